Source: an optimization exercise on an open RTL-to-GDS flow (aim: small area). Production flows keep margins and buffers that such runs may drop. Where RTL was checked, it was by simulation tests only, not by an equivalence proof against the original. Order is by start time. A run may have started before the one above it ended, and the first run may already hold edits. The series may have gaps, and a smaller design here may also do less where the tests do not look. Only the layout flow was run in runs 2 and 5; the RTL was not checked for function there. In runs 8 to 15 the design's own scripts or RTL, not TritonCTS, make the clock network. The clock input has no modelled driver; a real chip could not lean on it and would need a root buffer or a full tree.

==> flow/design.v <==
module reaction_game(
    input  wire clk,
    input  wire start_btn,
    input  wire resp_btn,
    input  wire reset_btn,
    output reg  [7:0] leds,
    output reg  [6:0] seg,
    output reg        dp,
    output reg  [7:0] an,
    output wire       piezo,
    output reg lcd_rs,
    output reg lcd_rw,
    output reg lcd_e,
    output reg [7:0] lcd_data,
    output wire fc_r,
    output wire fc_g,
    output wire fc_b
);
parameter CLOCK_FREQ=8000;
parameter MS_TICKS=CLOCK_FREQ/1000;
reg [31:0] clk_cnt;
reg ms_tick;
always@(posedge clk)begin
    if(reset_btn)begin clk_cnt<=0;ms_tick<=0;end
    else if(clk_cnt>=MS_TICKS-1)begin clk_cnt<=0;ms_tick<=1;end
    else begin clk_cnt<=clk_cnt+1;ms_tick<=0;end
end
parameter S_IDLE=0,S_WAIT=1,S_SIGNAL=2,S_CAPTURE=3,S_RESULT=4,S_FALSE=5;
reg [2:0] state,next_state,prev_state;
reg [15:0] lfsr;
always@(posedge clk)begin
    if(reset_btn) lfsr<=16'hACE1;
    else if(state==S_IDLE) lfsr<=16'hACE1;
    else lfsr<={lfsr[14:0],lfsr[15]^lfsr[13]^lfsr[12]^lfsr[10]};
end
parameter MIN_WAIT=500,MAX_WAIT=2000;
wire [31:0] wait_rng=MAX_WAIT-MIN_WAIT+1;
reg [31:0] wait_ms,wait_tgt,ms_counter,false_ms;
reg [3:0] wait_step;
reg was_signal;
reg intro_play;reg [31:0] intro_ms;
reg play_good,play_bad;
reg [15:0] melody_ms;reg [3:0] melody_step;
always@(*)begin
    next_state=state;
    case(state)
        S_IDLE:   if(start_btn) next_state=S_WAIT;
        S_WAIT:   if(resp_btn) next_state=S_FALSE; else if(wait_ms>=wait_tgt) next_state=S_SIGNAL;
        S_SIGNAL: if(resp_btn) next_state=S_CAPTURE;
        S_CAPTURE:next_state=S_RESULT;
        S_RESULT: if(start_btn) next_state=S_IDLE;
        S_FALSE:  if(false_ms>=2000) next_state=S_IDLE;
    endcase
end
always@(posedge clk)begin
    if(reset_btn)begin state<=S_IDLE;prev_state<=S_IDLE;end
    else begin prev_state<=state;state<=next_state;end
    was_signal<=(state==S_SIGNAL);
    if(reset_btn)begin
        ms_counter<=0;wait_ms<=0;false_ms<=0;wait_step<=0;wait_tgt<=0;was_signal<=0;
        intro_play<=0;intro_ms<=0;play_good<=0;play_bad<=0;
    end else
    case(state)
    S_IDLE:begin
        ms_counter<=0;wait_ms<=0;false_ms<=0;wait_step<=0;
        wait_tgt<=MIN_WAIT+(lfsr%wait_rng);
        intro_play<=0;intro_ms<=0;play_good<=0;play_bad<=0;
    end
    S_WAIT:begin
        if(!intro_play)begin intro_play<=1;intro_ms<=0;end
        if(ms_tick)begin intro_ms<=intro_ms+1;wait_ms<=wait_ms+1;if(wait_ms%10==0)wait_step<=wait_step+1;end
        play_good<=0;play_bad<=0;
    end
    S_SIGNAL:begin
        intro_play<=0;
        if(!was_signal)ms_counter<=0;
        else if(ms_tick)ms_counter<=ms_counter+1;
    end
    S_CAPTURE:intro_play<=0;
    S_RESULT:begin
        intro_play<=0;
        if(prev_state!=S_RESULT)begin
            if(ms_counter<1000)begin play_good<=1;play_bad<=0;end
            else begin play_good<=0;play_bad<=1;end
        end else begin
            if(melody_step>=7)begin play_good<=0;play_bad<=0;end
        end
    end
    S_FALSE:begin
        intro_play<=0;if(ms_tick)false_ms<=false_ms+1;ms_counter<=0;play_good<=0;play_bad<=0;
    end
    endcase
end
always@(*)begin
    case(state)
        S_IDLE:leds=8'b00000001;
        S_WAIT:leds=(8'b1<<wait_step[1:0]);
        S_SIGNAL, S_CAPTURE:leds=8'hFF;
        S_RESULT:leds=(ms_counter<=1000)?8'h0F:8'hF0;
        S_FALSE:leds=(false_ms%200<100)?8'hFF:8'h00;
        default:leds=8'b1;
    endcase
end
localparam T1=25000,T2=16666,T3=12500,FT=25000;
localparam Y0=9500,Y1=7100,Y2=6400,Y3=4800,Y4=6400,Y5=7100,Y6=9500;
localparam W0=13000,W1=15000,W2=19000,W3=22500,W4=26000,W5=30000,W6=34000;
reg [15:0] p_cnt;reg p_out;reg [31:0] tone;
always@(posedge clk)begin
    if(reset_btn)begin melody_ms<=0;melody_step<=0;end
    else if(play_good||play_bad)begin
        if(ms_tick)begin
            if(melody_step<12)begin
                if(melody_ms>=180)begin melody_ms<=0;melody_step<=melody_step+1;end
                else melody_ms<=melody_ms+1;
            end
        end
    end else begin melody_ms<=0;melody_step<=0;end
end
always@(posedge clk)begin
    tone=32'hFFFFFFFF;
    if(reset_btn)begin p_cnt<=0;p_out<=0;end
    else if(state==S_FALSE)begin
        if(p_cnt>=FT)begin p_cnt<=0;p_out<=~p_out;end else p_cnt<=p_cnt+1;
    end
    else if(intro_play)begin
        if(intro_ms<120)tone=T1;else if(intro_ms<240)tone=T2;else if(intro_ms<360)tone=T3;
        else tone=32'hFFFFFFFF;
        if(tone==32'hFFFFFFFF)begin p_cnt<=0;p_out<=0;end
        else if(p_cnt>=tone)begin p_cnt<=0;p_out<=~p_out;end else p_cnt<=p_cnt+1;
    end
    else if(play_good)begin
        case(melody_step)
            0:tone=Y0;1:tone=Y1;2:tone=Y2;3:tone=Y3;4:tone=Y4;5:tone=Y5;6:tone=Y6;
            default:tone=32'hFFFFFFFF;
        endcase
        if(tone==32'hFFFFFFFF)begin p_cnt<=0;p_out<=0;end
        else if(p_cnt>=tone)begin p_cnt<=0;p_out<=~p_out;end else p_cnt<=p_cnt+1;
    end
    else if(play_bad)begin
        case(melody_step)
            0:tone=W0;1:tone=W1;2:tone=W2;3:tone=W3;4:tone=W4;5:tone=W5;6:tone=W6;
            default:tone=32'hFFFFFFFF;
        endcase
        if(tone==32'hFFFFFFFF)begin p_cnt<=0;p_out<=0;end
        else if(p_cnt>=tone)begin p_cnt<=0;p_out<=~p_out;end else p_cnt<=p_cnt+1;
    end
    else begin p_cnt<=0;p_out<=0;end
end
assign piezo=p_out;
assign fc_r=1'b0;
assign fc_g=1'b0;
assign fc_b=1'b0;
reg [15:0] scan_div;reg[2:0] digit_sel;reg[3:0] digit;
always@(posedge clk)begin
    if(reset_btn)begin scan_div<=0;digit_sel<=0;end
    else begin scan_div<=scan_div+1;digit_sel<=scan_div[15:13];end
end
wire [13:0] sec=ms_counter/1000;
wire [13:0] ms10=(ms_counter%1000)/10;
wire [3:0] s_t=(sec/10)%10,s_o=sec%10,mt=(ms10/10)%10,mo=ms10%10;
always@(*)begin
    an=8'hFF;
    case(digit_sel)
        0:begin an[0]=0;digit=s_t;end
        1:begin an[1]=0;digit=s_o;end
        2:begin an[2]=0;digit=mt;end
        3:begin an[3]=0;digit=mo;end
        default:digit=4'hF;
    endcase
end
function [6:0] map(input[3:0]v);case(v)
0:map=7'b0111111;
1:map=7'b0000110;
2:map=7'b1011011;
3:map=7'b1001111;
4:map=7'b1100110;
5:map=7'b1101101;
6:map=7'b1111101;
7:map=7'b0000111;
8:map=7'b1111111;
9:map=7'b1101111;
default:map=7'b0000000;
endcase endfunction
always@(*)begin seg=map(digit);
dp=(digit_sel==1);end
function [47:0] msg1(input [2:0] s, input fast);
    case (s)
        S_IDLE:     msg1 = {"START "};
        S_WAIT:     msg1 = {"WAIT  "};
        S_SIGNAL:   msg1 = {"GO!!  "};
        S_RESULT:   msg1 = (fast ? {"GOOD!!"} : {"AGAIN "});
        S_FALSE:    msg1 = {"FALSE "};
        default:    msg1 = {"------"};
    endcase
endfunction
function [7:0] pick6(input [47:0] m, input integer i);
    case (i)
        1: pick6 = m[47:40];
        2: pick6 = m[39:32];
        3: pick6 = m[31:24];
        4: pick6 = m[23:16];
        5: pick6 = m[15:8];
        6: pick6 = m[7:0];
        default: pick6 = 8'h20;
    endcase
endfunction
reg [47:0] line1;
always @(*) begin
    line1 = msg1(state, (ms_counter < 1000));
end
reg [7:0] lcd_idx;
reg [1:0] lcd_phase;
reg [7:0] lcd_wait;
reg [2:0] lcd_prev_state;
always @(posedge clk) begin
    lcd_rw <= 0;
    if (reset_btn) begin
        lcd_prev_state <= 7;
        lcd_idx <= 0;
        lcd_phase <= 0;
        lcd_wait <= 0;
        lcd_rs <= 0;
        lcd_data <= 0;
        lcd_e <= 0;
    end else
    if (state != lcd_prev_state) begin
        lcd_prev_state <= state;
        lcd_idx <= 0;
        lcd_phase <= 0;
        lcd_wait <= 0;
    end else begin
        case (lcd_phase)
        0: begin
            if (lcd_idx == 0) begin
                lcd_rs   <= 0;
                lcd_data <= 8'h80;  
            end
            else begin
                lcd_rs   <= 1;      
                lcd_data <= pick6(line1, lcd_idx);
            end
            lcd_e <= 0;
            lcd_phase <= 1;
        end
        1: begin
            lcd_e <= 1;
            lcd_phase <= 2;
        end
        2: begin
            lcd_e <= 0;
            lcd_wait <= 0;
            lcd_phase <= 3;
        end
        3: begin
            if (ms_tick) begin
                lcd_wait <= lcd_wait + 1;
                if (lcd_wait >= 2) begin
                    lcd_wait <= 0;
                    lcd_idx <= lcd_idx + 1;
                    if (lcd_idx >= 6)
                        lcd_idx <= 6;  
                    else
                        lcd_phase <= 0;
                end
            end
        end
        endcase
    end
end
endmodule
==> flow/run.sh <==
#!/bin/bash
# synth_recipe.tcl (not shown) runs the flow's synth.tcl, then flattens the netlist and writes it again
# the make line also repeats each setting of config.mk as NAME=value (left out here)
make -C /OpenROAD-flow-scripts/flow DESIGN_CONFIG=/design/flow/config.mk WORK_HOME=/design/flow/orfs CLKGATE_MAP_FILE= SYNTH_SCRIPT=/design/flow/synth_recipe.tcl finish
==> flow/config.mk <==
export PLATFORM = sky130hd
export DESIGN_NAME = reaction_game
export DESIGN_NICKNAME = reaction_game
export VERILOG_FILES = /design/flow/design.v
export SDC_FILE = /design/flow/constraint.sdc
export NUM_CORES = 4
export LEC_CHECK = 0
export CAP_MARGIN = 20
export CORE_MARGIN = 2
export CORE_UTILIZATION = 40
export SLEW_MARGIN = 20
==> flow/constraint.sdc <==
create_clock -name core_clock -period 45.0 [get_ports {clk}]
set_input_delay 9.0000 -clock core_clock [delete_from_list [all_inputs] [get_ports {clk}]]
set_output_delay 9.0000 -clock core_clock [all_outputs]
set_load 0.01 [all_outputs]
==> flow_results.org, run 1 <==
** Placed design
- Detailed placement finished with a half-perimeter wire length of 80.6 mm.
- GP Congestion :: ~0.95
- PortBufs :: 34

** Critical path
- In this run the worst path has a maximum fanout of 26.
- The critical path is of the reg -> out type.
- R2r setup slk :: approximately 26 ns
- Worst EP required :: 36.00 ns
- Crit-path max cell delay :: 0.88 ns
- In this run the worst setup path begins at ms_counter[27].
- Largest delay share family, worst path :: compound AO/OA/AOI/OAI gates
- Worst R2R Start :: wait_ms[31]
- STA puts the critical path data arrival time at about 31 ns.
- Cell with the most instances on the worst path :: sky130_fd_sc_hd__o21ai_1
- STA classifies the critical path endpoint as an output port.
- Together, buffers and inverters on the worst path number 2.
- Highest-delay cell along the critical path :: sky130_fd_sc_hd__xnor2_1
- STA classifies the critical path startpoint as a register.

** Routing
- After detailed routing, the total wire length is between 100 and 150 mm.
- Routed wirelength normalized by instance count :: 15.9 µm
- Vias :: approximately 40000
- Pre-antenna DRT Iters :: 6
- Vias/cell :: approximately 6
- Iteration-0 DRC count of the detailed router :: 3388
- The count of nets left with antenna violations once routing finished came out at 0.
- Detailed-route DRC error count :: 0

** Clock tree
- H-tree depth :: 2
- Post-CTS repair changed the size of 0 cells.
- Clk pin slew, worst setup/hold paths :: ~0.060 ns
- Maximum buffer depth of the clock tree :: 3
- Sink count of the clock tree :: roughly 310
- For this design, the CTS-stage hold fixing added 0 buffers.
- Post-CTS setup-driven buffer insertion count :: 0
- TritonCTS built the clock tree.
- The tree is rooted in a sky130_fd_sc_hd__clkbuf_16.
- Clk latency of the worst-skew pair :: a little under 0.6 ns
- In this run, CTS created clock tree buffers numbering 40.

** Logic synthesis
- For this run, asynchronously set or reset flops after synthesis account for 0%.
- After synthesis, the largest family of logic cells by area is compound AO/OA/AOI/OAI gates.
- Avg Cell Area, Syn :: between 7 and 8 µm²
- Summing the areas of all fa, ha and maj instances in the mapped netlist gives between 4 and 5% of the synthesized area.
- After synthesis the netlist holds a flip-flop and latch count of between 300 and 400.
- Post-synthesis cell area :: roughly 40000 µm²
- Fraction of the mapped netlist area in compound gates :: 32.0%
- Summing the areas of all and, or, nand and nor instances in the mapped netlist gives around 30% of the synthesized area.
- Multiplexer cells account for around 3.8% of the synthesized area.
- Sequential area share after synthesis :: about 16%
- EDFF count, synth :: 0
- In this run, distinct cell masters in the synthesized netlist total approximately 160.
- The most used flip-flop cell after synthesis is sky130_fd_sc_hd__dfxtp_1.
- Synthesized instance count :: 5634
- Yosys warnings :: 1
- The synthesized netlist devotes under 10% of its cell area to XOR and XNOR gates.

** Min path
- The startpoint identified for the worst hold timing path is wait_tgt[18].
- Hold WC Path Type :: reg -> reg

** Flow run
- Across the run, the number of max-cap violations was 0.

** Final layout
- The area growth from synthesis to layout is 6.08%.
- Filler cell count in the final layout :: just over 10000
- Final-stage net count :: between 5000 and 6000
- The number of antenna diodes in the final layout is 0.
- Fraction of final layout cells with drive strength greater than 1 :: between 6 and 7%
- The library cells used most frequently in the layout, excluding fill and tap cells, are sky130_fd_sc_hd__nor2_1 (678), sky130_fd_sc_hd__nand2_1 (526), sky130_fd_sc_hd__a21oi_1 (416).
- The library cell used most frequently in the layout, excluding fill and tap cells, is sky130_fd_sc_hd__nor2_1.

** Die
- Once the floorplan was initialized, standard cells occupied between 40 and 50% of the core.
- Die Wd :: 318 µm
- The floorplan step defined a core boundary enclosing around 98000 µm².
- Std-Cell Rows :: between 100 and 150
- Height of the chip :: roughly 320 µm
- 43 I/O pins were placed.
- Full die area :: approximately 100000 µm²

** Timing
- Setup TNS Final :: 0 ns
- Setup violations remaining at the end of the flow were counted as 0.
- Max frequency :: 24.9 MHz
- Share of the cycle needed by the critical path after routing :: between 80% and 90%
- Max-slew headroom at the worst pin :: 29.3%
- For the pin with the worst max-slew slack, the measured transition is about 1.0 ns.
- Across all hold checks on the routed design, the worst slack comes to 0.451 ns.
- Setup repair after global routing left no endpoint under its margin.
- Clock skew after layout :: between 0.02 and 0.025 ns
- Number of hold violations in the final report :: 0
- Final period demand of the worst path :: slightly above 40 ns
- Final Max Tran Viols :: 0

** Global route
- Total grt overflow :: 0
- Maximum number of pins on one net before global-route repair :: around 80
- The number of antenna violations at the first check in global routing is 0.
- First-pass GRT wire length :: 183 mm
- The via count of the first global-routing pass came to roughly 37000.
- Total track usage :: approximately 20%

** Run status
- Result of the run :: complete, no violations
-- path summary, 6_finish.rpt --
path | end | depth (start not counted)
hold / removal | wait_tgt[18] | 1
setup / recovery | seg[0] | 84
setup reg to reg | wait_step[0] | 75
hold reg to reg | wait_tgt[18] | 1
-- cells in the mapped netlist, types with 91 or more instances --
cell,count,area share (%)
sky130_fd_sc_hd__nand2_1,526,5.0
sky130_fd_sc_hd__mux2i_1,91,2.3
sky130_fd_sc_hd__a21oi_1,416,5.3
sky130_fd_sc_hd__xnor2_1,222,4.9
sky130_fd_sc_hd__nand3_1,218,2.8
sky130_fd_sc_hd__clkbuf_1,183,1.7
sky130_fd_sc_hd__nor2_1,679,6.5
sky130_fd_sc_hd__inv_1,162,1.5
sky130_fd_sc_hd__nor3_1,185,2.3
sky130_fd_sc_hd__nand2b_1,93,1.5
sky130_fd_sc_hd__xor2_1,148,3.3
sky130_fd_sc_hd__o21ai_0,333,4.2
sky130_fd_sc_hd__ha_1,130,4.1
sky130_fd_sc_hd__dfxtp_1,308,16
-- registers in the layout (all words and copies together) (netlist names), 3 cells and up --
register,flops
melody_step,4
prev_state,3
p_cnt,16
lcd_prev_state,3
clk_cnt,32
wait_tgt,32
lcd_idx,8
wait_ms,32
intro_ms,32
state,3
ms_counter,32
melody_ms,16
lcd_wait,8
scan_div,16
false_ms,32
lfsr,16
lcd_data,8
digit_sel,3
-- routing by layer --
layer | GRT usage [%] | vias up | wire length, µm
li1 | - | 20600 | -
met1 | 28.9 | 19000 | 53300
met2 | 33.1 | 921 | 48400
met3 | 1.80 | 119 | 4360
met4 | 4.91 | 0 | 1940
met5 | 0 | - | 0
-- stage by stage --
step | instance area [µm²] | util, % | setup WS [ns] | cells
after floorplan | 39600 | - | 12.47 | 5668
after global placement | 40400 | 41.2 | 6.70 | 6722
after detailed placement | 40400 | 41.2 | 5.95 | 6722
after CTS | 41900 | 42.7 | 5.19 | 6796
after global routing | 41900 | 42.7 | 2.38 | 6797
final | 41900 | 42.7 | 4.76 | 6797
-- cell type report --
cell class	count	area, µm²	area share (%)
Clock buffer	44	1050	2.50
Clock inverter	30	408	0.973
Inverter	179	672	1.60
Multi-Input combinational cell	4881	31400	75.0
Sequential cell	308	6170	14.7
Tap cell	1287	1610	3.84
Timing Repair Buffer	68	591	1.41
-- kinds of logic after synthesis --
group | Yosys count
buf+inv | 479
fa+ha+maj | 157
simple gates | 2381
xor+xnor | 380
flops | 308
compound gates | 1788
mux | 139
other cells | 2
-- worst reg2reg max path, delay by kind of cell (launching register included) --
kind,cells,cell delay [ns]
AOI/OAI and AO/OA,41,10.53
and+or+nand+nor,17,2.50
muxes,6,2.06
xor gates and xnor gates,4,1.48
adders and majority gates,3,1.00
buffers and inverters,4,0.56
DFF,1,0.42
Power of run 1 is not shown: the default activity estimate is doubtful for this run.
==> inputs of run 2 (changes only) <==
==> flow/design.v (replaced) <==
module reaction_game(
    input  wire clk,
    input  wire start_btn,
    input  wire resp_btn,
    input  wire reset_btn,
    output reg  [7:0] leds,
    output reg  [6:0] seg,
    output reg        dp,
    output reg  [7:0] an,
    output wire       piezo,
    output wire lcd_rs,
    output wire lcd_rw,
    output reg  lcd_e,
    output reg [7:0] lcd_data,
    output wire fc_r,
    output wire fc_g,
    output wire fc_b
);
reg [15:0] scan;
reg        first;       
always @(posedge clk) begin
    if (reset_btn) scan <= 16'hFFFF;
    else           scan <= scan + 1'b1;
    first <= reset_btn;
end
wire ms_tick = &scan[2:0];
localparam S_IDLE=3'd0, S_WAIT=3'd1, S_SIGNAL=3'd2, S_CAPTURE=3'd3, S_RESULT=3'd4, S_FALSE=3'd5;
reg [2:0] state, next_state;
reg       chg;          
wire st_idle   = (state == S_IDLE);
wire st_wait   = (state == S_WAIT);
wire st_signal = (state == S_SIGNAL);
wire st_result = (state == S_RESULT);
wire st_false  = (state == S_FALSE);
reg [3:0] d0, d1, d2, d3, d4;
reg       hi;
wire m500  = (d3 != 0) | (d2 >= 5);                        
wire fast  = ~hi & (d4 == 0) & (d3 == 0);                  
wire le1k  = fast | (~hi & (d4 == 0) & (d3 == 1) & (d2 == 0) & (d1 == 0) & (d0 == 0));
reg [15:0] lfsr;
always @(posedge clk) begin
    if (reset_btn | st_idle) lfsr <= 16'hACE1;
    else lfsr <= {lfsr[14:0], lfsr[15]^lfsr[13]^lfsr[12]^lfsr[10]};
end
reg  [15:0] x;
wire [16:0] x_sub = {1'b0, x} - 17'd1501;
wire        x_ge  = ~x_sub[16];
wire        wait_done = m500 & (x[10:0] == 0);
always @(posedge clk) begin
    if (st_idle)              x <= lfsr;
    else if (x_ge)            x <= x_sub[15:0];
    else if (ms_tick & m500)  x <= x - 1'b1;
end
always @(*) begin
    next_state = state;
    case (state)
        S_IDLE:    if (start_btn) next_state = S_WAIT;
        S_WAIT:    if (resp_btn) next_state = S_FALSE; else if (wait_done) next_state = S_SIGNAL;
        S_SIGNAL:  if (resp_btn) next_state = S_CAPTURE;
        S_CAPTURE: next_state = S_RESULT;
        S_RESULT:  if (start_btn) next_state = S_IDLE;
        S_FALSE:   if (d3[1]) next_state = S_IDLE;
        default:   next_state = state;
    endcase
end
always @(posedge clk) begin
    if (reset_btn) begin state <= S_IDLE; chg <= 1'b1; end
    else begin state <= next_state; chg <= (next_state != state); end
end
wire cnt_clr = st_idle | (st_wait & (resp_btn | wait_done)) | (st_false & d3[1]);
wire cnt_inc = ms_tick & (st_wait | st_false | (st_signal & ~chg));
wire c0 = cnt_inc & (d0 == 9);
wire c1 = c0 & (d1 == 9);
wire c2 = c1 & (d2 == 9);
wire c3 = c2 & (d3 == 9);
wire c4 = c3 & (d4 == 9);
always @(posedge clk) begin
    if (reset_btn | cnt_clr) begin
        d0 <= 0; d1 <= 0; d2 <= 0; d3 <= 0; d4 <= 0; hi <= 0;
    end else begin
        if (cnt_inc) d0 <= c0 ? 4'd0 : d0 + 1'b1;
        if (c0) d1 <= c1 ? 4'd0 : d1 + 1'b1;
        if (c1) d2 <= c2 ? 4'd0 : d2 + 1'b1;
        if (c2) d3 <= c3 ? 4'd0 : d3 + 1'b1;
        if (c3) d4 <= c4 ? 4'd0 : d4 + 1'b1;
        if (c4) hi <= 1'b1;
    end
end
reg       play;
reg [7:0] mel_ms;
reg [2:0] mel_step;
always @(posedge clk) begin
    if (reset_btn) play <= 1'b0;
    else play <= st_result & (chg | (play & ~&mel_step));
end
always @(posedge clk) begin
    if (reset_btn | ~play) begin mel_ms <= 0; mel_step <= 0; end
    else if (ms_tick) begin
        if (mel_ms >= 180) begin mel_ms <= 0; mel_step <= mel_step + 1'b1; end
        else mel_ms <= mel_ms + 1'b1;
    end
end
localparam T1=25000,T2=16666,T3=12500,FT=25000;
localparam Y0=9500,Y1=7100,Y2=6400,Y3=4800,Y4=6400,Y5=7100,Y6=9500;
localparam W0=13000,W1=15000,W2=19000,W3=22500,W4=26000,W5=30000,W6=34000;
wire lt120 = (d3 == 0) & ((d2 == 0) | ((d2 == 1) & (d1 < 2)));
wire lt240 = (d3 == 0) & ((d2 < 2) | ((d2 == 2) & (d1 < 4)));
wire lt360 = (d3 == 0) & ((d2 < 3) | ((d2 == 3) & (d1 < 6)));
reg [15:0] tone;
reg        sound;
always @(*) begin
    tone = 16'd0; sound = 1'b0;
    if (st_false) begin tone = FT; sound = 1'b1; end
    else if (st_wait & ~chg) begin
        sound = lt360;
        tone = lt120 ? T1 : lt240 ? T2 : T3;
    end else if (play) begin
        sound = ~&mel_step;
        if (fast)
            case (mel_step)
                0: tone=Y0; 1: tone=Y1; 2: tone=Y2; 3: tone=Y3; 4: tone=Y4; 5: tone=Y5; default: tone=Y6;
            endcase
        else
            case (mel_step)
                0: tone=W0; 1: tone=W1; 2: tone=W2; 3: tone=W3; 4: tone=W4; 5: tone=W5; default: tone=W6;
            endcase
    end
end
reg [15:0] p_cnt; reg p_out;
always @(posedge clk) begin
    if (reset_btn | ~sound) begin p_cnt <= 0; p_out <= 0; end
    else if (p_cnt >= tone) begin p_cnt <= 0; p_out <= ~p_out; end
    else p_cnt <= p_cnt + 1'b1;
end
assign piezo = p_out;
assign fc_r = 1'b0;
assign fc_g = 1'b0;
assign fc_b = 1'b0;
wire [1:0] wstep = d1[1:0] + {d2[0], 1'b0} + (d0 != 0);
always @(*) begin
    case (state)
        S_IDLE:              leds = 8'b00000001;
        S_WAIT:              leds = 8'b1 << wstep;
        S_SIGNAL, S_CAPTURE: leds = 8'hFF;
        S_RESULT:            leds = le1k ? 8'h0F : 8'hF0;
        S_FALSE:             leds = d2[0] ? 8'h00 : 8'hFF;
        default:             leds = 8'b1;
    endcase
end
wire [2:0] digit_sel = first ? 3'd0 : scan[15:13];
wire       blank = st_wait | st_false;
reg  [3:0] digit;
always @(*) begin
    an = 8'hFF;
    case (digit_sel)
        0: begin an[0] = 0; digit = d4; end
        1: begin an[1] = 0; digit = d3; end
        2: begin an[2] = 0; digit = d2; end
        3: begin an[3] = 0; digit = d1; end
        default: digit = 4'hF;
    endcase
    if (blank & ~digit_sel[2]) digit = 4'd0;
end
function [6:0] map(input [3:0] v);
    case (v)
        0: map = 7'b0111111;
        1: map = 7'b0000110;
        2: map = 7'b1011011;
        3: map = 7'b1001111;
        4: map = 7'b1100110;
        5: map = 7'b1101101;
        6: map = 7'b1111101;
        7: map = 7'b0000111;
        8: map = 7'b1111111;
        9: map = 7'b1101111;
        default: map = 7'b0000000;
    endcase
endfunction
always @(*) begin
    seg = map(digit);
    dp = (digit_sel == 1);
end
function [7:0] lcd_char(input [2:0] s, input f, input [2:0] i);
    reg [47:0] m;
    begin
        case (s)
            S_IDLE:   m = "START ";
            S_WAIT:   m = "WAIT  ";
            S_SIGNAL: m = "GO!!  ";
            S_RESULT: m = f ? "GOOD!!" : "AGAIN ";
            S_FALSE:  m = "FALSE ";
            default:  m = "------";
        endcase
        case (i)
            1: lcd_char = m[47:40];
            2: lcd_char = m[39:32];
            3: lcd_char = m[31:24];
            4: lcd_char = m[23:16];
            5: lcd_char = m[15:8];
            6: lcd_char = m[7:0];
            default: lcd_char = 8'h80;
        endcase
    end
endfunction
reg [2:0] lcd_idx;
reg [2:0] lcd_st;       
always @(posedge clk) begin
    if (reset_btn | chg) begin
        lcd_idx <= 0;
        lcd_st <= 0;
    end else begin
        case (lcd_st)
            3'd0, 3'd1, 3'd2: lcd_st <= lcd_st + 1'b1;
            3'd3, 3'd4: if (ms_tick) lcd_st <= lcd_st + 1'b1;
            default: if (ms_tick) begin
                if (lcd_idx == 6) lcd_st <= 3'd3;
                else begin lcd_st <= 0; lcd_idx <= lcd_idx + 1'b1; end
            end
        endcase
    end
end
always @(posedge clk) begin
    if (reset_btn) begin lcd_e <= 0; lcd_data <= 0; end
    else if (~chg) begin
        lcd_e <= (lcd_st == 1);
        if (lcd_st == 0) lcd_data <= lcd_char(state, fast, lcd_idx);
    end
end
assign lcd_rs = lcd_data[6] | lcd_data[5];
assign lcd_rw = 1'b0;
endmodule
==> run 2 against run 1 <==
Non-clock buffer count fell by 28. Count of clock-buffer cells in the layout fell by 24. Flip-flop and latch count fell by 190.
==> flow_results.org, run 2 <==
** Placed design
- GP Congestion :: approximately 0.86
- PortBufs :: 34
- Detailed placement HPWL :: around 14 mm

** Routing
- For this run, the detailed router's first-pass iteration total came to 5.
- For this block, the initial DRC count from the detailed router was 420.
- Vias/cell :: 5.53
- Routed wirelength normalized by instance count :: around 15 µm
- The detail route stage leaves a number of antenna-violating nets equal to 0.
- In the routed design, unresolved DRC markers number 0.
- The final route contains 7152 vias.
- For this block, the routed nets add up to approximately 20 mm of wire.

** Critical path
- Highest net fanout along the worst path :: 38
- Arrival time of the worst setup path :: between 3 and 4 ns
- Kind of end point of the critical path :: output port
- Launching element type of the critical path :: register
- Crit path kind :: reg -> out
- At the worst endpoint, the required time is ~36 ns.

** Logic synthesis
- EDFF count, synth :: 16
- Counting flops and latches in the post-synthesis netlist gives 118.
- sky130_fd_sc_hd__nor2_1 is the most common cell in the netlist.
- After synthesis, the most frequently instantiated cells are sky130_fd_sc_hd__nor2_1 (103), sky130_fd_sc_hd__dfxtp_1 (102), sky130_fd_sc_hd__nand2_1 (78), sky130_fd_sc_hd__a21oi_1 (65), sky130_fd_sc_hd__ha_1 (65).
- Of all cell types, the one taking the most synthesized area is sky130_fd_sc_hd__dfxtp_1.
- For this run, the leading register cell type out of synthesis is sky130_fd_sc_hd__dfxtp_1.
- Area share of the leading cell type in the synthesized netlist :: 25.1%
- Area share of xor/xnor cells in the synthesized design :: ~3.9%
- After synthesis, the largest family of logic cells by area is simple AND/OR/NAND/NOR gates.
- In the synthesized netlist, the number of instances is between 1000 and 1500.
- After Yosys synthesis, full adders, half adders and majority gates account for under 10% of the synthesized area.
- A synthesized cell averages about 8.0 µm².
- In the post-synthesis netlist, the biggest area contributors are sky130_fd_sc_hd__dfxtp_1 (25%), sky130_fd_sc_hd__ha_1 (10%), sky130_fd_sc_hd__edfxtp_1 (5.9%).
- Sequential elements use between 30% and 40% of the synthesized area.
- Fraction of the mapped netlist area in compound gates :: 21.4%
- Post-synthesis share of cell area spent on and, or, nand and nor gates :: between 20% and 30%
- Counting flops with an async set or reset pin after synthesis yields a share of 0%.
- In the synthesized netlist, mux cells make up around 2.1% of the area.
- Yosys warnings :: 1
- Post-synthesis cell area :: 8140 µm²
- The synthesized netlist contains between 70 and 80 unique library cells.

** Timing
- Share of the cycle needed by the critical path after routing :: between 20% and 30%
- Setup repair after global routing left no endpoint under its margin.
- Setup violations remaining at the end of the flow were counted as 0.
- Setup total negative slack on the finished layout was measured at 0 ns.
- The routed design could run at a clock period as short as 12.67 ns.
- Final Max Tran Viols :: 0
- Derived from the worst setup path, the maximum achievable clock frequency is ~79 MHz.
- Slew at the pin with the worst max-slew slack :: about 1.0 ns
- Clock skew after layout :: between 0.006 and 0.007 ns
- The total count of hold-check failures in the final report was 0.
- Max-slew headroom at the worst pin :: a little under a third

** Final layout
- The post-route netlist has 6.35% of its cells at a drive strength greater than 1.
- Final-stage net count :: 1079
- The library cells used most frequently in the layout, excluding fill and tap cells, are sky130_fd_sc_hd__nor2_1 (103), sky130_fd_sc_hd__dfxtp_1 (102), sky130_fd_sc_hd__nand2_1 (78).
- Number of diodes :: 0
- Filler cell count in the final layout :: 1974
- Relative to the synthesized area, the layout overhead comes to 13.0%.
- The library cell used most frequently in the layout, excluding fill and tap cells, is sky130_fd_sc_hd__nor2_1.

** Die
- Once the floorplan was initialized, standard cells occupied between 40% and 50% of the core.
- The die covers around 22000 µm².
- Std-Cell Rows :: between 50 and 60
- Count of pins on the block boundary :: 43
- The floorplan step set the die width to 147 µm.
- Core region area :: 20100 µm²
- Height of the chip :: approximately 150 µm

** Global route
- Total track usage :: about a fifth
- Total grt overflow :: 0
- Maximum number of pins on one net before global-route repair :: 42
- Vias in the first global route :: around 6600
- The first global-routing pass estimated ~33 mm of wire.
- The number of antenna violations at the first check in global routing is 0.

** Clock tree
- CTS root buf :: sky130_fd_sc_hd__clkbuf_16
- Counting the buffers created by CTS gives 17.
- H-tree depth :: 4
- Counting along the longest clock path gives a buffer depth of 2.
- Clock-pin slew was measured on the worst setup and hold paths at 0.05 ns.
- Cts hold-fix bufs :: 0
- Post-CTS setup-driven buffer insertion count :: 0
- Sink count of the clock tree :: about 120
- The later pin in the worst-skew pair is clocked with a latency of between 0.4 and 0.5 ns.
- CTS tree :: done
- Count of instances resized after the clock tree is built :: 0

** Run status
- The flow ran to the end and the layout has no timing, DRC or antenna violations.

** Flow run
- Max-cap violations in this run came to 0.

** Min path
- The min-delay analysis places its worst path in the category reg -> reg.
[run 2: cell count changes in the layout (fill, tap and decap cells not counted), sizes merged, moves of 206 or more]
cell / delta
a21oi: -361
dfxtp: -206
nand2: -450
nor2: -586
o21ai: -334
xnor2: -206
[run 2: logic make-up (layout without fill, tap and decap cells)]
group	after synthesis	after routing
compound gates	260	260
flops	118	118
buf+inv	111	116
fa+ha+maj	65	65
simple gates	403	403
other cells	2	8
xor+xnor	36	36
mux	17	17
[run 2: per-stage QoR]
stage / std cells / hold WS, ns / util (%) / setup WS [ns] / area [µm²]
5_1_grt: 1293 / 0.440 / 45.7 / 32.00 / 9200
6_report: 1293 / 0.412 / 45.7 / 32.33 / 9200
3_5_place_dp: 1261 / 0.404 / 42.7 / 32.80 / 8590
2_1_floorplan: 1018 / 0.383 / - / 33.44 / 8160
4_1_cts: 1293 / 0.418 / 45.7 / 32.33 / 9200
3_3_place_gp: 1261 / 0.397 / 42.7 / 32.87 / 8590
[run 2: final timing paths]
path,from,endpoint,slack (ns),depth (start not counted)
worst max register to register,d4[0],p_cnt[15],40.93,13
worst max-delay path,state[0],seg[3],32.33,10
worst min-delay path,scan[0],scan[0],0.41,1
worst min register to register,scan[0],scan[0],0.41,1
[run 2: area by class of cell]
type                    instances  area (µm²)  share of cell area [%]
flip-flops and latches        118        2520                    27.4
repair buffers                 40         385                    4.19
well taps                     270         338                    3.67
clock buffers                  20         457                    4.97
inverters                      44         165                    1.80
multi-input cells             789        5180                    56.3
clock inverters                12         151                    1.65
[run 2: worst max-delay path, cell delays in order, from the launching register on]
cell and delay (ns):
sky130_fd_sc_hd__dfxtp_1 0.30, sky130_fd_sc_hd__buf_4 0.31, sky130_fd_sc_hd__nor2b_1 0.40, sky130_fd_sc_hd__nor3_1 0.14
sky130_fd_sc_hd__a221oi_1 0.73, sky130_fd_sc_hd__inv_1 0.15, sky130_fd_sc_hd__ha_1 0.34, sky130_fd_sc_hd__nor2_1 0.11
sky130_fd_sc_hd__a22o_1 0.13, sky130_fd_sc_hd__a21o_1 0.10, sky130_fd_sc_hd__clkdlybuf4s50_1 0.52
[run 2: routing by layer]
| metal | track usage (%) | vias up | wire (µm) |
|---|---|---|---|
| li1 | - | 3642 | - |
| met1 | 26.0 | 3361 | 9940 |
| met2 | 29.6 | 128 | 8910 |
| met3 | 3.62 | 21 | 674 |
| met4 | 5.58 | 0 | 286 |
| met5 | 0 | - | 0 |
Power of run 2 is not shown: the default activity estimate is doubtful for this run.
==> inputs of run 3 (changes only) <==
--- a/flow/design.v
+++ b/flow/design.v
@@ -19,3 +19,2 @@
 reg [15:0] scan;
-reg        first;       
 always @(posedge clk) begin
@@ -23,3 +22,2 @@
     else           scan <= scan + 1'b1;
-    first <= reset_btn;
 end
@@ -39,15 +37,12 @@
 wire le1k  = fast | (~hi & (d4 == 0) & (d3 == 1) & (d2 == 0) & (d1 == 0) & (d0 == 0));
+localparam [15:0] INJ = 16'h544F;    
 reg [15:0] lfsr;
-always @(posedge clk) begin
-    if (reset_btn | st_idle) lfsr <= 16'hACE1;
-    else lfsr <= {lfsr[14:0], lfsr[15]^lfsr[13]^lfsr[12]^lfsr[10]};
-end
-reg  [15:0] x;
-wire [16:0] x_sub = {1'b0, x} - 17'd1501;
-wire        x_ge  = ~x_sub[16];
-wire        wait_done = m500 & (x[10:0] == 0);
-always @(posedge clk) begin
-    if (st_idle)              x <= lfsr;
-    else if (x_ge)            x <= x_sub[15:0];
-    else if (ms_tick & m500)  x <= x - 1'b1;
+reg [4:0]  inj;                      
+wire       inj_on = ~inj[4];
+wire       lfsr_init = reset_btn | (st_idle & ~start_btn);
+always @(posedge clk) begin
+    if (lfsr_init) lfsr <= 16'hACE1;
+    else lfsr <= {lfsr[14:0], st_idle ? 1'b1 : inj_on ? INJ[inj[3:0]] : (lfsr[15]^lfsr[13]^lfsr[12]^lfsr[10])};
+    if (st_idle) inj <= 5'd1;
+    else if (inj_on) inj <= inj + 1'b1;
 end
@@ -88,49 +83,26 @@
 end
-reg       play;
-reg [7:0] mel_ms;
-reg [2:0] mel_step;
+reg        play;
+reg        p_out;
+assign piezo = p_out;
+localparam [13:0] MEL_K0  = 14'd10135;
+localparam [13:0] MEL_END = 14'h3FFF;
+reg  [13:0] m_cnt;
+wire [11:0] r2    = {m_cnt[10:0] & {11{~st_idle}}, lfsr[15]};
+wire [12:0] r2sub = {1'b0, r2} - 13'd1501;
+wire        wait_done = m500 & (m_cnt[10:0] == 0);
+wire        mel_end = (m_cnt == MEL_END);
+always @(posedge clk) begin
+    if (st_idle | inj_on)                       m_cnt <= {3'b0, r2sub[12] ? r2[10:0] : r2sub[10:0]};
+    else if (st_result & chg)                   m_cnt <= MEL_K0;
+    else if (play & ms_tick & (m_cnt[13:3] == 0)) m_cnt <= MEL_END;
+    else if (play | (ms_tick & m500))           m_cnt <= m_cnt - 1'b1;
+end
 always @(posedge clk) begin
     if (reset_btn) play <= 1'b0;
-    else play <= st_result & (chg | (play & ~&mel_step));
-end
-always @(posedge clk) begin
-    if (reset_btn | ~play) begin mel_ms <= 0; mel_step <= 0; end
-    else if (ms_tick) begin
-        if (mel_ms >= 180) begin mel_ms <= 0; mel_step <= mel_step + 1'b1; end
-        else mel_ms <= mel_ms + 1'b1;
-    end
-end
-localparam T1=25000,T2=16666,T3=12500,FT=25000;
-localparam Y0=9500,Y1=7100,Y2=6400,Y3=4800,Y4=6400,Y5=7100,Y6=9500;
-localparam W0=13000,W1=15000,W2=19000,W3=22500,W4=26000,W5=30000,W6=34000;
-wire lt120 = (d3 == 0) & ((d2 == 0) | ((d2 == 1) & (d1 < 2)));
-wire lt240 = (d3 == 0) & ((d2 < 2) | ((d2 == 2) & (d1 < 4)));
-wire lt360 = (d3 == 0) & ((d2 < 3) | ((d2 == 3) & (d1 < 6)));
-reg [15:0] tone;
-reg        sound;
-always @(*) begin
-    tone = 16'd0; sound = 1'b0;
-    if (st_false) begin tone = FT; sound = 1'b1; end
-    else if (st_wait & ~chg) begin
-        sound = lt360;
-        tone = lt120 ? T1 : lt240 ? T2 : T3;
-    end else if (play) begin
-        sound = ~&mel_step;
-        if (fast)
-            case (mel_step)
-                0: tone=Y0; 1: tone=Y1; 2: tone=Y2; 3: tone=Y3; 4: tone=Y4; 5: tone=Y5; default: tone=Y6;
-            endcase
-        else
-            case (mel_step)
-                0: tone=W0; 1: tone=W1; 2: tone=W2; 3: tone=W3; 4: tone=W4; 5: tone=W5; default: tone=W6;
-            endcase
-    end
-end
-reg [15:0] p_cnt; reg p_out;
-always @(posedge clk) begin
-    if (reset_btn | ~sound) begin p_cnt <= 0; p_out <= 0; end
-    else if (p_cnt >= tone) begin p_cnt <= 0; p_out <= ~p_out; end
-    else p_cnt <= p_cnt + 1'b1;
-end
-assign piezo = p_out;
+    else play <= st_result & (chg | (play & ~mel_end));
+end
+always @(posedge clk) begin
+    if (reset_btn) p_out <= 0;
+    else p_out <= play & ~mel_end & fast & (p_out | (m_cnt == MEL_K0 - 14'd4800));
+end
 assign fc_r = 1'b0;
@@ -149,3 +121,3 @@
 end
-wire [2:0] digit_sel = first ? 3'd0 : scan[15:13];
+wire [2:0] digit_sel = (lcd_data[7:5] == 0) ? 3'd0 : scan[15:13];
 wire       blank = st_wait | st_false;
--- a/flow/config.mk
+++ b/flow/config.mk
@@ -7,2 +7,3 @@
 export LEC_CHECK = 0
+export ABC_AREA = 1
 export CAP_MARGIN = 20
==> run 3 against run 2 <==
Maximum frequency rose by 6.3%. Flip-flop and latch count fell by 25. Final cell count fell by 13%. Register-to-register slack improved by 1.2 ns. Core utilization fell by 0.30 points. Synthesized area fell by 25%. Worst hold slack got worse by 0.0045 ns. Global-route usage fell by 0.72 points. Routed wire length fell by 29%.
==> flow_results.org, run 3 <==
** Routing
- Routed wirelength normalized by instance count :: between 10 and 15 µm
- Total detailed-routing wirelength :: between 10 and 15 mm
- Before antenna repair, the detailed router went through 5 iterations.
- After detailed routing, the number of vias per cell comes to approximately 5.
- The detail route stage leaves a number of antenna-violating nets equal to 0.
- The final route contains 5534 vias.
- Detailed-route DRC error count :: 0
- The first routing iteration left roughly 400 violations.

** Final layout
- Leaving out fill and tap cells, the most frequent cell in the layout is sky130_fd_sc_hd__nand2_1.
- Layout Cells excl Fill :: around 1100
- The library cells used most frequently in the layout, excluding fill and tap cells, are sky130_fd_sc_hd__nand2_1 (219), sky130_fd_sc_hd__inv_1 (129), sky130_fd_sc_hd__nor2_1 (97).
- The post-route netlist has between 5 and 6% of its cells at a drive strength greater than 1.
- After the last flow step, the layout net total stands at around 980.
- In the final layout, the registers with the most flip-flops are lfsr x16, scan x16, m_cnt x14.
- Number of diodes :: 0
- Filler cell count in the final layout :: about 1600
- The area growth from synthesis to layout is 11.9%.

** Critical path
- The largest individual stage delay along the critical path comes from the cell sky130_fd_sc_hd__clkdlybuf4s50_1.
- Number of buffer and inverter stages on the critical path :: 2
- STA puts the critical path data arrival time at about 3 ns.
- The worst register-to-register path has a setup slack of about 42 ns.
- In this run the critical register-to-register path is captured at m_cnt[7].
- Launching element type of the critical path :: register
- Largest delay share family, worst path :: simple AND/OR/NAND/NOR gates
- For this run, the slowest stage of the critical path takes 0.53 ns.
- Worst R2R Path Depth :: 7
- Highest net fanout along the worst path :: 7
- STA classifies the critical path endpoint as an output port.
- Among the stages of the critical path, the cell type that occurs most often is sky130_fd_sc_hd__nand2_1.
- By startpoint and endpoint, the worst setup path is classified as reg -> out.
- Worst R2R Start :: state[1]
- STA puts the critical path data required time at around 36 ns.
- Critical Path, Cell by Cell :: nor2_1, nand2_2, o21ai_0, nand3_1, nand2_1, nor2_1, nand2_1, nand2_1, ha_1, inv_1, nand3_1, nand2_1, nand2_1, nand2_1, clkdlybuf4s50_1

** Logic synthesis
- After synthesis, the cell types taking the most area are sky130_fd_sc_hd__dfxtp_1 (27%), sky130_fd_sc_hd__nand2_1 (13%), sky130_fd_sc_hd__ha_1 (8.4%).
- Most used standard cell by instance count after synthesis :: sky130_fd_sc_hd__nand2_1
- Distinct cell type count after synthesis :: 45
- For this run, the number of Yosys warnings is 1.
- Avg Cell Area, Syn :: 6.78 µm²
- Share of async-settable or async-resettable flops after synthesis :: 0%
- Synthesized instance count :: about 900
- Synthesized flop and latch total :: 93
- EDFF count, synth :: 11
- The most used flip-flop cell after synthesis is sky130_fd_sc_hd__dfxtp_1.
- The commonest cells after synthesis are sky130_fd_sc_hd__nand2_1 (219), sky130_fd_sc_hd__inv_1 (129), sky130_fd_sc_hd__nor2_1 (97), sky130_fd_sc_hd__dfxtp_1 (82), sky130_fd_sc_hd__nand3_1 (76).
- The top cell type by area accounts for around 27% of the synthesized area.
- The synthesized netlist occupies a cell area of between 6000 and 7000 µm².
- Post-synth top area cell :: sky130_fd_sc_hd__dfxtp_1
- Sequential area share after synthesis :: around a third

** Clock tree
- The clock tree synthesis step divided the H-tree into 3 levels.
- TritonCTS built the clock tree.
- Sink count of the clock tree :: 93
- Clock latency on the worst-skew pair, taken at its later pin, is around 0.36 ns.
- Clock-pin slew was measured on the worst setup and hold paths at ~0.07 ns.
- Cts hold-fix bufs :: 0
- Post-CTS setup-driven buffer insertion count :: 0
- Counting the buffers created by CTS gives 9.
- The tree is rooted in a sky130_fd_sc_hd__clkbuf_16.
- Count of instances resized after the clock tree is built :: 0
- The clock passes through at most 2 buffers.

** Placed design
- Total instance count after detailed placement :: around 1100
- GP Congestion :: between 0.8 and 0.9
- PortBufs :: 34
- Detailed placement HPWL :: approximately 11 mm

** Die
- In this run the horizontal extent of the chip is 128 µm.
- Row generation in the floorplan step produced between 40 and 50 rows.
- During I/O placement, the number of pins put on the boundary was 43.
- Effective utilization at floorplan :: 40.6%
- Height of the chip :: between 100 and 150 µm
- The die covers 16300 µm².
- The region available for standard cell placement spans approximately 15000 µm².

** Timing
- Setup violations remaining at the end of the flow were counted as 0.
- Number of hold violations in the final report :: 0
- Slew at the pin with the worst max-slew slack :: approximately 0.8 ns
- Setup total negative slack on the finished layout was measured at 0 ns.
- Across the routed clock network, the largest skew measured is 0.00847 ns.
- Max frequency :: between 80 and 90 MHz
- Final period demand of the worst path :: ~12 ns
- Setup repair after global routing left no endpoint under its margin.
- Final Max Tran Viols :: 0
- Share of the cycle needed by the critical path after routing :: between 20% and 30%
- Max-slew headroom at the worst pin :: 46.1%

** Min path
- Hold WC Path Type :: reg -> reg
- Counting instances, the worst hold path has a depth of 2.
- Worst hold endpoint :: lfsr[4]
- The worst hold path begins at lfsr[3].

** Global route
- The via count of the first global-routing pass was 5176.
- Maximum number of pins on one net before global-route repair :: 21
- First-pass GRT wire length :: between 20 and 25 mm
- After global routing the overflow that remains totals 0.
- The number of antenna violations at the first check in global routing was 0.
- Total track usage :: about 18%

** Run status
- Result of the run :: complete, no violations

** Flow run
- The tool flagged a number of max-cap violations equal to 0.
==> run 3: logic make-up (layout without fill, tap and decap cells) <==
kind of cell | count (synthesis) | after routing | synth area share (%)
and+or+nand+nor | 463 | 463 | 33.9
adders and majority gates | 41 | 41 | 8.37
xor gates and xnor gates | 26 | 26 | 3.72
other | 2 | 8 | 0.123
AOI/OAI and AO/OA | 118 | 118 | 10.6
buffers and inverters | 161 | 188 | 11.1
DFF | 93 | 93 | 32.2
==> run 3: worst reg2reg max path, delay by kind of cell (launching register included) <==
kind | cells | cell delay (ns)
AND/OR/NAND/NOR | 5 | 1.49
buffers and inverters | 2 | 0.52
flip-flops | 1 | 0.51
==> run 3: metrics by stage <==
step	hold slack [ns]	utilization, %	area, µm²	setup slack, ns
after detailed placement	0.400	43.5	6560	33.43
after floorplan	0.384	-	6150	34.15
after CTS	0.411	45.4	6860	33.05
after global placement	0.390	43.5	6560	33.50
final	0.408	45.4	6860	33.07
after global routing	0.432	45.4	6860	32.73
==> run 3: worst max path at each step <==
stage	from	end	cells after the start
5_1_grt	lcd_data[5]	seg[3]	15
4_1_cts	lcd_data[5]	seg[3]	15
6_report	lcd_data[5]	seg[3]	15
3_5_place_dp	lcd_data[5]	seg[3]	15
2_1_floorplan	lcd_data[5]	seg[3]	14
3_3_place_gp	lcd_data[5]	seg[3]	15
==> run 3: layout make-up <==
| cell class | count | area (µm²) | area share (%) |
|---|---|---|---|
| clock buffers | 10 | 239 | 3.49 |
| clock inverters | 6 | 53.8 | 0.785 |
| inverters | 138 | 518 | 7.55 |
| multi-input cells | 656 | 3500 | 51.0 |
| flip-flops and latches | 93 | 1970 | 28.8 |
| well taps | 188 | 235 | 3.43 |
| repair buffers | 34 | 340 | 4.96 |
==> run 3: layer usage <==
layer / vias to the layer above / global-route usage, % / share of wire, %
li1: 2949 / - / -
met1: 2481 / 23.8 / 49
met2: 86 / 29.4 / 46
met3: 18 / 3.80 / 3.8
met4: 0 / 6.21 / 1.6
met5: - / 0 / 0
Power of run 3 is not shown: the default activity estimate is doubtful for this run.
==> inputs of run 4 (changes only) <==
==> flow/flow/run.sh (new file) <==
#!/bin/bash
# The standard layout (standard.sh), with three changes:
#  - synthesis maps with an area-oriented ABC script (flow/area.abc) and
#    leaves adders to ABC instead of fixed half/full-adder cells;
#  - port buffers are the smallest buffer, buf_1.
# Registers are inferred exactly as in the standard synthesis.
set -euo pipefail
HERE=$(pwd)
export MY_ABC_SCRIPT=$HERE/flow/area.abc
export ADDER_MAP_FILE=
export ABC_AREA=1
export BUFFER_PORTS_ARGS="-buffer_cell sky130_fd_sc_hd__buf_1"
sed -e "s#SYNTH_SCRIPT=[^ ]*synth_recipe.tcl#SYNTH_SCRIPT=$HERE/flow/my_synth.tcl#" standard.sh > my_standard.sh
grep -q "flow/my_synth.tcl" my_standard.sh
bash my_standard.sh > flow.log 2>&1
cp orfs/logs/sky130hd/reaction_game/base/*.log . 2>/dev/null || true
==> flow/flow/area.abc (new file) <==
strash
&get -n
&deepsyn -T 20
&put
dch -f
map -a
topo
==> flow/flow/my_synth.tcl (new file) <==
# synth_recipe.tcl, with ORFS's ABC script replaced by flow/area.abc
proc synth {args} { yosys synth -nofsm -noshare {*}$args }
proc abc {args} {
  set i [lsearch -exact $args -script]
  if {$i >= 0} { lset args [expr {$i+1}] $::env(MY_ABC_SCRIPT) }
  yosys abc {*}$args
}
source $::env(SCRIPTS_DIR)/synth.tcl
# left out here: clear keep_hierarchy, flatten, clean up, hide names made inside functions, write 1_2_yosys.v
==> flow/standard.sh (new file) <==
#!/bin/bash
# synth_recipe.tcl (not shown) runs the flow's synth.tcl, then flattens the netlist and writes it again
# the make line also repeats each setting of config.mk as NAME=value (left out here)
make -C /OpenROAD-flow-scripts/flow DESIGN_CONFIG=/design/flow/config.mk WORK_HOME=/design/flow/orfs CLKGATE_MAP_FILE= SYNTH_SCRIPT=/design/flow/synth_recipe.tcl "${@:-finish}"
--- a/flow/config.mk
+++ b/flow/config.mk
@@ -7,3 +7,2 @@
 export LEC_CHECK = 0
-export ABC_AREA = 1
 export CAP_MARGIN = 20
removed: flow/run.sh
==> run 4 against run 3 <==
Still clean. Worst setup slack got worse by 0.60 ns. Maximum frequency is 4.8% lower. Routed wire length fell by 22%.
==> flow_results.org, run 4 <==
** Critical path
- The critical path is of the reg -> out type.
- The slowest stage of the critical path belongs to the cell sky130_fd_sc_hd__dfxtp_1.
- STA puts the critical path data required time at around 36 ns.
- The cell family contributing the most delay on the critical path is compound AO/OA/AOI/OAI gates.
- The worst setup path is captured at an output port.
- Among the stages of the critical path, the cell type that occurs most often is sky130_fd_sc_hd__nor2_1.
- STA classifies the critical path startpoint as a register.
- Number of buffer and inverter stages on the critical path :: 6
- Arrival time of the worst setup path :: 3.52 ns
- Highest net fanout along the worst path :: 5
- In this design, the stage delay of the slowest critical-path cell is 0.33 ns.
- Critical Path, Cell by Cell :: clkinv_1, nand2_1, nor2_1, nor2_1, clkinv_1, nor2_1, clkinv_1, nor2_1, clkinv_1, o22ai_1, a21oi_1, o21ai_0, nand2_1, nor2_1, clkinv_1, a21oi_1, nor2_1, a21oi_1, a21oi_1, o21bai_1, o31ai_1, a31oi_1, buf_1

** Final layout
- Layout Cells excl Fill :: roughly 870
- After the last flow step, the layout net total stands at about 730.
- Number of diodes :: 0
- After filler insertion, the fill cell instance count of the layout stands at roughly 1200.
- The largest registers in the layout are lfsr x16, scan x16, m_cnt x14.
- In the final layout, the share of cells above drive strength 1 is ~4.3%.
- In the layout the commonest cells are sky130_fd_sc_hd__nor2_1 (142), sky130_fd_sc_hd__clkinv_1 (130), sky130_fd_sc_hd__nand2_1 (83).
- From synthesis to final layout, the design area changed by 12.3%.
- The library cell used most frequently in the layout, excluding fill and tap cells, is sky130_fd_sc_hd__nor2_1.

** Global route
- Maximum number of pins on one net before global-route repair :: 28
- The first global-routing pass estimated ~18 mm of wire.
- Antenna violations before repair :: 0
- Total grt overflow :: 0
- Global routing used approximately 18% of the available tracks across all layers.
- Vias in the first global route :: approximately 4000

** Timing
- Final setup fails :: 0
- The worst path uses 27.8% of the clock period.
- Number of hold violations in the final report :: 0
- Setup repair after global routing left no endpoint under its margin.
- The max-slew violation total from the final report came to 0.
- Measured against its own limit, the worst slew margin works out to about 53%.
- After layout, the minimum clock period comes to ~13 ns.
- Across all hold checks on the routed design, the worst slack comes to 0.402 ns.
- Based on the critical path, the design can be clocked at up to ~80 MHz.
- Summed over all failing endpoints, the final setup total negative slack is 0 ns.
- At the pin with the least slew margin, the transition time is roughly 0.69 ns.
- Clock skew after layout :: around 0.011 ns

** Placed design
- Total instance count after detailed placement :: 856
- Input and output buffers added on the ports amount to 34.
- Detailed placement HPWL :: approximately 8.4 mm
- At the end of routability-driven placement, the weighted congestion stood at 0.980.

** Logic synthesis
- A synthesized cell averages ~6.8 µm².
- Predominant post-synthesis flop cell :: sky130_fd_sc_hd__dfxtp_1
- After synthesis, the cell types taking the most area are sky130_fd_sc_hd__dfxtp_1 (35%), sky130_fd_sc_hd__nor2_1 (11%), sky130_fd_sc_hd__clkinv_1 (10%).
- Yosys mapped a number of flops with a built-in enable equal to 11.
- Post-synth top area cell :: sky130_fd_sc_hd__dfxtp_1
- After synthesis, the most frequently instantiated cells are sky130_fd_sc_hd__nor2_1 (142), sky130_fd_sc_hd__clkinv_1 (130), sky130_fd_sc_hd__nand2_1 (83), sky130_fd_sc_hd__dfxtp_1 (82), sky130_fd_sc_hd__o21ai_0 (61).
- sky130_fd_sc_hd__nor2_1 is the most common cell in the netlist.
- After synthesis, flip-flops and latches occupy 42.4% of the total area.
- Post-synthesis cell area :: around 4700 µm²
- Synthesized instance count :: between 600 and 700
- The synthesized netlist contains 35 unique library cells.
- Share of async-settable or async-resettable flops after synthesis :: 0%
- For this run, the number of Yosys warnings is 1.
- Synthesized flop and latch total :: 93
- Area share of the leading cell type in the synthesized netlist :: between 30% and 40%

** Clock tree
- Post-CTS setup-driven buffer insertion count :: 0
- Number of buffers inserted during clock tree synthesis :: 9
- Count of instances resized after the clock tree is built :: 0
- Cts hold-fix bufs :: 0
- TritonCTS built the clock tree.
- CTS placed an instance of sky130_fd_sc_hd__clkbuf_16 at the clock tree root.
- H-tree depth :: 3
- The clock passes through at most 2 buffers.
- Clock-pin slew was measured on the worst setup and hold paths at about 0.070 ns.
- Sink count of the clock tree :: 93
- The later pin in the worst-skew pair is clocked with a latency of approximately 0.34 ns.

** Routing
- Detailed routing inserted a total of roughly 4500 vias.
- Wires add up to 11.0 mm.
- In this run, the number of DRC markers left after iteration 0 of detailed routing was approximately 260.
- Detailed-route DRC error count :: 0
- In the final routed layout, each cell accounts on average for around 13 µm.
- For this run, the detailed router's first-pass iteration total came to 5.
- Vias/cell :: roughly 5.1
- Final antenna-violating net count :: 0

** Die
- In this run the horizontal extent of the chip is ~110 µm.
- Std-Cell Rows :: 39
- Height of the chip :: between 100 and 150 µm
- Count of pins on the block boundary :: between 40 and 50
- Core region area :: 11400 µm²
- Full die area :: approximately 13000 µm²
- Effective utilization at floorplan :: 40.9%

** Run status
- Result of the run :: complete, no violations

** Min path
- Hold WC Path Type :: reg -> reg

** Flow run
- Maxcap violations :: 0
==> run 4: cell count changes after synthesis, moves of 23 or more <==
cell,delta
sky130_fd_sc_hd__nand2_1,-136
sky130_fd_sc_hd__clkinv_1,+129
sky130_fd_sc_hd__inv_1,-129
sky130_fd_sc_hd__nand3_1,-58
sky130_fd_sc_hd__nor2_1,+45
sky130_fd_sc_hd__ha_1,-41
sky130_fd_sc_hd__nor3_1,+23
==> run 4: layer usage <==
metal | vias up | share of wire, % | track usage, %
met3 | 18 | 5.1 | 3.97
li1 | 2315 | - | -
met1 | 2034 | 48 | 23.6
met4 | 0 | 1.9 | 6.67
met2 | 100 | 45 | 28.3
met5 | - | 0 | 0
==> run 4: cells by family after synthesis <==
logic type	after synthesis	synth area share, %
and+or+nand+nor	299	26.7
AOI/OAI and AO/OA	141	17.3
buffers and inverters	141	12.3
DFF	93	42.4
xor gates and xnor gates	6	1.13
other	2	0.161
==> run 4: worst register-to-register path, delay by kind of cell, from the launching register on <==
family	cells	cell delay, ns
simple gates	14	2.28
buf+inv	5	0.85
compound gates	3	0.50
flops	1	0.45
==> run 4: through the flow <==
stage	utilization, %	instance area [µm²]	setup slack (ns)
2_1_floorplan	-	4680	33.07
3_3_place_gp	43.2	4920	33.13
3_5_place_dp	43.2	4920	32.93
4_1_cts	46.0	5230	32.52
5_1_grt	46.0	5230	32.11
6_report	46.0	5230	32.48
==> run 4: area by class of cell <==
type | count | area [µm²] | share of cell area (%)
Clock buffer | 11 | 253 | 4.84
Clock inverter | 5 | 57.6 | 1.10
Inverter | 130 | 488 | 9.34
Sequential cell | 93 | 1970 | 37.7
Tap cell | 143 | 179 | 3.42
Timing Repair Buffer | 36 | 143 | 2.73
Multi-Input combinational cell | 454 | 2130 | 40.8
==> run 4: worst paths after layout <==
path | start | endpoint | slack [ns] | cells past startpoint
hold reg to reg | lfsr[8] | lfsr[9] | 0.40 | 2
hold / removal | lfsr[8] | lfsr[9] | 0.40 | 2
setup / recovery | lcd_data[6] | seg[1] | 32.48 | 23
setup reg to reg | state[0] | d4[3] | 40.84 | 22
Power of run 4 is not shown: the default activity estimate is doubtful for this run.
==> inputs of run 5 (changes only) <==
--- a/flow/design.v
+++ b/flow/design.v
@@ -163,3 +163,3 @@
             S_FALSE:  m = "FALSE ";
-            default:  m = "------";
+            default:  m = "GO!!  ";    
         endcase
@@ -177,10 +177,14 @@
 reg [2:0] lcd_idx;
-reg [2:0] lcd_st;       
-always @(posedge clk) begin
-    if (reset_btn | chg) begin
+reg [2:0] lcd_st;
+always @(posedge clk) begin
+    if (reset_btn) begin
         lcd_idx <= 0;
         lcd_st <= 0;
+    end else if (chg) begin
+        lcd_idx <= 0;
+        lcd_st <= (lcd_st == 2 || lcd_st == 6) ? 3'd6 : 3'd0;
     end else begin
         case (lcd_st)
-            3'd0, 3'd1, 3'd2: lcd_st <= lcd_st + 1'b1;
+            3'd0, 3'd6: lcd_st <= 3'd1;
+            3'd1, 3'd2: lcd_st <= lcd_st + 1'b1;
             3'd3, 3'd4: if (ms_tick) lcd_st <= lcd_st + 1'b1;
@@ -193,8 +197,6 @@
 end
-always @(posedge clk) begin
-    if (reset_btn) begin lcd_e <= 0; lcd_data <= 0; end
-    else if (~chg) begin
-        lcd_e <= (lcd_st == 1);
-        if (lcd_st == 0) lcd_data <= lcd_char(state, fast, lcd_idx);
-    end
+always @(*) lcd_e = (lcd_st == 2) | (lcd_st == 6);
+always @(posedge clk) begin
+    if (reset_btn) lcd_data <= 0;
+    else if (~chg & (lcd_st == 0 || lcd_st == 6)) lcd_data <= lcd_char(state, fast, lcd_idx);
 end
--- a/flow/config.mk
+++ b/flow/config.mk
@@ -9,3 +9,6 @@
 export CORE_MARGIN = 2
-export CORE_UTILIZATION = 40
+export CORE_UTILIZATION = 70
+export CTS_BUF_LIST = sky130_fd_sc_hd__clkbuf_8
+export CTS_CLUSTER_DIAMETER = 500
+export CTS_CLUSTER_SIZE = 100
 export SLEW_MARGIN = 20
==> run 5 against run 4 <==
Still clean on timing, DRC and antenna. Non-clock buffer count shrank 1. Via count rose by 2.8%. Core utilization up 32 points. Critical path type unchanged. Global-route usage up 12 points. Sequential share of layout area increased by 1.3 points. Worst setup slack better by 0.18 ns. Highest routed layer unchanged. Critical path depth shrank 5. Flip-flop and latch count shrank 1. Count of clock-buffer cells in the layout fell by 2.
==> flow_results.org, run 5 <==
** Run status
- Result of the run :: complete, no violations

** Clock tree
- Maximum buffer depth of the clock tree :: 2
- For this design, the sink count on the clock tree is 92.
- Post-CTS setup-driven buffer insertion count :: 0
- Cts hold-fix bufs :: 0
- Clk latency of the worst-skew pair :: 0.36 ns
- Buffers inserted during clock tree synthesis total 9.
- Clk pin slew, worst setup/hold paths :: approximately 0.10 ns
- Count of instances resized after the clock tree is built :: 0
- H-tree depth :: 3
- CTS tree :: done
- CTS root buf :: sky130_fd_sc_hd__clkbuf_8

** Timing
- Setup TNS Final :: 0 ns
- Setup violations remaining at the end of the flow were counted as 0.
- Slew at the pin with the worst max-slew slack :: around 0.71 ns
- Derived from the worst setup path, the maximum achievable clock frequency is a little over 80 MHz.
- Measured against its own limit, the worst slew margin works out to 52.2%.
- RSZ-0062 raised after global routing :: false
- The total count of hold-check failures in the final report came to 0.
- Final period demand of the worst path :: about 12 ns
- Clock skew after layout :: between 0.01 and 0.015 ns
- Final Max Tran Viols :: 0
- The worst path uses 27.4% of the clock period.

** Global route
- The number of antenna violations at the first check in global routing is 0.
- The first global-routing pass estimated 17.9 mm of wire.
- Total grt overflow :: 0
- Entering global routing, the biggest net connects 26 pins.
- Vias in the first global route :: between 4000 and 5000
- Total track usage :: around 30%

** Placed design
- Detailed placement HPWL :: between 8 and 9 mm
- Buffers placed on the I/O ports in this run total 34.
- GP Congestion :: between 1 and 1.5

** Routing
- Vias :: approximately 4600
- Detailed-route DRC error count :: 0
- Pre-antenna DRT Iters :: 5
- After detailed routing, the total wire length is about 11 mm.
- Dividing the detail-routed via count by the number of cells gives around 5.7.
- The count of nets left with antenna violations once routing finished came out at 0.
- In the final routed layout, each cell accounts on average for between 10 and 15 µm.
- Iteration-0 DRC count of the detailed router :: 392

** Critical path
- Kind of end point of the critical path :: output port
- Launching element type of the critical path :: register
- The setup path with the least slack is of type reg -> out.
- Arrival time of the worst setup path :: ~3.4 ns
- The worst register-to-register path begins at state[0].
- Worst EP required :: ~36 ns
- The worst register-to-register path has a depth of 20.
- Reg-to-Reg End :: d4[3]
- Highest net fanout along the worst path :: 4
- In this run the register-to-register setup slack is 41.41 ns.

** Die
- The die covers 7290 µm².
- For this design the top-level I/O count stands at 43.
- The initialized floorplan defines 29 standard-cell rows.
- Height of the chip :: approximately 85 µm
- Once the floorplan was initialized, standard cells occupied between 70 and 80% of the core.
- Die Wd :: between 80 and 90 µm
- Core region area :: 6390 µm²

** Min path
- Worst hold endpoint :: lfsr[12]
- The path class of the tightest hold or removal check is reg -> reg.
- In this run the most critical hold path is launched from lfsr[11].
- The worst hold path was traced through 2 stages.

** Final layout
- Number of diodes :: 0
- Compared with the post-synthesis result, the final layout area differs by 7.88%.
- The library cell used most frequently in the layout, excluding fill and tap cells, is sky130_fd_sc_hd__nor2_1.
- Largest registers :: lfsr x16, scan x16, m_cnt x14
- In the layout the commonest cells are sky130_fd_sc_hd__nor2_1 (152), sky130_fd_sc_hd__clkinv_1 (128), sky130_fd_sc_hd__dfxtp_1 (81).
- Final-stage net count :: 722
- Fraction of final layout cells with drive strength greater than 1 :: around 4%

** Logic synthesis
- Ranking of synthesized cells by area :: sky130_fd_sc_hd__dfxtp_1 (35%), sky130_fd_sc_hd__nor2_1 (12%), sky130_fd_sc_hd__clkinv_1 (10%)
- Of the post-synthesis cell area, the dominant cell type holds 35.0%.
- Yosys warnings :: 1
- Sequential cells were found to cover a little over two fifths of the synthesized design area.
- After Yosys synthesis, and, or, nand and nor cells account for a little over a quarter of the synthesized area.
- After synthesis, the largest family of logic cells by area is simple AND/OR/NAND/NOR gates.
- The synthesized netlist devotes less than 1% of its cell area to XOR and XNOR gates.
- Most used standard cells in the synthesized netlist :: sky130_fd_sc_hd__nor2_1 (152), sky130_fd_sc_hd__clkinv_1 (128), sky130_fd_sc_hd__dfxtp_1 (81), sky130_fd_sc_hd__nand2_1 (72), sky130_fd_sc_hd__o21ai_0 (51)
- Summed over all instances, the cell type with the most area after synthesis is sky130_fd_sc_hd__dfxtp_1.
- The synthesized design contains between 90 and 100 register bits.
- The synthesized design contains 11 enable-type register cells.
- Fraction of the mapped netlist area in compound gates :: between 10% and 20%
- Avg Cell Area, Syn :: between 6 and 7 µm²
- After Yosys synthesis, full adders, half adders and majority gates account for 0% of the synthesized area.
- Summing every instance area after synthesis gives ~4600 µm².
- Counting every instance in the synthesized netlist gives ~680.
- By instance count, the leading cell after synthesis is sky130_fd_sc_hd__nor2_1.
- Share of async-settable or async-resettable flops after synthesis :: 0%
- Share of synthesized area spent on multiplexers :: 0%
- The number of different library cells used by synthesis comes to 34.
- For this run, the leading register cell type out of synthesis is sky130_fd_sc_hd__dfxtp_1.

** Flow run
- Maxcap violations :: 0
## run 5: cell count changes in the layout (fill, tap and decap cells not counted), moves of 7 or more
cell / delta
sky130_fd_sc_hd__nand2_1: -11
sky130_fd_sc_hd__nor2_1: +10
sky130_fd_sc_hd__o21ai_0: -10
sky130_fd_sc_hd__clkbuf_16: -9
sky130_fd_sc_hd__clkbuf_8: +7
## run 5: final cells by class
cell class                 instances  area, µm²
fill                             467       1390
sequential                        92       1950
multi-input combinational        452       2140
clock inverter                     7       70.1
inverter                         128        480
tap                               77       96.3
timing repair buffer              35        135
clock buffer                       9        124
## run 5: cells by family after synthesis
family | after synthesis
xor gates and xnor gates | 5
other | 2
and+or+nand+nor | 302
buffers and inverters | 139
AOI/OAI and AO/OA | 137
DFF | 92
## run 5: critical path: stages (launching register included)
cell and delay, ns:
sky130_fd_sc_hd__dfxtp_1 0.35, sky130_fd_sc_hd__clkinv_1 0.08, sky130_fd_sc_hd__nand2_1 0.10, sky130_fd_sc_hd__nor2_1 0.07, sky130_fd_sc_hd__nor2_1 0.10, sky130_fd_sc_hd__clkinv_1 0.09
sky130_fd_sc_hd__nor3_1 0.41, sky130_fd_sc_hd__clkinv_1 0.24, sky130_fd_sc_hd__o22ai_1 0.20, sky130_fd_sc_hd__o21ai_0 0.18, sky130_fd_sc_hd__nand2_1 0.16, sky130_fd_sc_hd__nor2_1 0.09
sky130_fd_sc_hd__a21o_2 0.20, sky130_fd_sc_hd__nand2_1 0.06, sky130_fd_sc_hd__clkinv_1 0.09, sky130_fd_sc_hd__nor2_1 0.14, sky130_fd_sc_hd__clkinv_1 0.10, sky130_fd_sc_hd__nor2_1 0.13
sky130_fd_sc_hd__buf_1 0.19
## run 5: how the worst max path moves through the flow
| stage | start | to | slack, ns | cells after the start |
|---|---|---|---|---|
| after floorplan | lcd_data[6] | seg[3] | 33.22 | 17 |
| after global placement | state[0] | seg[3] | 33.56 | 14 |
| after detailed placement | lcd_data[6] | seg[3] | 33.31 | 18 |
| after CTS | lcd_data[6] | seg[3] | 32.83 | 18 |
| after global routing | lcd_data[5] | seg[3] | 32.49 | 18 |
| final | lcd_data[5] | seg[3] | 32.65 | 18 |
## run 5: per-stage QoR
step / hold WS, ns / cells / util (%) / area (µm²) / worst slack (ns)
after floorplan: 0.375 / 683 / - / 4660 / 33.22
after global placement: 0.386 / 784 / 75.3 / 4810 / 33.56
after detailed placement: 0.389 / 784 / 75.3 / 4810 / 33.31
after CTS: 0.410 / 800 / 78.3 / 5000 / 32.83
after global routing: 0.417 / 800 / 78.3 / 5000 / 32.49
final: 0.409 / 800 / 78.3 / 5000 / 32.65
## run 5: layer usage
metal / share of wire [%] / vias up / global-route usage (%)
met1: 43 / 2052 / 37.5
met4: 2.9 / 0 / 12.0
met3: 7.0 / 34 / 6.13
met5: 0 / - / 0
li1: - / 2307 / -
met2: 47 / 198 / 51.6
Power of run 5 is not shown: the default activity estimate is doubtful for this run.
==> inputs of run 6 (changes only) <==
--- a/flow/design.v
+++ b/flow/design.v
@@ -13,3 +13,3 @@
     output reg  lcd_e,
-    output reg [7:0] lcd_data,
+    output wire [7:0] lcd_data,
     output wire fc_r,
@@ -97,3 +97,3 @@
     else if (play & ms_tick & (m_cnt[13:3] == 0)) m_cnt <= MEL_END;
-    else if (play | (ms_tick & m500))           m_cnt <= m_cnt - 1'b1;
+    else                                        m_cnt <= m_cnt - {13'b0, play | (ms_tick & m500)};
 end
@@ -177,2 +177,4 @@
 reg [2:0] lcd_idx;
+reg [6:0] lcd_q;        
+wire [7:0] lcd_w = lcd_char(state, fast, lcd_idx);
 reg [2:0] lcd_st;
@@ -199,5 +201,6 @@
 always @(posedge clk) begin
-    if (reset_btn) lcd_data <= 0;
-    else if (~chg & (lcd_st == 0 || lcd_st == 6)) lcd_data <= lcd_char(state, fast, lcd_idx);
-end
+    if (reset_btn) lcd_q <= 0;
+    else if (~chg & (lcd_st == 0 || lcd_st == 6)) lcd_q <= {lcd_w[7], lcd_w[5:0]};
+end
+assign lcd_data = {lcd_q[6], ~lcd_q[6] & ~lcd_q[5] & (lcd_q[4:0] != 0), lcd_q[5:0]};
 assign lcd_rs = lcd_data[6] | lcd_data[5];
==> flow/flow/area.abc (replaced) <==
strash
dc2
balance; rewrite; refactor; balance; rewrite; rewrite -z; balance; refactor -z; rewrite -z; balance
&get -n
&deepsyn -T 60
&put
dch -f
amap
topo
--- a/flow/config.mk
+++ b/flow/config.mk
@@ -11,4 +11,2 @@
 export CTS_BUF_LIST = sky130_fd_sc_hd__clkbuf_8
-export CTS_CLUSTER_DIAMETER = 500
-export CTS_CLUSTER_SIZE = 100
 export SLEW_MARGIN = 20
==> run 6 against run 5 <==
Global-route usage up 0.77 points. Final area down 6.4%. Worst hold slack worse by 0.0095 ns. Critical path depth decreased by 1. First-iteration DRC count is 8.4% lower. Register-to-register slack lost 1.7 ns. Highest routed layer unchanged.
==> flow_results.org, run 6 <==
** Die
- Effective utilization at floorplan :: between 70% and 80%
- Std-Cell Rows :: 28
- In this run the vertical extent of the chip is 82.6 µm.
- In this run the standard cell core region covers between 5000 and 6000 µm².
- The floorplan step set the die width to ~83 µm.
- The die covers slightly below 7000 µm².
- Count of pins on the block boundary :: 43

** Min path
- Worst hold start :: scan[0]
- Hold WC Path Type :: reg -> reg
- Instance count along the most critical hold path :: 1
- Worst hold endpoint :: scan[0]

** Routing
- Before antenna repair, the detailed router went through 5 iterations.
- Detailed-route DRC error count :: 0
- Vias/cell :: about 5.9
- The routed layout has 4193 vias.
- Summed over all layers, the routed wires come to around 10 mm.
- The count of nets left with antenna violations once routing finished came out at 0.
- Iteration-0 DRC count of the detailed router :: between 300 and 400
- Routed wirelength normalized by instance count :: 14.2 µm

** Global route
- Total grt overflow :: 0
- Vias in the first global route :: 3872
- Total track usage :: a little under a third
- Entering global routing, the biggest net connects 20 pins.
- First-pass GRT wire length :: between 15 and 20 mm
- The number of antenna violations at the first check in global routing came to 0.

** Logic synthesis
- By area the synthesized netlist is led by sky130_fd_sc_hd__dfxtp_1 (42%), sky130_fd_sc_hd__nor2_1 (8.9%), sky130_fd_sc_hd__clkinv_1 (7.3%).
- In this run the cell area of the synthesized design comes to about 4300 µm².
- The synthesized design contains 0 enable-type register cells.
- Synthesized instance count :: between 500 and 600
- Synthesized flop and latch total :: 91
- Counting flops with an async set or reset pin after synthesis yields a share of 0%.
- Sequential elements use 42.1% of the synthesized area.
- Yosys warnings :: 1
- Post-synth top area cell :: sky130_fd_sc_hd__dfxtp_1
- Distinct cell type count after synthesis :: 42
- By count the netlist is led by sky130_fd_sc_hd__nor2_1 (103), sky130_fd_sc_hd__dfxtp_1 (91), sky130_fd_sc_hd__clkinv_1 (84), sky130_fd_sc_hd__o21ai_0 (49), sky130_fd_sc_hd__nand2_1 (37).
- Area share of the leading cell type in the synthesized netlist :: a little over two fifths
- Predominant post-synthesis flop cell :: sky130_fd_sc_hd__dfxtp_1
- sky130_fd_sc_hd__nor2_1 is the most common cell in the netlist.
- Each instance of the synthesized netlist takes up on average around 7.4 µm².

** Timing
- RSZ-0062 raised after global routing :: false
- Derived from the worst setup path, the maximum achievable clock frequency is roughly 80 MHz.
- In this run the tightest slew margin relative to its limit is around two fifths.
- In the final timing run, aggregate negative setup slack is 0 ns.
- Final period demand of the worst path :: 12.43 ns
- Number of hold violations in the final report :: 0
- Between clock sinks in the finished design, the worst skew comes to 0.0108 ns.
- Final setup fails :: 0
- Slew at the pin with the worst max-slew slack :: just under 0.9 ns
- Final Max Tran Viols :: 0
- Share of the cycle needed by the critical path after routing :: 27.6%

** Clock tree
- Number of buffers inserted during clock tree synthesis :: 9
- The H-tree was split into 3 levels.
- Maximum buffer depth of the clock tree :: 2
- Sink count of the clock tree :: between 90 and 100
- In this run, post-CTS repair resized a total of 0 instances.
- TritonCTS built the clock tree.
- Clk pin slew, worst setup/hold paths :: 0.09 ns
- Cts hold-fix bufs :: 0
- In this run the clock root is driven by a sky130_fd_sc_hd__clkbuf_8.
- Clk latency of the worst-skew pair :: between 0.3 and 0.4 ns
- Post-CTS setup-driven buffer insertion count :: 0

** Placed design
- Port buffering added 34 buffers.
- Detailed placement HPWL :: 7.47 mm
- Routability-driven placement finished with a final weighted congestion of just over 0.9.

** Critical path
- Kind of end point of the critical path :: output port
- Reg-to-Reg End :: d4[1]
- For the worst flop-to-flop path, the logic depth is 29.
- Worst EP required :: approximately 36 ns
- R2r setup slk :: 39.69 ns
- The worst setup path is of the reg -> out kind.
- Arrival time of the worst setup path :: between 3 and 4 ns
- The worst register-to-register path begins at state[0].
- Highest net fanout along the worst path :: 5
- Launching element type of the critical path :: register
- Setup crit start :: lcd_q[2]

** Final layout
- Footprint of the flip-flops and latches :: 1820 µm²
- Largest registers :: lfsr x16, scan x16, m_cnt x14
- In the final layout, the multi-input gates occupy between 2000 and 2500 µm².
- The library cell used most frequently in the layout, excluding fill and tap cells, is sky130_fd_sc_hd__nor2_1.
- Number of diodes :: 0
- Filler cell count in the final layout :: approximately 430
- Fraction of final layout cells with drive strength greater than 1 :: roughly 2.7%
- Leading cell types in the layout, fill and taps excluded :: sky130_fd_sc_hd__nor2_1 (103), sky130_fd_sc_hd__dfxtp_1 (91), sky130_fd_sc_hd__clkinv_1 (84)
- At the end of the flow, the number of nets in the layout was 630.
- P&R area growth vs syn :: 8.12%

** Run status
- Result of the run :: complete, no violations

** Flow run
- Across the run, the number of max-cap violations was 0.
## run 6: cell count changes after synthesis, sizes merged, moves of 7 or more
cell | previous run | this run
edfxtp | 11 | 0
a21oi | 40 | 22
nand2 | 72 | 37
or3 | 0 | 10
or2 | 10 | 17
nor2 | 152 | 103
dfxtp | 81 | 91
a31oi | 5 | 15
clkinv | 128 | 84
and3 | 0 | 11
nor2b | 0 | 9
nor3 | 37 | 28
## run 6: cell families (layout without fill, tap and decap cells)
family,Yosys count,in the layout,share of synthesized area [%]
buffers and inverters,95,136,9.19
other,2,8,0.174
AOI/OAI and AO/OA,150,150,22.0
and+or+nand+nor,246,246,26.5
DFF,91,91,42.1
## run 6: final cells by class
type / count / area share, %
Timing Repair Buffer: 36 / 3.05
Sequential cell: 91 / 38.9
Inverter: 84 / 6.74
Multi-Input combinational cell: 404 / 45.5
Tap cell: 75 / 2.01
Clock inverter: 7 / 1.10
Clock buffer: 9 / 2.65
## run 6: layer usage
metal / part of all wire, % / wire [µm] / vias up / GRT usage [%]
met1: 45 / 4470 / 1888 / 37.2
met3: 5.8 / 582 / 27 / 6.41
li1: - / - / 2118 / -
met4: 2.7 / 274 / 0 / 15.4
met2: 47 / 4710 / 160 / 52.7
met5: 0 / 0 / - / 0
## run 6: how the worst max path moves through the flow
stage,to,slack [ns]
after floorplan,seg[4],33.11
after global placement,seg[4],33.26
after detailed placement,seg[4],33.01
after CTS,seg[4],32.62
after global routing,seg[4],32.23
final,seg[4],32.57
## run 6: worst max-delay path: stages (launching register included)
cell and delay [ns]:
sky130_fd_sc_hd__dfxtp_1 0.33, sky130_fd_sc_hd__nor3_1 0.18, sky130_fd_sc_hd__nand3_1 0.12, sky130_fd_sc_hd__nor3_1 0.27
sky130_fd_sc_hd__or3_1 0.19, sky130_fd_sc_hd__or2_0 0.25, sky130_fd_sc_hd__o22ai_1 0.10, sky130_fd_sc_hd__nor2_1 0.19
sky130_fd_sc_hd__clkinv_1 0.12, sky130_fd_sc_hd__nor3_1 0.23, sky130_fd_sc_hd__nor3_1 0.08, sky130_fd_sc_hd__nor3_1 0.25
sky130_fd_sc_hd__nor2_1 0.09, sky130_fd_sc_hd__clkinv_1 0.07, sky130_fd_sc_hd__o32a_1 0.15, sky130_fd_sc_hd__or2_0 0.15
sky130_fd_sc_hd__o21a_1 0.13, sky130_fd_sc_hd__buf_1 0.14
## run 6: stage by stage
| stage | setup slack [ns] | utilization, % | hold slack [ns] | cell area (µm²) | std cells |
|---|---|---|---|---|---|
| after floorplan | 33.11 | - | 0.368 | 4350 | 590 |
| after global placement | 33.26 | 75.6 | 0.374 | 4500 | 690 |
| after detailed placement | 33.01 | 75.6 | 0.379 | 4500 | 690 |
| after CTS | 32.62 | 78.6 | 0.401 | 4680 | 706 |
| after global routing | 32.23 | 78.6 | 0.437 | 4680 | 706 |
| final | 32.57 | 78.6 | 0.399 | 4680 | 706 |
Power of run 6 is not shown: the default activity estimate is doubtful for this run.
==> inputs of run 7 (changes only) <==
--- a/flow/config.mk
+++ b/flow/config.mk
@@ -9,3 +9,3 @@
 export CORE_MARGIN = 2
-export CORE_UTILIZATION = 70
+export CORE_UTILIZATION = 85
 export CTS_BUF_LIST = sky130_fd_sc_hd__clkbuf_8
==> run 7 against run 6 <==
The run now fails in 3_1_place_gp_skip_io. Synthesized cell count unchanged. Synthesized area is the same.
==> flow_results.org, run 7 <==
** Die
- The floorplan has 25 rows.
- Once the floorplan was initialized, standard cells occupied roughly nine tenths of the core.
- Die Wd :: roughly 75 µm
- Height of the chip :: roughly 75 µm

** Logic synthesis
- A synthesized cell averages around 7.4 µm².
- Post-Synth Adder-Cell Area :: 0%
- The synthesized design contains 0 enable-type register cells.
- In the post-synthesis netlist, the cell with the most instances is sky130_fd_sc_hd__nor2_1.
- The commonest cells after synthesis are sky130_fd_sc_hd__nor2_1 (103), sky130_fd_sc_hd__dfxtp_1 (91), sky130_fd_sc_hd__clkinv_1 (84), sky130_fd_sc_hd__o21ai_0 (49), sky130_fd_sc_hd__nand2_1 (37).
- Post-synthesis cell area :: between 4000 and 5000 µm²
- Share of synthesized area spent on multiplexers :: 0%
- Of the post-synthesis cell area, the dominant cell type holds between 40% and 50%.
- Summing the sequential cell areas from Yosys gives between 40% and 50% of the chip area.
- Fraction of the mapped netlist area in compound gates :: roughly 22%
- The netlist uses 42 different library cells.
- After synthesis, the largest family of logic cells by area is simple AND/OR/NAND/NOR gates.
- Synthesized flop and latch total :: 91
- Post-synth top area cell :: sky130_fd_sc_hd__dfxtp_1
- Area share of xor/xnor cells in the synthesized design :: 0%
- Synthesized instance count :: 584
- Summing the areas of all and, or, nand and nor instances in the mapped netlist gives 26.5% of the synthesized area.
- Ranking of synthesized cells by area :: sky130_fd_sc_hd__dfxtp_1 (42%), sky130_fd_sc_hd__nor2_1 (8.9%), sky130_fd_sc_hd__clkinv_1 (7.3%)
- For this run, the number of Yosys warnings is 1.
- After synthesis, the share of flip-flops with an asynchronous set or reset is 0%.
- Predominant post-synthesis flop cell :: sky130_fd_sc_hd__dfxtp_1

** Run status
- Halt point of the flow :: 3_1_place_gp_skip_io
- Err :: [ERROR GPL-0301] Utilization 105.317 % exceeds 100%.
- The run stopped with a tool error.
## run 7: cell counts after synthesis
Identical to the previous run, type by type.
## run 7: kinds of logic after synthesis
logic type / after synthesis
other: 2
DFF: 91
AOI/OAI and AO/OA: 150
and+or+nand+nor: 246
buffers and inverters: 95
==> inputs of run 8 (changes only) <==
==> flow/flow/run.sh (replaced) <==
#!/bin/bash
# The standard layout (standard.sh), with these changes:
#  - synthesis maps with an area-oriented ABC script (flow/area.abc) and
#    leaves adders to ABC instead of fixed half/full-adder cells;
#    registers are inferred exactly as in the standard synthesis;
#  - port buffers are the smallest buffer, buf_1;
#  - the clock is buffered by flow/my_cts.tcl: MY_CLK_K buffers, each
#    driving one group of nearby registers, driven from the clock port.
set -euo pipefail
HERE=$(pwd)
export MY_ABC_SCRIPT=$HERE/flow/area.abc
export ADDER_MAP_FILE=
export ABC_AREA=1
export BUFFER_PORTS_ARGS="-buffer_cell sky130_fd_sc_hd__buf_1"
export PRE_CTS_TCL=$HERE/flow/my_cts.tcl
export MY_CLK_K=4
export MY_CLK_BUF=sky130_fd_sc_hd__buf_12
export MY_CLK_ROOT=
sed -e "s#SYNTH_SCRIPT=[^ ]*synth_recipe.tcl#SYNTH_SCRIPT=$HERE/flow/my_synth.tcl#" standard.sh > my_standard.sh
grep -q "flow/my_synth.tcl" my_standard.sh
bash my_standard.sh > flow.log 2>&1
==> flow/flow/my_cts.tcl (new file) <==
# Clock buffering without TritonCTS (sourced as PRE_CTS_TCL): the clock sinks are split into
# MY_CLK_K groups by k-means on their positions; each group gets one buffer
# (MY_CLK_BUF) at its centre, driven straight from the clock port.
proc my_clock_buffer {} {
  set block [ord::get_db_block]
  set db [ord::get_db]
  set clk_net [$block findNet clk]
  set master [$db findMaster $::env(MY_CLK_BUF)]
  set K $::env(MY_CLK_K)
  set sinks {}
  foreach it [$clk_net getITerms] {
    set loc [[$it getInst] getLocation]
    lappend sinks [list $it [lindex $loc 0] [lindex $loc 1]]
  }
  set n [llength $sinks]
  # initial centres: sinks spread by sorted order of x+y and y-x
  set order [lsort -real -index 1 $sinks]
  set cx {}; set cy {}
  for {set k 0} {$k < $K} {incr k} {
    set s [lindex $order [expr {int(($k + 0.5) * $n / $K)}]]
    lappend cx [lindex $s 1]; lappend cy [lindex $s 2]
  }
  for {set iter 0} {$iter < 50} {incr iter} {
    set asg {}
    foreach s $sinks {
      set best 0; set bd 1e30
      for {set k 0} {$k < $K} {incr k} {
        set d [expr {abs([lindex $s 1] - [lindex $cx $k]) + abs([lindex $s 2] - [lindex $cy $k])}]
        if {$d < $bd} { set bd $d; set best $k }
      }
      lappend asg $best
    }
    for {set k 0} {$k < $K} {incr k} { set sx($k) 0.0; set sy($k) 0.0; set sn($k) 0 }
    foreach s $sinks a $asg {
      set sx($a) [expr {$sx($a) + [lindex $s 1]}]; set sy($a) [expr {$sy($a) + [lindex $s 2]}]; incr sn($a)
    }
    for {set k 0} {$k < $K} {incr k} {
      if {$sn($k) > 0} { lset cx $k [expr {$sx($k) / $sn($k)}]; lset cy $k [expr {$sy($k) / $sn($k)}] }
    }
  }
  set drv_net $clk_net
  if {[info exists ::env(MY_CLK_ROOT)] && $::env(MY_CLK_ROOT) ne ""} {
    set rinst [odb::dbInst_create $block [$db findMaster $::env(MY_CLK_ROOT)] clkbuf_root]
    set drv_net [odb::dbNet_create $block clknet_root]
    $drv_net setSigType CLOCK
    [$rinst findITerm A] connect $clk_net
    [$rinst findITerm X] connect $drv_net
    set rx 0.0; set ry 0.0
    for {set k 0} {$k < $K} {incr k} { set rx [expr {$rx + [lindex $cx $k]}]; set ry [expr {$ry + [lindex $cy $k]}] }
    $rinst setLocation [expr {int($rx / $K)}] [expr {int($ry / $K)}]
    $rinst setPlacementStatus PLACED
  }
  for {set k 0} {$k < $K} {incr k} {
    if {$sn($k) == 0} continue
    set inst [odb::dbInst_create $block $master clkbuf_leaf_$k]
    set net [odb::dbNet_create $block clknet_leaf_$k]
    $net setSigType CLOCK
    [$inst findITerm A] connect $drv_net
    [$inst findITerm X] connect $net
    $inst setLocation [expr {int([lindex $cx $k])}] [expr {int([lindex $cy $k])}]
    $inst setPlacementStatus PLACED
    set net_of($k) $net
    puts "my_clock_buffer: $::env(MY_CLK_BUF) clkbuf_leaf_$k drives $sn($k) sinks"
  }
  foreach s $sinks a $asg {
    set it [lindex $s 0]
    $it disconnect
    $it connect $net_of($a)
  }
}

# Replace TritonCTS (which always builds a tree of at least 9 buffers here)
# by the buffering above. cts.tcl then legalizes, repairs timing as usual.
rename clock_tree_synthesis orig_clock_tree_synthesis
proc clock_tree_synthesis {args} {
  my_clock_buffer
  set_propagated_clock [all_clocks]
}
--- a/flow/config.mk
+++ b/flow/config.mk
@@ -9,4 +9,3 @@
 export CORE_MARGIN = 2
-export CORE_UTILIZATION = 85
-export CTS_BUF_LIST = sky130_fd_sc_hd__clkbuf_8
+export CORE_UTILIZATION = 70
 export SLEW_MARGIN = 20
==> run 8 against run 7 <==
Now clean on timing, DRC and antenna. Synthesized cell count fell by 0.51%. Synthesized area fell by 1.1%.
==> flow_results.org, run 8 <==
** Clock tree
- After clock tree synthesis, the clock-pin slew on the worst setup and hold paths is ~0.11 ns.
- Cts hold-fix bufs :: 0
- Clock latency on the worst-skew pair, taken at its later pin, is 0.14 ns.
- Post-CTS setup-driven buffer insertion count :: 0
- Count of instances resized after the clock tree is built :: 0

** Placed design
- Input and output buffers added on the ports amount to 34.
- At the end of routability-driven placement, the weighted congestion stood at between 0.9 and 1.
- Detailed placement HPWL :: approximately 7.3 mm

** Logic synthesis
- Among all cell types in the netlist, the one instantiated most often is sky130_fd_sc_hd__nor2_1.
- In the synthesized netlist, mux cells make up 0% of the area.
- In this run, synthesis produced a sequential element count of 91.
- Yosys mapped a number of flops with a built-in enable equal to 0.
- Fraction of the mapped netlist area in compound gates :: a little over a fifth
- Of the total synthesized cell area, the portion taken by full adders, half adders and majority gates is 0%.
- Ranking of synthesized cells by area :: sky130_fd_sc_hd__dfxtp_1 (43%), sky130_fd_sc_hd__nor2_1 (9.6%), sky130_fd_sc_hd__o21ai_0 (6.7%)
- Predominant post-synthesis flop cell :: sky130_fd_sc_hd__dfxtp_1
- In this run the mean area of a mapped cell was 7.37 µm².
- Synthesized instance count :: 581
- The synthesized netlist devotes roughly 28% of its cell area to simple gates.
- Area share of xor/xnor cells in the synthesized design :: 0%
- Sequential area share after synthesis :: a little over two fifths
- Share of async-settable or async-resettable flops after synthesis :: 0%
- After synthesis, the most frequently instantiated cells are sky130_fd_sc_hd__nor2_1 (109), sky130_fd_sc_hd__dfxtp_1 (91), sky130_fd_sc_hd__clkinv_1 (70), sky130_fd_sc_hd__nand2_1 (57), sky130_fd_sc_hd__o21ai_0 (57).
- Distinct cell type count after synthesis :: between 40 and 50
- In this run the cell area of the synthesized design comes to 4280 µm².
- Post-synth top area cell :: sky130_fd_sc_hd__dfxtp_1
- The top cell type by area accounts for roughly 43% of the synthesized area.
- By area, the combinational part of the netlist is dominated by simple AND/OR/NAND/NOR gates.
- Yosys warnings :: 1

** Global route
- Total track usage :: between 20% and 30%
- Total grt overflow :: 0
- First-pass GRT wire length :: 16.1 mm
- Vias in the first global route :: about 3600
- The number of antenna violations at the first check in global routing is 0.
- Entering global routing, the biggest net connects 34 pins.

** Timing
- At the pin with the least slew margin, the transition time is approximately 0.86 ns.
- Clock skew after layout :: 0.0376 ns
- After layout, the minimum clock period comes to roughly 12 ns.
- Final setup fails :: 0
- Final Max Tran Viols :: 0
- RSZ-0062 raised after global routing :: false
- Number of hold violations in the final report :: 0
- In this run the tightest slew margin relative to its limit is between 40% and 50%.
- Setup TNS Final :: 0 ns
- Timing would allow up to about 82 MHz.
- Dividing the final minimum period by the clock period gives approximately 27%.

** Critical path
- For this design, the slowest cell found on the critical path is sky130_fd_sc_hd__dfxtp_1.
- Arrival time of the worst setup path :: between 3 and 4 ns
- The critical path is of the reg -> out type.
- Critical Path, Cell by Cell :: nor3_1, nand3_1, nor3_1, or3_1, or2_0, o22ai_1, a21oi_1, o21ai_0, clkinv_1, nor2_1, clkinv_1, and3_1, a31oi_1, o21ai_0, a21oi_1, buf_1
- Kind of end point of the critical path :: output port
- Number of buffer and inverter stages on the critical path :: 3
- Highest net fanout along the worst path :: 5
- Launching element type of the critical path :: register
- Largest delay share family, worst path :: simple AND/OR/NAND/NOR gates
- Crit-path max cell delay :: 0.38 ns
- For the worst setup path, the data required time is roughly 36 ns.

** Routing
- Summed over all layers, the routed wires come to a little under 10 mm.
- Routed wirelength normalized by instance count :: about 14 µm
- The routed layout has 4166 vias.
- For this run, design rule violations remaining after detail routing come to 0.
- The detailed router finished its first iteration with between 300 and 400 violations.
- The first detailed-routing pass ran for 5 iterations.
- Using the TritonRoute via totals, the vias-per-cell ratio works out to between 6 and 7.
- Final antenna-violating net count :: 0

** Final layout
- Largest registers :: lfsr x16, scan x16, m_cnt x14
- Multi-input logic area :: approximately 2100 µm²
- Number of diodes :: 0
- Filler cell count in the final layout :: 469
- In the final layout, the share of cells above drive strength 1 is less than 1%.
- For this run, the post-layout net count is a little over 600.
- Leading cell types in the layout, fill and taps excluded :: sky130_fd_sc_hd__nor2_1 (109), sky130_fd_sc_hd__dfxtp_1 (91), sky130_fd_sc_hd__clkinv_1 (70)
- Commonest non-fill, non-tap cell in the layout :: sky130_fd_sc_hd__nor2_1
- The sequential cells in the finished layout cover a total of 1820 µm².
- From synthesis to final layout, the design area changed by 5.82%.
- Utilization after layout :: 76.5%

** Die
- The die covers a little under 7000 µm².
- Effective utilization at floorplan :: between 70% and 80%
- Die Wd :: roughly 82 µm
- The floorplan has 28 rows.
- From bottom edge to top edge, the die measures just over 80 µm.
- Core region area :: between 5000 and 6000 µm²
- Count of pins on the block boundary :: between 40 and 50

** Run status
- Result of the run :: complete, no violations

** Flow run
- The tool flagged a number of max-cap violations equal to 0.

** Min path
- In this run the worst hold path is classified as reg -> reg.
run 8: logic make-up after synthesis:
kind of cell    Yosys count
flops                    91
other cells               2
compound gates          146
buf+inv                  81
simple gates            261
run 8: layout make-up:
type	count	area share [%]
multi-input cells	415	47.2
flip-flops and latches	91	40.2
inverters	70	5.80
repair buffers	35	2.98
well taps	75	2.07
plain buffers	4	1.77
run 8: metal layers:
metal	part of all wire, %	track usage (%)	vias up	routed length, µm
met3	6.7	3.26	16	660
met4	1.2	4.00	0	121
met2	48	52.2	171	4720
li1	-	-	2075	-
met5	0	0	-	0
met1	44	38.9	1904	4350
run 8: worst paths after layout:
| check | end | slack [ns] | depth (start not counted) | startpoint |
|---|---|---|---|---|
| setup reg to reg | d4[3] | 40.34 | 19 | state[0] |
| setup / recovery | seg[4] | 32.79 | 16 | lcd_q[0] |
| hold reg to reg | scan[0] | 0.41 | 1 | scan[0] |
| hold / removal | scan[0] | 0.41 | 1 | scan[0] |
run 8: metrics by stage:
step / area [µm²] / cells / worst slack [ns] / hold WS, ns
detailed placement: 4450 / 686 / 33.07 / 0.386
global placement: 4450 / 686 / 33.29 / 0.375
finish: 4530 / 690 / 32.79 / 0.410
CTS: 4530 / 690 / 32.88 / 0.413
floorplan: 4300 / 587 / 33.33 / 0.368
global route: 4530 / 690 / 32.54 / 0.433
Power of run 8 is not shown: the default activity estimate is doubtful for this run.
==> inputs of run 9 (changes only) <==
--- a/flow/design.v
+++ b/flow/design.v
@@ -18,2 +18,4 @@
 );
+parameter CLOCK_FREQ=8000;
+parameter MS_TICKS=CLOCK_FREQ/1000;
 reg [15:0] scan;
@@ -34,5 +36,5 @@
 reg       hi;
-wire m500  = (d3 != 0) | (d2 >= 5);                        
+wire m500  = d3[1] | d3[0] | d2[3] | (d2[2] & (d2[1] | d2[0]));   
 wire fast  = ~hi & (d4 == 0) & (d3 == 0);                  
-wire le1k  = fast | (~hi & (d4 == 0) & (d3 == 1) & (d2 == 0) & (d1 == 0) & (d0 == 0));
+wire le1k  = fast | (~hi & (d4 == 0) & (d3 == 4'd1) & (d2 == 0) & (d1 == 0) & (d0 == 0));
 localparam [15:0] INJ = 16'h544F;    
@@ -60,13 +62,20 @@
 end
+wire leave_wait  = st_wait & (resp_btn | wait_done);
+wire leave_false = st_false & d3[1];
+wire trans = (st_idle & start_btn) | leave_wait | (st_signal & resp_btn) | (state == S_CAPTURE)
+           | (st_result & start_btn) | leave_false;
 always @(posedge clk) begin
     if (reset_btn) begin state <= S_IDLE; chg <= 1'b1; end
-    else begin state <= next_state; chg <= (next_state != state); end
-end
-wire cnt_clr = st_idle | (st_wait & (resp_btn | wait_done)) | (st_false & d3[1]);
+    else begin state <= next_state; chg <= trans; end
+end
+wire cnt_clr = st_idle | leave_wait | leave_false;
 wire cnt_inc = ms_tick & (st_wait | st_false | (st_signal & ~chg));
-wire c0 = cnt_inc & (d0 == 9);
-wire c1 = c0 & (d1 == 9);
-wire c2 = c1 & (d2 == 9);
-wire c3 = c2 & (d3 == 9);
-wire c4 = c3 & (d4 == 9);
+function [3:0] inc10(input [3:0] d);
+    inc10 = (d + 1'b1) & {4{~(d[3] & d[0])}};
+endfunction
+wire c0 = cnt_inc & d0[3] & d0[0];
+wire c1 = c0 & d1[3] & d1[0];
+wire c2 = c1 & d2[3] & d2[0];
+wire c3 = c2 & d3[3] & d3[0];
+wire c4 = c3 & d4[3] & d4[0];
 always @(posedge clk) begin
@@ -75,7 +84,7 @@
     end else begin
-        if (cnt_inc) d0 <= c0 ? 4'd0 : d0 + 1'b1;
-        if (c0) d1 <= c1 ? 4'd0 : d1 + 1'b1;
-        if (c1) d2 <= c2 ? 4'd0 : d2 + 1'b1;
-        if (c2) d3 <= c3 ? 4'd0 : d3 + 1'b1;
-        if (c3) d4 <= c4 ? 4'd0 : d4 + 1'b1;
+        if (cnt_inc) d0 <= inc10(d0);
+        if (c0) d1 <= inc10(d1);
+        if (c1) d2 <= inc10(d2);
+        if (c2) d3 <= inc10(d3);
+        if (c3) d4 <= inc10(d4);
         if (c4) hi <= 1'b1;
@@ -86,4 +95,3 @@
 assign piezo = p_out;
-localparam [13:0] MEL_K0  = 14'd10135;
-localparam [13:0] MEL_END = 14'h3FFF;
+localparam [13:0] MEL_K0  = 14'd12991;
 reg  [13:0] m_cnt;
@@ -92,3 +100,3 @@
 wire        wait_done = m500 & (m_cnt[10:0] == 0);
-wire        mel_end = (m_cnt == MEL_END);
+wire        mel_end = m_cnt[13] & m_cnt[12] & m_cnt[11];
 always @(posedge clk) begin
@@ -96,3 +104,3 @@
     else if (st_result & chg)                   m_cnt <= MEL_K0;
-    else if (play & ms_tick & (m_cnt[13:3] == 0)) m_cnt <= MEL_END;
+    else if (play & ms_tick & (m_cnt[13:3] == 11'd357)) m_cnt <= 14'h3FFF;
     else                                        m_cnt <= m_cnt - {13'b0, play | (ms_tick & m500)};
@@ -105,3 +113,3 @@
     if (reset_btn) p_out <= 0;
-    else p_out <= play & ~mel_end & fast & (p_out | (m_cnt == MEL_K0 - 14'd4800));
+    else p_out <= play & ~mel_end & fast & ~m_cnt[13];
 end
@@ -126,28 +134,23 @@
     an = 8'hFF;
-    case (digit_sel)
-        0: begin an[0] = 0; digit = d4; end
-        1: begin an[1] = 0; digit = d3; end
-        2: begin an[2] = 0; digit = d2; end
-        3: begin an[3] = 0; digit = d1; end
-        default: digit = 4'hF;
+    an[digit_sel] = 1'b0;
+    an[7:4] = 4'hF;
+    case (digit_sel[1:0])
+        0: digit = d4;
+        1: digit = d3;
+        2: digit = d2;
+        default: digit = d1;
     endcase
-    if (blank & ~digit_sel[2]) digit = 4'd0;
+    if (blank) digit = 4'd0;
 end
 function [6:0] map(input [3:0] v);
-    case (v)
-        0: map = 7'b0111111;
-        1: map = 7'b0000110;
-        2: map = 7'b1011011;
-        3: map = 7'b1001111;
-        4: map = 7'b1100110;
-        5: map = 7'b1101101;
-        6: map = 7'b1111101;
-        7: map = 7'b0000111;
-        8: map = 7'b1111111;
-        9: map = 7'b1101111;
-        default: map = 7'b0000000;
-    endcase
+    map = {v[3] | (v[2] & ~v[1]) | (~v[2] & v[1]) | (v[1] & ~v[0]),                     
+           v[3] | (~v[1] & ~v[0]) | (v[2] & ~v[1]) | (v[2] & ~v[0]),                     
+           (~v[2] & ~v[0]) | (v[1] & ~v[0]),                                             
+           v[3] | (~v[2] & ~v[0]) | (v[1] & ~v[0]) | (~v[2] & v[1]) | (v[2] & ~v[1] & v[0]),  
+           v[2] | ~v[1] | v[0],                                                          
+           ~v[2] | (v[1] & v[0]) | (~v[1] & ~v[0]),                                      
+           v[3] | v[1] | (v[2] & v[0]) | (~v[2] & ~v[0])};                               
 endfunction
 always @(*) begin
-    seg = map(digit);
+    seg = digit_sel[2] ? 7'd0 : map(digit);
     dp = (digit_sel == 1);
@@ -193,3 +196,3 @@
             default: if (ms_tick) begin
-                if (lcd_idx == 6) lcd_st <= 3'd3;
+                if (lcd_idx[2] & lcd_idx[1]) lcd_st <= 3'd3;    
                 else begin lcd_st <= 0; lcd_idx <= lcd_idx + 1'b1; end
--- a/flow/flow/run.sh
+++ b/flow/flow/run.sh
@@ -2,4 +2,5 @@
 # The standard layout (standard.sh), with these changes:
-#  - synthesis maps with an area-oriented ABC script (flow/area.abc) and
-#    leaves adders to ABC instead of fixed half/full-adder cells;
+#  - synthesis maps with an area-oriented ABC script (flow/area.abc), run
+#    with several seeds keeping the smallest, and leaves adders to ABC
+#    instead of fixed half/full-adder cells;
 #    registers are inferred exactly as in the standard synthesis;
@@ -7,3 +8,4 @@
 #  - the clock is buffered by flow/my_cts.tcl: MY_CLK_K buffers, each
-#    driving one group of nearby registers, driven from the clock port.
+#    driving one group of nearby registers, driven from the clock port;
+#  - after floorplan, flow/my_ties.tcl lets one tie cell drive a 0 and a 1.
 set -euo pipefail
@@ -11,2 +13,3 @@
 export MY_ABC_SCRIPT=$HERE/flow/area.abc
+export MY_ABC_SEEDS="1 2 3 4 5 6 7 8"
 export ADDER_MAP_FILE=
@@ -15,2 +18,3 @@
 export PRE_CTS_TCL=$HERE/flow/my_cts.tcl
+export POST_FLOORPLAN_TCL=$HERE/flow/my_ties.tcl
 export MY_CLK_K=4
--- a/flow/flow/area.abc
+++ b/flow/flow/area.abc
@@ -4,3 +4,3 @@
 &get -n
-&deepsyn -T 60
+&deepsyn -T 30 -S SEED
 &put
==> flow/flow/my_synth.tcl (replaced) <==
# synth_recipe.tcl, with ORFS's ABC mapping replaced: the combinational logic
# is mapped with flow/area.abc (area-oriented, with &deepsyn) once per seed in
# MY_ABC_SEEDS, and the smallest result is kept. Registers are untouched.
proc synth {args} { yosys synth -nofsm -noshare {*}$args }
proc abc {args} {
  set i [lsearch -exact $args -script]
  set tmpl [open $::env(MY_ABC_SCRIPT) r]
  set text [read $tmpl]
  close $tmpl
  set lib $::env(LIB_FILES)
  yosys design -save my_pre_abc
  set best -1
  set best_area 1e30
  foreach seed $::env(MY_ABC_SEEDS) {
    yosys design -load my_pre_abc
    set f $::env(OBJECTS_DIR)/area_$seed.abc
    set fh [open $f w]
    puts -nonewline $fh [string map [list SEED $seed] $text]
    close $fh
    set a $args
    if {$i >= 0} { lset a [expr {$i+1}] $f }
    yosys abc {*}$a
    set rpt $::env(OBJECTS_DIR)/area_$seed.txt
    yosys tee -q -o $rpt stat -liberty [lindex $lib 0]
    set fh [open $rpt r]
    set area 1e30
    regexp {Chip area for module[^:]*: ([0-9.]+)} [read $fh] -> area
    close $fh
    puts "my_synth: ABC seed $seed area $area"
    yosys design -save my_abc_$seed
    if {$area < $best_area} { set best_area $area; set best $seed }
  }
  puts "my_synth: keeping ABC seed $best (area $best_area)"
  yosys design -load my_abc_$best
}
source $::env(SCRIPTS_DIR)/synth.tcl
# left out here: clear keep_hierarchy, flatten, clean up, hide names made inside functions, write 1_2_yosys.v
==> flow/flow/my_ties.tcl (new file) <==
# Sourced as POST_FLOORPLAN_TCL. repair_tie_fanout gives every constant
# output its own sky130 conb_1 tie cell, using only its HI or only its LO
# pin; a conb_1 has both, so pair them up: one cell drives a 1 and a 0.
proc my_merge_ties {} {
  set block [ord::get_db_block]
  set his {}
  set los {}
  foreach inst [$block getInsts] {
    if {[[$inst getMaster] getName] ne "sky130_fd_sc_hd__conb_1"} continue
    set hn [[$inst findITerm HI] getNet]
    set ln [[$inst findITerm LO] getNet]
    if {$hn ne "NULL" && $ln eq "NULL"} { lappend his $inst }
    if {$ln ne "NULL" && $hn eq "NULL"} { lappend los $inst }
  }
  set n 0
  foreach h $his l $los {
    if {$h eq "" || $l eq ""} break
    set it [$l findITerm LO]
    set net [$it getNet]
    $it disconnect
    [$h findITerm LO] connect $net
    odb::dbInst_destroy $l
    incr n
  }
  puts "my_merge_ties: merged $n pairs of tie cells"
}
my_merge_ties
--- a/flow/config.mk
+++ b/flow/config.mk
@@ -7,5 +7,6 @@
 export LEC_CHECK = 0
-export CAP_MARGIN = 20
+export CAP_MARGIN = 5
 export CORE_MARGIN = 2
 export CORE_UTILIZATION = 70
-export SLEW_MARGIN = 20
+export PLACE_DENSITY = 0.9
+export SLEW_MARGIN = 5
==> run 9 against run 8 <==
Die area is 0.90% lower. Final area is 1.0% lower. Sequential share of layout area is 0.43 points higher. Synthesized area is 0.94% lower. Clock skew is 0.013 ns lower. Highest routed layer unchanged. Final cell count is 0.58% lower. Global-route usage is 0.51 points lower. Critical path depth is 6 lower. Register-to-register slack better by 1.4 ns. Largest cell class unchanged. Via count is 0.58% lower. Maximum frequency is 5.8% higher. Core utilization is 0.35 points lower.
==> flow_results.org, run 9 <==
** Run status
- The run finished with no timing, DRC or antenna violations.

** Logic synthesis
- The synthesized design spends more area on one cell type than any other, namely sky130_fd_sc_hd__dfxtp_1.
- Post-synthesis share of cell area spent on and, or, nand and nor gates :: a little over a quarter
- Largest family of logic cells by synthesized area :: simple AND/OR/NAND/NOR gates
- By instance count, the leading cell after synthesis is sky130_fd_sc_hd__nor2_1.
- The cell count after synthesis came out at 580.
- Area share of the leading cell type in the synthesized netlist :: 42.9%
- Each instance of the synthesized netlist takes up on average 7.31 µm².
- Share of synthesized area spent on multiplexers :: 0%
- Distinct cell type count after synthesis :: 40
- Share of async-settable or async-resettable flops after synthesis :: 0%
- The synthesized design contains 0 enable-type register cells.
- Post-Synth Adder-Cell Area :: 0%
- After synthesis the cells add up to 4240 µm².
- Yosys warnings :: 1
- Sequential area share after synthesis :: 42.9%
- Predominant post-synthesis flop cell :: sky130_fd_sc_hd__dfxtp_1
- Summing the areas of all compound-gate instances in the mapped netlist gives between 20% and 30% of the synthesized area.
- In the synthesized netlist, the cells that appear most often are sky130_fd_sc_hd__nor2_1 (129), sky130_fd_sc_hd__dfxtp_1 (91), sky130_fd_sc_hd__clkinv_1 (75), sky130_fd_sc_hd__o21ai_0 (50), sky130_fd_sc_hd__nand2_1 (37).
- After Yosys synthesis, XOR and XNOR cells account for 0% of the synthesized area.
- Ranking of synthesized cells by area :: sky130_fd_sc_hd__dfxtp_1 (43%), sky130_fd_sc_hd__nor2_1 (11%), sky130_fd_sc_hd__clkinv_1 (6.6%)
- Synthesized flop and latch total :: 91

** Final layout
- Footprint of the flip-flops and latches :: about 1800 µm²
- Number of diodes :: 0
- Cells with a size suffix above 1 make up 0.982% of the layout.
- Relative to the synthesized area, the layout overhead comes to 5.69%.
- For this run, the post-layout net count is 621.
- The largest registers in the layout are lfsr x16, scan x16, m_cnt x14.
- Filler cell count in the final layout :: 469
- Leaving out fill and tap cells, the most frequent cell in the layout is sky130_fd_sc_hd__nor2_1.
- Multi-input logic area :: slightly above 2000 µm²
- Leading cell types in the layout, fill and taps excluded :: sky130_fd_sc_hd__nor2_1 (129), sky130_fd_sc_hd__dfxtp_1 (91), sky130_fd_sc_hd__clkinv_1 (75)

** Die
- The initialized floorplan defines 28 standard-cell rows.
- The floorplan step set the die width to between 80 and 90 µm.
- In this run the count of I/O pins placed on the die edge is 43.
- Once the floorplan was initialized, standard cells occupied between 70% and 80% of the core.
- Full die area :: ~6700 µm²
- In this run the standard cell core region covers between 5000 and 6000 µm².
- Height of the chip :: about 82 µm

** Timing
- Final Max Tran Viols :: 0
- Max frequency :: between 80 and 90 MHz
- In this run the tightest slew margin relative to its limit is 48.0%.
- Setup repair after global routing left no endpoint under its margin.
- For the final routed database, the setup TNS stands at 0 ns.
- The clock period could shrink to ~12 ns.
- Dividing the final minimum period by the clock period gives 25.6%.
- Final setup fails :: 0
- On the final layout, the worst clock skew is roughly 0.024 ns.
- Number of hold violations in the final report :: 0
- Slew at the pin with the worst max-slew slack :: between 0.7 and 0.8 ns

** Global route
- Entering global routing, the biggest net connects 29 pins.
- Antenna violations before repair :: 0
- Across every metal layer, demand over resource in global routing totals ~29%.
- The first global-routing pass estimated approximately 16 mm of wire.
- Total grt overflow :: 0
- Vias in the first global route :: between 3000 and 4000

** Min path
- The worst hold path belongs to the class reg -> reg.

** Critical path
- Critical Path, Cell by Cell :: clkinv_1, a21oi_1, clkinv_1, o22ai_1, nor2_1, a21oi_1, o22ai_1, nor3_1, a21oi_1, buf_1
- Crit path kind :: reg -> out
- The most numerous cell type found on the critical path is sky130_fd_sc_hd__a21oi_1.
- Highest-delay cell along the critical path :: sky130_fd_sc_hd__dfxtp_1
- STA classifies the critical path startpoint as a register.
- Highest net fanout along the worst path :: 7
- Crit-path max cell delay :: between 0.3 and 0.4 ns
- Arrival time of the worst setup path :: 2.53 ns
- STA puts the critical path data required time at 36.00 ns.
- Kind of end point of the critical path :: output port

** Routing
- Pre-antenna DRT Iters :: 6
- Vias :: between 4000 and 5000
- Total detailed-routing wirelength :: roughly 9.6 mm
- After detailed routing, the number of remaining DRC violations is 0.
- In the final routed layout, each cell accounts on average for 13.9 µm.
- Vias/cell :: 6.04
- The first routing iteration left about 270 violations.
- Once detail routing completed, the nets flagged for antenna violations numbered 0.

** Clock tree
- Count of instances resized after the clock tree is built :: 0
- The number of setup buffers added after CTS is 0.
- Clock-pin slew was measured on the worst setup and hold paths at around 0.11 ns.
- Cts hold-fix bufs :: 0
- Clk latency of the worst-skew pair :: between 0.1 and 0.15 ns

** Placed design
- GP Congestion :: around 0.9
- After legalization and detailed placement, the total HPWL measured ~7.4 mm.
- PortBufs :: 34

** Flow run
- Maxcap violations :: 0
-- run 9: critical path: cells and delay by family (launching register included) --
kind / cells / cell delay (ns)
and+or+nand+nor: 2 / 0.36
buffers and inverters: 3 / 0.54
DFF: 1 / 0.39
AOI/OAI and AO/OA: 5 / 1.11
-- run 9: final timing paths --
kind                            startpoint       to  slack [ns]  cells past startpoint
worst max register to register     scan[0]    d4[1]       41.71                     14
worst min register to register     lfsr[6]  lfsr[7]        0.41                      1
worst min-delay path               lfsr[6]  lfsr[7]        0.41                      1
worst max-delay path              scan[14]   seg[0]       33.47                     10
-- run 9: per-layer routing --
metal  track usage [%]  vias up  routed length [µm]
li1                  -     2062                   -
met1              34.3     1895                4000
met2              52.0      156                4700
met3              3.19       29                 582
met4              12.2        0                 276
met5                 0        -                   0
-- run 9: final cells by class --
cell class,count,share of cell area [%]
Tap cell,75,2.09
Timing Repair Buffer,36,3.18
Sequential cell,91,40.6
Multi-Input combinational cell,405,46.0
Inverter,75,6.28
Buffer,4,1.79
-- run 9: through the flow --
step	hold slack, ns	util [%]	cell area [µm²]	worst slack (ns)	std cells
6_report	0.410	76.2	4480	33.47	686
5_1_grt	0.426	76.2	4480	33.12	686
4_1_cts	0.407	76.2	4480	33.52	686
3_5_place_dp	0.387	74.8	4400	33.70	682
3_3_place_gp	0.373	74.8	4400	33.83	682
2_1_floorplan	0.367	-	4260	33.94	586
-- run 9: kinds of logic (layout without fill, tap and decap cells) --
family / Yosys count / after routing
other: 2 / 4
DFF: 91 / 91
and+or+nand+nor: 258 / 258
buffers and inverters: 86 / 115
AOI/OAI and AO/OA: 143 / 143
Power of run 9 is not shown: the default activity estimate is doubtful for this run.
==> inputs of run 10 (changes only) <==
--- a/flow/design.v
+++ b/flow/design.v
@@ -39,5 +39,8 @@
 wire le1k  = fast | (~hi & (d4 == 0) & (d3 == 4'd1) & (d2 == 0) & (d1 == 0) & (d0 == 0));
+reg  [13:0] m_cnt;
 localparam [15:0] INJ = 16'h544F;    
 reg [15:0] lfsr;
-reg [4:0]  inj;                      
+reg [4:3]  inj_hi;
+wire [4:0] inj = {inj_hi, m_cnt[13:11]};
+wire [4:0] inj_inc = inj + 1'b1;
 wire       inj_on = ~inj[4];
@@ -47,4 +50,4 @@
     else lfsr <= {lfsr[14:0], st_idle ? 1'b1 : inj_on ? INJ[inj[3:0]] : (lfsr[15]^lfsr[13]^lfsr[12]^lfsr[10])};
-    if (st_idle) inj <= 5'd1;
-    else if (inj_on) inj <= inj + 1'b1;
+    if (st_idle) inj_hi <= 2'd0;
+    else if (inj_on) inj_hi <= inj_inc[4:3];
 end
@@ -96,3 +99,2 @@
 localparam [13:0] MEL_K0  = 14'd12991;
-reg  [13:0] m_cnt;
 wire [11:0] r2    = {m_cnt[10:0] & {11{~st_idle}}, lfsr[15]};
@@ -102,3 +104,3 @@
 always @(posedge clk) begin
-    if (st_idle | inj_on)                       m_cnt <= {3'b0, r2sub[12] ? r2[10:0] : r2sub[10:0]};
+    if (st_idle | inj_on)                       m_cnt <= {st_idle ? 3'd1 : inj_inc[2:0], r2sub[12] ? r2[10:0] : r2sub[10:0]};
     else if (st_result & chg)                   m_cnt <= MEL_K0;
==> run 10 against run 9 <==
Still clean on timing, DRC and antenna. Synthesized area decreased by 1.2%. Synthesized cell count decreased by 1.2%. Clock skew increased by 0.020 ns. Highest routed layer unchanged.
==> flow_results.org, run 10 <==
** Timing
- Hold timing on the final database bottoms out at a slack of ~0.41 ns.
- For the finished layout, the period the worst path requires is ~12 ns.
- In this run the tightest slew margin relative to its limit is a little under half.
- Setup violations remaining at the end of the flow were counted as 0.
- The total count of hold-check failures in the final report is 0.
- At the pin with the least slew margin, the transition time is ~0.8 ns.
- For the final routed database, the setup TNS stands at 0 ns.
- Between clock sinks in the finished design, the worst skew comes to between 0.04 and 0.05 ns.
- Dividing the final minimum period by the clock period gives 26.2%.
- The max-slew violation total from the final report was 0.
- Setup repair after global routing left no endpoint under its margin.
- Max frequency :: 84.9 MHz

** Logic synthesis
- Post-synthesis cell area :: ~4200 µm²
- The cell count after synthesis came out at about 570.
- Post-synth top area cell :: sky130_fd_sc_hd__dfxtp_1
- Avg Cell Area, Syn :: 7.31 µm²
- Most used standard cell by instance count after synthesis :: sky130_fd_sc_hd__nor2_1
- Yosys attributes the largest share of cell area to sky130_fd_sc_hd__dfxtp_1 (42%), sky130_fd_sc_hd__nor2_1 (11%), sky130_fd_sc_hd__clkinv_1 (6.3%).
- Distinct cell type count after synthesis :: 41
- Predominant post-synthesis flop cell :: sky130_fd_sc_hd__dfxtp_1
- Yosys warnings :: 1
- In this run the biggest area consumer among cell types represents 42.0% of the synthesized area.
- The synthesized design contains 0 enable-type register cells.
- Sequential area share after synthesis :: between 40% and 50%
- The commonest cells after synthesis are sky130_fd_sc_hd__nor2_1 (121), sky130_fd_sc_hd__dfxtp_1 (88), sky130_fd_sc_hd__clkinv_1 (70), sky130_fd_sc_hd__o21ai_0 (50), sky130_fd_sc_hd__nand2_1 (43).
- The synthesized design contains 88 register bits.
- Counting flops with an async set or reset pin after synthesis yields a share of 0%.

** Routing
- After detailed routing, the number of vias per cell comes to between 6 and 7.
- For this block, the via count after detailed routing is approximately 4200.
- Iteration-0 DRC count of the detailed router :: about 400
- Routed wirelength normalized by instance count :: roughly 15 µm
- Pre-antenna DRT Iters :: 5
- Total detailed-routing wirelength :: between 9 and 10 mm
- Detailed-route DRC error count :: 0
- Final antenna-violating net count :: 0

** Global route
- Global routing finished with a remaining overflow of 0.
- For this run, the total global-route usage over all layers was measured as ~30%.
- Entering global routing, the biggest net connects 36 pins.
- The via count of the first global-routing pass was 3679.
- Antenna violations before repair :: 0
- First-pass GRT wire length :: between 15 and 20 mm

** Placed design
- The congestion estimate from routability-driven global placement came to 1.02.
- Detailed placement HPWL :: 7.34 mm
- The count of buffers added on input and output ports is 34.

** Final layout
- Final-stage net count :: around 600
- The largest registers in the layout are lfsr x16, scan x16, m_cnt x14.
- The top cell types in the final layout, fill and taps aside, are sky130_fd_sc_hd__nor2_1 (121), sky130_fd_sc_hd__dfxtp_1 (88), sky130_fd_sc_hd__clkinv_1 (70).
- The repair_antennas step left the layout with diodes totalling 0.
- Fraction of final layout cells with drive strength greater than 1 :: less than 1%
- From synthesis to final layout, the design area changed by 5.58%.
- Commonest non-fill, non-tap cell in the layout :: sky130_fd_sc_hd__nor2_1

** Flow run
- Across the run, the number of max-cap violations was 0.

** Clock tree
- The number of hold buffers added after CTS was 0.
- Clk pin slew, worst setup/hold paths :: around 0.12 ns
- Post-CTS setup-driven buffer insertion count :: 0
- Count of instances resized after the clock tree is built :: 0
- The clock reaches the later pin of the worst-skew pair after about 0.15 ns.

** Min path
- The path class of the tightest hold or removal check is reg -> reg.

** Critical path
- Kind of end point of the critical path :: output port
- At the worst endpoint, the required time is between 30 and 40 ns.
- In this run the worst path has a maximum fanout of 5.
- Launching element type of the critical path :: register
- For the worst setup path, the data arrival time is around 2.8 ns.
- The critical path is of the reg -> out type.

** Die
- Full die area :: between 6000 and 7000 µm²
- Core region area :: 5850 µm²
- Count of pins on the block boundary :: between 40 and 50
- Effective utilization at floorplan :: a little under three quarters
- The floorplan has 28 rows.
- The die is roughly 81 µm wide.
- In this run the vertical extent of the chip is between 80 and 90 µm.

** Run status
- The run finished with no timing, DRC or antenna violations.
-- run 10: cell types whose count changed in the layout (fill, tap and decap cells not counted), sizes merged, moves of 4 or more --
cell and change:
a21oi -7, a22oi -4, a31oi +8, clkinv -5, nand2 +6, nor2 -8, o21a -4, or2 +4
or3 +6
-- run 10: cells by family (layout without fill, tap and decap cells) --
logic type             after synthesis  in the layout  share of synthesized area, %
buffers and inverters               81            109                          8.24
AND/OR/NAND/NOR                    268            268                          29.4
other                                2              4                         0.179
flip-flops                          88             88                          42.0
AO/OA/AOI/OAI                      134            134                          20.1
-- run 10: worst paths after layout --
path | cells past startpoint | startpoint | slack (ns) | to
worst min-delay path | 1 | scan[0] | 0.41 | scan[0]
worst max-delay path | 12 | lcd_q[4] | 33.22 | seg[0]
worst max register to register | 13 | scan[0] | 41.47 | m_cnt[13]
worst min register to register | 1 | scan[0] | 0.41 | scan[0]
-- run 10: metrics by stage --
stage,utilization [%],std cells,instance area [µm²],setup WS [ns]
after global placement,74.3,674,4340,33.65
final,75.6,678,4420,33.22
after floorplan,-,579,4210,33.85
after detailed placement,74.3,674,4340,33.45
after global routing,75.6,678,4420,32.90
after CTS,75.6,678,4420,33.30
-- run 10: critical path: stages, from the launching register on --
cell	delay, ns
sky130_fd_sc_hd__dfxtp_1	0.34
sky130_fd_sc_hd__clkinv_1	0.09
sky130_fd_sc_hd__nand3_1	0.10
sky130_fd_sc_hd__nor3_1	0.09
sky130_fd_sc_hd__a21oi_1	0.32
sky130_fd_sc_hd__clkinv_1	0.21
sky130_fd_sc_hd__o22ai_1	0.39
sky130_fd_sc_hd__nor2b_1	0.32
sky130_fd_sc_hd__or2_0	0.19
sky130_fd_sc_hd__o21ai_0	0.12
sky130_fd_sc_hd__o21ai_0	0.23
sky130_fd_sc_hd__o21ai_0	0.11
sky130_fd_sc_hd__buf_1	0.14
-- run 10: layout make-up --
cell class	count	area [µm²]
fillers	459	1430
repair buffers	35	135
multi-input cells	406	2090
plain buffers	4	80.1
well taps	75	93.8
flip-flops and latches	88	1760
inverters	70	263
-- run 10: per-layer routing --
| metal | vias to the layer above | GRT usage (%) | routed length (µm) |
|---|---|---|---|
| met5 | - | 0 | 0 |
| met4 | 0 | 9.32 | 268 |
| met3 | 31 | 2.11 | 864 |
| met2 | 228 | 51.2 | 4660 |
| met1 | 1905 | 40.0 | 4080 |
| li1 | 2042 | - | - |
Power of run 10 is not shown: the default activity estimate is doubtful for this run.
==> inputs of run 11 (changes only) <==
--- a/flow/flow/run.sh
+++ b/flow/flow/run.sh
@@ -2,3 +2,3 @@
 # The standard layout (standard.sh), with these changes:
-#  - synthesis maps with an area-oriented ABC script (flow/area.abc), run
+#  - synthesis maps with area-oriented ABC scripts (flow/area*.abc), run
 #    with several seeds keeping the smallest, and leaves adders to ABC
@@ -12,3 +12,3 @@
 HERE=$(pwd)
-export MY_ABC_SCRIPT=$HERE/flow/area.abc
+export MY_ABC_SCRIPTS="$HERE/flow/area.abc $HERE/flow/area2.abc"
 export MY_ABC_SEEDS="1 2 3 4 5 6 7 8"
==> flow/flow/area2.abc (new file) <==
strash
dc2
balance; rewrite; refactor; balance; rewrite; rewrite -z; balance; refactor -z; rewrite -z; balance
&get -n
&deepsyn -T 30 -S SEED
&put
dch -f
amap
strash
dch -f
amap
topo
==> flow/flow/my_synth.tcl (replaced) <==
# synth_recipe.tcl, with ORFS's ABC mapping replaced: the combinational logic
# is mapped with each ABC script in MY_ABC_SCRIPTS (area-oriented, with
# &deepsyn) once per seed in MY_ABC_SEEDS, and the smallest result is kept.
# Registers are untouched.
proc synth {args} { yosys synth -nofsm -noshare {*}$args }
proc abc {args} {
  set i [lsearch -exact $args -script]
  set lib $::env(LIB_FILES)
  yosys design -save my_pre_abc
  set best ""
  set best_area 1e30
  foreach script $::env(MY_ABC_SCRIPTS) {
    set tmpl [open $script r]
    set text [read $tmpl]
    close $tmpl
    foreach seed $::env(MY_ABC_SEEDS) {
      set tag "[file rootname [file tail $script]]_$seed"
      yosys design -load my_pre_abc
      set f $::env(OBJECTS_DIR)/$tag.abc
      set fh [open $f w]
      puts -nonewline $fh [string map [list SEED $seed] $text]
      close $fh
      set a $args
      if {$i >= 0} { lset a [expr {$i+1}] $f }
      yosys abc {*}$a
      set rpt $::env(OBJECTS_DIR)/$tag.txt
      yosys tee -q -o $rpt stat -liberty [lindex $lib 0]
      set fh [open $rpt r]
      set area 1e30
      regexp {Chip area for module[^:]*: ([0-9.]+)} [read $fh] -> area
      close $fh
      puts "my_synth: ABC $tag area $area"
      yosys design -save my_abc_$tag
      if {$area < $best_area} { set best_area $area; set best $tag }
    }
  }
  puts "my_synth: keeping ABC $best (area $best_area)"
  yosys design -load my_abc_$best
}
source $::env(SCRIPTS_DIR)/synth.tcl
# left out here: clear keep_hierarchy, flatten, clean up, hide names made inside functions, write 1_2_yosys.v
==> run 11 against run 10 <==
Critical path depth is 3 lower. Worst setup slack better by 0.26 ns. Still clean. Core utilization is 0.21 points lower. Flip-flop and latch count did not move. Critical path type unchanged. Synthesized area fell by 0.93%. Routed wire length fell by 4.9%. Synthesized cell count down 1.7%.
==> flow_results.org, run 11 <==
** Logic synthesis
- For this run, the leading register cell type out of synthesis is sky130_fd_sc_hd__dfxtp_1.
- Most used standard cell by instance count after synthesis :: sky130_fd_sc_hd__nor2_1
- Yosys warnings :: 1
- Area share of the leading cell type in the synthesized netlist :: a little over two fifths
- In this run the cell area of the synthesized design comes to slightly above 4000 µm².
- In the synthesized netlist the async set-or-reset flop fraction comes to 0%.
- Sequential area share after synthesis :: a little over two fifths
- Distinct cell type count after synthesis :: 40
- Synthesized instance count :: about 560
- Sorting the synthesized cells by how often they occur yields sky130_fd_sc_hd__nor2_1 (116), sky130_fd_sc_hd__dfxtp_1 (88), sky130_fd_sc_hd__clkinv_1 (68), sky130_fd_sc_hd__o21ai_0 (47), sky130_fd_sc_hd__nand2_1 (34).
- Ranking of synthesized cells by area :: sky130_fd_sc_hd__dfxtp_1 (42%), sky130_fd_sc_hd__nor2_1 (10%), sky130_fd_sc_hd__clkinv_1 (6.1%)
- Each instance of the synthesized netlist takes up on average between 7 and 8 µm².
- Post-synth top area cell :: sky130_fd_sc_hd__dfxtp_1
- Synthesis inferred between 80 and 90 register bits.
- In this run, synthesis inferred 0 flip-flops with an integrated enable.

** Die
- The total area inside the core boundary comes to 5820 µm².
- Height of the chip :: between 80 and 90 µm
- Count of pins on the block boundary :: between 40 and 50
- Full die area :: approximately 6600 µm²
- Std-Cell Rows :: 28
- The floorplan step set the die width to approximately 81 µm.
- For this configuration, the core starts out at a cell density of around 71%.

** Clock tree
- Count of instances resized after the clock tree is built :: 0
- Cts hold-fix bufs :: 0
- Clk latency of the worst-skew pair :: 0.13 ns
- Post-CTS setup-driven buffer insertion count :: 0
- Clock-pin slew was measured on the worst setup and hold paths at roughly 0.08 ns.

** Routing
- Iteration-0 DRC count of the detailed router :: roughly 430
- After detailed routing, the average wire length per cell comes to 14.1 µm.
- Final antenna-violating net count :: 0
- The routed design has between 9 and 10 mm of wire.
- Vias :: 4068
- The first detailed-routing pass took 6 iterations.
- In the routed layout, each cell is associated on average with a via count of 6.09.
- Detailed-route DRC error count :: 0

** Placed design
- The HPWL after detailed placement is between 7 and 8 mm.
- At the end of routability-driven placement, the weighted congestion stood at 0.962.
- Placement-stage worst setup slack :: 33.66 ns
- PortBufs :: 34

** Global route
- Antenna violations before repair :: 0
- Summed over all layers, the global routing overflow is 0.
- Total track usage :: 27.9%
- Vias in the first global route :: 3500
- Entering global routing, the biggest net connects 30 pins.
- The first global-routing pass estimated around 15 mm of wire.

** Critical path
- For the worst setup path, the data arrival time is 2.51 ns.
- Critical Path, Cell by Cell :: clkinv_1, nor2_1, clkinv_1, nor3_1, nor2_1, a21oi_1, o21ai_0, o21ai_0, buf_1
- Along the worst path, the maximum fanout reaches 11.
- Crit path kind :: reg -> out
- Counting both buffers and inverters, the worst setup path holds a total of 3.
- At the worst endpoint, the required time is 36.00 ns.
- Crit-path max cell delay :: around 0.4 ns
- Broken down by cell family, the worst path's largest delay share belongs to buffers and inverters.
- On the critical path, the stage with the largest delay is an instance of sky130_fd_sc_hd__dfxtp_1.
- Launching element type of the critical path :: register
- Kind of end point of the critical path :: output port

** Run status
- The flow ran to the end and the layout has no timing, DRC or antenna violations.

** Timing
- Derived from the worst setup path, the maximum achievable clock frequency is 86.9 MHz.
- Final setup fails :: 0
- Final period demand of the worst path :: around 12 ns
- Max-slew headroom at the worst pin :: between 40% and 50%
- The max-slew violation total from the final report came to 0.
- The total count of hold-check failures in the final report is 0.
- Setup repair after global routing left no endpoint under its margin.
- Slew at the pin with the worst max-slew slack :: about 0.75 ns
- Fin Hold WS :: 0.415 ns
- Setup TNS Final :: 0 ns
- Dividing the final minimum period by the clock period gives between 20 and 30%.
- For the final database, setup skew stands at 0.0291 ns.
- Setup WS post-layout :: ~33 ns

** Final layout
- Leaving out fill and tap cells, the most frequent cell in the layout is sky130_fd_sc_hd__nor2_1.
- Number of diodes :: 0
- Fill cells in the final layout number approximately 480.
- Fraction of final layout cells with drive strength greater than 1 :: less than 1%
- Leading cell types in the layout, fill and taps excluded :: sky130_fd_sc_hd__nor2_1 (116), sky130_fd_sc_hd__dfxtp_1 (88), sky130_fd_sc_hd__clkinv_1 (68)
- P&R area growth vs syn :: 5.64%
- The largest registers in the layout are lfsr x16, scan x16, m_cnt x14.
- Final-stage net count :: about 600

** Flow run
- Maxcap violations :: 0

** Min path
- The min-delay analysis places its worst path in the category reg -> reg.
run 11: through the flow:
| step | cell area [µm²] | utilization (%) | cells |
|---|---|---|---|
| after CTS | 4390 | 75.4 | 668 |
| after global placement | 4310 | 74.0 | 664 |
| after global routing | 4390 | 75.4 | 668 |
| after detailed placement | 4310 | 74.0 | 664 |
| final | 4390 | 75.4 | 668 |
| after floorplan | 4170 | - | 569 |
run 11: area by class of cell:
| type | count | area [µm²] | area share (%) |
|---|---|---|---|
| plain buffers | 4 | 80.1 | 1.83 |
| inverters | 68 | 255 | 5.82 |
| multi-input cells | 398 | 2060 | 47.0 |
| flip-flops and latches | 88 | 1760 | 40.2 |
| well taps | 75 | 93.8 | 2.14 |
| repair buffers | 35 | 135 | 3.08 |
run 11: worst paths after layout:
kind	startpoint	end	slack, ns	depth (start not counted)
setup / recovery	state[0]	leds[1]	33.49	9
hold / removal	scan[0]	scan[0]	0.41	1
setup reg to reg	state[0]	d4[1]	41.32	19
hold reg to reg	scan[0]	scan[0]	0.41	1
run 11: logic make-up after synthesis:
kind of cell | synth area share [%]
other | 0.181
flip-flops | 42.4
AND/OR/NAND/NOR | 28.7
buffers and inverters | 8.14
AO/OA/AOI/OAI | 20.6
run 11: metal layers:
metal	routed length, µm	up-vias	share of wire, %	GRT usage [%]
met4	157	0	1.7	6.27
met1	4120	1882	44	37.9
met5	0	-	0	0
li1	-	2014	-	-
met2	4480	157	48	48.8
met3	638	15	6.8	1.78
run 11: worst register-to-register path, delay by kind of cell (launching register included):
| kind | cells | cell delay (ns) |
|---|---|---|
| buffers and inverters | 4 | 0.60 |
| AO/OA/AOI/OAI | 1 | 0.10 |
| flip-flops | 1 | 0.39 |
| AND/OR/NAND/NOR | 14 | 2.45 |
Power of run 11 is not shown: the default activity estimate is doubtful for this run.
==> inputs of run 12 (changes only) <==
--- a/flow/flow/run.sh
+++ b/flow/flow/run.sh
@@ -13,3 +13,4 @@
 export MY_ABC_SCRIPTS="$HERE/flow/area.abc $HERE/flow/area2.abc"
-export MY_ABC_SEEDS="1 2 3 4 5 6 7 8"
+export MY_ABC_SEEDS="4"
+export SYNTH_INSBUF=0
 export ADDER_MAP_FILE=
--- a/flow/config.mk
+++ b/flow/config.mk
@@ -10,2 +10,3 @@
 export CORE_UTILIZATION = 70
+export GPL_TIMING_DRIVEN = 0
 export PLACE_DENSITY = 0.9
==> run 12 against run 11 <==
Still clean on timing, DRC and antenna. Critical path depth unchanged. Worst hold slack lost 0.018 ns. Via count down 0.71%. Routed wire length up 3.2%. Clock skew fell by 0.0070 ns. Core utilization grew 3.1 points. First-iteration DRC count is 22% lower. Die area shrank 1.9%. Sequential share of layout area up 0.10 points. Critical path type unchanged. Critical endpoint unchanged. Largest cell class unchanged.
==> flow_results.org, run 12 <==
** Global route
- Antenna violations before repair :: 0
- Vias in the first global route :: 3687
- Total grt overflow :: 0
- Total track usage :: between 30% and 40%
- Entering global routing, the biggest net connects 29 pins.
- First-pass GRT wire length :: roughly 16 mm

** Critical path
- Number of buffer and inverter stages on the critical path :: 3
- Launching element type of the critical path :: register
- In this run the worst setup path begins at state[0].
- In this run the worst path has a maximum fanout of 11.
- Highest-delay cell along the critical path :: sky130_fd_sc_hd__nor2_1
- Total stage count of the critical path :: 9
- Reg-to-Reg End :: d4[1]
- Kind of end point of the critical path :: output port
- Crit path capture :: leds[1]
- Worst R2R Start :: state[0]
- Crit-path max cell delay :: 0.45 ns
- R2r setup slk :: between 40 and 50 ns
- Critical Path, Cell by Cell :: clkinv_1, nor2_1, clkinv_1, nor3_1, nor2_1, a21oi_1, o21ai_0, o21ai_0, buf_1
- Crit path kind :: reg -> out
- Arrival time of the worst setup path :: 2.79 ns
- Worst EP required :: approximately 36 ns
- Worst R2R Path Depth :: 19
- Largest delay share family, worst path :: buffers and inverters

** Placed design
- Detailed placement HPWL :: ~7.1 mm
- Placement-stage worst setup slack :: roughly 33 ns
- Routability-driven placement finished with a final weighted congestion of ~1.
- Summing all placed instances gives a cell area of roughly 4300 µm².
- PortBufs :: 34

** Routing
- After detailed routing, the number of vias per cell comes to slightly above 6.
- In the routed design, unresolved DRC markers number 0.
- Summed over all layers, the routed wires come to approximately 9.7 mm.
- The detail route stage leaves a number of antenna-violating nets equal to 0.
- After detailed routing, the average wire length per cell comes to roughly 15 µm.
- Iteration-0 DRC count of the detailed router :: roughly 330
- Pre-antenna DRT Iters :: 6
- Summing over every cut layer, the via total after detailed routing is around 4000.

** Clock tree
- Post-CTS setup-driven buffer insertion count :: 0
- After clock tree synthesis, the repair step resized 0 gates.
- Clk pin slew, worst setup/hold paths :: approximately 0.10 ns
- Clk latency of the worst-skew pair :: between 0.1 and 0.15 ns
- After clock tree synthesis, the flow added hold-fix buffers numbering 0.

** Logic synthesis
- The share of the Yosys chip area taken by registers is approximately 43%.
- The share of synthesized area in the top cell type comes to between 40% and 50%.
- Largest family of logic cells by synthesized area :: simple AND/OR/NAND/NOR gates
- Post-synthesis cell area :: ~4100 µm²
- Fraction of the mapped netlist area in compound gates :: approximately a fifth
- Share of async-settable or async-resettable flops after synthesis :: 0%
- EDFF count, synth :: 0
- Ranking of synthesized cells by area :: sky130_fd_sc_hd__dfxtp_1 (43%), sky130_fd_sc_hd__nor2_1 (11%), sky130_fd_sc_hd__clkinv_1 (6.3%)
- Post-synthesis share of cell area spent on and, or, nand and nor gates :: around 30%
- Most used standard cells in the synthesized netlist :: sky130_fd_sc_hd__nor2_1 (116), sky130_fd_sc_hd__dfxtp_1 (88), sky130_fd_sc_hd__clkinv_1 (68), sky130_fd_sc_hd__o21ai_0 (47), sky130_fd_sc_hd__nand2_1 (34)
- For this run, the leading register cell type out of synthesis is sky130_fd_sc_hd__dfxtp_1.
- Averaged over all synthesized cells, the footprint is 7.37 µm².
- Of the total synthesized cell area, the portion taken by XOR and XNOR cells is 0%.
- Counting flops and latches in the post-synthesis netlist gives 88.
- Post-synth top area cell :: sky130_fd_sc_hd__dfxtp_1
- Of the post-synthesis cell area, the part taken by muxes is 0%.
- For this run, the number of Yosys warnings is 1.
- Of the total synthesized cell area, the portion taken by full adders, half adders and majority gates is 0%.
- Most used standard cell by instance count after synthesis :: sky130_fd_sc_hd__nor2_1
- Synthesized instance count :: 552
- Distinct cell type count after synthesis :: 39

** Min path
- Hold WC Path Type :: reg -> reg

** Die
- The initialized floorplan defines 27 standard-cell rows.
- The die is about 80 µm tall.
- The die covers roughly 6400 µm².
- Die Wd :: ~80 µm
- Effective utilization at floorplan :: ~73%
- Core region area :: between 5000 and 6000 µm²
- Count of pins on the block boundary :: 43

** Final layout
- Commonest non-fill, non-tap cell in the layout :: sky130_fd_sc_hd__nor2_1
- The largest registers in the layout are lfsr x16, scan x16, m_cnt x14.
- Multi-input logic area :: a little over 2000 µm²
- Fraction of final layout cells with drive strength greater than 1 :: 0.676%
- The repair_antennas step left the layout with diodes totalling 0.
- Leading cell types in the layout, fill and taps excluded :: sky130_fd_sc_hd__nor2_1 (116), sky130_fd_sc_hd__dfxtp_1 (88), sky130_fd_sc_hd__clkinv_1 (68)
- Summing all flip-flop and latch instances after layout gives between 1500 and 2000 µm².
- Final design instance area without fill :: between 4000 and 5000 µm²
- Counting the fill cells in the layout gives 446.
- P&R area growth vs syn :: 7.50%
- Final-stage net count :: 602

** Run status
- The flow ran to the end and the layout has no timing, DRC or antenna violations.

** Timing
- Slew at the pin with the worst max-slew slack :: 0.863 ns
- Final setup fails :: 0
- The total count of hold-check failures in the final report was 0.
- The worst pin sits at a relative slew slack of ~42%.
- The worst path meets setup with 33.21 ns of slack.
- Max frequency :: between 80 and 90 MHz
- Share of the cycle needed by the critical path after routing :: a little over a quarter
- Setup repair after global routing left no endpoint under its margin.
- The smallest clock period supported by the final layout is computed as around 12 ns.
- For the final database, setup skew stands at about 0.022 ns.
- The max-slew violation total from the final report came to 0.
- Setup TNS Final :: 0 ns

** Flow run
- Max-cap violations in this run came to 0.
-- run 12: cell types whose count changed after synthesis --
cell	change
sky130_fd_sc_hd__buf_4	-11
-- run 12: kinds of logic after synthesis --
group / Yosys count
and+or+nand+nor: 257
buffers and inverters: 68
DFF: 88
other: 2
AOI/OAI and AO/OA: 137
-- run 12: worst min-delay path by stage --
stage / start / end / cells past startpoint
after floorplan: scan[0] / scan[0] / 1
after global placement: scan[0] / scan[0] / 1
after detailed placement: scan[0] / scan[0] / 1
after CTS: scan[0] / scan[0] / 1
after global routing: scan[0] / scan[0] / 1
final: scan[0] / scan[0] / 1
-- run 12: layer usage --
metal | up-vias | share of wire, % | global-route usage, % | wire length (µm)
met5 | - | 0 | 0 | 0
met1 | 1852 | 45 | 41.4 | 4330
met4 | 0 | 1.2 | 5.93 | 112
met3 | 9 | 6.8 | 3.26 | 655
met2 | 162 | 47 | 52.8 | 4600
li1 | 2016 | - | - | -
-- run 12: final cells by class --
type	instances	share of cell area [%]
Tap cell	72	2.06
Inverter	68	5.84
Multi-Input combinational cell	398	47.1
Buffer	4	1.83
Timing Repair Buffer	34	2.92
Sequential cell	88	40.3
-- run 12: worst register-to-register path: stages (launching register included) --
cell                       delay [ns]
sky130_fd_sc_hd__dfxtp_1         0.42
sky130_fd_sc_hd__clkinv_1        0.28
sky130_fd_sc_hd__nor2_1          0.45
sky130_fd_sc_hd__a31oi_1         0.08
sky130_fd_sc_hd__nor2_1          0.21
sky130_fd_sc_hd__and2_0          0.27
sky130_fd_sc_hd__nand2_1         0.13
sky130_fd_sc_hd__nor2_1          0.21
sky130_fd_sc_hd__nand2_1         0.13
sky130_fd_sc_hd__nor2_1          0.16
sky130_fd_sc_hd__clkinv_1        0.15
sky130_fd_sc_hd__nor2_1          0.22
sky130_fd_sc_hd__nand2_1         0.17
sky130_fd_sc_hd__clkinv_1        0.09
sky130_fd_sc_hd__nand2_1         0.09
sky130_fd_sc_hd__nor2_1          0.25
sky130_fd_sc_hd__clkinv_1        0.14
sky130_fd_sc_hd__nor2_1          0.14
sky130_fd_sc_hd__or3_1           0.16
sky130_fd_sc_hd__nor3_1          0.06
-- run 12: stage by stage --
stage | instances | util [%] | hold WS (ns)
2_1_floorplan | 558 | - | 0.367
3_3_place_gp | 660 | 77.0 | 0.374
3_5_place_dp | 660 | 77.0 | 0.382
4_1_cts | 664 | 78.5 | 0.399
5_1_grt | 664 | 78.5 | 0.431
6_report | 664 | 78.5 | 0.396
Power of run 12 is not shown: the default activity estimate is doubtful for this run.
==> inputs of run 13 (changes only) <==
--- a/flow/flow/run.sh
+++ b/flow/flow/run.sh
@@ -7,5 +7,5 @@
 #  - port buffers are the smallest buffer, buf_1;
-#  - the clock is buffered by flow/my_cts.tcl: MY_CLK_K buffers, each
-#    driving one group of nearby registers, driven from the clock port;
-#  - after floorplan, flow/my_ties.tcl lets one tie cell drive a 0 and a 1.
+#  - after floorplan, flow/my_ties.tcl lets one tie cell drive a 0 and a 1;
+#  - synthesis inserts no buffers between output ports (SYNTH_INSBUF=0):
+#    the port buffers separate them anyway.
 set -euo pipefail
@@ -13,3 +13,3 @@
 export MY_ABC_SCRIPTS="$HERE/flow/area.abc $HERE/flow/area2.abc"
-export MY_ABC_SEEDS="4"
+export MY_ABC_SEEDS="1 2 3 4 5 6 7 8"
 export SYNTH_INSBUF=0
@@ -20,3 +20,7 @@
 export POST_FLOORPLAN_TCL=$HERE/flow/my_ties.tcl
+export POST_CTS_TCL=$HERE/flow/my_cts_check.tcl
+export MY_CLK_BUF_BIG=sky130_fd_sc_hd__buf_16
+export MY_CLK_SLEW_NS=0.110
 export MY_CLK_K=4
+export MY_CLK_BALANCE=1
 export MY_CLK_BUF=sky130_fd_sc_hd__buf_12
--- a/flow/flow/my_cts.tcl
+++ b/flow/flow/my_cts.tcl
@@ -1,3 +1,4 @@
-# Clock buffering without TritonCTS (sourced as PRE_CTS_TCL): the clock sinks are split into
-# MY_CLK_K groups by k-means on their positions; each group gets one buffer
+# Clock buffering without TritonCTS (sourced as PRE_CTS_TCL): the clock sinks
+# are split into MY_CLK_K groups by k-means on their positions, balanced to
+# equal sizes (MY_CLK_BALANCE); each group gets one buffer
 # (MY_CLK_BUF) at its centre, driven straight from the clock port.
@@ -39,2 +40,31 @@
     }
+  }
+  # balance: while some group has more than its share, move the member of
+  # the largest group whose distance grows least to another group with room
+  if {[info exists ::env(MY_CLK_BALANCE)] && $::env(MY_CLK_BALANCE)} {
+    set cap [expr {int(ceil(double($n) / $K))}]
+    for {set guard 0} {$guard < 1000} {incr guard} {
+      set big -1; set bign 0
+      for {set k 0} {$k < $K} {incr k} { if {$sn($k) > $bign} { set bign $sn($k); set big $k } }
+      if {$bign <= $cap} break
+      set bestd 1e30; set besti -1; set bestk -1
+      set idx 0
+      foreach s $sinks a $asg {
+        if {$a == $big} {
+          set d0 [expr {abs([lindex $s 1] - [lindex $cx $a]) + abs([lindex $s 2] - [lindex $cy $a])}]
+          for {set k 0} {$k < $K} {incr k} {
+            if {$k == $big || $sn($k) >= $cap} continue
+            set d [expr {abs([lindex $s 1] - [lindex $cx $k]) + abs([lindex $s 2] - [lindex $cy $k]) - $d0}]
+            if {$d < $bestd} { set bestd $d; set besti $idx; set bestk $k }
+          }
+        }
+        incr idx
+      }
+      if {$besti < 0} break
+      lset asg $besti $bestk
+      incr sn($big) -1; incr sn($bestk)
+    }
+    for {set k 0} {$k < $K} {incr k} { set sx($k) 0.0; set sy($k) 0.0 }
+    foreach s $sinks a $asg { set sx($a) [expr {$sx($a) + [lindex $s 1]}]; set sy($a) [expr {$sy($a) + [lindex $s 2]}] }
+    for {set k 0} {$k < $K} {incr k} { if {$sn($k) > 0} { lset cx $k [expr {$sx($k) / $sn($k)}]; lset cy $k [expr {$sy($k) / $sn($k)}] } }
   }
==> flow/flow/my_cts_check.tcl (new file) <==
proc my_clock_check {} {
  set db [ord::get_db]
  set block [ord::get_db_block]
  set big [$db findMaster $::env(MY_CLK_BUF_BIG)]
  set_propagated_clock [all_clocks]
  estimate_parasitics -placement
  set changed 0
  foreach inst [$block getInsts] {
    if {![string match "clkbuf_leaf_*" [$inst getName]]} continue
    set net [[$inst findITerm X] getNet]
    set worst 0.0
    foreach p [get_pins -of_objects [get_nets [$net getName]] -filter "direction==input"] {
      foreach prop {slew_max_rise slew_max_fall} {
        set v [get_property $p $prop]
        if {$v > $worst} { set worst $v }
      }
    }
    if {$worst > $::env(MY_CLK_SLEW_NS)} {
      $inst swapMaster $big
      incr changed
      puts "my_clock_check: [$inst getName] sink slew $worst ns, upsized to $::env(MY_CLK_BUF_BIG)"
    } else {
      puts "my_clock_check: [$inst getName] sink slew $worst ns"
    }
  }
  if {$changed} {
    detailed_placement
    estimate_parasitics -placement
  }
}
my_clock_check
==> run 13 against run 12 <==
Via count is 0.67% lower. Sequential share of layout area stayed put. Synthesized area did not move. Largest cell class unchanged. Register-to-register slack improved by 0.14 ns. Critical path depth is the same. Global-route usage decreased by 0.49 points.
==> flow_results.org, run 13 <==
** Run status
- The flow ran to the end and the layout has no timing, DRC or antenna violations.

** Clock tree
- Clock-pin slew was measured on the worst setup and hold paths at around 0.090 ns.
- At the later pin of the worst-skew pair, clock insertion delay measures about 0.12 ns.

** Die
- Effective utilization at floorplan :: ~73%
- Count of pins on the block boundary :: 43
- The region available for standard cell placement spans ~5600 µm².
- The die is ~80 µm tall.
- Std-Cell Rows :: 27
- Full die area :: about 6400 µm²
- The floorplan step set the die width to roughly 80 µm.

** Routing
- Wire segments on met2 add up to 4.54 mm in the final route.
- Total met3 wirelength after detailed routing :: around 580 µm
- Detailed routing inserted a total of about 4000 vias.
- In the final routing, the length of wire on met1 measures 4.28 mm.
- For this run, the detailed router's first-pass iteration total came to 6.
- In this run the top signal layer used is met4.
- Vias/cell :: about 6
- Iteration-0 DRC count of the detailed router :: 330
- Total detailed-routing wirelength :: 9.51 mm
- In the routed design, unresolved DRC markers number 0.
- Routed wirelength normalized by instance count :: ~14 µm
- In this run the remaining antenna-violating nets after routing total 0.

** Global route
- For this run the aggregate overflow at the end of global routing stands at 0.
- The first global-routing pass estimated around 16 mm of wire.
- Global routing used between 20% and 30% of the available tracks.
- Antenna violations before repair :: 0
- Entering global routing, the biggest net connects 23 pins.
- Vias in the first global route :: around 3600

** Placed design
- Timing analysis after detailed placement gives a worst setup slack of roughly 33 ns.
- GP Congestion :: ~0.98
- Detailed placement HPWL :: slightly above 7 mm
- Input and output buffers added on the ports amount to 34.

** Critical path
- Kind of end point of the critical path :: output port
- In this run the critical register-to-register path is launched from state[0].
- Launching element type of the critical path :: register
- Setup crit start :: state[0]
- Highest net fanout along the worst path :: 11
- The critical path is of the reg -> out type.
- Arrival time of the worst setup path :: between 2 and 3 ns
- Worst EP required :: approximately 36 ns

** Flow run
- The tool flagged a number of max-cap violations equal to 0.

** Timing
- Based on the critical path, the design can be clocked at up to 85.3 MHz.
- Setup repair after global routing left no endpoint under its margin.
- Final hold analysis gives a worst-case slack of about 0.4 ns.
- Clock skew after layout :: slightly below 0.009 ns
- Setup violations remaining at the end of the flow were counted as 0.
- For the pin with the worst max-slew slack, the measured transition is roughly 0.86 ns.
- Number of hold violations in the final report :: 0
- Setup TNS Final :: 0 ns
- The routed design could run at a clock period as short as 11.72 ns.
- Max-slew headroom at the worst pin :: 42.0%
- Share of the cycle needed by the critical path after routing :: roughly a quarter
- In the post-route analysis, the smallest setup slack over all paths is 33.28 ns.
- The max-slew violation total from the final report was 0.

** Final layout
- The multi-input combinational cells in the finished layout cover a total of roughly 2100 µm².
- P&R area growth vs syn :: 7.50%
- Cells with a size suffix above 1 make up less than 1% of the layout.
- Commonest non-fill, non-tap cell in the layout :: sky130_fd_sc_hd__nor2_1
- Number of diodes :: 0
- Counting the fill cells in the layout gives between 400 and 500.
- Summing all flip-flop and latch instances after layout gives around 1800 µm².
- In the final design database the tool counted between 600 and 700 nets.
- Leading cell types in the layout, fill and taps excluded :: sky130_fd_sc_hd__nor2_1 (116), sky130_fd_sc_hd__dfxtp_1 (88), sky130_fd_sc_hd__clkinv_1 (68)
- Largest registers :: lfsr x16, scan x16, m_cnt x14

** Logic synthesis
- Post-synthesis cell area :: 4070 µm²
- Among all cell types in the netlist, the one instantiated most often is sky130_fd_sc_hd__nor2_1.
- Yosys warnings :: 1
- The cell count after synthesis came out at between 500 and 600.
- Area share of the leading cell type in the synthesized netlist :: between 40 and 50%
- Predominant post-synthesis flop cell :: sky130_fd_sc_hd__dfxtp_1
- Synthesized flop and latch total :: between 80 and 90
- EDFF count, synth :: 0
- Share of async-settable or async-resettable flops after synthesis :: 0%
- The synthesized netlist contains 39 unique library cells.
- The synthesized design spends more area on one cell type than any other, namely sky130_fd_sc_hd__dfxtp_1.
- After synthesis, flip-flops and latches occupy around 43% of the total area.
- Most used standard cells in the synthesized netlist :: sky130_fd_sc_hd__nor2_1 (116), sky130_fd_sc_hd__dfxtp_1 (88), sky130_fd_sc_hd__clkinv_1 (68), sky130_fd_sc_hd__o21ai_0 (47), sky130_fd_sc_hd__nand2_1 (34)
- Ranking of synthesized cells by area :: sky130_fd_sc_hd__dfxtp_1 (43%), sky130_fd_sc_hd__nor2_1 (11%), sky130_fd_sc_hd__clkinv_1 (6.3%)
- Each instance of the synthesized netlist takes up on average around 7.4 µm².

** Min path
- The path class of the tightest hold or removal check is reg -> reg.
- The startpoint identified for the worst hold timing path is scan[0].
[run 13: cell counts after synthesis]
No cell type changed its count.
[run 13: kinds of logic after synthesis]
family / Yosys count / share of synthesized area, %
AND/OR/NAND/NOR: 257 / 29.2
buffers and inverters: 68 / 6.27
flip-flops: 88 / 43.3
other: 2 / 0.185
AO/OA/AOI/OAI: 137 / 21.0
[run 13: cell type report]
cell class / count / area share (%)
Multi-Input combinational cell: 398 / 47.1
Sequential cell: 88 / 40.3
Inverter: 68 / 5.84
Timing Repair Buffer: 34 / 2.92
Tap cell: 72 / 2.06
Buffer: 4 / 1.83
[run 13: per-layer routing]
metal	up-vias	global-route usage (%)
met3	12	1.80
met4	0	7.29
met5	-	0
met1	1819	41.2
met2	162	51.7
li1	2019	-
[run 13: stage by stage]
step / std cells / util, % / cell area (µm²)
after floorplan: 558 / - / 4090
after global placement: 660 / 77.0 / 4290
after detailed placement: 660 / 77.0 / 4290
after global routing: 664 / 78.5 / 4370
final: 664 / 78.5 / 4370
[run 13: worst paths after layout]
kind,endpoint,slack [ns],cells past startpoint
worst max-delay path,leds[1],33.28,9
worst min-delay path,scan[0],0.40,1
worst max register to register,d4[1],41.21,19
worst min register to register,scan[0],0.40,1
[run 13: critical path, cell delays in order, from the launching register on]
cell and delay [ns]:
sky130_fd_sc_hd__dfxtp_1 0.40, sky130_fd_sc_hd__clkinv_1 0.27, sky130_fd_sc_hd__nor2_1 0.45, sky130_fd_sc_hd__clkinv_1 0.37, sky130_fd_sc_hd__nor3_1 0.30, sky130_fd_sc_hd__nor2_1 0.06, sky130_fd_sc_hd__a21oi_1 0.24, sky130_fd_sc_hd__o21ai_0 0.19
sky130_fd_sc_hd__o21ai_0 0.13, sky130_fd_sc_hd__buf_1 0.19
Power of run 13 is not shown: the default activity estimate is doubtful for this run.
==> inputs of run 14 (changes only) <==
--- a/flow/flow/run.sh
+++ b/flow/flow/run.sh
@@ -13,3 +13,3 @@
 export MY_ABC_SCRIPTS="$HERE/flow/area.abc $HERE/flow/area2.abc"
-export MY_ABC_SEEDS="1 2 3 4 5 6 7 8"
+export MY_ABC_SEEDS="4"
 export SYNTH_INSBUF=0
==> run 14 against run 13 <==
Register-to-register slack about the same. Worst setup slack stayed put. First-iteration DRC count unchanged. Flip-flop and latch count unchanged. Worst hold slack stayed put. Synthesized area is the same. Critical endpoint unchanged. Core utilization stayed put. Via count unchanged. Final area stayed put.
==> flow_results.org, run 14 <==
** Global route
- Total track usage :: approximately 30%
- Maximum number of pins on one net before global-route repair :: 23
- Global routing finished with a remaining overflow of 0.
- The via count of the first global-routing pass came to roughly 3600.
- The first global-routing pass estimated 15.9 mm of wire.
- The number of antenna violations at the first check in global routing was 0.

** Timing
- At the pin with the least slew margin, the transition time is roughly 0.86 ns.
- Share of the cycle needed by the critical path after routing :: roughly a quarter
- In the final timing run, aggregate negative setup slack is 0 ns.
- The total count of hold-check failures in the final report was 0.
- The smallest clock period supported by the final layout is computed as 11.72 ns.
- Final Max Tran Viols :: 0
- Final setup fails :: 0
- Max-slew headroom at the worst pin :: 42.0%
- Setup repair after global routing left no endpoint under its margin.
- Static timing analysis puts the maximum clock frequency at between 80 and 90 MHz.
- Clock skew after layout :: between 0.008 and 0.009 ns

** Logic synthesis
- Area share of the leading cell type in the synthesized netlist :: a little over two fifths
- Post-synthesis cell area :: about 4100 µm²
- After technology mapping, the gate count stands at ~550.
- Yosys warnings :: 1
- After synthesis the netlist holds a flip-flop and latch count of 88.
- Yosys instantiated no cell more often than sky130_fd_sc_hd__nor2_1.
- After synthesis, the mean cell area works out to between 7 and 8 µm².
- Counting flops with an async set or reset pin after synthesis yields a share of 0%.
- EDFF count, synth :: 0
- Distinct cell type count after synthesis :: 39
- Predominant post-synthesis flop cell :: sky130_fd_sc_hd__dfxtp_1
- Sorting the synthesized cells by how often they occur yields sky130_fd_sc_hd__nor2_1 (116), sky130_fd_sc_hd__dfxtp_1 (88), sky130_fd_sc_hd__clkinv_1 (68), sky130_fd_sc_hd__o21ai_0 (47), sky130_fd_sc_hd__nand2_1 (34).
- Sorting the synthesized cells by area gives the leading types as sky130_fd_sc_hd__dfxtp_1 (43%), sky130_fd_sc_hd__nor2_1 (11%), sky130_fd_sc_hd__clkinv_1 (6.3%).
- The biggest area contributor in the post-synthesis netlist is sky130_fd_sc_hd__dfxtp_1.
- Sequential area share after synthesis :: between 40% and 50%

** Run status
- The flow ran to the end and the layout has no timing, DRC or antenna violations.

** Die
- Height of the chip :: about 80 µm
- Std-Cell Rows :: 27
- Full die area :: around 6400 µm²
- Core region area :: 5570 µm²
- Once the floorplan was initialized, standard cells occupied between 70 and 80% of the core.
- The die is between 80 and 90 µm wide.
- Count of pins on the block boundary :: 43

** Final layout
- Number of diodes :: 0
- Cells with a size suffix above 1 make up less than 1% of the layout.
- Multi-input logic area :: ~2100 µm²
- Footprint of the flip-flops and latches :: around 1800 µm²
- For this run, the number of standard cells in the final layout without fillers is between 600 and 700.
- At the end of the flow, the number of nets in the layout was about 600.
- The layout has about 450 filler cells.
- Leading cell types in the layout, fill and taps excluded :: sky130_fd_sc_hd__nor2_1 (116), sky130_fd_sc_hd__dfxtp_1 (88), sky130_fd_sc_hd__clkinv_1 (68)
- Final design instance area without fill :: 4370 µm²
- Relative to the synthesized area, the layout overhead comes to 7.50%.
- In the final layout, the registers with the most flip-flops are lfsr x16, scan x16, m_cnt x14.
- Leaving out fill and tap cells, the most frequent cell in the layout is sky130_fd_sc_hd__nor2_1.

** Routing
- In the routed design, unresolved DRC markers number 0.
- Vias/cell :: roughly 6.0
- For this block, the initial DRC count from the detailed router was 330.
- The detailed router placed 4012 vias in this run.
- Final antenna-violating net count :: 0
- Summed over all layers, the routed wires come to about 9.5 mm.
- After detailed routing, the average wire length per cell comes to between 10 and 15 µm.
- Pre-antenna DRT Iters :: 6

** Placed design
- PortBufs :: 34
- Total instance count after detailed placement :: 660
- Post-detailed-placement cell area :: 4290 µm²
- Detailed placement HPWL :: just over 7 mm
- Routability-driven placement finished with a final weighted congestion of slightly below 1.

** Critical path
- Data on the critical path arrives at its endpoint at 2.72 ns.
- The setup path with the least slack is of type reg -> out.
- Worst EP required :: 36.00 ns
- Launching element type of the critical path :: register
- Kind of end point of the critical path :: output port
- Across all register-to-register paths, the minimum setup slack is 41.21 ns.
- Highest net fanout along the worst path :: 11

** Clock tree
- Clk pin slew, worst setup/hold paths :: around 0.090 ns
- For the worst-skew pair, the clock arrives at the later sink with an insertion delay of ~0.12 ns.

** Flow run
- Max-cap violations in this run came to 0.

** Min path
- The path class of the tightest hold or removal check is reg -> reg.
-- run 14: cell counts after synthesis --
Identical to the previous run, type by type.
-- run 14: logic make-up after synthesis --
group	count (synthesis)	synth area share (%)
compound gates	137	21.0
buf+inv	68	6.27
flops	88	43.3
other cells	2	0.185
simple gates	257	29.2
-- run 14: through the flow --
step / utilization, % / worst slack [ns] / hold WS (ns)
finish: 78.5 / 33.28 / 0.400
global route: 78.5 / 32.86 / 0.435
detailed placement: 77.0 / 33.48 / 0.382
global placement: 77.0 / 33.52 / 0.374
floorplan: - / 33.95 / 0.367
-- run 14: area by class of cell --
type,instances,share of cell area [%]
repair buffers,34,2.92
multi-input cells,398,47.1
well taps,72,2.06
inverters,68,5.84
plain buffers,4,1.83
flip-flops and latches,88,40.3
-- run 14: path summary, 6_finish.rpt --
kind,start,to,cells after the start
hold reg to reg,scan[0],scan[0],1
setup reg to reg,state[0],d4[1],19
hold / removal,scan[0],scan[0],1
setup / recovery,state[0],leds[1],9
-- run 14: worst max-delay path, stage by stage, from the launching register on --
cell	delay (ns)
sky130_fd_sc_hd__dfxtp_1	0.40
sky130_fd_sc_hd__clkinv_1	0.27
sky130_fd_sc_hd__nor2_1	0.45
sky130_fd_sc_hd__clkinv_1	0.37
sky130_fd_sc_hd__nor3_1	0.30
sky130_fd_sc_hd__nor2_1	0.06
sky130_fd_sc_hd__a21oi_1	0.24
sky130_fd_sc_hd__o21ai_0	0.19
sky130_fd_sc_hd__o21ai_0	0.13
sky130_fd_sc_hd__buf_1	0.19
-- run 14: layer usage --
metal  part of all wire [%]  routed length [µm]  up-vias  track usage [%]
li1                       -                   -     2019                -
met1                     45                4280     1819             41.2
met2                     48                4540      162             51.7
met3                    6.0                 575       12             1.80
met4                    1.2                 112        0             7.29
met5                      0                   0        -                0
Power of run 14 is not shown: the default activity estimate is doubtful for this run.
==> inputs of run 15 (changes only) <==
--- a/flow/flow/run.sh
+++ b/flow/flow/run.sh
@@ -13,3 +13,3 @@
 export MY_ABC_SCRIPTS="$HERE/flow/area.abc $HERE/flow/area2.abc"
-export MY_ABC_SEEDS="4"
+export MY_ABC_SEEDS="1 2 3 4 5 6 7 8 9 10 11 12 13 14 15 16 17 18 19 20"
 export SYNTH_INSBUF=0
==> run 15 against run 14 <==
First-iteration DRC count stayed put. Sequential share of layout area stayed put. Final cell count stayed put. Final area stayed put.
==> flow_results.org, run 15 <==
** Timing
- Number of hold violations in the final report :: 0
- Final period demand of the worst path :: between 10 and 15 ns
- Clock skew after layout :: ~0.009 ns
- At the pin with the least slew margin, the transition time is 0.864 ns.
- RSZ-0062 raised after global routing :: false
- Max frequency :: roughly 85 MHz
- Max-slew headroom at the worst pin :: 42.0%
- Final Max Tran Viols :: 0
- Setup TNS Final :: 0 ns
- Final setup fails :: 0
- Share of the cycle needed by the critical path after routing :: between 20% and 30%

** Min path
- Hold WC Path Type :: reg -> reg
- The startpoint identified for the worst hold timing path is scan[0].

** Die
- Height of the chip :: about 80 µm
- In this run the count of I/O pins placed on the die edge is 43.
- Std-Cell Rows :: 27
- Once the floorplan was initialized, standard cells occupied approximately 73% of the core.
- Core region area :: roughly 5600 µm²
- From left edge to right edge, the die measures ~80 µm.
- The die covers ~6400 µm².

** Logic synthesis
- In the post-synthesis netlist, the biggest area contributors are sky130_fd_sc_hd__dfxtp_1 (43%), sky130_fd_sc_hd__nor2_1 (11%), sky130_fd_sc_hd__clkinv_1 (6.3%).
- Post-synth top area cell :: sky130_fd_sc_hd__dfxtp_1
- For this run, the register share of the synthesized area comes to between 40 and 50%.
- Counting every instance in the synthesized netlist gives approximately 550.
- In this run, synthesis produced a sequential element count of 88.
- For this run, the number of Yosys warnings is 1.
- After synthesis, the largest area contributor takes up 43.3% of total cell area.
- In the synthesized netlist the async set-or-reset flop fraction comes to 0%.
- Averaged over all synthesized cells, the footprint is between 7 and 8 µm².
- The mapped netlist covers approximately 4100 µm².
- In the synthesized netlist, the cells that appear most often are sky130_fd_sc_hd__nor2_1 (116), sky130_fd_sc_hd__dfxtp_1 (88), sky130_fd_sc_hd__clkinv_1 (68), sky130_fd_sc_hd__o21ai_0 (47), sky130_fd_sc_hd__nand2_1 (34).
- Predominant post-synthesis flop cell :: sky130_fd_sc_hd__dfxtp_1
- EDFF count, synth :: 0
- Most used standard cell by instance count after synthesis :: sky130_fd_sc_hd__nor2_1
- Yosys mapped the design onto 39 distinct sky130hd cell types.

** Critical path
- Kind of end point of the critical path :: output port
- STA classifies the critical path startpoint as a register.
- Highest net fanout along the worst path :: 11
- The startpoint identified for the worst register-to-register timing path is state[0].
- Crit path kind :: reg -> out
- Worst EP required :: 36.00 ns
- Arrival time of the worst setup path :: approximately 2.7 ns
- Tracing the worst setup path back leads to its startpoint at state[0].

** Global route
- Global routing consumed, on the met1 layer, 41.2% of the routing resources.
- Entering global routing, the biggest net connects 23 pins.
- The number of antenna violations at the first check in global routing was 0.
- The global routing stage identified its most utilized layer as met2.
- For this run, global-route usage on met2 was measured as 51.7%.
- Vias in the first global route :: between 3000 and 4000
- Global routing finished with a remaining overflow of 0.
- Met3 track utilization from global routing :: 1.80%
- For this run, the total global-route usage over all layers was measured as about 30%.
- The first global-routing pass estimated about 16 mm of wire.

** Flow run
- Maxcap violations :: 0

** Routing
- Using the TritonRoute via totals, the vias-per-cell ratio works out to about 6.
- Pre-antenna DRT Iters :: 6
- For this block, the initial DRC count from the detailed router was 330.
- Detailed-route DRC error count :: 0
- Wires add up to approximately 9.5 mm.
- In the final routed layout, each cell accounts on average for 14.3 µm.
- The count of nets left with antenna violations once routing finished came out at 0.
- Vias :: 4012

** Clock tree
- The clock reaches the later pin of the worst-skew pair after 0.12 ns.
- After clock tree synthesis, the clock-pin slew on the worst setup and hold paths is roughly 0.09 ns.

** Placed design
- Once detailed placement completed, the half-perimeter wirelength came to between 7 and 8 mm.
- GP Congestion :: slightly below 1
- During placement, the flow inserted port buffers numbering 34.

** Final layout
- Utilization after layout :: between 70% and 80%
- The number of antenna diodes in the final layout is 0.
- In the layout the commonest cells are sky130_fd_sc_hd__nor2_1 (116), sky130_fd_sc_hd__dfxtp_1 (88), sky130_fd_sc_hd__clkinv_1 (68).
- Largest registers :: lfsr x16, scan x16, m_cnt x14
- Leaving out fill and tap cells, the most frequent cell in the layout is sky130_fd_sc_hd__nor2_1.
- Fraction of final layout cells with drive strength greater than 1 :: less than 1%
- Final-stage net count :: around 600
- P&R area growth vs syn :: 7.50%

** Run status
- The flow ran to the end and the layout has no timing, DRC or antenna violations.
## run 15: worst max-delay path, cell delays in order, from the launching register on
cell	delay, ns
sky130_fd_sc_hd__dfxtp_1	0.40
sky130_fd_sc_hd__clkinv_1	0.27
sky130_fd_sc_hd__nor2_1	0.45
sky130_fd_sc_hd__clkinv_1	0.37
sky130_fd_sc_hd__nor3_1	0.30
sky130_fd_sc_hd__nor2_1	0.06
sky130_fd_sc_hd__a21oi_1	0.24
sky130_fd_sc_hd__o21ai_0	0.19
sky130_fd_sc_hd__o21ai_0	0.13
sky130_fd_sc_hd__buf_1	0.19
## run 15: cell families after synthesis
kind of cell	synth area share, %
buffers and inverters	6.27
DFF	43.3
and+or+nand+nor	29.2
AOI/OAI and AO/OA	21.0
other	0.185
## run 15: worst paths after layout
kind,to,slack (ns),cells past startpoint
max,leds[1],33.28,9
min,scan[0],0.40,1
max reg2reg,d4[1],41.21,19
min reg2reg,scan[0],0.40,1
## run 15: layer usage
layer,vias to the layer above,share of wire [%]
met4,0,1.2
met2,162,48
met3,12,6.0
li1,2019,-
met1,1819,45
met5,-,0
## run 15: stage by stage
step	std cells	hold slack [ns]	setup slack, ns	cell area, µm²
floorplan	558	0.367	33.95	4090
global placement	660	0.374	33.52	4290
detailed placement	660	0.382	33.48	4290
global route	664	0.435	32.86	4370
finish	664	0.400	33.28	4370
## run 15: layout make-up
cell class | instances | area, µm²
plain buffers | 4 | 80.1
fillers | 448 | 1200
inverters | 68 | 255
multi-input cells | 398 | 2060
flip-flops and latches | 88 | 1760
well taps | 72 | 90.1
repair buffers | 34 | 128
Power of run 15 is not shown: the default activity estimate is doubtful for this run.

-- separate check: timing with driven ports --
No port has a modelled driver above. Below, the same layouts with a new extraction and two added sets of constraints. Step 1 sets driving cells, clkbuf_16 on the clock port and buf_2 on the other inputs (assumed; they add their load-dependent delay and slew). Step 2 moves the port delays by t, midway between the first and last clock arrival at a register: inputs arrive t later, outputs are due t later. That takes back most of the time a late clock gives input paths. a / b / c = no drivers / after step 1 / after step 2; a / b = the first two.
run | t (ns) | setup slack, ns | worst hold slack (ns) | worst data-port slew with drivers (ns) | pins driven straight from the clock port
run 1 | 0.633 | 4.765 / 4.694 / 5.327 | 0.451 / 0.451 / 0.451 | 0.03 | 1
run 2 | 0.470 | 32.326 / 32.278 / 32.748 | 0.412 / 0.412 / 0.412 | 0.06 | 1
run 3 | 0.391 | 33.072 / 33.033 / 33.424 | 0.408 / 0.408 / 0.408 | 0.03 | 1
run 4 | 0.371 | 32.476 / 32.440 / 32.811 | 0.402 / 0.402 / 0.402 | 0.03 | 1
run 5 | 0.380 | 32.654 / 32.625 / 33.004 | 0.409 / 0.409 / 0.409 | 0.03 | 1
run 6 | 0.387 | 32.572 / 32.541 / 32.928 | 0.399 / 0.399 / 0.399 | 0.03 | 1
run 8 | 0.213 | 32.792 / 32.705 / 32.918 | 0.410 / 0.410 / 0.410 | 0.04 | 4
run 9 | 0.211 | 33.466 / 33.384 / 33.594 | 0.410 / 0.410 / 0.410 | 0.03 | 4
run 10 | 0.215 | 33.224 / 33.138 / 33.353 | 0.410 / 0.410 / 0.410 | 0.03 | 4
run 11 | 0.207 | 33.487 / 33.401 / 33.608 | 0.415 / 0.415 / 0.415 | 0.03 | 4
run 12 | 0.207 | 33.214 / 33.129 / 33.336 | 0.396 / 0.397 / 0.397 | 0.04 | 4
run 13 | 0.203 | 33.277 / 33.195 / 33.397 | 0.400 / 0.400 / 0.400 | 0.04 | 4
run 14 | 0.203 | 33.277 / 33.195 / 33.397 | 0.400 / 0.400 / 0.400 | 0.04 | 4
run 15 | 0.203 | 33.277 / 33.195 / 33.397 | 0.400 / 0.400 / 0.400 | 0.04 | 4
After both steps setup and hold are still met in every run listed.
